Context: an optimization exercise on an open-source flow, tuned for a short achievable clock period and few clock cycles. The choices shown serve that exercise and are no tape-out recipe.
At most, simulation tests tie the RTL to the original design; equivalence was not proved.
Runs are listed by start time; runs that overlapped did not see each other's results, and the first one shown may already differ from the original design.
Not every run is shown, and edits may drop behaviour that the tests do not exercise.
The RTL of runs 3 to 7, 9 to 12 and 15 was laid out without a check of its function.
The clock cells of runs 10 to 18 come from the design's own scripts or RTL, not from TritonCTS.
The clock port is modelled as an ideal driver, which makes a skipped or thinned clock tree look cheaper than it is; a real chip needs a root buffer or a tree.

### design/flow/design.v
`timescale 1ns / 1ps
module AND(
input a,
input b,
output c
    );
assign c = a & b;
endmodule
`timescale 1ns / 1ps
module MUX(
    input wire signal,
    input wire [7:0] mux_in1,
    input wire [7:0] mux_in2,
    output reg [7:0] mux_out
);
always @(*) begin
   case(signal)
       1'b0: mux_out = mux_in1;
       1'b1: mux_out = mux_in2;
   endcase
end
endmodule
`timescale 1ns / 1ps
module ALU(
    input wire [7:0] data_in1,
    input wire [7:0] data_in2,
    input wire [3:0] opcode,
    input wire ALU_src,
    input wire clk,
    input wire rst,
    output reg [7:0] result,
    output reg compare
);
reg [7:0] alu_value;
always @(*) begin
    alu_value = 8'b00000000;
    case (opcode)
        4'b0000: alu_value = data_in1 + data_in2;    
        4'b0001: alu_value = data_in1 - data_in2;    
        4'b0010: alu_value = data_in1 & data_in2;    
        4'b0011: alu_value = data_in1 | data_in2;    
        4'b0100: alu_value = data_in1 ^ data_in2;    
        4'b0101: alu_value = data_in1 >> data_in2;   
        4'b0110: alu_value = data_in1 << data_in2;   
        4'b1001: alu_value = data_in1 + data_in2;    
        4'b1010: alu_value = data_in1 + data_in2;    
        default: alu_value = 8'b00000000;
    endcase
end
always @(*) begin
    compare = 1'b0;
    if (ALU_src) begin
        case (opcode)
            4'b0111: compare = (data_in1 == data_in2);  
            4'b1000: compare = (data_in1 != data_in2);  
            default: compare = 1'b0;
        endcase
    end
end
always @(posedge clk or posedge rst) begin
    if (rst)
        result <= 8'b00000000;
    else if (ALU_src)
        result <= alu_value;
end
endmodule
`timescale 1ns / 1ps
module program_counter(
    input clk,
    input rst,
    input [7:0] pc_increment,  
    input jump,
    input PC_enable,
    input [7:0] jump_label,
    output reg [5:0] instruction_addr
);
    always @(posedge clk or posedge rst) begin
        if (rst) begin
            instruction_addr <= 6'b000001;
        end
        else if (PC_enable) begin
            if (jump)
                instruction_addr <= jump_label[5:0];   
            else if (pc_increment[5:0] == 6'b000000)
                instruction_addr <= instruction_addr + 6'b000001;   
            else
                instruction_addr <= instruction_addr + pc_increment[5:0];  
        end
    end
endmodule
module instruction_decoder(
    input wire [16:0] instruction,   
    output reg [4:0] opcode,         
    output reg [3:0] read_reg1,      
    output reg [3:0] read_reg2,      
    output reg [3:0] write_reg,      
    output reg [7:0] immediate       
);
always @(*) begin
    opcode    = instruction[16:12];  
    read_reg1 = instruction[11:8];   
    read_reg2 = instruction[7:4];    
    if (opcode < 5'b00111) begin  
        write_reg  = instruction[3:0];    
        immediate  = 8'b00000000;         
    end
    else if (instruction[16] == 1'b1) begin  
        write_reg  = instruction[3:0];    
        immediate  = {4'b0000, instruction[11:8]};
    end
    else begin
        write_reg  = instruction[11:8];              
        immediate  = {4'b0000, instruction[3:0]};    
    end
end
endmodule
module control_unit_multicycle(
    input wire clk,               
    input wire reset,             
    input wire [4:0] opcode,      
    output reg reg_write,         
    output reg branch,
    output reg ALU_src,
    output reg load,
    output reg immediate_signal,
    output reg mem_write,
    output reg jump,
    output reg PC_enable,         
    output reg IR_enable,         
    output reg mem_enable,        
    output reg reg_enable,        
    output reg halted             
);
localparam FETCH = 3'b000;
localparam DECODE = 3'b001;
localparam EXECUTE = 3'b010;
localparam MEMORY = 3'b011;
localparam WRITEBACK = 3'b100;
reg [2:0] state, next_state;
always @(posedge clk or posedge reset) begin
    if (reset)
        state <= FETCH;
    else
        state <= next_state;
end
always @(posedge clk or posedge reset) begin
    if (reset)
        halted <= 1'b0;
    else if (state == EXECUTE && opcode > 5'b01011)
        halted <= 1'b1;
end
always @(*) begin
    case (state)
        FETCH: next_state = DECODE;
        DECODE: next_state = EXECUTE;
        EXECUTE: begin
            if (opcode == 5'b01001 || opcode == 5'b01010)   
                next_state = MEMORY;
            else if (opcode < 7)                           
                next_state = WRITEBACK;
            else                                         
                next_state = FETCH;
        end
        MEMORY: begin
            if (opcode == 5'b01001)                       
                next_state = WRITEBACK;
            else                                         
                next_state = FETCH;
        end
        WRITEBACK: next_state = FETCH;
        default: next_state = FETCH;
    endcase
end
always @(*) begin
    reg_write = 1'b0;
    branch = 1'b0;
    ALU_src = 1'b0;
    load = 1'b0;
    immediate_signal = 1'b0;
    mem_write = 1'b0;
    jump = 1'b0;
    PC_enable = 1'b0;
    IR_enable = 1'b0;
    mem_enable = 1'b0;
    reg_enable = 1'b0;
    case (state)
        FETCH: begin
            IR_enable = 1'b1;     
        end
        DECODE: begin
            reg_enable = 1'b1;    
        end
        EXECUTE: begin
            if (opcode < 7) begin
                ALU_src = 1'b1;   
            end
            else if (opcode[4] == 1'b1) begin
                ALU_src = 1'b0;   
                immediate_signal = 1'b1;
            end
            else begin
                case (opcode)
                    5'b00111, 5'b01000: begin   
                        ALU_src = 1'b1;
                        branch = 1'b1;
                        PC_enable = 1'b1;     
                    end
                    5'b01001, 5'b01010: begin   
                        ALU_src = 1'b1;
                        load = 1'b1;          
                    end
                    5'b01011: begin           
                        jump = 1'b1;
                        PC_enable = 1'b1;     
                    end
                    default: ;
                endcase
            end
        end
        MEMORY: begin
            mem_enable = 1'b1;    
            if (opcode == 5'b01010) begin   
                mem_write = 1'b1;
                PC_enable = 1'b1;   
            end
        end
        WRITEBACK: begin
            reg_enable = 1'b1;     
            reg_write = 1'b1;      
            load = (opcode == 5'b01001);  
            PC_enable = 1'b1;      
        end
        default: ;
    endcase
end
endmodule
`timescale 1ns / 1ps
module Register_file(
input clk,
input rst,
input [3:0] read_reg1,
input [3:0] read_reg2,
input [3:0] write_reg,
input [7:0] write_data,
input reg_write,
input reg_enable,
output reg [7:0] read_data1,
output reg [7:0] read_data2,
    output [7:0] r4_out,
    output [7:0] r8_out
);
reg [7:0] register_memory [15:0];
function [7:0] reset_value;
    input [3:0] idx;
    begin
        case (idx)
            4'd1, 4'd2, 4'd7: reset_value = 8'd1;
            4'd6, 4'd8, 4'd9, 4'd10: reset_value = 8'd0;
            4'd11: reset_value = 8'd4;
            default: reset_value = 8'd5;
        endcase
    end
endfunction
integer i;
always @(posedge clk or posedge rst) begin
    if (rst) begin
        for (i = 0; i < 16; i = i + 1)
            register_memory[i] <= reset_value(i[3:0]);
    end
    else if (reg_enable && reg_write) begin
        register_memory[write_reg] <= write_data;
    end
end
always @(posedge clk or posedge rst) begin
    if (rst) begin
        read_data1 <= 8'b00000000;
        read_data2 <= 8'b00000000;
    end
    else if (reg_enable && !reg_write) begin
        read_data1 <= register_memory[read_reg1];
        read_data2 <= register_memory[read_reg2];
    end
end
assign r4_out = register_memory[4];
assign r8_out = register_memory[8];
endmodule
`timescale 1ns / 1ps
module RISC_16_top(
    input clk,
    input rst,
    output [5:0] instruction_addr,
    input [16:0] instruction,
    output [7:0] mem_addr,
    output [7:0] mem_wdata,
    output mem_we,
    input [7:0] mem_rdata,
    output halted,
    output [7:0] r4_out,   
    output [7:0] r8_out    
);
    wire [4:0] opcode;    
    wire [3:0] read_reg1;  
    wire [3:0] read_reg2;  
    wire [3:0] write_reg;  
    wire [7:0] write_data;
    wire [7:0] read_data1;
    wire [7:0] read_data2;
    wire [7:0] immediate;
    wire compare;
    wire mem_write;
    wire load_signal;
    wire reg_write;         
    wire ALU_src;
    wire branch;
    wire jump;
    wire immediate_signal;
    wire branch_increment_signal;
    wire [7:0] pc_increment;
    wire [7:0] alu_result;
    wire [7:0] read_data1_mux;
    wire PC_enable;
    wire reg_enable;
    wire IR_enable;
    wire mem_enable;
    program_counter uut (
        .clk(clk),
        .rst(rst),
        .instruction_addr(instruction_addr),
        .pc_increment(pc_increment),
        .jump(jump),
        .jump_label(immediate),
        .PC_enable(PC_enable)
    );
    instruction_decoder id(
    .opcode(opcode),
    .read_reg1(read_reg1),
    .read_reg2(read_reg2),
    .write_reg(write_reg),
    .instruction(instruction),
    .immediate(immediate)
    );
    control_unit_multicycle cu(
    .reset(rst),
    .clk(clk),
    .opcode(opcode),
    .branch(branch),
    .ALU_src(ALU_src),
    .reg_write(reg_write),
    .load(load_signal),
    .mem_write(mem_write),
    .jump(jump),
    .immediate_signal(immediate_signal),
    .PC_enable(PC_enable),
    .reg_enable(reg_enable),
    .mem_enable(mem_enable),
    .IR_enable(IR_enable),
    .halted(halted)
    );
    Register_file rf(
    .clk(clk),
    .rst(rst),
    .read_reg1(read_reg1),
    .read_reg2(read_reg2),
    .write_reg(write_reg),
    .write_data(write_data),
    .read_data1(read_data1),
    .read_data2(read_data2),
    .reg_write(reg_write),
    .reg_enable(reg_enable),
    .r4_out(r4_out),
    .r8_out(r8_out)
    );
    ALU alu(
    .data_in1(read_data1_mux),
    .data_in2(read_data2),
    .opcode(opcode[3:0]),
    .clk(clk),
    .rst(rst),
    .result(alu_result),
    .ALU_src(ALU_src),
    .compare(compare)
    );
    assign mem_addr  = alu_result;
    assign mem_wdata = read_data1;
    assign mem_we    = mem_write & mem_enable;
    MUX memory_ALU_mux(
    .signal(load_signal),
    .mux_in2(mem_rdata),
    .mux_in1(alu_result),
    .mux_out(write_data)
    );
    AND branch_ALU(
    .a(branch),
    .b(compare),
    .c(branch_increment_signal)
    );
     MUX alu_input_selector(
    .signal(load_signal),
    .mux_in2(immediate),
    .mux_in1(read_data1),
    .mux_out(read_data1_mux)
    );
    MUX branch_mux(
    .signal(branch_increment_signal),
    .mux_in2(immediate),
    .mux_in1(8'b1),
    .mux_out(pc_increment)
    );
endmodule
### design/flow/run.sh
#!/bin/bash
# synth_recipe.tcl (not shown) runs the flow's synth.tcl, then flattens the netlist and writes it again
# the make line also repeats each setting of config.mk as NAME=value (left out here)
make -C /OpenROAD-flow-scripts/flow DESIGN_CONFIG=/design/flow/config.mk WORK_HOME=/design/flow/orfs CLKGATE_MAP_FILE= SYNTH_SCRIPT=/design/flow/synth_recipe.tcl finish
### design/flow/constraint.sdc
create_clock -name core_clock -period 10.0 [get_ports {clk}]
set_input_delay 2.0000 -clock core_clock [delete_from_list [all_inputs] [get_ports {clk}]]
set_output_delay 2.0000 -clock core_clock [all_outputs]
set_load 0.01 [all_outputs]
### design/flow/config.mk
export PLATFORM = sky130hd
export DESIGN_NAME = RISC_16_top
export DESIGN_NICKNAME = RISC_16_top
export VERILOG_FILES = /design/flow/design.v
export SDC_FILE = /design/flow/constraint.sdc
export NUM_CORES = 4
export LEC_CHECK = 0
export CAP_MARGIN = 20
export CORE_MARGIN = 2
export CORE_UTILIZATION = 40
export PLACE_DENSITY = 0.6
export SLEW_MARGIN = 20
==> results of run 1 <==
flip-flops by register name, summed over array words and instances (netlist names):
| signal | count |
|---|---|
| alu.result | 8 |
| cu.halted | 1 |
| cu.state | 3 |
| rf.read_data1 | 8 |
| rf.read_data2 | 8 |
| rf.register_memory | 128 |
| uut.instruction_addr | 6 |
stage by stage:
step	hold slack [ps]	setup WS (ps)	area, um2	util
after floorplan	456.9	3658	11010	-
after global placement	464.1	2725	11910	0.4408
after detailed placement	480.5	2605	11910	0.4408
after CTS	490.2	3041	12510	0.4628
after global routing	511.5	2565	12540	0.4639
final	483.5	2976	12540	0.4639
worst max path at each step:
stage	startpoint	endpoint	slack, ps	depth (start not counted)
floorplan	rst	alu.result[0]	3660	1
global placement	instruction[15]	uut.instruction_addr[5]	2730	19
detailed placement	instruction[15]	uut.instruction_addr[5]	2610	19
CTS	instruction[15]	uut.instruction_addr[5]	3040	19
global route	instruction[15]	uut.instruction_addr[5]	2570	19
finish	instruction[15]	uut.instruction_addr[5]	2980	19
cells by family (layout without fill, tap and decap cells):
family,count (synthesis),in the layout
multiplexers,109,109
AO/OA/AOI/OAI,400,400
AND/OR/NAND/NOR,428,428
buffers and inverters,131,165
adder cells (fa/ha/maj),34,34
XOR/XNOR,11,11
flip-flops,162,162
layer usage:
| layer | track usage | share of wire | wire (um) |
|---|---|---|---|
| met5 | 0 | 0 | 0 |
| met1 | 0.3859 | 0.44 | 17120 |
| met3 | 0.03186 | 0.070 | 2737 |
| met4 | 0.1301 | 0.050 | 1960 |
| met2 | 0.4257 | 0.44 | 17480 |
layout make-up:
cell class | count | area (um2)
flip-flops and latches | 162 | 4080
fillers | 2665 | 14490
repair buffers | 92 | 860.8
inverters | 41 | 158.9
clock buffers | 18 | 429.2
multi-input cells | 982 | 6417
clock inverters | 14 | 165.2
well taps | 341 | 426.7
placed cells by master (no fill, tap or decap), types with 7 or more instances in the layout:
| master | netlist | layout |
|---|---|---|
| nand2_1 | 165 | 165 |
| dfrtp_1 | 141 | 141 |
| o21ai_0 | 115 | 115 |
| nor2_1 | 100 | 100 |
| a21oi_1 | 99 | 99 |
| mux2_2 | 63 | 63 |
| clkdlybuf4s50_1 | 0 | 63 |
| inv_1 | 40 | 39 |
| mux2i_1 | 37 | 36 |
| ha_1 | 31 | 31 |
| nand3_1 | 29 | 29 |
| nor2b_1 | 28 | 27 |
| buf_4 | 0 | 25 |
| a22oi_1 | 21 | 21 |
| dfstp_2 | 21 | 21 |
| a221oi_1 | 18 | 18 |
| clkbuf_16 | 0 | 17 |
| and2_1 | 16 | 16 |
| nand2b_1 | 15 | 15 |
| nor3_1 | 15 | 15 |
| o22ai_1 | 15 | 15 |
| a32oi_1 | 14 | 14 |
| o211ai_1 | 14 | 14 |
| a31oi_1 | 13 | 13 |
| a211oi_1 | 12 | 12 |
| and3_1 | 10 | 10 |
| nand4_1 | 9 | 9 |
| mux4_2 | 9 | 9 |
| inv_6 | 0 | 8 |
| or3_1 | 7 | 7 |
==> run notes, run 1 <==
outcome=no timing/DRC/antenna violations; flip-flop and latch count after synthesis=162; overall fraction of global-route tracks in use=0.2754; number of buffer and inverter stages on the critical path=3; data arrival time at the worst-slack endpoint=7360 ps; overall routed net length=39,300 um; dominant cells by area after synthesis=dfrtp_1 (32%), mux2_2 (6.4%), nand2_1 (5.6%), o21ai_0 (5.2%), dfstp_2 (5.0%); fraction of the yosys area taken by sequential cells=0.3706; number of antenna violations at the first check in global routing=0; Cells on Worst Hold Path=1; Yosys top cell by area=dfrtp_1; largest net degree at the start of global routing=108; Core Rows=60; internal reg-to-reg setup slack=5110 ps; full die area=28,870 um2; source-to-sink clock delay at the later pin of the worst-skew pair=440 ps; combinational family with the most area after synthesis=compound AO/OA/AOI/OAI gates; commonest cells in the netlist=nand2_1 (165), dfrtp_1 (141), o21ai_0 (115); total of max-cap violations=0; hold path startpoint=cu.halted; Crit Path Category=in -> reg; post-synthesis average cell area=8.636 um2; clock-pin slew on the worst setup and hold paths=70 ps; startpoint type of the worst setup path=input port; detailed-router iteration count before antenna repair=5; WP data required=10,330 ps; final sum of negative setup slack=0 ps; Clk Tree Root Cell=clkbuf_16; Post-CTS Resized=0; hpwl dp=27,780 um; first-pass GRT wire length=60,150 um; Max stage delay cell, worst path=clkdlybuf4s50_1; iteration-0 DRC count of the detailed router=1,199; cell family with the largest share of critical-path delay=simple AND/OR/NAND/NOR gates; vias per std cell=6.270; critical register-to-register path endpoint=uut.instruction_addr[5]; Finish-stage setup viols=0; Layout Skew=13.89 ps; number of nets at the end of the flow=1,357; global placer's final weighted congestion=0.9643; stage delay of the slowest cell on the critical path=900 ps; count of hold-fix buffers inserted at cts=0; synthesized-area fraction occupied by ao, oa, aoi and oai cells=0.2328; Syn. warnings=7; count of flip-flops with a built-in enable after synthesis=0; fraction of the mapped netlist area in simple logic gates=0.1835; multiplexer area fraction after synthesis=0.1165; starting density of the core=0.4074; number of standard cells in the final layout excluding fillers=1,650; die outline height=169.9 um; fraction of final layout cells sized beyond drive strength 1=0.1337; total DRC errors in the routed layout=0; I/O pins=67; Post-Synth Adder-Cell Area=0.04068; # diodes=0; Inserted Clock Buffers=17; cell with the most instances after synthesis=nand2_1; Post-Synthesis Cells=1,275; proportion of register bits with asynchronous set or reset after synthesis=1.000; Yosys top cell area share=0.3205; Core Area=27,030 um2; fin crit share=0.7024; die extent in x=169.9 um; largest driver fanout on the critical path=20; summed instance area of the synthesized netlist=11,010 um2; number of levels in the clock H-tree=4; post-CTS setup buffers=0; critical path cell sequence=clkdlybuf4s50_1 -> nor3b_2 -> nand2_1 -> nor2_4 -> mux2i_1 -> inv_1 -> ha_1 -> nand4_1 -> or3_1 -> a211o_1 -> nand2b_1 -> inv_1 -> ha_1 -> a21o_1 -> a21oi_1 -> nor2b_1 -> o211ai_1 -> xnor2_1 -> and2_1; Final Hold Fails=0; number of buffers added on ports=66; minimum period implied by the final worst setup slack=7024 ps; synthesized netlist net count=1,336; number of max-slew violations in the final report=0; maximum count of clock buffers along a single path=2; most common flop cell mapped by yosys=dfrtp_1; unique cell type count in the Yosys netlist=78; area overhead of the layout relative to synthesis=13.88%; endpoint with the worst hold slack=cu.halted; HP Class=reg -> reg; vias=10,350; number of placed instances, taps included=1,617; clk sink count=162; Final ANT Viol Nets=0; critical path endpoint category=register; via count of the first global-routing pass=9,662; Critical R2R Launch=cu.state[2]; total global routing overflow=0; synthesized-area fraction occupied by xor and xnor cells=0.008750; Tightest Pin Transition=1037 ps; timing-limited maximum frequency=0.1424 GHz; TritonCTS clock tree=built; Register-to-Register Path Depth=20; post-detailed-route wirelength per cell=23.82 um; RSZ-0062 raised after global routing=no; slew margin rel.=0.2886
Testbench counts, summed over its fixed seeds: cycles 177,589.
Power of run 1 is not shown: the default activity estimate is doubtful for this run.
==> run 2: changes to the inputs <==
--- a/design/flow/design.v
+++ b/design/flow/design.v
@@ -298,112 +298,143 @@
     output [7:0] r4_out,   
     output [7:0] r8_out    
 );
-    wire [4:0] opcode;    
-    wire [3:0] read_reg1;  
-    wire [3:0] read_reg2;  
-    wire [3:0] write_reg;  
-    wire [7:0] write_data;
-    wire [7:0] read_data1;
-    wire [7:0] read_data2;
-    wire [7:0] immediate;
-    wire compare;
-    wire mem_write;
-    wire load_signal;
-    wire reg_write;         
-    wire ALU_src;
-    wire branch;
-    wire jump;
-    wire immediate_signal;
-    wire branch_increment_signal;
-    wire [7:0] pc_increment;
-    wire [7:0] alu_result;
-    wire [7:0] read_data1_mux;
-    wire PC_enable;
-    wire reg_enable;
-    wire IR_enable;
-    wire mem_enable;
-    program_counter uut (
-        .clk(clk),
-        .rst(rst),
-        .instruction_addr(instruction_addr),
-        .pc_increment(pc_increment),
-        .jump(jump),
-        .jump_label(immediate),
-        .PC_enable(PC_enable)
-    );
-    instruction_decoder id(
-    .opcode(opcode),
-    .read_reg1(read_reg1),
-    .read_reg2(read_reg2),
-    .write_reg(write_reg),
-    .instruction(instruction),
-    .immediate(immediate)
-    );
-    control_unit_multicycle cu(
-    .reset(rst),
-    .clk(clk),
-    .opcode(opcode),
-    .branch(branch),
-    .ALU_src(ALU_src),
-    .reg_write(reg_write),
-    .load(load_signal),
-    .mem_write(mem_write),
-    .jump(jump),
-    .immediate_signal(immediate_signal),
-    .PC_enable(PC_enable),
-    .reg_enable(reg_enable),
-    .mem_enable(mem_enable),
-    .IR_enable(IR_enable),
-    .halted(halted)
-    );
-    Register_file rf(
-    .clk(clk),
-    .rst(rst),
-    .read_reg1(read_reg1),
-    .read_reg2(read_reg2),
-    .write_reg(write_reg),
-    .write_data(write_data),
-    .read_data1(read_data1),
-    .read_data2(read_data2),
-    .reg_write(reg_write),
-    .reg_enable(reg_enable),
-    .r4_out(r4_out),
-    .r8_out(r8_out)
-    );
-    ALU alu(
-    .data_in1(read_data1_mux),
-    .data_in2(read_data2),
-    .opcode(opcode[3:0]),
-    .clk(clk),
-    .rst(rst),
-    .result(alu_result),
-    .ALU_src(ALU_src),
-    .compare(compare)
-    );
-    assign mem_addr  = alu_result;
-    assign mem_wdata = read_data1;
-    assign mem_we    = mem_write & mem_enable;
-    MUX memory_ALU_mux(
-    .signal(load_signal),
-    .mux_in2(mem_rdata),
-    .mux_in1(alu_result),
-    .mux_out(write_data)
-    );
-    AND branch_ALU(
-    .a(branch),
-    .b(compare),
-    .c(branch_increment_signal)
-    );
-     MUX alu_input_selector(
-    .signal(load_signal),
-    .mux_in2(immediate),
-    .mux_in1(read_data1),
-    .mux_out(read_data1_mux)
-    );
-    MUX branch_mux(
-    .signal(branch_increment_signal),
-    .mux_in2(immediate),
-    .mux_in1(8'b1),
-    .mux_out(pc_increment)
-    );
+    reg [5:0] f_pc;      
+    reg [5:0] d_pc;      
+    reg       d_v;       
+    reg       boot;      
+    reg [16:0] ir;
+    reg [5:0]  e_pc;
+    reg        e_v;
+    reg [7:0] R [0:15];
+    reg       l1_v, l2_v;
+    reg [3:0] l1_d, l2_d;
+    reg [7:0] ma, mwd;
+    reg       mwe;
+    reg       halted_r;
+    assign instruction_addr = f_pc;
+    assign mem_addr  = ma;
+    assign mem_wdata = mwd;
+    assign mem_we    = mwe;
+    assign halted    = halted_r;
+    assign r4_out    = R[4];
+    assign r8_out    = R[8];
+    wire [4:0] op = ir[16:12];
+    wire [3:0] fa = ir[11:8];
+    wire [3:0] fb = ir[7:4];
+    wire [3:0] fd = ir[3:0];
+    wire is_alu  = (op < 5'd7);
+    wire is_br   = (op == 5'd7) || (op == 5'd8);
+    wire is_ld   = (op == 5'd9);
+    wire is_st   = (op == 5'd10);
+    wire is_halt = (op >= 5'd12);
+    wire use_a = is_alu | is_br | is_st;
+    wire use_b = is_alu | is_br | is_ld | is_st;
+    wire haz_a = use_a & ((l1_v & (l1_d == fa)) | (l2_v & (l2_d == fa)));
+    wire haz_b = use_b & ((l1_v & (l1_d == fb)) | (l2_v & (l2_d == fb)));
+    wire stall = haz_a | haz_b | (is_halt & l1_v);
+    wire go      = e_v & ~stall & ~halted_r;
+    wire ex_free = ~e_v | go;
+    wire [7:0] a = R[fa];
+    wire [7:0] b = R[fb];
+    reg [7:0] res;
+    always @(*) begin
+        case (op[2:0])
+            3'd0: res = a + b;
+            3'd1: res = a - b;
+            3'd2: res = a & b;
+            3'd3: res = a | b;
+            3'd4: res = a ^ b;
+            3'd5: res = (b[7:3] != 5'd0) ? 8'd0 : (a >> b[2:0]);
+            3'd6: res = (b[7:3] != 5'd0) ? 8'd0 : (a << b[2:0]);
+            default: res = 8'd0;
+        endcase
+    end
+    wire eq    = (a == b);
+    wire taken = go & is_br & (op[0] ? eq : ~eq);    
+    wire [5:0] br_target = e_pc + ((fd == 4'd0) ? 6'd1 : {2'b00, fd});
+    wire halt_now = go & is_halt;
+    wire alu_we   = go & is_alu;
+    wire id_jump = d_v & (instruction[16:12] == 5'd11) & ~taken;
+    wire refetch = d_v & ~ex_free & ~id_jump;
+    always @(posedge clk or posedge rst) begin
+        if (rst) begin
+            f_pc <= 6'd1;
+            d_pc <= 6'd1;
+            d_v  <= 1'b1;
+            boot <= 1'b1;
+        end else if (!halted_r) begin
+            boot <= 1'b0;
+            d_pc <= f_pc;
+            if (halt_now) begin
+                f_pc <= e_pc;
+                d_v  <= 1'b0;
+            end else if (taken) begin
+                f_pc <= br_target;
+                d_v  <= 1'b0;
+            end else if (id_jump) begin
+                f_pc <= {2'b00, instruction[3:0]};
+                d_v  <= 1'b0;
+            end else if (refetch) begin
+                f_pc <= d_pc;
+                d_v  <= 1'b0;
+            end else begin
+                f_pc <= f_pc + 6'd1;
+                d_v  <= ~boot;
+            end
+        end
+    end
+    always @(posedge clk or posedge rst) begin
+        if (rst) begin
+            ir   <= 17'd0;
+            e_pc <= 6'd0;
+            e_v  <= 1'b0;
+        end else if (ex_free) begin
+            ir   <= instruction;
+            e_pc <= d_pc;
+            e_v  <= d_v & ~taken & ~id_jump & ~halt_now
+                    & (instruction[16:12] != 5'd11);
+        end
+    end
+    always @(posedge clk or posedge rst) begin
+        if (rst) begin
+            halted_r <= 1'b0;
+            l1_v <= 1'b0; l1_d <= 4'd0;
+            l2_v <= 1'b0; l2_d <= 4'd0;
+            ma <= 8'd0; mwd <= 8'd0; mwe <= 1'b0;
+        end else begin
+            if (halt_now) halted_r <= 1'b1;
+            l1_v <= go & is_ld;
+            l1_d <= fa;
+            l2_v <= l1_v & ~(alu_we & (fd == l1_d));
+            l2_d <= l1_d;
+            ma  <= b + {4'b0000, fd};
+            mwd <= a;
+            mwe <= go & is_st;
+        end
+    end
+    function [7:0] reset_value;
+        input [3:0] idx;
+        begin
+            case (idx)
+                4'd1, 4'd2, 4'd7: reset_value = 8'd1;
+                4'd6, 4'd8, 4'd9, 4'd10: reset_value = 8'd0;
+                4'd11: reset_value = 8'd4;
+                default: reset_value = 8'd5;
+            endcase
+        end
+    endfunction
+    integer i;
+    always @(posedge clk or posedge rst) begin
+        if (rst) begin
+            for (i = 0; i < 16; i = i + 1)
+                R[i] <= reset_value(i[3:0]);
+        end else begin
+            for (i = 0; i < 16; i = i + 1) begin
+                if (alu_we && fd == i[3:0])
+                    R[i] <= res;
+                else if (l2_v && l2_d == i[3:0])
+                    R[i] <= mem_rdata;
+            end
+        end
+    end
 endmodule
==> run 2 against run 1 <==
Still clean on timing, DRC and antenna. First-iteration DRC count rose by 7.8%. Critical path depth fell by 1. Synthesized cell count rose by 15%. Core utilization fell by 1.1 points. Largest cell class unchanged. Highest routed layer unchanged.
==> run notes, run 2 <==
outcome=no timing/DRC/antenna violations; Syn. warnings=2 (-5); final sum of negative setup slack=0 ps (unchanged); register ranked first by flip-flop count=R; HP Class=reg -> reg; minimum period implied by the final worst setup slack=5412 ps (-1611 ps); detailed-router iteration count before antenna repair=5 (unchanged); most frequent standard cell in the layout excluding fill and tap cells=dfrtp_1; WP data required=10,290 ps (-40 ps); Max stage delay cell, worst path=a21oi_4; cell with the most instances after synthesis=dfrtp_1; Yosys top cell area share=0.3126 (-0.007840); number of nets at the end of the flow=1,534 (+13%); maximum count of clock buffers along a single path=2 (unchanged); most common flop cell mapped by yosys=dfrtp_1; proportion of register bits with asynchronous set or reset after synthesis=1.000 (unchanged); Inserted Clock Buffers=17 (unchanged); Final ANT Viol Nets=0 (unchanged); fraction of final layout cells sized beyond drive strength 1=0.1388 (+0.005124); hpwl dp=35,760 um (+29%); Multi-input gate area=8100 um2 (+26%); fin crit share=0.5412 (-0.1611); endpoint with the worst hold slack=e_pc[1]; summed instance area of the synthesized netlist=13,610 um2 (+24%); area overhead of the layout relative to synthesis=11.56%; Largest register FFs=128 (unchanged); Yosys top cell by area=dfrtp_1; synthesized netlist net count=1,535 (+15%); via count of the first global-routing pass=11,570 (+20%); critical register-to-register path endpoint=R[15][6]; overall routed net length=50,230 um (+28%); Critical R2R Launch=ir[10]; total of max-cap violations=0 (unchanged); Placed Instance Area=14,600 um2 (+23%); number of levels in the clock H-tree=4 (unchanged); cell family with the largest share of critical-path delay=compound AO/OA/AOI/OAI gates; die extent in x=188.4 um (+11%); die outline height=188.4 um (+11%); source-to-sink clock delay at the later pin of the worst-skew pair=460 ps (+20 ps); Core Rows=67 (+12%); clk sink count=194 (+20%); commonest cells in the netlist=dfrtp_1 (170), a21oi_1 (150), mux2i_1 (111); I/O pins=67 (unchanged); dominant cells by area after synthesis=dfrtp_1 (31%), mux2i_1 (8.2%), mux2_2 (6.4%), a21oi_1 (5.5%), dfstp_2 (4.6%); RSZ-0062 raised after global routing=no; post-CTS setup buffers=0 (unchanged); largest net degree at the start of global routing=122 (+13%); critical path endpoint category=register; full die area=35,510 um2 (+23%); data arrival time at the worst-slack endpoint=5700 ps (-1660 ps); Post-CTS Resized=0 (unchanged); unique cell type count in the Yosys netlist=86 (+10%); Post-Synthesis Cells=1,472 (+15%); Final Hold Fails=0 (unchanged); Tightest Pin Transition=1145 ps (+107.4 ps); Crit Path Category=reg -> reg; slew margin rel.=0.2344 (-0.05420); critical path cell sequence=buf_4 -> nor2_1 -> a22o_1 -> a221oi_1 -> o21ai_0 -> o32ai_1 -> inv_1 -> ha_1 -> fa_1 -> inv_1 -> o21bai_1 -> a21o_1 -> a21o_1 -> a21oi_1 -> o31a_1 -> o221ai_1 -> a21oi_4 -> mux2i_1; largest driver fanout on the critical path=38 (+90%); vias per std cell=6.286 (+0.26%); Core Area=33,530 um2 (+24%); TritonCTS clock tree=built; count of flip-flops with a built-in enable after synthesis=0 (unchanged); post-synthesis average cell area=9.245 um2 (+7.1%); internal reg-to-reg setup slack=4590 ps (-520 ps); flip-flop and latch count after synthesis=194 (+20%); total global routing overflow=0 (unchanged); number of antenna violations at the first check in global routing=0 (unchanged); startpoint type of the worst setup path=register; Register-to-Register Path Depth=18 (-10%); # diodes=0 (unchanged); post-detailed-route wirelength per cell=26.00 um (+9.2%); sequential standard cell area=4890 um2 (+20%); final instance area=15,180 um2 (+21%); Finish-stage setup viols=0 (unchanged); timing-limited maximum frequency=0.1848 GHz (+30%); first-pass GRT wire length=75,630 um (+26%); number of buffer and inverter stages on the critical path=3 (unchanged); Clk Tree Root Cell=clkbuf_16; leading cell types in the layout, fill and taps excluded=dfrtp_1 (166), a21oi_1 (150), mux2i_1 (111); hold path startpoint=d_pc[1]; iteration-0 DRC count of the detailed router=1,292 (+7.8%); Filler Cells Inserted=3,230 (+21%); global placer's final weighted congestion=1.002 (+3.9%); number of buffers added on ports=66 (unchanged); Cells on Worst Hold Path=2 (+1); clock-pin slew on the worst setup and hold paths=80 ps (about the same); starting density of the core=0.4058 (-0.001587); stage delay of the slowest cell on the critical path=630 ps (-270 ps); Layout Skew=15.63 ps (+1.746 ps); overall fraction of global-route tracks in use=0.2822 (+0.006882); number of max-slew violations in the final report=0 (unchanged); count of hold-fix buffers inserted at cts=0 (unchanged); fraction of the yosys area taken by sequential cells=0.3590 (-0.01161); total DRC errors in the routed layout=0 (unchanged); vias=12,140 (+17%)
## run 2: cell types whose count changed in the layout (fill, tap and decap cells not counted), moves of 15 or more
| cell | before | now |
|---|---|---|
| nand2_1 | 165 | 62 |
| mux2i_1 | 36 | 111 |
| o21ai_0 | 115 | 52 |
| a211oi_1 | 12 | 64 |
| a21oi_1 | 99 | 150 |
| nor2b_1 | 27 | 72 |
| dfrtp_1 | 141 | 166 |
| nand3b_1 | 3 | 18 |
## run 2: area by class of cell
class	count	share of cell area
inverter	49	0.01269
clock buffer	21	0.02901
clock inverter	11	0.005522
sequential	194	0.3221
timing repair buffer	97	0.06017
multi-input combinational	1112	0.5336
tap	448	0.03692
## run 2: worst max-delay path by stage
| stage | cells past startpoint | to | start |
|---|---|---|---|
| after floorplan | 1 | R[0][1] | rst |
| after global placement | 18 | R[13][6] | ir[10] |
| after detailed placement | 18 | R[15][6] | ir[10] |
| after CTS | 18 | R[2][6] | ir[10] |
| after global routing | 18 | R[2][6] | ir[10] |
| final | 18 | R[15][6] | ir[10] |
## run 2: cells by family after synthesis
group                    after synthesis  share of synthesized area
AO/OA/AOI/OAI                        434                     0.2144
AND/OR/NAND/NOR                      413                     0.1614
multiplexers                         194                     0.1553
flip-flops                           194                     0.3590
buffers and inverters                166                    0.05213
adder cells (fa/ha/maj)               36                    0.03531
XOR/XNOR                              35                    0.02253
## run 2: stage by stage
step / hold WS [ps] / setup WS [ps] / utilization / instances
3_5_place_dp: 488.3 / 4546 / 0.4355 / 1899
5_1_grt: 517.7 / 4232 / 0.4527 / 1932
2_1_floorplan: 348.7 / 2756 / - / 1472
3_3_place_gp: 469.0 / 4648 / 0.4352 / 1899
6_report: 501.6 / 4588 / 0.4527 / 1932
4_1_cts: 503.1 / 4516 / 0.4512 / 1931
## run 2: worst reg2reg max path, delay by kind of cell (launching register included)
kind | cells | cell delay [ps]
flip-flops | 1 | 590
multiplexers | 1 | 190
AND/OR/NAND/NOR | 1 | 190
adder cells (fa/ha/maj) | 2 | 700
AO/OA/AOI/OAI | 11 | 2820
buffers and inverters | 3 | 740
## run 2: per-layer routing
metal / share of wire / vias up / global-route usage / wire length [um]
met2: 0.46 / 548 / 0.4498 / 23140
met1: 0.43 / 6042 / 0.3781 / 21620
met3: 0.061 / 139 / 0.04396 / 3089
li1: - / 5415 / - / -
met4: 0.047 / 0 / 0.1292 / 2380
met5: 0 / - / 0 / 0
Testbench counts for the RTL of run 2, summed over its fixed seeds: cycles 55,868.
Power of run 2 is not shown: the default activity estimate is doubtful for this run.
==> run 3: changes to the inputs <==
--- a/design/flow/design.v
+++ b/design/flow/design.v
@@ -298,19 +298,52 @@
     output [7:0] r4_out,   
     output [7:0] r8_out    
 );
-    reg [5:0] f_pc;      
-    reg [5:0] d_pc;      
-    reg       d_v;       
-    reg       boot;      
-    reg [16:0] ir;
-    reg [5:0]  e_pc;
+    function [15:0] onehot;
+        input [3:0] x;
+        begin
+            onehot = 16'd1 << x;
+        end
+    endfunction
+    function [7:0] reset_value;
+        input [3:0] idx;
+        begin
+            case (idx)
+                4'd1, 4'd2, 4'd7: reset_value = 8'd1;
+                4'd6, 4'd8, 4'd9, 4'd10: reset_value = 8'd0;
+                4'd11: reset_value = 8'd4;
+                default: reset_value = 8'd5;
+            endcase
+        end
+    endfunction
+    reg [5:0]  f_pc;
+    reg [5:0]  d_pc;
+    reg        d_v;         
+    reg        d_pt;        
+    reg        boot;        
     reg        e_v;
-    reg [7:0] R [0:15];
-    reg       l1_v, l2_v;
-    reg [3:0] l1_d, l2_d;
-    reg [7:0] ma, mwd;
-    reg       mwe;
-    reg       halted_r;
+    reg [1:0]  e_cnt;       
+    reg [5:0]  e_pc;
+    reg        e_pt;
+    reg [7:0]  op_a, op_b;  
+    reg [15:0] e_sa, e_sb;  
+    reg [15:0] e_wd;        
+    reg [3:0]  e_fa;        
+    reg [3:0]  e_fd;        
+    reg        e_add, e_sub, e_and, e_or, e_xor, e_srl, e_sll;
+    reg        e_alu, e_br, e_beq, e_ld, e_st, e_halt;
+    reg [5:0]  e_bt;        
+    reg [5:0]  e_rt;        
+    reg [7:0]  R [0:15];
+    reg [15:0] l1_m, l2_m;  
+    reg [7:0]  ma, mwd;
+    reg        mwe;
+    reg        halted_r;
+    reg [15:0] bt_v, bt_t;
+    reg [1:0]  bt_tag [0:15];
+    reg [5:0]  bt_tgt [0:15];
+    reg        js_v;
+    reg [5:0]  js_key;
+    reg [3:0]  js_tgt;
     assign instruction_addr = f_pc;
     assign mem_addr  = ma;
     assign mem_wdata = mwd;
@@ -318,111 +351,188 @@
     assign halted    = halted_r;
     assign r4_out    = R[4];
     assign r8_out    = R[8];
-    wire [4:0] op = ir[16:12];
-    wire [3:0] fa = ir[11:8];
-    wire [3:0] fb = ir[7:4];
-    wire [3:0] fd = ir[3:0];
-    wire is_alu  = (op < 5'd7);
-    wire is_br   = (op == 5'd7) || (op == 5'd8);
-    wire is_ld   = (op == 5'd9);
-    wire is_st   = (op == 5'd10);
-    wire is_halt = (op >= 5'd12);
-    wire use_a = is_alu | is_br | is_st;
-    wire use_b = is_alu | is_br | is_ld | is_st;
-    wire haz_a = use_a & ((l1_v & (l1_d == fa)) | (l2_v & (l2_d == fa)));
-    wire haz_b = use_b & ((l1_v & (l1_d == fb)) | (l2_v & (l2_d == fb)));
-    wire stall = haz_a | haz_b | (is_halt & l1_v);
+    wire stall   = (e_cnt != 2'd0);
     wire go      = e_v & ~stall & ~halted_r;
     wire ex_free = ~e_v | go;
-    wire [7:0] a = R[fa];
-    wire [7:0] b = R[fb];
-    reg [7:0] res;
+    wire       sub = e_sub;
+    wire [7:0] sum = op_a + (op_b ^ {8{sub}}) + {7'd0, sub};
+    wire       shz = |op_b[7:3];
+    wire [7:0] srl = shz ? 8'd0 : (op_a >> op_b[2:0]);
+    wire [7:0] sll = shz ? 8'd0 : (op_a << op_b[2:0]);
+    wire [7:0] res = ({8{e_add | e_sub}} & sum)
+                   | ({8{e_and}} & (op_a & op_b))
+                   | ({8{e_or}}  & (op_a | op_b))
+                   | ({8{e_xor}} & (op_a ^ op_b))
+                   | ({8{e_srl}} & srl)
+                   | ({8{e_sll}} & sll);
+    wire eq       = (op_a == op_b);
+    wire br_cond  = e_beq ? eq : ~eq;
+    wire br_go    = go & e_br;
+    wire mispred  = br_go & (br_cond != e_pt);
+    wire halt_now = go & e_halt;
+    wire [15:0] alu_we = go ? e_wd : 16'd0;
+    wire hit_a = |(l2_m & e_sa);
+    wire hit_b = |(l2_m & e_sb);
+    wire [7:0] a_m = hit_a ? mem_rdata : op_a;
+    wire [7:0] b_m = hit_b ? mem_rdata : op_b;
+    wire [4:0] i_op = instruction[16:12];
+    wire [3:0] i_a  = instruction[11:8];
+    wire [3:0] i_b  = instruction[7:4];
+    wire [3:0] i_d  = instruction[3:0];
+    wire i_alu  = (i_op < 5'd7);
+    wire i_br   = (i_op == 5'd7) | (i_op == 5'd8);
+    wire i_ld   = (i_op == 5'd9);
+    wire i_st   = (i_op == 5'd10);
+    wire i_jmp  = (i_op == 5'd11);
+    wire i_halt = (i_op >= 5'd12);
+    wire [15:0] i_sa = onehot(i_a);
+    wire [15:0] i_sb = onehot(i_b);
+    wire i_ua  = i_alu | i_br | i_st;          
+    wire i_ub  = i_alu | i_br | i_ld | i_st;   
+    wire i_mem = i_ld | i_st;                  
+    wire p_alu = e_v & e_alu;                  
+    wire [15:0] l2_w = l2_m & ~(p_alu ? e_wd : 16'd0);
+    reg  [7:0] rf_a, rf_b;
+    integer k;
     always @(*) begin
-        case (op[2:0])
-            3'd0: res = a + b;
-            3'd1: res = a - b;
-            3'd2: res = a & b;
-            3'd3: res = a | b;
-            3'd4: res = a ^ b;
-            3'd5: res = (b[7:3] != 5'd0) ? 8'd0 : (a >> b[2:0]);
-            3'd6: res = (b[7:3] != 5'd0) ? 8'd0 : (a << b[2:0]);
-            default: res = 8'd0;
-        endcase
-    end
-    wire eq    = (a == b);
-    wire taken = go & is_br & (op[0] ? eq : ~eq);    
-    wire [5:0] br_target = e_pc + ((fd == 4'd0) ? 6'd1 : {2'b00, fd});
-    wire halt_now = go & is_halt;
-    wire alu_we   = go & is_alu;
-    wire id_jump = d_v & (instruction[16:12] == 5'd11) & ~taken;
+        rf_a = R[i_a];
+        rf_b = R[i_b];
+    end
+    wire [7:0] rd_a = (p_alu & (e_fd == i_a)) ? res : (|(l2_w & i_sa)) ? mem_rdata : rf_a;
+    wire [7:0] rd_b = (p_alu & (e_fd == i_b)) ? res : (|(l2_w & i_sb)) ? mem_rdata : rf_b;
+    wire ex_ld = e_v & e_ld;                            
+    wire [15:0] l1_live = l1_m & ~(p_alu ? e_wd : 16'd0);  
+    wire h1a = ex_ld & i_ua & (i_a == e_fa);
+    wire h1b = ex_ld & i_ub & (i_b == e_fa);
+    wire h2a = i_ua & |(i_sa & l1_live);
+    wire h2b = i_ub & |(i_sb & l1_live);
+    wire [1:0] i_cnt = ((h1a | h1b) & ~i_mem) ? 2'd2 :
+                       ((h1a | h1b) | ((h2a | h2b) & ~i_mem) | (i_halt & ex_ld)) ? 2'd1 : 2'd0;
+    wire [5:0] i_bt  = d_pc + ((i_d == 4'd0) ? 6'd1 : {2'b00, i_d});
+    wire id_jump = d_v & i_jmp & ~mispred;
+    wire id_fix  = d_v & d_pt & ~i_br & ~i_jmp & ~mispred;
     wire refetch = d_v & ~ex_free & ~id_jump;
+    wire [3:0] f_ix = f_pc[3:0];
+    wire       f_bh = bt_v[f_ix] & (bt_tag[f_ix] == f_pc[5:4]);
+    wire       f_bt = f_bh & bt_t[f_ix];
+    wire       f_js = js_v & (js_key == f_pc);
+    wire [5:0] f_next = f_bt ? bt_tgt[f_ix] :
+                        f_js ? {2'b00, js_tgt} : f_pc + 6'd1;
     always @(posedge clk or posedge rst) begin
         if (rst) begin
             f_pc <= 6'd1;
             d_pc <= 6'd1;
             d_v  <= 1'b1;
+            d_pt <= 1'b0;
             boot <= 1'b1;
         end else if (!halted_r) begin
             boot <= 1'b0;
             d_pc <= f_pc;
-            if (halt_now) begin
-                f_pc <= e_pc;
+            d_pt <= f_bt;
+            if (mispred) begin
+                f_pc <= e_rt;
                 d_v  <= 1'b0;
-            end else if (taken) begin
-                f_pc <= br_target;
+            end else if (halt_now) begin
+                f_pc <= e_pc;
                 d_v  <= 1'b0;
             end else if (id_jump) begin
-                f_pc <= {2'b00, instruction[3:0]};
+                f_pc <= {2'b00, i_d};
                 d_v  <= 1'b0;
             end else if (refetch) begin
                 f_pc <= d_pc;
                 d_v  <= 1'b0;
+            end else if (id_fix) begin
+                f_pc <= d_pc + 6'd1;
+                d_v  <= 1'b0;
             end else begin
-                f_pc <= f_pc + 6'd1;
+                f_pc <= f_next;
                 d_v  <= ~boot;
             end
         end
     end
     always @(posedge clk or posedge rst) begin
         if (rst) begin
-            ir   <= 17'd0;
-            e_pc <= 6'd0;
-            e_v  <= 1'b0;
+            e_v   <= 1'b0;
+            e_cnt <= 2'd0;
         end else if (ex_free) begin
-            ir   <= instruction;
+            e_v   <= d_v & ~i_jmp & ~mispred & ~id_fix & ~halt_now;
+            e_cnt <= i_cnt;
+        end else if (stall) begin
+            e_cnt <= e_cnt - 2'd1;
+        end
+    end
+    always @(posedge clk) begin
+        if (ex_free) begin
             e_pc <= d_pc;
-            e_v  <= d_v & ~taken & ~id_jump & ~halt_now
-                    & (instruction[16:12] != 5'd11);
+            e_pt <= d_pt;
+            op_a <= rd_a;
+            op_b <= rd_b;
+            e_sa <= i_sa;
+            e_sb <= i_sb;
+            e_wd <= i_alu ? onehot(i_d) : 16'd0;
+            e_fa <= i_a;
+            e_fd <= i_d;
+            e_add <= (i_op == 5'd0);
+            e_sub <= (i_op == 5'd1);
+            e_and <= (i_op == 5'd2);
+            e_or  <= (i_op == 5'd3);
+            e_xor <= (i_op == 5'd4);
+            e_srl <= (i_op == 5'd5);
+            e_sll <= (i_op == 5'd6);
+            e_alu <= i_alu;
+            e_br  <= i_br;
+            e_beq <= (i_op == 5'd7);
+            e_ld  <= i_ld;
+            e_st  <= i_st;
+            e_halt <= i_halt;
+            e_bt  <= i_bt;
+            e_rt  <= d_pt ? d_pc + 6'd1 : i_bt;
+        end else begin
+            op_a <= a_m;
+            op_b <= b_m;
         end
     end
     always @(posedge clk or posedge rst) begin
         if (rst) begin
             halted_r <= 1'b0;
-            l1_v <= 1'b0; l1_d <= 4'd0;
-            l2_v <= 1'b0; l2_d <= 4'd0;
-            ma <= 8'd0; mwd <= 8'd0; mwe <= 1'b0;
+            l1_m <= 16'd0;
+            l2_m <= 16'd0;
+            mwe  <= 1'b0;
         end else begin
             if (halt_now) halted_r <= 1'b1;
-            l1_v <= go & is_ld;
-            l1_d <= fa;
-            l2_v <= l1_v & ~(alu_we & (fd == l1_d));
-            l2_d <= l1_d;
-            ma  <= b + {4'b0000, fd};
-            mwd <= a;
-            mwe <= go & is_st;
+            l1_m <= (go & e_ld) ? onehot(e_fa) : 16'd0;
+            l2_m <= l1_m & ~alu_we;
+            mwe  <= go & e_st;
         end
     end
-    function [7:0] reset_value;
-        input [3:0] idx;
-        begin
-            case (idx)
-                4'd1, 4'd2, 4'd7: reset_value = 8'd1;
-                4'd6, 4'd8, 4'd9, 4'd10: reset_value = 8'd0;
-                4'd11: reset_value = 8'd4;
-                default: reset_value = 8'd5;
-            endcase
+    always @(posedge clk) begin
+        ma  <= b_m + {4'b0000, e_fd};
+        mwd <= a_m;
+    end
+    always @(posedge clk or posedge rst) begin
+        if (rst) begin
+            bt_v <= 16'd0;
+            bt_t <= 16'd0;
+            js_v <= 1'b0;
+        end else begin
+            if (br_go) begin
+                bt_v[e_pc[3:0]] <= 1'b1;
+                bt_t[e_pc[3:0]] <= br_cond;
+            end
+            if (d_v && i_jmp && !halted_r)
+                js_v <= 1'b1;
         end
-    endfunction
+    end
+    always @(posedge clk) begin
+        if (br_go) begin
+            bt_tag[e_pc[3:0]] <= e_pc[5:4];
+            bt_tgt[e_pc[3:0]] <= e_bt;
+        end
+        if (d_v && i_jmp && !halted_r) begin
+            js_key <= d_pc - 6'd1;
+            js_tgt <= i_d;
+        end
+    end
     integer i;
     always @(posedge clk or posedge rst) begin
         if (rst) begin
@@ -430,9 +540,9 @@
                 R[i] <= reset_value(i[3:0]);
         end else begin
             for (i = 0; i < 16; i = i + 1) begin
-                if (alu_we && fd == i[3:0])
+                if (alu_we[i])
                     R[i] <= res;
-                else if (l2_v && l2_d == i[3:0])
+                else if (l2_m[i])
                     R[i] <= mem_rdata;
             end
         end
==> design/flow/flow/run.sh (new file) <==
#!/bin/bash
# Layout: the standard flow (standard.sh), with the standard synthesis
# unchanged. Placement and repair differ only in: ports are buffered with
# buf_4 cells instead of the default delay buffer, the resizer may change a
# cell's footprint, and timing repair aims for extra setup margin.
set -euo pipefail
bash standard.sh synth > synth.log 2>&1
bash standard.sh MATCH_CELL_FOOTPRINT=0 \
    "BUFFER_PORTS_ARGS=-buffer_cell sky130_fd_sc_hd__buf_4" \
    SETUP_SLACK_MARGIN=7.5 finish > layout.log 2>&1
==> design/flow/standard.sh (new file) <==
#!/bin/bash
# synth_recipe.tcl (not shown) runs the flow's synth.tcl, then flattens the netlist and writes it again
# the make line also repeats each setting of config.mk as NAME=value (left out here)
make -C /OpenROAD-flow-scripts/flow DESIGN_CONFIG=/design/flow/config.mk WORK_HOME=/design/flow/orfs CLKGATE_MAP_FILE= SYNTH_SCRIPT=/design/flow/synth_recipe.tcl "${@:-finish}"
--- a/design/flow/config.mk
+++ b/design/flow/config.mk
@@ -5,6 +5,7 @@
 export SDC_FILE = /design/flow/constraint.sdc
 export NUM_CORES = 4
 export LEC_CHECK = 0
+export ABC_CLOCK_PERIOD_IN_PS = 2000
 export CAP_MARGIN = 20
 export CORE_MARGIN = 2
 export CORE_UTILIZATION = 40
removed: design/flow/run.sh
==> run 3 against run 2 <==
Worst hold slack lost 36 ps. Flip-flop and latch count grew 277. Die area grew 76%. Setup slack gained 1900 ps. Critical path depth shrank 16. Non-clock buffer count grew 285. Global-route usage grew 3.6 points. Final cell count grew 69%. Synthesized cell count grew 47%. Still clean on timing, DRC and antenna. Sequential share of layout area grew 6.8 points.
==> run notes, run 3 <==
outcome=no timing/DRC/antenna violations; area overhead of the layout relative to synthesis=36.54%; summed instance area of the synthesized netlist=24,150 um2 (+77%); vias per std cell=6.322 (+0.57%); first-pass GRT wire length=144,000 um (+90%); fraction of the yosys area taken by sequential cells=0.5295 (+0.1705); Filler Cells Inserted=4,985 (+54%); post-detailed-route wirelength per cell=31.47 um (+21%); overall fraction of global-route tracks in use=0.3183 (+0.03603); detailed-router iteration count before antenna repair=9 (+4); number of buffers added on ports=66 (unchanged); die outline height=249.7 um (+33%); WP data required=8000 ps (-2290 ps); I/O pins=67 (unchanged); RSZ-0062 raised after global routing=yes; cell family with the largest share of critical-path delay=flip-flops; data arrival time at the worst-slack endpoint=1480 ps (-4220 ps); most common flop cell mapped by yosys=edfxtp_1; unique cell type count in the Yosys netlist=82 (-4.7%); starting density of the core=0.4024 (-0.003444); post-synthesis average cell area=11.18 um2 (+21%); number of nets at the end of the flow=2,500 (+63%); vias=20,590 (+70%); Layout Skew=46.48 ps (+30.85 ps); Largest register FFs=128 (unchanged); Yosys top cell area share=0.2810 (-0.03161); number of levels in the clock H-tree=2 (-2); fin crit share=0.3476 (-0.1937); register ranked first by flip-flop count=R; total of max-cap violations=0 (unchanged); total global routing overflow=0 (unchanged); via count of the first global-routing pass=19,880 (+72%); full die area=62,360 um2 (+76%); Final Hold Fails=0 (unchanged); flip-flop and latch count after synthesis=471 (+140%); timing-limited maximum frequency=0.2877 GHz (+56%); cell with the most instances after synthesis=edfxtp_1; number of antenna violations at the first check in global routing=2 (+2); minimum period implied by the final worst setup slack=3476 ps (-1937 ps); die extent in x=249.7 um (+33%); count of flip-flops with a built-in enable after synthesis=226 (+226); Inserted Clock Buffers=53 (+36); maximum count of clock buffers along a single path=3 (+1); stage delay of the slowest cell on the critical path=640 ps (about the same); synthesized netlist net count=2,231 (+45%); internal reg-to-reg setup slack=6980 ps (+2390 ps); source-to-sink clock delay at the later pin of the worst-skew pair=640 ps (+180 ps); # diodes=0 (unchanged); Clk Tree Root Cell=clkbuf_16; global placer's final weighted congestion=1.012 (+1.0%); clock-pin slew on the worst setup and hold paths=60 ps (-20 ps); hpwl dp=63,640 um (+78%); Syn. warnings=2 (unchanged); commonest cells in the netlist=edfxtp_1 (226), nor2_1 (203), dfrtp_1 (189); Yosys top cell by area=edfxtp_1; HP Class=reg -> reg; fraction of final layout cells sized beyond drive strength 1=0.3976 (+0.2588); slew margin rel.=0.4079 (+0.1735); Final ANT Viol Nets=0 (unchanged); critical path endpoint category=primary output; number of standard cells in the final layout excluding fillers=3,257 (+69%); sequential standard cell area=12,870 um2 (+160%); Multi-input gate area=12,570 um2 (+55%); largest driver fanout on the critical path=2 (-95%); overall routed net length=102,500 um (+100%); critical path cell sequence=buf_12 -> buf_6; Tightest Pin Transition=883.3 ps (-261.6 ps); dominant cells by area after synthesis=edfxtp_1 (28%), dfrtp_1 (20%), mux2i_1 (6.1%), mux4_2 (3.8%), nor2_1 (3.2%); leading cell types in the layout, fill and taps excluded=edfxtp_1 (226), buf_4 (210), dfrtp_1 (170); Finish-stage setup viols=0 (unchanged); Max stage delay cell, worst path=dfstp_4; largest net degree at the start of global routing=74 (-39%); Core Area=60,020 um2 (+79%); TritonCTS clock tree=built; total DRC errors in the routed layout=0 (unchanged); clk sink count=471 (+140%); Crit Path Category=reg -> out; number of max-slew violations in the final report=0 (unchanged); Post-Synthesis Cells=2,161 (+47%); Core Rows=90 (+34%); iteration-0 DRC count of the detailed router=2,497 (+93%); startpoint type of the worst setup path=register; count of hold-fix buffers inserted at cts=0 (unchanged); proportion of register bits with asynchronous set or reset after synthesis=0.4522 (-0.5478); final sum of negative setup slack=0 ps (unchanged); most frequent standard cell in the layout excluding fill and tap cells=edfxtp_1; number of placed instances, taps included=2,884 (+52%); number of buffer and inverter stages on the critical path=2 (-1)
-- run 3: cell types whose count changed in the layout (fill, tap and decap cells not counted), moves of 53 or more --
cell and delta:
buf_4 +180, nor2b_1 -68, nand2_1 +53, mux2_2 -59
a211oi_1 -62, nor2_4 +57, clkdlybuf4s50_1 -66, a22oi_1 +63
nand3_1 +60, clkbuf_16 +65, buf_6 +83, edfxtp_1 +226
-- run 3: layer usage --
metal / track usage / vias to the layer above / wire length [um]
li1: - / 8609 / -
met1: 0.4639 / 10500 / 43530
met2: 0.4634 / 1213 / 44590
met3: 0.06341 / 269 / 9921
met4: 0.1293 / 2 / 4431
met5: 0 / - / 13
-- run 3: what timing repair did --
action,CTS,global route
buffers inserted,186,54
endpoints found under the setup margin,662,431
pin swaps,124,90
cloned,27,6
resized for setup,440,189
-- run 3: layout make-up --
class,count,area share
Clock buffer,82,0.04917
Inverter,59,0.008423
Sequential cell,471,0.3902
Tap cell,782,0.02967
Multi-Input combinational cell,1462,0.3813
Clock inverter,18,0.007095
Timing Repair Buffer,382,0.1340
Timing Repair inverter,1,0.0001518
-- run 3: logic make-up (layout without fill, tap and decap cells) --
family / count (synthesis) / count (layout) / share of synthesized area
AO/OA/AOI/OAI: 478 / 478 / 0.1301
XOR/XNOR: 64 / 64 / 0.02414
adder cells (fa/ha/maj): 43 / 43 / 0.02321
buffers and inverters: 228 / 542 / 0.03730
flip-flops: 471 / 471 / 0.5295
multiplexers: 248 / 248 / 0.1272
AND/OR/NAND/NOR: 629 / 629 / 0.1285
-- run 3: worst register-to-register path, delay by kind of cell (launching register included) --
kind	cells	cell delay, ps
muxes	3	1220
xor gates and xnor gates	1	220
AOI/OAI and AO/OA	2	440
DFF	1	430
and+or+nand+nor	1	280
buffers and inverters	3	370
-- run 3: path summary, 6_finish.rpt --
path	startpoint	depth (start not counted)	end
worst max register to register	f_pc[2]	10	f_pc[1]
worst min-delay path	bt_v[7]	1	bt_v[7]
min in group asynchronous	rst	2	R[13][1]
worst max-delay path	f_pc[0]	2	instruction_addr[0]
max in group asynchronous	rst	3	R[4][4]
worst min register to register	bt_v[7]	1	bt_v[7]
-- run 3: stage by stage --
stage | utilization | cell area, um2 | hold WS (ps) | setup WS, ps
after CTS | 0.5282 | 31700 | 470.3 | 6502
after global routing | 0.5494 | 32980 | 486.9 | 6503
after floorplan | - | 25450 | 423.1 | 5249
after global placement | 0.4328 | 25970 | 449.4 | 5208
after detailed placement | 0.4334 | 26020 | 452.7 | 5140
final | 0.5494 | 32980 | 465.9 | 6524
Power of run 3 is not shown: the default activity estimate is doubtful for this run.
==> run 4: changes to the inputs <==
--- a/design/flow/design.v
+++ b/design/flow/design.v
@@ -315,7 +315,8 @@
             endcase
         end
     endfunction
-    reg [5:0]  f_pc;
+    reg [5:0]  f_pcs;       
+    wire [5:0] f_pc = f_pcs ^ 6'd1;
     reg [5:0]  d_pc;
     reg        d_v;         
     reg        d_pt;        
@@ -333,7 +334,14 @@
     reg        e_alu, e_br, e_beq, e_ld, e_st, e_halt;
     reg [5:0]  e_bt;        
     reg [5:0]  e_rt;        
-    reg [7:0]  R [0:15];
+    reg [7:0]  Rs [0:15];   
+    wire [7:0] R [0:15];
+    genvar g;
+    generate
+        for (g = 0; g < 16; g = g + 1) begin : rdec
+            assign R[g] = Rs[g] ^ reset_value(g);
+        end
+    endgenerate
     reg [15:0] l1_m, l2_m;  
     reg [7:0]  ma, mwd;
     reg        mwe;
@@ -420,7 +428,7 @@
                         f_js ? {2'b00, js_tgt} : f_pc + 6'd1;
     always @(posedge clk or posedge rst) begin
         if (rst) begin
-            f_pc <= 6'd1;
+            f_pcs <= 6'd0;
             d_pc <= 6'd1;
             d_v  <= 1'b1;
             d_pt <= 1'b0;
@@ -430,22 +438,22 @@
             d_pc <= f_pc;
             d_pt <= f_bt;
             if (mispred) begin
-                f_pc <= e_rt;
+                f_pcs <= (e_rt) ^ 6'd1;
                 d_v  <= 1'b0;
             end else if (halt_now) begin
-                f_pc <= e_pc;
+                f_pcs <= (e_pc) ^ 6'd1;
                 d_v  <= 1'b0;
             end else if (id_jump) begin
-                f_pc <= {2'b00, i_d};
+                f_pcs <= ({2'b00, i_d}) ^ 6'd1;
                 d_v  <= 1'b0;
             end else if (refetch) begin
-                f_pc <= d_pc;
+                f_pcs <= (d_pc) ^ 6'd1;
                 d_v  <= 1'b0;
             end else if (id_fix) begin
-                f_pc <= d_pc + 6'd1;
+                f_pcs <= (d_pc + 6'd1) ^ 6'd1;
                 d_v  <= 1'b0;
             end else begin
-                f_pc <= f_next;
+                f_pcs <= (f_next) ^ 6'd1;
                 d_v  <= ~boot;
             end
         end
@@ -537,13 +545,13 @@
     always @(posedge clk or posedge rst) begin
         if (rst) begin
             for (i = 0; i < 16; i = i + 1)
-                R[i] <= reset_value(i[3:0]);
+                Rs[i] <= 8'd0;
         end else begin
             for (i = 0; i < 16; i = i + 1) begin
                 if (alu_we[i])
-                    R[i] <= res;
+                    Rs[i] <= res ^ reset_value(i[3:0]);
                 else if (l2_m[i])
-                    R[i] <= mem_rdata;
+                    Rs[i] <= mem_rdata ^ reset_value(i[3:0]);
             end
         end
     end
==> run 4 against run 3 <==
Still clean. Global-route usage up 1.2 points. Wire length up 5.3%. Clock skew up 8.6 ps. Flip-flop and latch count unchanged. Via count up 3.6%. Critical path depth up 8. Worst hold slack worse by 9.8 ps. Maximum frequency down 0.63%. Clock-buffer cell count down 7. Design area up 2.9%. Register-to-register slack worse by 60 ps. Highest routed layer is now met4.
==> run notes, run 4 <==
hold path startpoint=e_st; final sum of negative setup slack=0 ps (unchanged); die outline height=252.8 um (+1.2%); unique cell type count in the Yosys netlist=96 (+17%); number of max-slew violations in the final report=0 (unchanged); Final Hold Fails=0 (unchanged); endpoint with the worst hold slack=mwe; via count of the first global-routing pass=20,480 (+3.0%); register ranked first by flip-flop count=Rs; slew margin rel.=0.4076 (about the same); total global routing overflow=0 (unchanged); Inserted Clock Buffers=53 (unchanged); fin crit share=0.3498 (+0.002212); Layout Skew=55.09 ps (+8.604 ps); maximum count of clock buffers along a single path=3 (unchanged); Syn. warnings=2 (unchanged); vias=21,330 (+3.6%); clk sink count=471 (unchanged); fraction of the yosys area taken by sequential cells=0.5152 (-0.01425); overall routed net length=107,900 um (+5.3%); number of placed instances, taps included=2,948 (+2.2%); HP Class=reg -> reg; I/O pins=67 (unchanged); cell with the most instances after synthesis=edfxtp_1; Largest register FFs=128 (unchanged); Register-to-Register Path Depth=12 (+2); most common flop cell mapped by yosys=edfxtp_1; largest net degree at the start of global routing=68 (-8.1%); dominant cells by area after synthesis=edfxtp_1 (27%), dfrtp_1 (21%), mux4_2 (4.2%), mux2i_1 (3.8%), mux2_2 (3.6%); number of antenna violations at the first check in global routing=3 (+1); Core Area=61,480 um2 (+2.4%); count of flip-flops with a built-in enable after synthesis=226 (unchanged); timing-limited maximum frequency=0.2859 GHz (-0.63%); number of levels in the clock H-tree=2 (unchanged); most frequent standard cell in the layout excluding fill and tap cells=edfxtp_1; area overhead of the layout relative to synthesis=37.02%; flip-flop and latch count after synthesis=471 (unchanged); TritonCTS clock tree=built; clock-pin slew on the worst setup and hold paths=60 ps (about the same); proportion of register bits with asynchronous set or reset after synthesis=0.4522 (unchanged); Yosys top cell by area=edfxtp_1; number of nets at the end of the flow=2,552 (+2.1%); full die area=63,930 um2 (+2.5%); outcome=no timing/DRC/antenna violations; Tightest Pin Transition=881.2 ps (-2.035 ps); vias per std cell=6.426 (+1.6%); Clk Tree Root Cell=clkbuf_16; internal reg-to-reg setup slack=6920 ps (-60 ps); die extent in x=252.8 um (+1.2%); critical path endpoint category=register; Crit Path Category=in -> reg; critical register-to-register path endpoint=Rs[7][7]; RSZ-0062 raised after global routing=yes; leading cell types in the layout, fill and taps excluded=edfxtp_1 (226), buf_4 (196), dfrtp_1 (192); Core Rows=91 (+1.1%); Post-Synthesis Cells=2,231 (+3.2%); commonest cells in the netlist=edfxtp_1 (226), dfrtp_1 (210), nand2_1 (176); fraction of final layout cells sized beyond drive strength 1=0.4052 (+0.007648); post-detailed-route wirelength per cell=32.49 um (+3.3%); number of standard cells in the final layout excluding fillers=3,320 (+1.9%); WP data required=10,520 ps (+2520 ps); total of max-cap violations=0 (unchanged); global placer's final weighted congestion=1.017 (+0.44%); worst slack at placement=5001 ps (-139.5 ps); worst hold slack after final layout=456.1 ps (-9.805 ps); Finish-stage setup viols=0 (unchanged); detailed-router iteration count before antenna repair=9 (unchanged); hpwl dp=64,900 um (+2.0%); source-to-sink clock delay at the later pin of the worst-skew pair=640 ps (about the same); data arrival time at the worst-slack endpoint=4020 ps (+2540 ps); Yosys top cell area share=0.2740 (-0.006999); total DRC errors in the routed layout=0 (unchanged); synthesized netlist net count=2,301 (+3.1%); largest driver fanout on the critical path=8 (+6); startpoint type of the worst setup path=input port; minimum period implied by the final worst setup slack=3498 ps (+22.12 ps); first-pass GRT wire length=150,500 um (+4.5%); starting density of the core=0.4028 (+0.0004522); count of hold-fix buffers inserted at cts=0 (unchanged); overall fraction of global-route tracks in use=0.3303 (+0.01205); Critical R2R Launch=e_sub; Cells on Worst Hold Path=1 (unchanged); iteration-0 DRC count of the detailed router=2,576 (+3.2%); summed instance area of the synthesized netlist=24,770 um2 (+2.6%); Final ANT Viol Nets=0 (unchanged); post-synthesis average cell area=11.10 um2 (-0.66%); post-route worst setup slack=6502 ps (-22.12 ps); number of buffers added on ports=66 (unchanged)
## run 4: cell types whose count changed after synthesis, moves of 34 or more
| cell | previous run | this run |
|---|---|---|
| nor2_1 | 203 | 139 |
| mux2i_1 | 146 | 95 |
| o21ai_0 | 51 | 102 |
| a21oi_1 | 148 | 104 |
| o21ai_1 | 41 | 1 |
| nand2_1 | 142 | 176 |
## run 4: cells by family (layout without fill, tap and decap cells)
| logic type | count (synthesis) | count (layout) | synth area share |
|---|---|---|---|
| xor+xnor | 59 | 59 | 0.02086 |
| buf+inv | 265 | 560 | 0.04718 |
| flops | 471 | 471 | 0.5152 |
| mux | 222 | 222 | 0.1172 |
| other cells | 0 | 3 | 0 |
| compound gates | 505 | 505 | 0.1395 |
| simple gates | 666 | 667 | 0.1374 |
| fa+ha+maj | 43 | 43 | 0.02263 |
## run 4: repair_timing
action,CTS,global route
buffers inserted,171,62
pin swaps,106,120
hold endpoints to repair,0,0
endpoints found under the setup margin,727,382
gates resized for setup,463,223
cloned,27,9
## run 4: through the flow
stage | area (um2) | util
after floorplan | 26060 | -
after global placement | 26560 | 0.4320
after detailed placement | 26560 | 0.4320
after CTS | 32340 | 0.5259
after global routing | 33930 | 0.5519
final | 33940 | 0.5520
## run 4: routing by layer
layer,vias up,share of wire,track usage
met5,-,0,0
met2,1192,0.47,0.5320
met4,0,0.066,0.1748
li1,8903,-,-
met3,358,0.083,0.06312
met1,10880,0.38,0.4229
## run 4: how the worst max path moves through the flow
stage / start / slack (ps) / cells past startpoint / endpoint
floorplan: rst / 5230 / 1 / Rs[0][0]
global placement: instruction[5] / 5050 / 8 / op_b[6]
detailed placement: instruction[5] / 5000 / 8 / op_b[1]
CTS: f_pcs[0] / 6530 / 3 / instruction_addr[0]
global route: instruction[8] / 6510 / 12 / op_a[1]
finish: instruction[11] / 6500 / 10 / e_cnt[0]
## run 4: layout make-up
class | instances | area (um2)
fillers | 5103 | 27550
multi-input cells | 1496 | 13370
flip-flops and latches | 471 | 12840
repair buffers | 380 | 4541
clock buffers | 75 | 1514
well taps | 790 | 988.4
inverters | 79 | 375.4
clock inverters | 25 | 296.5
diodes | 3 | 7.507
repair inverters | 1 | 5.005
## run 4: critical path: stages
cell,delay [ps]
buf_16,100
buf_12,140
buf_4,120
and4b_4,210
o211ai_1,200
and4_1,210
nand4_1,140
o41ai_4,520
a21boi_1,130
or2_4,230
Power of run 4 is not shown: the default activity estimate is doubtful for this run.
==> run 5: changes to the inputs <==
--- a/design/flow/design.v
+++ b/design/flow/design.v
@@ -315,12 +315,19 @@
             endcase
         end
     endfunction
-    reg [5:0]  f_pcs;       
-    wire [5:0] f_pc = f_pcs ^ 6'd1;
+    reg [5:0]  f_pc;        
     reg [5:0]  d_pc;
     reg        d_v;         
     reg        d_pt;        
-    reg        boot;        
+    reg        d1_v;
+    reg [5:0]  d1_pc;
+    reg        d1_pt;
+    reg [3:0]  d1_a, d1_b, d1_d;
+    reg        d1_add, d1_sub, d1_and, d1_or, d1_xor, d1_srl, d1_sll;
+    reg        d1_alu, d1_br, d1_beq, d1_ld, d1_st, d1_halt;
+    reg        d1_ua, d1_ub, d1_mem;
+    reg [15:0] d1_sa, d1_sb, d1_wd;
+    reg [5:0]  d1_bt, d1_rt;
     reg        e_v;
     reg [1:0]  e_cnt;       
     reg [5:0]  e_pc;
@@ -334,14 +341,7 @@
     reg        e_alu, e_br, e_beq, e_ld, e_st, e_halt;
     reg [5:0]  e_bt;        
     reg [5:0]  e_rt;        
-    reg [7:0]  Rs [0:15];   
-    wire [7:0] R [0:15];
-    genvar g;
-    generate
-        for (g = 0; g < 16; g = g + 1) begin : rdec
-            assign R[g] = Rs[g] ^ reset_value(g);
-        end
-    endgenerate
+    reg [7:0]  R [0:15];    
     reg [15:0] l1_m, l2_m;  
     reg [7:0]  ma, mwd;
     reg        mwe;
@@ -378,11 +378,28 @@
     wire br_go    = go & e_br;
     wire mispred  = br_go & (br_cond != e_pt);
     wire halt_now = go & e_halt;
+    wire flush    = mispred | halt_now;
     wire [15:0] alu_we = go ? e_wd : 16'd0;
     wire hit_a = |(l2_m & e_sa);
     wire hit_b = |(l2_m & e_sb);
     wire [7:0] a_m = hit_a ? mem_rdata : op_a;
     wire [7:0] b_m = hit_b ? mem_rdata : op_b;
+    wire p_alu = e_v & e_alu;                  
+    wire [15:0] p_wd = p_alu ? e_wd : 16'd0;
+    wire [15:0] l2_w = l2_m & ~p_wd;
+    wire [7:0] rd_a = (p_alu & (e_fd == d1_a)) ? res :
+                      (|(l2_w & d1_sa)) ? mem_rdata : R[d1_a];
+    wire [7:0] rd_b = (p_alu & (e_fd == d1_b)) ? res :
+                      (|(l2_w & d1_sb)) ? mem_rdata : R[d1_b];
+    wire ex_ld = e_v & e_ld;                   
+    wire [15:0] l1_live = l1_m & ~p_wd;        
+    wire h1a = ex_ld & d1_ua & (d1_a == e_fa);
+    wire h1b = ex_ld & d1_ub & (d1_b == e_fa);
+    wire h2a = d1_ua & |(d1_sa & l1_live);
+    wire h2b = d1_ub & |(d1_sb & l1_live);
+    wire [1:0] d1_cnt = ((h1a | h1b) & ~d1_mem) ? 2'd2 :
+                        ((h1a | h1b) | ((h2a | h2b) & ~d1_mem) | (d1_halt & ex_ld)) ? 2'd1 : 2'd0;
+    wire d1_free = ~d1_v | ex_free;
     wire [4:0] i_op = instruction[16:12];
     wire [3:0] i_a  = instruction[11:8];
     wire [3:0] i_b  = instruction[7:4];
@@ -393,69 +410,79 @@
     wire i_st   = (i_op == 5'd10);
     wire i_jmp  = (i_op == 5'd11);
     wire i_halt = (i_op >= 5'd12);
-    wire [15:0] i_sa = onehot(i_a);
-    wire [15:0] i_sb = onehot(i_b);
-    wire i_ua  = i_alu | i_br | i_st;          
-    wire i_ub  = i_alu | i_br | i_ld | i_st;   
-    wire i_mem = i_ld | i_st;                  
-    wire p_alu = e_v & e_alu;                  
-    wire [15:0] l2_w = l2_m & ~(p_alu ? e_wd : 16'd0);
-    reg  [7:0] rf_a, rf_b;
-    integer k;
-    always @(*) begin
-        rf_a = R[i_a];
-        rf_b = R[i_b];
-    end
-    wire [7:0] rd_a = (p_alu & (e_fd == i_a)) ? res : (|(l2_w & i_sa)) ? mem_rdata : rf_a;
-    wire [7:0] rd_b = (p_alu & (e_fd == i_b)) ? res : (|(l2_w & i_sb)) ? mem_rdata : rf_b;
-    wire ex_ld = e_v & e_ld;                            
-    wire [15:0] l1_live = l1_m & ~(p_alu ? e_wd : 16'd0);  
-    wire h1a = ex_ld & i_ua & (i_a == e_fa);
-    wire h1b = ex_ld & i_ub & (i_b == e_fa);
-    wire h2a = i_ua & |(i_sa & l1_live);
-    wire h2b = i_ub & |(i_sb & l1_live);
-    wire [1:0] i_cnt = ((h1a | h1b) & ~i_mem) ? 2'd2 :
-                       ((h1a | h1b) | ((h2a | h2b) & ~i_mem) | (i_halt & ex_ld)) ? 2'd1 : 2'd0;
-    wire [5:0] i_bt  = d_pc + ((i_d == 4'd0) ? 6'd1 : {2'b00, i_d});
-    wire id_jump = d_v & i_jmp & ~mispred;
-    wire id_fix  = d_v & d_pt & ~i_br & ~i_jmp & ~mispred;
-    wire refetch = d_v & ~ex_free & ~id_jump;
+    wire [5:0] i_bt = d_pc + ((i_d == 4'd0) ? 6'd1 : {2'b00, i_d});
+    wire id_jump = d_v & i_jmp & ~flush;
+    wire id_fix  = d_v & d_pt & ~i_br & ~i_jmp & ~flush;
+    wire refetch = d_v & ~d1_free & ~i_jmp;
     wire [3:0] f_ix = f_pc[3:0];
     wire       f_bh = bt_v[f_ix] & (bt_tag[f_ix] == f_pc[5:4]);
     wire       f_bt = f_bh & bt_t[f_ix];
     wire       f_js = js_v & (js_key == f_pc);
     wire [5:0] f_next = f_bt ? bt_tgt[f_ix] :
                         f_js ? {2'b00, js_tgt} : f_pc + 6'd1;
+    always @(posedge clk) begin
+        if (rst)
+            f_pc <= 6'd1;
+        else if (!halted_r) begin
+            if (mispred)
+                f_pc <= e_rt;
+            else if (halt_now)
+                f_pc <= e_pc;
+            else if (id_jump)
+                f_pc <= {2'b00, i_d};
+            else if (refetch)
+                f_pc <= d_pc;
+            else if (id_fix)
+                f_pc <= d_pc + 6'd1;
+            else
+                f_pc <= f_next;
+        end
+    end
     always @(posedge clk or posedge rst) begin
         if (rst) begin
-            f_pcs <= 6'd0;
             d_pc <= 6'd1;
-            d_v  <= 1'b1;
+            d_v  <= 1'b0;
             d_pt <= 1'b0;
-            boot <= 1'b1;
         end else if (!halted_r) begin
-            boot <= 1'b0;
             d_pc <= f_pc;
             d_pt <= f_bt;
-            if (mispred) begin
-                f_pcs <= (e_rt) ^ 6'd1;
-                d_v  <= 1'b0;
-            end else if (halt_now) begin
-                f_pcs <= (e_pc) ^ 6'd1;
-                d_v  <= 1'b0;
-            end else if (id_jump) begin
-                f_pcs <= ({2'b00, i_d}) ^ 6'd1;
-                d_v  <= 1'b0;
-            end else if (refetch) begin
-                f_pcs <= (d_pc) ^ 6'd1;
-                d_v  <= 1'b0;
-            end else if (id_fix) begin
-                f_pcs <= (d_pc + 6'd1) ^ 6'd1;
-                d_v  <= 1'b0;
-            end else begin
-                f_pcs <= (f_next) ^ 6'd1;
-                d_v  <= ~boot;
-            end
+            d_v  <= ~(flush | id_jump | refetch | id_fix);
+        end
+    end
+    always @(posedge clk or posedge rst) begin
+        if (rst)
+            d1_v <= 1'b0;
+        else if (d1_free)
+            d1_v <= d_v & ~i_jmp & ~id_fix & ~flush;
+    end
+    always @(posedge clk) begin
+        if (d1_free) begin
+            d1_pc <= d_pc;
+            d1_pt <= d_pt;
+            d1_a  <= i_a;
+            d1_b  <= i_b;
+            d1_d  <= i_d;
+            d1_sa <= onehot(i_a);
+            d1_sb <= onehot(i_b);
+            d1_wd <= i_alu ? onehot(i_d) : 16'd0;
+            d1_add <= (i_op == 5'd0);
+            d1_sub <= (i_op == 5'd1);
+            d1_and <= (i_op == 5'd2);
+            d1_or  <= (i_op == 5'd3);
+            d1_xor <= (i_op == 5'd4);
+            d1_srl <= (i_op == 5'd5);
+            d1_sll <= (i_op == 5'd6);
+            d1_alu <= i_alu;
+            d1_br  <= i_br;
+            d1_beq <= (i_op == 5'd7);
+            d1_ld  <= i_ld;
+            d1_st  <= i_st;
+            d1_halt <= i_halt;
+            d1_ua  <= i_alu | i_br | i_st;
+            d1_ub  <= i_alu | i_br | i_ld | i_st;
+            d1_mem <= i_ld | i_st;
+            d1_bt  <= i_bt;
+            d1_rt  <= d_pt ? d_pc + 6'd1 : i_bt;
         end
     end
     always @(posedge clk or posedge rst) begin
@@ -463,38 +490,38 @@
             e_v   <= 1'b0;
             e_cnt <= 2'd0;
         end else if (ex_free) begin
-            e_v   <= d_v & ~i_jmp & ~mispred & ~id_fix & ~halt_now;
-            e_cnt <= i_cnt;
+            e_v   <= d1_v & ~flush;
+            e_cnt <= d1_cnt;
         end else if (stall) begin
             e_cnt <= e_cnt - 2'd1;
         end
     end
     always @(posedge clk) begin
         if (ex_free) begin
-            e_pc <= d_pc;
-            e_pt <= d_pt;
+            e_pc <= d1_pc;
+            e_pt <= d1_pt;
             op_a <= rd_a;
             op_b <= rd_b;
-            e_sa <= i_sa;
-            e_sb <= i_sb;
-            e_wd <= i_alu ? onehot(i_d) : 16'd0;
-            e_fa <= i_a;
-            e_fd <= i_d;
-            e_add <= (i_op == 5'd0);
-            e_sub <= (i_op == 5'd1);
-            e_and <= (i_op == 5'd2);
-            e_or  <= (i_op == 5'd3);
-            e_xor <= (i_op == 5'd4);
-            e_srl <= (i_op == 5'd5);
-            e_sll <= (i_op == 5'd6);
-            e_alu <= i_alu;
-            e_br  <= i_br;
-            e_beq <= (i_op == 5'd7);
-            e_ld  <= i_ld;
-            e_st  <= i_st;
-            e_halt <= i_halt;
-            e_bt  <= i_bt;
-            e_rt  <= d_pt ? d_pc + 6'd1 : i_bt;
+            e_sa <= d1_sa;
+            e_sb <= d1_sb;
+            e_wd <= d1_wd;
+            e_fa <= d1_a;
+            e_fd <= d1_d;
+            e_add <= d1_add;
+            e_sub <= d1_sub;
+            e_and <= d1_and;
+            e_or  <= d1_or;
+            e_xor <= d1_xor;
+            e_srl <= d1_srl;
+            e_sll <= d1_sll;
+            e_alu <= d1_alu;
+            e_br  <= d1_br;
+            e_beq <= d1_beq;
+            e_ld  <= d1_ld;
+            e_st  <= d1_st;
+            e_halt <= d1_halt;
+            e_bt  <= d1_bt;
+            e_rt  <= d1_rt;
         end else begin
             op_a <= a_m;
             op_b <= b_m;
@@ -505,15 +532,14 @@
             halted_r <= 1'b0;
             l1_m <= 16'd0;
             l2_m <= 16'd0;
-            mwe  <= 1'b0;
         end else begin
             if (halt_now) halted_r <= 1'b1;
             l1_m <= (go & e_ld) ? onehot(e_fa) : 16'd0;
             l2_m <= l1_m & ~alu_we;
-            mwe  <= go & e_st;
         end
     end
     always @(posedge clk) begin
+        mwe <= go & e_st;
         ma  <= b_m + {4'b0000, e_fd};
         mwd <= a_m;
     end
@@ -542,17 +568,14 @@
         end
     end
     integer i;
-    always @(posedge clk or posedge rst) begin
-        if (rst) begin
-            for (i = 0; i < 16; i = i + 1)
-                Rs[i] <= 8'd0;
-        end else begin
-            for (i = 0; i < 16; i = i + 1) begin
-                if (alu_we[i])
-                    Rs[i] <= res ^ reset_value(i[3:0]);
-                else if (l2_m[i])
-                    Rs[i] <= mem_rdata ^ reset_value(i[3:0]);
-            end
+    always @(posedge clk) begin
+        for (i = 0; i < 16; i = i + 1) begin
+            if (rst)
+                R[i] <= reset_value(i[3:0]);
+            else if (alu_we[i])
+                R[i] <= res;
+            else if (l2_m[i])
+                R[i] <= mem_rdata;
         end
     end
 endmodule
==> run 5 against run 4 <==
Setup slack improved by 100 ps. Global-route usage fell by 6.6 points. Critical path type unchanged. Still clean. Largest cell class is now registers. Non-clock buffer count fell by 69. Critical path depth fell by 1. Flip-flop and latch count rose by 99. Clock skew fell by 15 ps. Maximum frequency rose by 3.0%. Worst hold slack got worse by 43 ps. First-iteration DRC count fell by 2.8%. Sequential share of layout area rose by 4.2 points. Core utilization fell by 2.6 points.
==> run notes, run 5 <==
Final Hold Fails=0 (unchanged); outcome=no timing/DRC/antenna violations; Cells on Worst Hold Path=0 (-1); most common flop cell mapped by yosys=edfxtp_1; post-synthesis average cell area=11.10 um2 (about the same); Core Rows=96 (+5.5%); area overhead of the layout relative to synthesis=29.67%; Largest register FFs=128 (unchanged); Register-to-Register Path Depth=9 (-3); WP data required=10,550 ps (+30 ps); I/O pins=67 (unchanged); Core Area=68,830 um2 (+12%); register ranked first by flip-flop count=R; fraction of final layout cells sized beyond drive strength 1=0.3511 (-0.05415); Final ANT Viol Nets=0 (unchanged); Filler Cells Inserted=5,891 (+15%); post-detailed-route wirelength per cell=27.58 um (-15%); clk sink count=570 (+21%); Inserted Clock Buffers=61 (+15%); final sum of negative setup slack=0 ps (unchanged); internal reg-to-reg setup slack=6890 ps (-30 ps); worst hold slack after final layout=413.3 ps (-42.77 ps); summed instance area of the synthesized netlist=27,940 um2 (+13%); proportion of register bits with asynchronous set or reset after synthesis=0.1368 (-0.3154); unique cell type count in the Yosys netlist=93 (-3.1%); most frequent standard cell in the layout excluding fill and tap cells=edfxtp_1; clock-pin slew on the worst setup and hold paths=60 ps (about the same); number of max-slew violations in the final report=0 (unchanged); detailed-router iteration count before antenna repair=6 (-3); Clk Tree Root Cell=clkbuf_16; vias=22,590 (+5.9%); startpoint type of the worst setup path=input port; Finish-stage setup viols=0 (unchanged); RSZ-0062 raised after global routing=yes; overall routed net length=101,300 um (-6.1%); Syn. warnings=2 (unchanged); dominant cells by area after synthesis=edfxtp_1 (35%), dfxtp_1 (12%), dfrtp_1 (6.9%), a211oi_1 (4.2%), mux4_2 (3.4%); total DRC errors in the routed layout=0 (unchanged); data arrival time at the worst-slack endpoint=3950 ps (-70 ps); Yosys top cell area share=0.3450 (+0.07101); die outline height=268.3 um (+6.1%); die extent in x=268.3 um (+6.1%); count of flip-flops with a built-in enable after synthesis=321 (+42%); number of standard cells in the final layout excluding fillers=3,675 (+11%); via count of the first global-routing pass=21,430 (+4.6%); full die area=71,970 um2 (+13%); leading cell types in the layout, fill and taps excluded=edfxtp_1 (321), buf_4 (171), nor2_1 (160); total global routing overflow=0 (unchanged); TritonCTS clock tree=built; iteration-0 DRC count of the detailed router=2,503 (-2.8%); vias per std cell=6.147 (-4.3%); number of nets at the end of the flow=2,762 (+8.2%); total of max-cap violations=0 (unchanged); number of placed instances, taps included=3,354 (+14%); overall fraction of global-route tracks in use=0.2644 (-0.06589); first-pass GRT wire length=142,000 um (-5.6%); source-to-sink clock delay at the later pin of the worst-skew pair=660 ps (+20 ps); HP Class=reg -> reg; global placer's final weighted congestion=0.9432 (-7.2%); slew margin rel.=0.5305 (+0.1229); count of hold-fix buffers inserted at cts=0 (unchanged); Post-Synthesis Cells=2,518 (+13%); number of antenna violations at the first check in global routing=2 (-1); hold path startpoint=d1_add; cell with the most instances after synthesis=edfxtp_1; fin crit share=0.3395 (-0.01030); flip-flop and latch count after synthesis=570 (+21%); critical path endpoint category=register; largest driver fanout on the critical path=2 (-6); timing-limited maximum frequency=0.2946 GHz (+3.0%); endpoint with the worst hold slack=e_add; hpwl dp=63,390 um (-2.3%); number of levels in the clock H-tree=2 (unchanged); commonest cells in the netlist=edfxtp_1 (321), nor2_1 (185), dfxtp_1 (171); minimum period implied by the final worst setup slack=3395 ps (-103.0 ps); maximum count of clock buffers along a single path=3 (unchanged); Critical R2R Launch=halted_r; Yosys top cell by area=edfxtp_1; largest net degree at the start of global routing=72 (+5.9%); starting density of the core=0.4059 (+0.003094); Crit Path Category=in -> reg; fraction of the yosys area taken by sequential cells=0.5375 (+0.02223); final instance area=36,230 um2 (+6.8%); launching instance or port of the critical path=instruction[12]; Tightest Pin Transition=698.4 ps (-182.8 ps); Layout Skew=40.48 ps (-14.61 ps); number of buffers added on ports=66 (unchanged); synthesized netlist net count=2,588 (+12%); Placed Instance Area=30,060 um2 (+13%)
==> run 5: through the flow <==
| stage | utilization | setup WS [ps] |
|---|---|---|
| after floorplan | - | 6148 |
| after global placement | 0.4368 | 5811 |
| after detailed placement | 0.4368 | 5799 |
| after CTS | 0.4978 | 6629 |
| after global routing | 0.5263 | 6589 |
| final | 0.5264 | 6605 |
==> run 5: final cells by class <==
cell class                 instances  area [um2]  area share
antenna                            1       2.502  0.00006908
multi-input combinational       1690       13860      0.3827
clock buffer                      82        1665     0.04597
clock inverter                    32       520.5     0.01437
timing repair buffer             311        3521     0.09719
tap                              931        1165     0.03215
inverter                          58       269.0    0.007426
sequential                       570       15220      0.4201
==> run 5: worst max-delay path by stage <==
stage,end,slack [ps],depth (start not counted)
CTS,f_pc[0],6630,9
detailed placement,register,5800,9
floorplan,register,6150,8
global route,f_pc[0],6590,9
global placement,register,5810,9
finish,register,6610,9
==> run 5: per-layer routing <==
metal | GRT usage | wire length, um
met1 | 0.3682 | 42030
met2 | 0.4270 | 46810
met3 | 0.03464 | 8547
met4 | 0.08772 | 3952
met5 | 0 | 9
==> run 5: logic make-up after synthesis <==
group           count (synthesis)  share of synthesized area
xor+xnor                       60                    0.01881
mux                           199                    0.09557
buf+inv                       259                    0.03704
flops                         570                     0.5375
compound gates                596                     0.1490
simple gates                  791                     0.1421
fa+ha+maj                      43                    0.02006
==> run 5: critical path, stage by stage <==
cell and delay (ps):
buf_12 100, or4b_4 550, a21oi_4 160, nor2b_2 70, nor4b_4 120, buf_4 150
or4b_1 460, a31o_1 200, a41oi_2 140
==> run 5: what timing repair did <==
| item | in CTS | in global routing |
|---|---|---|
| hold endpoints to repair | 0 | 0 |
| setup endpoints to repair | 609 | 453 |
| pin swaps | 37 | 47 |
| setup buffers | 90 | 94 |
| resized for setup | 327 | 200 |
| cloned | 4 | 18 |
Power of run 5 is not shown: the default activity estimate is doubtful for this run.
==> run 6: changes to the inputs <==
--- a/design/flow/design.v
+++ b/design/flow/design.v
@@ -319,13 +319,17 @@
     reg [5:0]  d_pc;
     reg        d_v;         
     reg        d_pt;        
+    reg        sk_v;
+    reg [16:0] sk_w;
+    reg [5:0]  sk_pc;
+    reg        sk_pt;
     reg        d1_v;
     reg [5:0]  d1_pc;
     reg        d1_pt;
     reg [3:0]  d1_a, d1_b, d1_d;
     reg        d1_add, d1_sub, d1_and, d1_or, d1_xor, d1_srl, d1_sll;
     reg        d1_alu, d1_br, d1_beq, d1_ld, d1_st, d1_halt;
-    reg        d1_ua, d1_ub, d1_mem;
+    reg        d1_ua, d1_ub, d1_mem, d1_jmp;
     reg [15:0] d1_sa, d1_sb, d1_wd;
     reg [5:0]  d1_bt, d1_rt;
     reg        e_v;
@@ -345,7 +349,8 @@
     reg [15:0] l1_m, l2_m;  
     reg [7:0]  ma, mwd;
     reg        mwe;
-    reg        halted_r;
+    reg        halted_r;    
+    reg        frz;         
     reg [15:0] bt_v, bt_t;
     reg [1:0]  bt_tag [0:15];
     reg [5:0]  bt_tgt [0:15];
@@ -360,7 +365,7 @@
     assign r4_out    = R[4];
     assign r8_out    = R[8];
     wire stall   = (e_cnt != 2'd0);
-    wire go      = e_v & ~stall & ~halted_r;
+    wire go      = e_v & ~stall;
     wire ex_free = ~e_v | go;
     wire       sub = e_sub;
     wire [7:0] sum = op_a + (op_b ^ {8{sub}}) + {7'd0, sub};
@@ -399,21 +404,28 @@
     wire h2b = d1_ub & |(d1_sb & l1_live);
     wire [1:0] d1_cnt = ((h1a | h1b) & ~d1_mem) ? 2'd2 :
                         ((h1a | h1b) | ((h2a | h2b) & ~d1_mem) | (d1_halt & ex_ld)) ? 2'd1 : 2'd0;
-    wire d1_free = ~d1_v | ex_free;
-    wire [4:0] i_op = instruction[16:12];
-    wire [3:0] i_a  = instruction[11:8];
-    wire [3:0] i_b  = instruction[7:4];
-    wire [3:0] i_d  = instruction[3:0];
+    wire d1_jump = d1_v & d1_jmp & ~flush;
+    wire d1_fix  = d1_v & d1_pt & ~d1_br & ~d1_jmp & ~flush;
+    wire redir1  = d1_jump | d1_fix;
+    wire d1_free = ~d1_v | ex_free | d1_jump;
+    wire [16:0] s_w  = sk_v ? sk_w  : instruction;
+    wire [5:0]  s_pc = sk_v ? sk_pc : d_pc;
+    wire        s_pt = sk_v ? sk_pt : d_pt;
+    wire        s_v  = sk_v | d_v;
+    wire [4:0] i_op = s_w[16:12];
+    wire [3:0] i_a  = s_w[11:8];
+    wire [3:0] i_b  = s_w[7:4];
+    wire [3:0] i_d  = s_w[3:0];
     wire i_alu  = (i_op < 5'd7);
     wire i_br   = (i_op == 5'd7) | (i_op == 5'd8);
     wire i_ld   = (i_op == 5'd9);
     wire i_st   = (i_op == 5'd10);
     wire i_jmp  = (i_op == 5'd11);
     wire i_halt = (i_op >= 5'd12);
-    wire [5:0] i_bt = d_pc + ((i_d == 4'd0) ? 6'd1 : {2'b00, i_d});
-    wire id_jump = d_v & i_jmp & ~flush;
-    wire id_fix  = d_v & d_pt & ~i_br & ~i_jmp & ~flush;
-    wire refetch = d_v & ~d1_free & ~i_jmp;
+    wire [5:0] i_bt = s_pc + ((i_d == 4'd0) ? 6'd1 : {2'b00, i_d});
+    wire kill    = flush | redir1;
+    wire refetch = d_v & sk_v & ~d1_free;
+    wire sk_load = d_v & ((sk_v & d1_free) | (~sk_v & ~d1_free));
     wire [3:0] f_ix = f_pc[3:0];
     wire       f_bh = bt_v[f_ix] & (bt_tag[f_ix] == f_pc[5:4]);
     wire       f_bt = f_bh & bt_t[f_ix];
@@ -423,17 +435,17 @@
     always @(posedge clk) begin
         if (rst)
             f_pc <= 6'd1;
-        else if (!halted_r) begin
+        else if (!frz) begin
             if (mispred)
                 f_pc <= e_rt;
             else if (halt_now)
                 f_pc <= e_pc;
-            else if (id_jump)
-                f_pc <= {2'b00, i_d};
+            else if (d1_jump)
+                f_pc <= {2'b00, d1_d};
+            else if (d1_fix)
+                f_pc <= d1_pc + 6'd1;
             else if (refetch)
                 f_pc <= d_pc;
-            else if (id_fix)
-                f_pc <= d_pc + 6'd1;
             else
                 f_pc <= f_next;
         end
@@ -443,22 +455,37 @@
             d_pc <= 6'd1;
             d_v  <= 1'b0;
             d_pt <= 1'b0;
-        end else if (!halted_r) begin
+        end else begin
             d_pc <= f_pc;
             d_pt <= f_bt;
-            d_v  <= ~(flush | id_jump | refetch | id_fix);
+            d_v  <= ~(frz | kill | refetch);
         end
     end
     always @(posedge clk or posedge rst) begin
         if (rst)
             d1_v <= 1'b0;
         else if (d1_free)
-            d1_v <= d_v & ~i_jmp & ~id_fix & ~flush;
+            d1_v <= s_v & ~kill;
+    end
+    always @(posedge clk or posedge rst) begin
+        if (rst)
+            sk_v <= 1'b0;
+        else if (kill)
+            sk_v <= 1'b0;
+        else
+            sk_v <= sk_load | (sk_v & ~d1_free);
+    end
+    always @(posedge clk) begin
+        if (sk_load) begin
+            sk_w  <= instruction;
+            sk_pc <= d_pc;
+            sk_pt <= d_pt;
+        end
     end
     always @(posedge clk) begin
         if (d1_free) begin
-            d1_pc <= d_pc;
-            d1_pt <= d_pt;
+            d1_pc <= s_pc;
+            d1_pt <= s_pt;
             d1_a  <= i_a;
             d1_b  <= i_b;
             d1_d  <= i_d;
@@ -481,8 +508,9 @@
             d1_ua  <= i_alu | i_br | i_st;
             d1_ub  <= i_alu | i_br | i_ld | i_st;
             d1_mem <= i_ld | i_st;
+            d1_jmp <= i_jmp;
             d1_bt  <= i_bt;
-            d1_rt  <= d_pt ? d_pc + 6'd1 : i_bt;
+            d1_rt  <= s_pt ? s_pc + 6'd1 : i_bt;
         end
     end
     always @(posedge clk or posedge rst) begin
@@ -490,7 +518,7 @@
             e_v   <= 1'b0;
             e_cnt <= 2'd0;
         end else if (ex_free) begin
-            e_v   <= d1_v & ~flush;
+            e_v   <= d1_v & ~d1_jmp & ~flush;
             e_cnt <= d1_cnt;
         end else if (stall) begin
             e_cnt <= e_cnt - 2'd1;
@@ -530,10 +558,12 @@
     always @(posedge clk or posedge rst) begin
         if (rst) begin
             halted_r <= 1'b0;
+            frz  <= 1'b0;
             l1_m <= 16'd0;
             l2_m <= 16'd0;
         end else begin
             if (halt_now) halted_r <= 1'b1;
+            if (halt_now) frz <= 1'b1;
             l1_m <= (go & e_ld) ? onehot(e_fa) : 16'd0;
             l2_m <= l1_m & ~alu_we;
         end
@@ -553,7 +583,7 @@
                 bt_v[e_pc[3:0]] <= 1'b1;
                 bt_t[e_pc[3:0]] <= br_cond;
             end
-            if (d_v && i_jmp && !halted_r)
+            if (d1_jump)
                 js_v <= 1'b1;
         end
     end
@@ -562,9 +592,9 @@
             bt_tag[e_pc[3:0]] <= e_pc[5:4];
             bt_tgt[e_pc[3:0]] <= e_bt;
         end
-        if (d_v && i_jmp && !halted_r) begin
-            js_key <= d_pc - 6'd1;
-            js_tgt <= i_d;
+        if (d1_jump) begin
+            js_key <= d1_pc - 6'd1;
+            js_tgt <= d1_d;
         end
     end
     integer i;
==> run 6 against run 5 <==
Clock-buffer cell count up 10. Register-to-register slack better by 90 ps. Worst hold slack better by 0.65 ps. Synthesized cell count down 0.48%. Critical path type unchanged. Highest routed layer is now met4.
==> run notes, run 6 <==
outcome=no timing/DRC/antenna violations; number of nets at the end of the flow=2,729 (-1.2%); Post-Synth Adder-Cell Area=0.02029 (+0.0002286); fraction of the yosys area taken by sequential cells=0.5472 (+0.009778); number of buffers added on ports=66 (unchanged); die extent in x=272.6 um (+1.6%); startpoint type of the worst setup path=input port; first-pass GRT wire length=140,600 um (-1.0%); Final Hold Fails=0 (unchanged); internal reg-to-reg setup slack=6980 ps (+90 ps); stage delay of the slowest cell on the critical path=340 ps (-210 ps); post-route worst setup slack=6666 ps (+60.75 ps); Cells on Worst Hold Path=0 (unchanged); Final ANT Viol Nets=0 (unchanged); synthesized-area fraction occupied by ao, oa, aoi and oai cells=0.1355 (-0.01350); number of antenna violations at the first check in global routing=0 (-2); starting density of the core=0.4037 (-0.002258); vias per std cell=6.076 (-1.2%); post-synthesis average cell area=11.51 um2 (+3.8%); fraction of final layout cells sized beyond drive strength 1=0.3676 (+0.01655); die outline height=272.6 um (+1.6%); synthesized netlist net count=2,578 (-0.39%); Tightest Pin Transition=1130 ps (+432.0 ps); total of max-cap violations=0 (unchanged); vias=22,250 (-1.5%); Core Area=71,490 um2 (+3.9%); TritonCTS clock tree=built; fin crit share=0.3334 (-0.006075); number of buffer and inverter stages on the critical path=3 (+1); final sum of negative setup slack=0 ps (unchanged); number of max-slew violations in the final report=0 (unchanged); Crit Path Category=in -> reg; fraction of the mapped netlist area in simple logic gates=0.1312 (-0.01089); met1 Use GR=0.3498 (-0.01845); I/O pins=67 (unchanged); Yosys top cell area share=0.3601 (+0.01504); hold path startpoint=d1_beq; count of hold-fix buffers inserted at cts=0 (unchanged); RSZ-0062 raised after global routing=yes; GR Util met2=0.3980 (-0.02897); total DRC errors in the routed layout=0 (unchanged); source-to-sink clock delay at the later pin of the worst-skew pair=630 ps (-30 ps); worst slack at placement=5919 ps (+120.0 ps); total global routing overflow=0 (unchanged); Post-Synthesis Cells=2,506 (-0.48%); cell family with the largest share of critical-path delay=adder cells; critical path endpoint category=register; Core Rows=98 (+2.1%); critical register-to-register path endpoint=d1_rt[5]; largest net degree at the start of global routing=86 (+19%); commonest cells in the netlist=edfxtp_1 (346), dfxtp_1 (171), a211oi_1 (167); dominant cells by area after synthesis=edfxtp_1 (36%), dfxtp_1 (12%), dfrtp_1 (6.8%), mux4_2 (4.5%), a211oi_1 (4.3%); Yosys top cell by area=edfxtp_1; minimum period implied by the final worst setup slack=3334 ps (-60.75 ps); hpwl dp=61,730 um (-2.6%); detailed-router iteration count before antenna repair=7 (+1); full die area=74,310 um2 (+3.2%); largest driver fanout on the critical path=2 (unchanged); timing-limited maximum frequency=0.2999 GHz (+1.8%); global placer's final weighted congestion=0.9484 (+0.55%); synthesized-area fraction occupied by xor and xnor cells=0.02029 (+0.001483); count of flip-flops with a built-in enable after synthesis=346 (+7.8%); most common flop cell mapped by yosys=edfxtp_1; global routing met3 resource utilization=0.03963 (+0.004990); register ranked first by flip-flop count=R; via count of the first global-routing pass=21,660 (+1.1%); Max stage delay cell, worst path=fa_2; slew margin rel.=0.2464 (-0.2841); leading cell types in the layout, fill and taps excluded=edfxtp_1 (346), buf_4 (153), nor2_1 (134); Inserted Clock Buffers=68 (+11%); Crit path top cell by count=inv_2; summed instance area of the synthesized netlist=28,860 um2 (+3.3%); cell with the most instances after synthesis=edfxtp_1; data arrival time at the worst-slack endpoint=3720 ps (-230 ps); Critical R2R Launch=sk_v; number of levels in the clock H-tree=3 (+1); flip-flop and latch count after synthesis=596 (+4.6%); combinational family with the most area after synthesis=compound AO/OA/AOI/OAI gates; multiplexer area fraction after synthesis=0.1087 (+0.01317); HP Class=reg -> reg; Finish-stage setup viols=0 (unchanged); clock-pin slew on the worst setup and hold paths=60 ps (about the same); maximum count of clock buffers along a single path=3 (unchanged); clk sink count=596 (+4.6%); post-detailed-route wirelength per cell=26.61 um (-3.5%); Clk Tree Root Cell=clkbuf_16; area overhead of the layout relative to synthesis=28.21%; unique cell type count in the Yosys netlist=87 (-6.5%); WP data required=10,390 ps (-160 ps); most crowded layer after global routing=met2; Largest register FFs=128 (unchanged); overall routed net length=97,450 um (-3.8%); Register-to-Register Path Depth=11 (+2); Layout Skew=36.99 ps (-3.495 ps); proportion of register bits with asynchronous set or reset after synthesis=0.1326 (-0.004292); # diodes=0 (-1); most frequent standard cell in the layout excluding fill and tap cells=edfxtp_1; Syn. warnings=2 (unchanged); overall fraction of global-route tracks in use=0.2508 (-0.01359); fraction of the core area covered by cells at the end of the flow=0.5176 (-0.008805); critical path cell sequence=buf_6 -> mux2_4 -> o31ai_2 -> ha_2 -> inv_2 -> fa_2 -> inv_2 -> a21o_1 -> a21oi_2 -> xnor2_1 -> nor2_1 -> a21oi_1; endpoint with the worst hold slack=e_beq; iteration-0 DRC count of the detailed router=2,268 (-9.4%)
[run 6: layer usage]
metal	share of wire	wire length (um)
met5	0	0
met4	0.043	4181
met3	0.077	7462
met2	0.46	44710
met1	0.42	41100
[run 6: worst max path at each step]
stage	start	end	slack [ps]	cells after the start
2_1_floorplan	instruction[2]	d1_rt[4]	6180	11
3_3_place_gp	instruction[1]	d1_rt[4]	5920	13
3_5_place_dp	instruction[1]	d1_rt[4]	5920	13
4_1_cts	instruction[3]	d1_rt[4]	6730	12
5_1_grt	instruction[3]	d1_rt[4]	6620	12
6_report	instruction[3]	d1_rt[4]	6670	12
[run 6: what timing repair did]
action,in CTS,in global routing
gates cloned,11,12
setup endpoints to repair,362,320
resized for setup,307,167
pin swaps,45,72
setup buffers,96,59
[run 6: kinds of logic (layout without fill, tap and decap cells)]
logic type	Yosys count	count (layout)
adder cells (fa/ha/maj)	45	45
flip-flops	596	596
XOR/XNOR	66	66
AND/OR/NAND/NOR	744	747
buffers and inverters	272	475
multiplexers	222	222
AO/OA/AOI/OAI	561	561
[run 6: area by class of cell]
cell class                      count  area, um2
Timing Repair Buffer              273       2970
Tap cell                          950       1189
Fill cell                        6029      34490
Clock buffer                       92       1842
Timing Repair inverter              1      11.26
Sequential cell                   596      16020
Clock inverter                     33      420.4
Inverter                           76      346.6
Multi-Input combinational cell   1641      14200
[run 6: through the flow]
step,std cells,cell area (um2),hold WS [ps]
2_1_floorplan,2506,30430,360.4
3_3_place_gp,3359,31220,404.6
3_5_place_dp,3359,31220,404.5
4_1_cts,3591,35560,416.0
5_1_grt,3662,37000,424.7
6_report,3662,37000,413.9
Power of run 6 is not shown: the default activity estimate is doubtful for this run.
==> run 7: changes to the inputs <==
--- a/design/flow/design.v
+++ b/design/flow/design.v
@@ -330,23 +330,23 @@
     reg        d1_add, d1_sub, d1_and, d1_or, d1_xor, d1_srl, d1_sll;
     reg        d1_alu, d1_br, d1_beq, d1_ld, d1_st, d1_halt;
     reg        d1_ua, d1_ub, d1_mem, d1_jmp;
-    reg [15:0] d1_sa, d1_sb, d1_wd;
-    reg [5:0]  d1_bt, d1_rt;
     reg        e_v;
     reg [1:0]  e_cnt;       
     reg [5:0]  e_pc;
     reg        e_pt;
     reg [7:0]  op_a, op_b;  
-    reg [15:0] e_sa, e_sb;  
     reg [15:0] e_wd;        
     reg [3:0]  e_fa;        
+    reg [3:0]  e_fb;        
     reg [3:0]  e_fd;        
     reg        e_add, e_sub, e_and, e_or, e_xor, e_srl, e_sll;
     reg        e_alu, e_br, e_beq, e_ld, e_st, e_halt;
     reg [5:0]  e_bt;        
     reg [5:0]  e_rt;        
     reg [7:0]  R [0:15];    
-    reg [15:0] l1_m, l2_m;  
+    reg        l1_v, l2_v;
+    reg [3:0]  l1_d, l2_d;  
+    wire [15:0] l2_m = l2_v ? onehot(l2_d) : 16'd0;
     reg [7:0]  ma, mwd;
     reg        mwe;
     reg        halted_r;    
@@ -385,25 +385,26 @@
     wire halt_now = go & e_halt;
     wire flush    = mispred | halt_now;
     wire [15:0] alu_we = go ? e_wd : 16'd0;
-    wire hit_a = |(l2_m & e_sa);
-    wire hit_b = |(l2_m & e_sb);
+    wire hit_a = l2_v & (l2_d == e_fa);
+    wire hit_b = l2_v & (l2_d == e_fb);
     wire [7:0] a_m = hit_a ? mem_rdata : op_a;
     wire [7:0] b_m = hit_b ? mem_rdata : op_b;
     wire p_alu = e_v & e_alu;                  
-    wire [15:0] p_wd = p_alu ? e_wd : 16'd0;
-    wire [15:0] l2_w = l2_m & ~p_wd;
+    wire l2_live = l2_v & ~(p_alu & (e_fd == l2_d));
     wire [7:0] rd_a = (p_alu & (e_fd == d1_a)) ? res :
-                      (|(l2_w & d1_sa)) ? mem_rdata : R[d1_a];
+                      (l2_live & (l2_d == d1_a)) ? mem_rdata : R[d1_a];
     wire [7:0] rd_b = (p_alu & (e_fd == d1_b)) ? res :
-                      (|(l2_w & d1_sb)) ? mem_rdata : R[d1_b];
+                      (l2_live & (l2_d == d1_b)) ? mem_rdata : R[d1_b];
     wire ex_ld = e_v & e_ld;                   
-    wire [15:0] l1_live = l1_m & ~p_wd;        
+    wire l1_live = l1_v & ~(p_alu & (e_fd == l1_d));    
     wire h1a = ex_ld & d1_ua & (d1_a == e_fa);
     wire h1b = ex_ld & d1_ub & (d1_b == e_fa);
-    wire h2a = d1_ua & |(d1_sa & l1_live);
-    wire h2b = d1_ub & |(d1_sb & l1_live);
+    wire h2a = l1_live & d1_ua & (d1_a == l1_d);
+    wire h2b = l1_live & d1_ub & (d1_b == l1_d);
     wire [1:0] d1_cnt = ((h1a | h1b) & ~d1_mem) ? 2'd2 :
                         ((h1a | h1b) | ((h2a | h2b) & ~d1_mem) | (d1_halt & ex_ld)) ? 2'd1 : 2'd0;
+    wire [5:0] d1_bt = d1_pc + ((d1_d == 4'd0) ? 6'd1 : {2'b00, d1_d});
+    wire [5:0] d1_rt = d1_pt ? d1_pc + 6'd1 : d1_bt;
     wire d1_jump = d1_v & d1_jmp & ~flush;
     wire d1_fix  = d1_v & d1_pt & ~d1_br & ~d1_jmp & ~flush;
     wire redir1  = d1_jump | d1_fix;
@@ -422,7 +423,6 @@
     wire i_st   = (i_op == 5'd10);
     wire i_jmp  = (i_op == 5'd11);
     wire i_halt = (i_op >= 5'd12);
-    wire [5:0] i_bt = s_pc + ((i_d == 4'd0) ? 6'd1 : {2'b00, i_d});
     wire kill    = flush | redir1;
     wire refetch = d_v & sk_v & ~d1_free;
     wire sk_load = d_v & ((sk_v & d1_free) | (~sk_v & ~d1_free));
@@ -489,9 +489,6 @@
             d1_a  <= i_a;
             d1_b  <= i_b;
             d1_d  <= i_d;
-            d1_sa <= onehot(i_a);
-            d1_sb <= onehot(i_b);
-            d1_wd <= i_alu ? onehot(i_d) : 16'd0;
             d1_add <= (i_op == 5'd0);
             d1_sub <= (i_op == 5'd1);
             d1_and <= (i_op == 5'd2);
@@ -509,8 +506,6 @@
             d1_ub  <= i_alu | i_br | i_ld | i_st;
             d1_mem <= i_ld | i_st;
             d1_jmp <= i_jmp;
-            d1_bt  <= i_bt;
-            d1_rt  <= s_pt ? s_pc + 6'd1 : i_bt;
         end
     end
     always @(posedge clk or posedge rst) begin
@@ -530,10 +525,9 @@
             e_pt <= d1_pt;
             op_a <= rd_a;
             op_b <= rd_b;
-            e_sa <= d1_sa;
-            e_sb <= d1_sb;
-            e_wd <= d1_wd;
+            e_wd <= d1_alu ? onehot(d1_d) : 16'd0;
             e_fa <= d1_a;
+            e_fb <= d1_b;
             e_fd <= d1_d;
             e_add <= d1_add;
             e_sub <= d1_sub;
@@ -559,16 +553,20 @@
         if (rst) begin
             halted_r <= 1'b0;
             frz  <= 1'b0;
-            l1_m <= 16'd0;
-            l2_m <= 16'd0;
+            l1_v <= 1'b0;
+            l2_v <= 1'b0;
         end else begin
             if (halt_now) halted_r <= 1'b1;
             if (halt_now) frz <= 1'b1;
-            l1_m <= (go & e_ld) ? onehot(e_fa) : 16'd0;
-            l2_m <= l1_m & ~alu_we;
+            l1_v <= go & e_ld;
+            l2_v <= l1_v & ~(go & e_alu & (e_fd == l1_d));
         end
     end
     always @(posedge clk) begin
+        l1_d <= e_fa;
+        l2_d <= l1_d;
+    end
+    always @(posedge clk) begin
         mwe <= go & e_st;
         ma  <= b_m + {4'b0000, e_fd};
         mwd <= a_m;
==> run 7 against run 6 <==
Still clean. Setup slack better by 110 ps. Core utilization up 0.80 points. Die area shrank 15%. Clock-buffer cell count is 24 lower. Worst hold slack lost 10 ps. Synthesized cell count is 9.5% lower. Non-clock buffer count shrank 29. Clock skew decreased by 4.1 ps. Critical path depth shrank 10. Sequential share of layout area is 3.3 points lower. Area after synthesis decreased by 15%. Via count down 12%. Critical path type is now reg -> out.
==> run notes, run 7 <==
commonest cells in the netlist=edfxtp_1 (258), nor2_1 (228), nand2_1 (216); Core Area=60,580 um2 (-15%); Yosys top cell by area=edfxtp_1; endpoint with the worst hold slack=l2_d[0]; WP data required=8000 ps (-2390 ps); iteration-0 DRC count of the detailed router=1,797 (-21%); most common flop cell mapped by yosys=edfxtp_1; fraction of the mapped netlist area in simple logic gates=0.1190 (-0.01213); minimum period implied by the final worst setup slack=3227 ps (-106.7 ps); starting density of the core=0.4060 (+0.002345); Crit Path Category=reg -> out; stage delay of the slowest cell on the critical path=350 ps (about the same); startpoint type of the worst setup path=register; hold path startpoint=l1_d[0]; number of standard cells in the final layout excluding fillers=3,234 (-12%); area overhead of the layout relative to synthesis=29.43%; die outline height=252.0 um (-7.6%); fraction of the yosys area taken by sequential cells=0.5106 (-0.03669); first-pass GRT wire length=123,600 um (-12%); clk sink count=486 (-18%); slew margin rel.=0.2979 (+0.05149); overall fraction of global-route tracks in use=0.2580 (+0.007135); TritonCTS clock tree=built; Critical R2R Launch=e_sub; combinational family with the most area after synthesis=multiplexers; multiplexer area fraction after synthesis=0.1458 (+0.03704); critical path endpoint category=primary output; dominant cells by area after synthesis=edfxtp_1 (31%), dfxtp_1 (15%), mux2i_1 (6.8%), dfrtp_1 (4.9%), mux4_2 (4.7%); global placer's final weighted congestion=0.9690 (+2.2%); total global routing overflow=0 (unchanged); Inserted Clock Buffers=53 (-22%); Register-to-Register Path Depth=12 (+1); data arrival time at the worst-slack endpoint=1230 ps (-2490 ps); Post-Synth Adder-Cell Area=0.02330 (+0.003005); number of buffers added on ports=66 (unchanged); via count of the first global-routing pass=19,230 (-11%); worst hold slack after final layout=403.5 ps (-10.43 ps); flip-flop and latch count after synthesis=486 (-18%); fin crit share=0.3227 (-0.01067); number of placed instances, taps included=2,983 (-11%); Syn. warnings=2 (unchanged); detailed-router iteration count before antenna repair=5 (-2); synthesized netlist net count=2,338 (-9.3%); largest net degree at the start of global routing=71 (-17%); final instance area=31,840 um2 (-14%); internal reg-to-reg setup slack=7090 ps (+110 ps); number of antenna violations at the first check in global routing=1 (+1); count of flip-flops with a built-in enable after synthesis=258 (-25%); source-to-sink clock delay at the later pin of the worst-skew pair=650 ps (+20 ps); Yosys top cell area share=0.3150 (-0.04509); synthesized-area fraction occupied by xor and xnor cells=0.03276 (+0.01247); summed instance area of the synthesized netlist=24,600 um2 (-15%); outcome=no timing/DRC/antenna violations; number of nets at the end of the flow=2,480 (-9.1%); Largest register FFs=128 (unchanged); total DRC errors in the routed layout=0 (unchanged); hpwl dp=53,600 um (-13%); cell with the most instances after synthesis=edfxtp_1; Clk Tree Root Cell=clkbuf_16; post-detailed-route wirelength per cell=26.15 um (-1.8%); Post-Synthesis Cells=2,267 (-9.5%); RSZ-0062 raised after global routing=yes; HP Class=reg -> reg; final sum of negative setup slack=0 ps (unchanged); Final ANT Viol Nets=0 (unchanged); vias per std cell=6.071 (about the same); overall routed net length=84,550 um (-13%); # diodes=0 (unchanged); largest driver fanout on the critical path=2 (unchanged); Layout Skew=32.88 ps (-4.109 ps); count of hold-fix buffers inserted at cts=0 (unchanged); vias=19,630 (-12%); Cells on Worst Hold Path=0 (unchanged); Tightest Pin Transition=1049 ps (-81.11 ps); number of max-slew violations in the final report=0 (unchanged); timing-limited maximum frequency=0.3099 GHz (+3.3%); register ranked first by flip-flop count=R; most frequent standard cell in the layout excluding fill and tap cells=edfxtp_1; clock-pin slew on the worst setup and hold paths=60 ps (about the same); total of max-cap violations=0 (unchanged); Placed Instance Area=26,170 um2 (-16%); critical register-to-register path endpoint=R[2][6]; synthesized-area fraction occupied by ao, oa, aoi and oai cells=0.1340 (-0.001514); unique cell type count in the Yosys netlist=74 (-15%); post-synthesis average cell area=10.85 um2 (-5.8%); Core Rows=90 (-8.2%); die extent in x=252.0 um (-7.6%); critical path cell sequence=buf_12 -> buf_6; I/O pins=67 (unchanged); maximum count of clock buffers along a single path=3 (unchanged); proportion of register bits with asynchronous set or reset after synthesis=0.1008 (-0.03173); number of levels in the clock H-tree=2 (-1); Max stage delay cell, worst path=dfxtp_4; Finish-stage setup viols=0 (unchanged); leading cell types in the layout, fill and taps excluded=edfxtp_1 (258), nand2_1 (195), mux2i_1 (162); Final Hold Fails=0 (unchanged); full die area=63,490 um2 (-15%); fraction of final layout cells sized beyond drive strength 1=0.3442 (-0.02342)
run 7: stage by stage:
step / util / setup slack, ps
finish: 0.5255 / 6773
floorplan: - / 6535
global route: 0.5255 / 6739
detailed placement: 0.4320 / 5929
CTS: 0.5026 / 6746
global placement: 0.4317 / 5871
run 7: routing by layer:
layer | share of wire | track usage | vias to the layer above | wire length [um]
met5 | 0.00012 | 0 | - | 10
li1 | - | - | 8740 | -
met2 | 0.49 | 0.4403 | 855 | 41600
met4 | 0.044 | 0.1079 | 2 | 3729
met3 | 0.065 | 0.03446 | 214 | 5525
met1 | 0.40 | 0.3298 | 9823 | 33690
run 7: cells by family (layout without fill, tap and decap cells):
kind of cell	Yosys count	count (layout)
simple gates	659	663
fa+ha+maj	44	44
flops	486	486
mux	286	286
compound gates	480	480
xor+xnor	92	92
buf+inv	220	401
run 7: layout make-up:
cell class              instances  area [um2]
inverters                      59       271.5
well taps                     782       978.4
clock buffers                  68        1466
repair buffers                244        2655
fillers                      5169       28750
multi-input cells            1565       13350
clock inverters                30       384.1
flip-flops and latches        486       12740
run 7: how the worst max path moves through the flow:
stage,start,end
2_1_floorplan,mem_rdata[0],ma[6]
3_5_place_dp,rst,f_pc[4]
4_1_cts,f_pc[1],instruction_addr[1]
5_1_grt,f_pc[1],instruction_addr[1]
3_3_place_gp,rst,f_pc[4]
6_report,f_pc[1],instruction_addr[1]
run 7: repair_timing:
action,4_1_cts,5_1_grt
buffers inserted,97,37
endpoints found under the setup margin,507,264
hold endpoints to repair,0,0
pin swaps,97,96
gates cloned,13,5
resized for setup,371,209
run 7: critical path: cells and delay by family (launching register included):
family | cells | cell delay, ps
buffers and inverters | 2 | 230
flip-flops | 1 | 350
Power of run 7 is not shown: the default activity estimate is doubtful for this run.
==> run 8: changes to the inputs <==
--- a/design/flow/design.v
+++ b/design/flow/design.v
@@ -315,6 +315,15 @@
             endcase
         end
     endfunction
+    function sum_is;
+        input [7:0] a, b, c;
+        input cin;
+        reg [7:0] k;
+        begin
+            k = {(a[6:0] & b[6:0]) | ((a[6:0] ^ b[6:0]) & ~c[6:0]), cin};
+            sum_is = ((a ^ b ^ c) == k);
+        end
+    endfunction
     reg [5:0]  f_pc;        
     reg [5:0]  d_pc;
     reg        d_v;         
@@ -405,6 +414,22 @@
                         ((h1a | h1b) | ((h2a | h2b) & ~d1_mem) | (d1_halt & ex_ld)) ? 2'd1 : 2'd0;
     wire [5:0] d1_bt = d1_pc + ((d1_d == 4'd0) ? 6'd1 : {2'b00, d1_d});
     wire [5:0] d1_rt = d1_pt ? d1_pc + 6'd1 : d1_bt;
+    wire [7:0] ra = R[d1_a];
+    wire [7:0] rb = R[d1_b];
+    wire by_a = p_alu & (e_fd == d1_a);
+    wire by_b = p_alu & (e_fd == d1_b);
+    wire ld_a = (l2_live & (l2_d == d1_a)) | (ex_ld & (d1_a == e_fa)) | (l1_live & (d1_a == l1_d));
+    wire ld_b = (l2_live & (l2_d == d1_b)) | (ex_ld & (d1_b == e_fa)) | (l1_live & (d1_b == l1_d));
+    wire [7:0] by_c = by_a ? rb : ra;            
+    wire res_is_c = ((e_add | e_sub) & sum_is(op_a, op_b ^ {8{e_sub}}, by_c, e_sub))
+                  | (e_and & ((op_a & op_b) == by_c))
+                  | (e_or  & ((op_a | op_b) == by_c))
+                  | (e_xor & ((op_a ^ op_b) == by_c));
+    wire eq1 = (d1_a == d1_b) | ((by_a | by_b) ? res_is_c : (ra == rb));
+    wire early = d1_v & d1_br & ex_free & ~flush & ~ld_a & ~ld_b
+               & ~((by_a | by_b) & (e_srl | e_sll));
+    wire cond1 = d1_beq ? eq1 : ~eq1;
+    wire mis1  = early & (cond1 != d1_pt);
     wire d1_jump = d1_v & d1_jmp & ~flush;
     wire d1_fix  = d1_v & d1_pt & ~d1_br & ~d1_jmp & ~flush;
     wire redir1  = d1_jump | d1_fix;
@@ -423,7 +448,7 @@
     wire i_st   = (i_op == 5'd10);
     wire i_jmp  = (i_op == 5'd11);
     wire i_halt = (i_op >= 5'd12);
-    wire kill    = flush | redir1;
+    wire kill    = flush | redir1 | mis1;
     wire refetch = d_v & sk_v & ~d1_free;
     wire sk_load = d_v & ((sk_v & d1_free) | (~sk_v & ~d1_free));
     wire [3:0] f_ix = f_pc[3:0];
@@ -440,6 +465,8 @@
                 f_pc <= e_rt;
             else if (halt_now)
                 f_pc <= e_pc;
+            else if (mis1)
+                f_pc <= d1_rt;
             else if (d1_jump)
                 f_pc <= {2'b00, d1_d};
             else if (d1_fix)
@@ -522,7 +549,7 @@
     always @(posedge clk) begin
         if (ex_free) begin
             e_pc <= d1_pc;
-            e_pt <= d1_pt;
+            e_pt <= early ? cond1 : d1_pt;
             op_a <= rd_a;
             op_b <= rd_b;
             e_wd <= d1_alu ? onehot(d1_d) : 16'd0;
--- a/design/flow/config.mk
+++ b/design/flow/config.mk
@@ -8,6 +8,6 @@
 export ABC_CLOCK_PERIOD_IN_PS = 2000
 export CAP_MARGIN = 20
 export CORE_MARGIN = 2
-export CORE_UTILIZATION = 40
-export PLACE_DENSITY = 0.6
+export CORE_UTILIZATION = 60
+export PLACE_DENSITY = 0.75
 export SLEW_MARGIN = 20
==> run 8 against run 7 <==
Setup slack got worse by 1700 ps. Design area rose by 6.6%. Global-route usage up 21 points. Wire length up 32%. Synthesized cell count grew 6.4%. Critical path depth grew 17. Largest cell class unchanged.
==> run notes, run 8 <==
outcome=no timing/DRC/antenna violations; clock-pin slew on the worst setup and hold paths=60 ps (about the same); launching instance or port of the critical path=d1_b[3]; Finish-stage setup viols=0 (unchanged); post-detailed-route wirelength per cell=34.37 um (+31%); number of antenna violations at the first check in global routing=6 (+5); number of standard cells in the final layout excluding fillers=3,240 (+0.19%); fin crit share=0.4961 (+0.1734); sequential standard cell area=12,720 um2 (about the same); fraction of final layout cells sized beyond drive strength 1=0.3603 (+0.01614); register ranked first by flip-flop count=R; Layout Skew=36.99 ps (+4.114 ps); via count of the first global-routing pass=21,810 (+13%); largest net degree at the start of global routing=77 (+8.5%); Multi-input gate area=14,710 um2 (+10%); fraction of the core area covered by cells at the end of the flow=0.7897 (+0.2642); number of max-slew violations in the final report=0 (unchanged); worst hold slack after final layout=399.3 ps (-4.163 ps); Inserted Clock Buffers=49 (-7.5%); leading cell types in the layout, fill and taps excluded=edfxtp_1 (258), mux2i_1 (191), nand2_1 (166); area overhead of the layout relative to synthesis=30.36%; synthesized-area fraction occupied by xor and xnor cells=0.04873 (+0.01597); synthesized-area fraction occupied by ao, oa, aoi and oai cells=0.1270 (-0.006978); synthesized netlist net count=2,486 (+6.3%); number of nets at the end of the flow=2,686 (+8.3%); commonest cells in the netlist=edfxtp_1 (258), nor2_1 (248), mux2i_1 (198); multiplexer area fraction after synthesis=0.1491 (+0.003325); most common flop cell mapped by yosys=edfxtp_1; full die area=45,080 um2 (-29%); number of levels in the clock H-tree=2 (unchanged); detailed-router iteration count before antenna repair=8 (+3); total global routing overflow=0 (unchanged); Post-Synth Adder-Cell Area=0.02403 (+0.0007297); Final ANT Viol Nets=0 (unchanged); Critical R2R Launch=d1_b[3]; dominant cells by area after synthesis=edfxtp_1 (30%), dfxtp_1 (14%), mux2i_1 (7.6%), dfrtp_1 (4.6%), mux4_2 (4.2%); hpwl dp=60,730 um (+13%); fraction of the mapped netlist area in simple logic gates=0.1284 (+0.009322); proportion of register bits with asynchronous set or reset after synthesis=0.1008 (unchanged); Clk Tree Root Cell=clkbuf_16; flip-flop and latch count after synthesis=486 (unchanged); Core Rows=76 (-16%); number of placed instances, taps included=2,922 (-2.0%); combinational family with the most area after synthesis=multiplexers; timing-limited maximum frequency=0.2016 GHz (-35%); I/O pins=67 (unchanged); overall routed net length=111,300 um (+32%); largest driver fanout on the critical path=8 (+6); Filler Cells Inserted=2,426 (-53%); summed instance area of the synthesized netlist=26,040 um2 (+5.9%); critical path endpoint category=register; Post-Synthesis Cells=2,412 (+6.4%); startpoint type of the worst setup path=register; RSZ-0062 raised after global routing=yes; source-to-sink clock delay at the later pin of the worst-skew pair=660 ps (about the same); hold path startpoint=d1_and; Yosys top cell area share=0.2975 (-0.01742); data arrival time at the worst-slack endpoint=5450 ps (+4220 ps); count of flip-flops with a built-in enable after synthesis=258 (unchanged); post-synthesis average cell area=10.79 um2 (-0.51%); HP Class=reg -> reg; Tightest Pin Transition=1160 ps (+110.4 ps); fraction of the yosys area taken by sequential cells=0.4823 (-0.02824); total of max-cap violations=0 (unchanged); global placer's final weighted congestion=1.014 (+4.6%); Cells on Worst Hold Path=0 (unchanged); vias per std cell=7.228 (+19%); slew margin rel.=0.2250 (-0.07289); number of buffers added on ports=66 (unchanged); final sum of negative setup slack=0 ps (unchanged); most frequent standard cell in the layout excluding fill and tap cells=edfxtp_1; Yosys top cell by area=edfxtp_1; die extent in x=212.3 um (-16%); maximum count of clock buffers along a single path=3 (unchanged); total DRC errors in the routed layout=0 (unchanged); unique cell type count in the Yosys netlist=93 (+26%); TritonCTS clock tree=built; clk sink count=486 (unchanged); Final Hold Fails=0 (unchanged); vias=23,420 (+19%); count of hold-fix buffers inserted at cts=0 (unchanged); Syn. warnings=2 (unchanged); cell with the most instances after synthesis=edfxtp_1; Core Area=42,980 um2 (-29%); Register-to-Register Path Depth=19 (+7); minimum period implied by the final worst setup slack=4961 ps (+1734 ps); WP data required=10,490 ps (+2490 ps); Crit Path Category=reg -> reg; die outline height=212.3 um (-16%); overall fraction of global-route tracks in use=0.4637 (+0.2057); iteration-0 DRC count of the detailed router=3,892 (+120%); first-pass GRT wire length=149,100 um (+21%); Largest register FFs=128 (unchanged); starting density of the core=0.6058 (+0.1998)
[run 8: cell types whose count changed in the layout (fill, tap and decap cells not counted), sizes merged, moves of 13 or more]
cell / delta
clkbuf: +23
nand2: -36
mux2i: +37
xor2: +36
a31oi: -13
nor2: +23
buf: +56
inv: +13
xnor2: +16
[run 8: worst paths after layout]
kind	endpoint	slack, ps
setup reg to reg	f_pc[2]	5040
setup / recovery	f_pc[2]	5040
hold reg to reg	e_and	400
hold / removal	e_and	400
max in group asynchronous	frz	7660
min in group asynchronous	bt_v[0]	1810
[run 8: critical path, cell delays in order (launching register included)]
cell and delay (ps):
edfxtp_1 420, buf_6 150, buf_12 140, buf_4 140
buf_12 120, mux2i_1 350, o2bb2ai_1 160, a22oi_1 450
a31oi_4 270, mux2i_4 340, nor2_1 110, nor4_2 300
o311ai_1 140, or4_1 450, o2111a_1 290, nor2_4 220
xnor2_4 200, mux2_4 330, o21ai_2 130, a221oi_2 80
[run 8: logic make-up (layout without fill, tap and decap cells)]
logic type / Yosys count / in the layout
DFF: 486 / 486
buffers and inverters: 245 / 483
xor gates and xnor gates: 144 / 144
AOI/OAI and AO/OA: 472 / 472
and+or+nand+nor: 705 / 708
adders and majority gates: 47 / 47
other: 0 / 2
muxes: 313 / 313
[run 8: routing by layer]
| metal | track usage | vias up | routed length (um) |
|---|---|---|---|
| met1 | 0.5744 | 11300 | 37940 |
| met4 | 0.3164 | 10 | 10790 |
| met5 | 0 | - | 106 |
| met3 | 0.1350 | 679 | 14560 |
| met2 | 0.7047 | 2076 | 47940 |
| li1 | - | 9357 | - |
[run 8: what timing repair did]
action                                  CTS  global route
buffers inserted                        100            83
gates resized for setup                 417           271
cloned                                   30             8
pin swaps                               126           113
endpoints found under the setup margin  399           472
[run 8: metrics by stage]
stage	area, um2	worst slack, ps
floorplan	26990	5342
global placement	27260	4059
detailed placement	27260	4017
CTS	32020	5216
global route	33940	4994
finish	33940	5039
[run 8: area by class of cell]
cell class | count | area share
antenna | 2 | 0.0001474
clock buffer | 75 | 0.04320
clock inverter | 17 | 0.006414
inverter | 74 | 0.009474
multi-input combinational | 1684 | 0.4333
sequential | 486 | 0.3749
tap | 585 | 0.02156
timing repair buffer | 316 | 0.1108
timing repair inverter | 1 | 0.0002212
Testbench counts for the RTL of run 8, summed over its fixed seeds: cycles 48,744.
Power of run 8 is not shown: the default activity estimate is doubtful for this run.
==> run 9: changes to the inputs <==
--- a/design/flow/design.v
+++ b/design/flow/design.v
@@ -324,6 +324,30 @@
             sum_is = ((a ^ b ^ c) == k);
         end
     endfunction
+    function [7:0] fast_add;
+        input [7:0] a, b;
+        input cin;
+        reg [7:0] p, g, gg, pp, g1, p1;
+        integer n, d;
+        begin
+            p = a ^ b;
+            g = a & b;
+            g[0] = g[0] | (p[0] & cin);
+            gg = g;
+            pp = p;
+            for (d = 1; d < 8; d = d * 2) begin
+                g1 = gg;
+                p1 = pp;
+                for (n = d; n < 8; n = n + 1) begin
+                    g1[n] = gg[n] | (pp[n] & gg[n - d]);
+                    p1[n] = pp[n] & pp[n - d];
+                end
+                gg = g1;
+                pp = p1;
+            end
+            fast_add = p ^ {gg[6:0], cin};
+        end
+    endfunction
     reg [5:0]  f_pc;        
     reg [5:0]  d_pc;
     reg        d_v;         
@@ -338,7 +362,7 @@
     reg [3:0]  d1_a, d1_b, d1_d;
     reg        d1_add, d1_sub, d1_and, d1_or, d1_xor, d1_srl, d1_sll;
     reg        d1_alu, d1_br, d1_beq, d1_ld, d1_st, d1_halt;
-    reg        d1_ua, d1_ub, d1_mem, d1_jmp;
+    reg        d1_ua, d1_ub, d1_mem;
     reg        e_v;
     reg [1:0]  e_cnt;       
     reg [5:0]  e_pc;
@@ -377,7 +401,7 @@
     wire go      = e_v & ~stall;
     wire ex_free = ~e_v | go;
     wire       sub = e_sub;
-    wire [7:0] sum = op_a + (op_b ^ {8{sub}}) + {7'd0, sub};
+    wire [7:0] sum = fast_add(op_a, op_b ^ {8{sub}}, sub);
     wire       shz = |op_b[7:3];
     wire [7:0] srl = shz ? 8'd0 : (op_a >> op_b[2:0]);
     wire [7:0] sll = shz ? 8'd0 : (op_a << op_b[2:0]);
@@ -430,14 +454,17 @@
                & ~((by_a | by_b) & (e_srl | e_sll));
     wire cond1 = d1_beq ? eq1 : ~eq1;
     wire mis1  = early & (cond1 != d1_pt);
-    wire d1_jump = d1_v & d1_jmp & ~flush;
-    wire d1_fix  = d1_v & d1_pt & ~d1_br & ~d1_jmp & ~flush;
-    wire redir1  = d1_jump | d1_fix;
-    wire d1_free = ~d1_v | ex_free | d1_jump;
+    wire d1_fix  = d1_v & d1_pt & ~d1_br & ~flush;
+    wire redir1  = d1_fix;
+    wire d1_free = ~d1_v | ex_free;
+    wire j_jmp  = (instruction[16:12] == 5'd11);
+    wire [3:0] j_d = instruction[3:0];
+    wire d0_jump = d_v & j_jmp;
+    wire d_keep  = d_v & ~j_jmp;
     wire [16:0] s_w  = sk_v ? sk_w  : instruction;
     wire [5:0]  s_pc = sk_v ? sk_pc : d_pc;
     wire        s_pt = sk_v ? sk_pt : d_pt;
-    wire        s_v  = sk_v | d_v;
+    wire        s_v  = sk_v | d_keep;
     wire [4:0] i_op = s_w[16:12];
     wire [3:0] i_a  = s_w[11:8];
     wire [3:0] i_b  = s_w[7:4];
@@ -446,11 +473,10 @@
     wire i_br   = (i_op == 5'd7) | (i_op == 5'd8);
     wire i_ld   = (i_op == 5'd9);
     wire i_st   = (i_op == 5'd10);
-    wire i_jmp  = (i_op == 5'd11);
     wire i_halt = (i_op >= 5'd12);
     wire kill    = flush | redir1 | mis1;
     wire refetch = d_v & sk_v & ~d1_free;
-    wire sk_load = d_v & ((sk_v & d1_free) | (~sk_v & ~d1_free));
+    wire sk_load = d_keep & ((sk_v & d1_free) | (~sk_v & ~d1_free));
     wire [3:0] f_ix = f_pc[3:0];
     wire       f_bh = bt_v[f_ix] & (bt_tag[f_ix] == f_pc[5:4]);
     wire       f_bt = f_bh & bt_t[f_ix];
@@ -467,10 +493,10 @@
                 f_pc <= e_pc;
             else if (mis1)
                 f_pc <= d1_rt;
-            else if (d1_jump)
-                f_pc <= {2'b00, d1_d};
             else if (d1_fix)
                 f_pc <= d1_pc + 6'd1;
+            else if (d0_jump)
+                f_pc <= {2'b00, j_d};
             else if (refetch)
                 f_pc <= d_pc;
             else
@@ -485,7 +511,7 @@
         end else begin
             d_pc <= f_pc;
             d_pt <= f_bt;
-            d_v  <= ~(frz | kill | refetch);
+            d_v  <= ~(frz | kill | refetch | d0_jump);
         end
     end
     always @(posedge clk or posedge rst) begin
@@ -503,7 +529,7 @@
             sk_v <= sk_load | (sk_v & ~d1_free);
     end
     always @(posedge clk) begin
-        if (sk_load) begin
+        if (!(sk_v && !d1_free)) begin
             sk_w  <= instruction;
             sk_pc <= d_pc;
             sk_pt <= d_pt;
@@ -532,7 +558,6 @@
             d1_ua  <= i_alu | i_br | i_st;
             d1_ub  <= i_alu | i_br | i_ld | i_st;
             d1_mem <= i_ld | i_st;
-            d1_jmp <= i_jmp;
         end
     end
     always @(posedge clk or posedge rst) begin
@@ -540,7 +565,7 @@
             e_v   <= 1'b0;
             e_cnt <= 2'd0;
         end else if (ex_free) begin
-            e_v   <= d1_v & ~d1_jmp & ~flush;
+            e_v   <= d1_v & ~flush;
             e_cnt <= d1_cnt;
         end else if (stall) begin
             e_cnt <= e_cnt - 2'd1;
@@ -595,7 +620,7 @@
     end
     always @(posedge clk) begin
         mwe <= go & e_st;
-        ma  <= b_m + {4'b0000, e_fd};
+        ma  <= fast_add(b_m, {4'b0000, e_fd}, 1'b0);
         mwd <= a_m;
     end
     always @(posedge clk or posedge rst) begin
@@ -608,7 +633,7 @@
                 bt_v[e_pc[3:0]] <= 1'b1;
                 bt_t[e_pc[3:0]] <= br_cond;
             end
-            if (d1_jump)
+            if (d0_jump)
                 js_v <= 1'b1;
         end
     end
@@ -617,9 +642,9 @@
             bt_tag[e_pc[3:0]] <= e_pc[5:4];
             bt_tgt[e_pc[3:0]] <= e_bt;
         end
-        if (d1_jump) begin
-            js_key <= d1_pc - 6'd1;
-            js_tgt <= d1_d;
+        if (d0_jump) begin
+            js_key <= d_pc - 6'd1;
+            js_tgt <= j_d;
         end
     end
     integer i;
==> run 9 against run 8 <==
Clock skew about the same. Non-clock buffer count decreased by 37. Worst hold slack improved by 15 ps. Setup slack improved by 660 ps. Critical endpoint is now d_v. Highest routed layer unchanged. Via count decreased by 3.3%. Maximum frequency increased by 15%.
==> run notes, run 9 <==
first-pass GRT wire length=142,700 um (-4.3%); register ranked first by flip-flop count=R; most frequent standard cell in the layout excluding fill and tap cells=edfxtp_1; iteration-0 DRC count of the detailed router=3,265 (-16%); via count of the first global-routing pass=21,400 (-1.9%); slew margin rel.=0.2264 (+0.001377); post-detailed-route wirelength per cell=32.03 um (-6.8%); Filler Cells Inserted=2,478 (+2.1%); clk sink count=485 (-0.21%); dominant cells by area after synthesis=edfxtp_1 (30%), dfxtp_1 (14%), mux2i_1 (7.9%), dfrtp_1 (4.6%), mux4_2 (4.2%); Core Rows=76 (unchanged); Register-to-Register Path Depth=17 (-2); area overhead of the layout relative to synthesis=29.32%; Largest register FFs=128 (unchanged); clock-pin slew on the worst setup and hold paths=60 ps (about the same); number of antenna violations at the first check in global routing=4 (-2); count of flip-flops with a built-in enable after synthesis=257 (-0.39%); minimum period implied by the final worst setup slack=4298 ps (-662.7 ps); number of buffers added on ports=66 (unchanged); overall fraction of global-route tracks in use=0.4355 (-0.02821); overall routed net length=102,500 um (-7.9%); cell with the most instances after synthesis=edfxtp_1; Tightest Pin Transition=1158 ps (-2.061 ps); Finish-stage setup viols=0 (unchanged); Cells on Worst Hold Path=0 (unchanged); summed instance area of the synthesized netlist=25,970 um2 (-0.24%); HP Class=reg -> reg; largest driver fanout on the critical path=12 (+4); hpwl dp=59,320 um (-2.3%); vias=22,650 (-3.3%); sequential standard cell area=12,660 um2 (-0.47%); total global routing overflow=0 (unchanged); global placer's final weighted congestion=0.9999 (-1.4%); final sum of negative setup slack=0 ps (unchanged); leading cell types in the layout, fill and taps excluded=edfxtp_1 (257), mux2i_1 (195), nand2_1 (176); detailed-router iteration count before antenna repair=7 (-1); die extent in x=212.1 um (-0.12%); source-to-sink clock delay at the later pin of the worst-skew pair=640 ps (-20 ps); maximum count of clock buffers along a single path=3 (unchanged); Crit path top cell by count=buf_12; total of max-cap violations=0 (unchanged); I/O pins=67 (unchanged); full die area=44,970 um2 (-0.24%); vias per std cell=7.075 (-2.1%); number of levels in the clock H-tree=2 (unchanged); starting density of the core=0.6057 (about the same); Layout Skew=37.34 ps (+0.3456 ps); Crit Path Category=reg -> reg; fraction of the core area covered by cells at the end of the flow=0.7833 (-0.006448); Syn. warnings=2 (unchanged); outcome=no timing/DRC/antenna violations; Final ANT Viol Nets=0 (unchanged); most common flop cell mapped by yosys=edfxtp_1; Core Area=42,890 um2 (-0.22%); startpoint type of the worst setup path=register; Inserted Clock Buffers=49 (unchanged); Yosys top cell area share=0.2971 (-0.0004394); Yosys top cell by area=edfxtp_1; Clk Tree Root Cell=clkbuf_16; synthesized netlist net count=2,486 (unchanged); proportion of register bits with asynchronous set or reset after synthesis=0.1010 (+0.0002079); number of nets at the end of the flow=2,650 (-1.3%); Max stage delay cell, worst path=or4_4; unique cell type count in the Yosys netlist=90 (-3.2%); TritonCTS clock tree=built; # diodes=0 (-2); number of max-slew violations in the final report=0 (unchanged); RSZ-0062 raised after global routing=yes; WP data required=10,520 ps (+30 ps); fraction of the yosys area taken by sequential cells=0.4823 (about the same); Multi-input gate area=14,670 um2 (-0.23%); total DRC errors in the routed layout=0 (unchanged); fraction of final layout cells sized beyond drive strength 1=0.3486 (-0.01172); data arrival time at the worst-slack endpoint=4820 ps (-630 ps); critical path cell sequence=buf_6 -> buf_12 -> or2b_4 -> a21oi_1 -> or4_4 -> o32a_1 -> mux2i_4 -> o21ai_2 -> mux2_2 -> a2111oi_4 -> o2111ai_2 -> and4_4 -> o21ai_4 -> buf_12 -> buf_4 -> nand2_4 -> nor4b_4; post-synthesis average cell area=10.77 um2 (-0.24%); Final Hold Fails=0 (unchanged); die outline height=212.1 um (-0.12%); stage delay of the slowest cell on the critical path=560 ps (+110 ps); commonest cells in the netlist=edfxtp_1 (257), nor2_1 (229), mux2i_1 (204); largest net degree at the start of global routing=71 (-7.8%); flip-flop and latch count after synthesis=485 (-0.21%); critical path endpoint category=register; Post-Synthesis Cells=2,412 (unchanged); fin crit share=0.4298 (-0.06627); worst hold slack after final layout=413.9 ps (+14.52 ps); timing-limited maximum frequency=0.2327 GHz (+15%)
-- run 9: stage by stage --
step                      std cells  instance area (um2)  worst slack (ps)
final                          3201                33590              5702
after detailed placement       2924                27440              5116
after floorplan                2412                27090              6218
after global placement         2924                27440              5168
after global routing           3201                33590              5545
after CTS                      3147                32090              5847
-- run 9: logic make-up after synthesis --
family | after synthesis | synth area share
AND/OR/NAND/NOR | 702 | 0.1313
buffers and inverters | 246 | 0.03931
adder cells (fa/ha/maj) | 47 | 0.02408
flip-flops | 485 | 0.4823
AO/OA/AOI/OAI | 482 | 0.1282
multiplexers | 310 | 0.1475
XOR/XNOR | 140 | 0.04721
-- run 9: layer usage --
layer  track usage  wire length, um  vias to the layer above
met3       0.08966            11100                      533
met2        0.6903            46080                     1738
met5             0               60                        -
met1        0.5525            36850                    11080
li1              -                -                     9286
met4        0.2635             8424                        6
-- run 9: cell type report --
class	instances	area share
Timing Repair inverter	1	0.0002235
Sequential cell	485	0.3770
Tap cell	585	0.02179
Clock inverter	21	0.008567
Inverter	75	0.009684
Clock buffer	70	0.04094
Timing Repair Buffer	279	0.1050
Multi-Input combinational cell	1685	0.4368
-- run 9: timing repair --
action	CTS	global route
resized for setup	425	199
endpoints found under the setup margin	352	305
setup buffers	106	39
cloned	26	15
hold buffers	0	0
pin swaps	136	103
-- run 9: critical path, delay by kind of cell (launching register included) --
kind | cells | cell delay (ps)
buffers and inverters | 4 | 600
AO/OA/AOI/OAI | 6 | 1230
AND/OR/NAND/NOR | 5 | 1340
flip-flops | 1 | 410
multiplexers | 2 | 600
-- run 9: final timing paths --
path                       startpoint  endpoint  slack, ps
setup / recovery              d1_b[1]       d_v       5700
hold / removal                 d1_srl     e_srl        410
setup reg to reg              d1_b[1]       d_v       5700
hold reg to reg                d1_srl     e_srl        410
max in group asynchronous         rst   d_pc[0]       8020
min in group asynchronous         rst       e_v       1610
Power of run 9 is not shown: the default activity estimate is doubtful for this run.
==> run 10: changes to the inputs <==
--- a/design/flow/design.v
+++ b/design/flow/design.v
@@ -315,15 +315,6 @@
             endcase
         end
     endfunction
-    function sum_is;
-        input [7:0] a, b, c;
-        input cin;
-        reg [7:0] k;
-        begin
-            k = {(a[6:0] & b[6:0]) | ((a[6:0] ^ b[6:0]) & ~c[6:0]), cin};
-            sum_is = ((a ^ b ^ c) == k);
-        end
-    endfunction
     function [7:0] fast_add;
         input [7:0] a, b;
         input cin;
@@ -360,9 +351,23 @@
     reg [5:0]  d1_pc;
     reg        d1_pt;
     reg [3:0]  d1_a, d1_b, d1_d;
-    reg        d1_add, d1_sub, d1_and, d1_or, d1_xor, d1_srl, d1_sll;
-    reg        d1_alu, d1_br, d1_beq, d1_ld, d1_st, d1_halt;
-    reg        d1_ua, d1_ub, d1_mem;
+    reg [4:0]  d1_op;
+    wire d1_add = (d1_op == 5'd0);
+    wire d1_sub = (d1_op == 5'd1);
+    wire d1_and = (d1_op == 5'd2);
+    wire d1_or  = (d1_op == 5'd3);
+    wire d1_xor = (d1_op == 5'd4);
+    wire d1_srl = (d1_op == 5'd5);
+    wire d1_sll = (d1_op == 5'd6);
+    wire d1_alu = (d1_op < 5'd7);
+    wire d1_br  = (d1_op == 5'd7) | (d1_op == 5'd8);
+    wire d1_beq = (d1_op == 5'd7);
+    wire d1_ld  = (d1_op == 5'd9);
+    wire d1_st  = (d1_op == 5'd10);
+    wire d1_halt = (d1_op >= 5'd12);
+    wire d1_ua  = d1_alu | d1_br | d1_st;
+    wire d1_ub  = d1_alu | d1_br | d1_ld | d1_st;
+    wire d1_mem = d1_ld | d1_st;
     reg        e_v;
     reg [1:0]  e_cnt;       
     reg [5:0]  e_pc;
@@ -422,6 +427,9 @@
     wire hit_b = l2_v & (l2_d == e_fb);
     wire [7:0] a_m = hit_a ? mem_rdata : op_a;
     wire [7:0] b_m = hit_b ? mem_rdata : op_b;
+    wire [4:0] rd_lo = {1'b0, mem_rdata[3:0]} + {1'b0, e_fd};
+    wire [3:0] rd_hi1 = mem_rdata[7:4] + 4'd1;
+    wire [7:0] rd_addr = {rd_lo[4] ? rd_hi1 : mem_rdata[7:4], rd_lo[3:0]};
     wire p_alu = e_v & e_alu;                  
     wire l2_live = l2_v & ~(p_alu & (e_fd == l2_d));
     wire [7:0] rd_a = (p_alu & (e_fd == d1_a)) ? res :
@@ -438,22 +446,6 @@
                         ((h1a | h1b) | ((h2a | h2b) & ~d1_mem) | (d1_halt & ex_ld)) ? 2'd1 : 2'd0;
     wire [5:0] d1_bt = d1_pc + ((d1_d == 4'd0) ? 6'd1 : {2'b00, d1_d});
     wire [5:0] d1_rt = d1_pt ? d1_pc + 6'd1 : d1_bt;
-    wire [7:0] ra = R[d1_a];
-    wire [7:0] rb = R[d1_b];
-    wire by_a = p_alu & (e_fd == d1_a);
-    wire by_b = p_alu & (e_fd == d1_b);
-    wire ld_a = (l2_live & (l2_d == d1_a)) | (ex_ld & (d1_a == e_fa)) | (l1_live & (d1_a == l1_d));
-    wire ld_b = (l2_live & (l2_d == d1_b)) | (ex_ld & (d1_b == e_fa)) | (l1_live & (d1_b == l1_d));
-    wire [7:0] by_c = by_a ? rb : ra;            
-    wire res_is_c = ((e_add | e_sub) & sum_is(op_a, op_b ^ {8{e_sub}}, by_c, e_sub))
-                  | (e_and & ((op_a & op_b) == by_c))
-                  | (e_or  & ((op_a | op_b) == by_c))
-                  | (e_xor & ((op_a ^ op_b) == by_c));
-    wire eq1 = (d1_a == d1_b) | ((by_a | by_b) ? res_is_c : (ra == rb));
-    wire early = d1_v & d1_br & ex_free & ~flush & ~ld_a & ~ld_b
-               & ~((by_a | by_b) & (e_srl | e_sll));
-    wire cond1 = d1_beq ? eq1 : ~eq1;
-    wire mis1  = early & (cond1 != d1_pt);
     wire d1_fix  = d1_v & d1_pt & ~d1_br & ~flush;
     wire redir1  = d1_fix;
     wire d1_free = ~d1_v | ex_free;
@@ -469,12 +461,7 @@
     wire [3:0] i_a  = s_w[11:8];
     wire [3:0] i_b  = s_w[7:4];
     wire [3:0] i_d  = s_w[3:0];
-    wire i_alu  = (i_op < 5'd7);
-    wire i_br   = (i_op == 5'd7) | (i_op == 5'd8);
-    wire i_ld   = (i_op == 5'd9);
-    wire i_st   = (i_op == 5'd10);
-    wire i_halt = (i_op >= 5'd12);
-    wire kill    = flush | redir1 | mis1;
+    wire kill    = flush | redir1;
     wire refetch = d_v & sk_v & ~d1_free;
     wire sk_load = d_keep & ((sk_v & d1_free) | (~sk_v & ~d1_free));
     wire [3:0] f_ix = f_pc[3:0];
@@ -483,25 +470,17 @@
     wire       f_js = js_v & (js_key == f_pc);
     wire [5:0] f_next = f_bt ? bt_tgt[f_ix] :
                         f_js ? {2'b00, js_tgt} : f_pc + 6'd1;
+    wire j_hold = mispred | halt_now | d1_fix;
+    wire j_take = d0_jump & ~j_hold;
+    wire [5:0] f_base = mispred  ? e_rt :
+                        halt_now ? e_pc :
+                        d1_fix   ? d1_pc + 6'd1 :
+                        refetch  ? d_pc : f_next;
     always @(posedge clk) begin
         if (rst)
             f_pc <= 6'd1;
-        else if (!frz) begin
-            if (mispred)
-                f_pc <= e_rt;
-            else if (halt_now)
-                f_pc <= e_pc;
-            else if (mis1)
-                f_pc <= d1_rt;
-            else if (d1_fix)
-                f_pc <= d1_pc + 6'd1;
-            else if (d0_jump)
-                f_pc <= {2'b00, j_d};
-            else if (refetch)
-                f_pc <= d_pc;
-            else
-                f_pc <= f_next;
-        end
+        else if (!frz)
+            f_pc <= j_take ? {2'b00, j_d} : f_base;
     end
     always @(posedge clk or posedge rst) begin
         if (rst) begin
@@ -542,22 +521,7 @@
             d1_a  <= i_a;
             d1_b  <= i_b;
             d1_d  <= i_d;
-            d1_add <= (i_op == 5'd0);
-            d1_sub <= (i_op == 5'd1);
-            d1_and <= (i_op == 5'd2);
-            d1_or  <= (i_op == 5'd3);
-            d1_xor <= (i_op == 5'd4);
-            d1_srl <= (i_op == 5'd5);
-            d1_sll <= (i_op == 5'd6);
-            d1_alu <= i_alu;
-            d1_br  <= i_br;
-            d1_beq <= (i_op == 5'd7);
-            d1_ld  <= i_ld;
-            d1_st  <= i_st;
-            d1_halt <= i_halt;
-            d1_ua  <= i_alu | i_br | i_st;
-            d1_ub  <= i_alu | i_br | i_ld | i_st;
-            d1_mem <= i_ld | i_st;
+            d1_op <= i_op;
         end
     end
     always @(posedge clk or posedge rst) begin
@@ -574,7 +538,7 @@
     always @(posedge clk) begin
         if (ex_free) begin
             e_pc <= d1_pc;
-            e_pt <= early ? cond1 : d1_pt;
+            e_pt <= d1_pt;
             op_a <= rd_a;
             op_b <= rd_b;
             e_wd <= d1_alu ? onehot(d1_d) : 16'd0;
@@ -620,7 +584,7 @@
     end
     always @(posedge clk) begin
         mwe <= go & e_st;
-        ma  <= fast_add(b_m, {4'b0000, e_fd}, 1'b0);
+        ma  <= hit_b ? rd_addr : fast_add(op_b, {4'b0000, e_fd}, 1'b0);
         mwd <= a_m;
     end
     always @(posedge clk or posedge rst) begin
==> design/flow/flow/run.sh (replaced) <==
#!/bin/bash
# Layout: the standard flow (standard.sh), with the standard synthesis
# unchanged, except:
#  - ports are buffered with buf_4 cells instead of the default delay
#    buffer, and the resizer may change a cell's footprint;
#  - timing repair aims for extra setup margin;
#  - the clock tree is built by flow/cts.tcl instead of TritonCTS: the clock
#    port drives one root buffer per column of flip-flop groups, each root
#    drives the leaf buffers of its column, each leaf drives one group
#    (balanced, about 22 flip-flops); then the same repair as ORFS's CTS.
set -euo pipefail
KNOBS=(MATCH_CELL_FOOTPRINT=0 "BUFFER_PORTS_ARGS=-buffer_cell sky130_fd_sc_hd__buf_4" SETUP_SLACK_MARGIN=7.5)
bash standard.sh synth > synth.log 2>&1
bash standard.sh "${KNOBS[@]}" place > place.log 2>&1
RES=orfs/results/sky130hd/RISC_16_top/base
RES=$RES OUT_DIR=$RES MARGIN=7.5 PER_LEAF=22 \
    openroad -no_init -exit flow/cts.tcl > cts.log 2>&1
bash standard.sh "${KNOBS[@]}" finish > layout.log 2>&1
==> design/flow/flow/cts.tcl (new file) <==
# Clock tree built by hand: the clock port drives one root buffer, which
# drives one leaf buffer per group of flip-flops; groups come from a
# balanced grid split of the flip-flops by position. Then the same repair
# and legalization as ORFS's CTS step.
# env: RES (results folder), LIB, RC (setRC.tcl), MARGIN, OUT_ODB, OUT_SDC
if {![info exists ::env(LIB)]} { set ::env(LIB) /OpenROAD-flow-scripts/flow/platforms/sky130hd/lib/sky130_fd_sc_hd__tt_025C_1v80.lib }
if {![info exists ::env(RC)]} { set ::env(RC) /OpenROAD-flow-scripts/flow/platforms/sky130hd/setRC.tcl }
read_liberty $::env(LIB)
read_db $::env(RES)/3_place.odb
read_sdc $::env(RES)/3_place.sdc
source $::env(RC)
set_dont_use [get_lib_cells {sky130_fd_sc_hd__probe* sky130_fd_sc_hd__lpflow*}]

set db [ord::get_db]
set block [ord::get_db_block]
set clk_net [$block findNet clk]
set bufm [$db findMaster sky130_fd_sc_hd__clkbuf_16]
set per [expr {[info exists ::env(PER_LEAF)] ? $::env(PER_LEAF) : 36}]

set sinks {}
foreach it [$clk_net getITerms] {
  set inst [$it getInst]
  set bb [$inst getBBox]
  set x [expr {([$bb xMin] + [$bb xMax]) / 2}]
  set y [expr {([$bb yMin] + [$bb yMax]) / 2}]
  lappend sinks [list $it $x $y]
}
set n [llength $sinks]
set k [expr {int(ceil(double($n) / $per))}]
set cols [expr {min(4, max(1, int(round(sqrt($k)))))}]
puts "manual CTS: $n sinks, $k leaves, $cols columns"

# balanced grid split: columns by x, then rows by y within each column
set byx [lsort -integer -index 1 $sinks]
set groups {}
set gcol {}
set left $k
set rest $n
set start 0
for {set c 0} {$c < $cols} {incr c} {
  set kc [expr {int(round(double($left) / ($cols - $c)))}]
  set nc [expr {int(round(double($rest) * $kc / $left))}]
  set col [lsort -integer -index 2 [lrange $byx $start [expr {$start + $nc - 1}]]]
  set s2 0
  for {set r 0} {$r < $kc} {incr r} {
    set nr [expr {int(round(double($nc - $s2) / ($kc - $r)))}]
    lappend groups [lrange $col $s2 [expr {$s2 + $nr - 1}]]
    lappend gcol $c
    incr s2 $nr
  }
  incr start $nc
  incr rest -$nc
  incr left -$kc
}

# one root buffer per column, all driven by the clock port
set roots {}
for {set c 0} {$c < $cols} {incr c} {
  set r [odb::dbInst_create $block $bufm clkbuf_root_$c]
  set rn [odb::dbNet_create $block clknet_root_$c]
  $rn setSigType CLOCK
  [$r findITerm A] connect $clk_net
  [$r findITerm X] connect $rn
  lappend roots [list $r $rn 0 0 0]
}

set i 0
foreach g $groups c $gcol {
  set gx 0
  set gy 0
  foreach s $g {
    incr gx [lindex $s 1]
    incr gy [lindex $s 2]
  }
  set gx [expr {$gx / [llength $g]}]
  set gy [expr {$gy / [llength $g]}]
  set leaf [odb::dbInst_create $block $bufm clkbuf_leaf_$i]
  set net [odb::dbNet_create $block clknet_leaf_$i]
  $net setSigType CLOCK
  $leaf setLocation $gx $gy
  $leaf setPlacementStatus PLACED
  set rt [lindex $roots $c]
  [$leaf findITerm A] connect [lindex $rt 1]
  [$leaf findITerm X] connect $net
  lset roots $c [list [lindex $rt 0] [lindex $rt 1] [expr {[lindex $rt 2] + $gx}] [expr {[lindex $rt 3] + $gy}] [expr {[lindex $rt 4] + 1}]]
  foreach s $g {
    set it [lindex $s 0]
    $it disconnect
    $it connect $net
  }
  incr i
}
foreach rt $roots {
  set r [lindex $rt 0]
  set m [lindex $rt 4]
  $r setLocation [expr {[lindex $rt 2] / $m}] [expr {[lindex $rt 3] / $m}]
  $r setPlacementStatus PLACED
}

detailed_placement
set_propagated_clock [all_clocks]
estimate_parasitics -placement
report_clock_latency -clock core_clock
if {[info exists ::env(MARGIN)]} {
  repair_timing -setup_margin $::env(MARGIN) -hold_margin 0 -repair_tns 100
  detailed_placement
  check_placement -verbose
  estimate_parasitics -placement
  report_clock_latency -clock core_clock
}
report_worst_slack -max
if {[info exists ::env(OUT_DIR)]} {
  write_db $::env(OUT_DIR)/4_1_cts.odb
  write_db $::env(OUT_DIR)/4_cts.odb
  write_sdc -no_timestamp $::env(OUT_DIR)/4_cts.sdc
}
if {[info exists ::env(SHOWPATH)]} {
  report_checks -path_delay max -to [lindex [all_registers -clock_pins] 0] -format full_clock_expanded -fields {cap slew fanout}
  report_checks -path_delay max -to [all_outputs] -format full_clock_expanded -fields {cap slew fanout}
}
--- a/design/flow/config.mk
+++ b/design/flow/config.mk
@@ -5,7 +5,7 @@
 export SDC_FILE = /design/flow/constraint.sdc
 export NUM_CORES = 4
 export LEC_CHECK = 0
-export ABC_CLOCK_PERIOD_IN_PS = 2000
+export ABC_CLOCK_PERIOD_IN_PS = 1000
 export CAP_MARGIN = 20
 export CORE_MARGIN = 2
 export CORE_UTILIZATION = 60
==> run 10 against run 9 <==
Still clean. Final cell count fell by 8.3%. Core utilization fell by 3.4 points. First-iteration DRC count fell by 16%. Worst hold slack improved by 13 ps. Critical path depth fell by 8. Wire length fell by 18%. Setup slack improved by 990 ps. Via count fell by 9.6%. Register-to-register slack improved by 1200 ps. Critical path type is now in -> reg. Highest routed layer is now met4.
==> run notes, run 10 <==
first-pass GRT wire length=122,500 um (-14%); count of flip-flops with a built-in enable after synthesis=254 (-1.2%); I/O pins=67 (unchanged); hold path startpoint=l1_d[2]; Register-to-Register Path Depth=12 (-5); minimum period implied by the final worst setup slack=3303 ps (-994.8 ps); global placer's final weighted congestion=1.012 (+1.3%); Tightest Pin Transition=1196 ps (+38.84 ps); Yosys top cell by area=edfxtp_1; startpoint type of the worst setup path=input port; die extent in x=206.1 um (-2.8%); Syn. warnings=2 (unchanged); vias per std cell=6.971 (-1.5%); Crit Path Category=in -> reg; dominant cells by area after synthesis=edfxtp_1 (31%), dfxtp_1 (14%), mux2i_1 (6.2%), dfrtp_1 (4.9%), mux4_2 (4.3%); Final ANT Viol Nets=0 (unchanged); unique cell type count in the Yosys netlist=84 (-6.7%); iteration-0 DRC count of the detailed router=2,757 (-16%); Layout Skew=31.64 ps (-5.695 ps); overall routed net length=84,020 um (-18%); outcome=no timing/DRC/antenna violations; RSZ-0062 raised after global routing=yes; number of buffers added on ports=66 (unchanged); leading cell types in the layout, fill and taps excluded=edfxtp_1 (254), nand2_1 (165), mux2i_1 (139); post-detailed-route wirelength per cell=28.62 um (-11%); detailed-router iteration count before antenna repair=8 (+1); most frequent standard cell in the layout excluding fill and tap cells=edfxtp_1; summed instance area of the synthesized netlist=24,520 um2 (-5.6%); total global routing overflow=0 (unchanged); synthesized netlist net count=2,365 (-4.9%); Cells on Worst Hold Path=0 (unchanged); register ranked first by flip-flop count=R; HP Class=reg -> reg; WP data required=10,250 ps (-270 ps); number of antenna violations at the first check in global routing=1 (-3); largest driver fanout on the critical path=3 (-9); Core Rows=74 (-2.6%); fraction of final layout cells sized beyond drive strength 1=0.3400 (-0.008632); Core Area=40,550 um2 (-5.4%); fraction of the yosys area taken by sequential cells=0.5008 (+0.01847); total DRC errors in the routed layout=0 (unchanged); commonest cells in the netlist=edfxtp_1 (254), nor2_1 (241), nand2_1 (187); overall fraction of global-route tracks in use=0.3884 (-0.04713); fin crit share=0.3303 (-0.09948); Multi-input gate area=13,480 um2 (-8.1%); critical register-to-register path endpoint=R[0][6]; total of max-cap violations=0 (unchanged); post-synthesis average cell area=10.72 um2 (-0.50%); Yosys top cell area share=0.3111 (+0.01399); number of max-slew violations in the final report=0 (unchanged); Largest register FFs=128 (unchanged); clock-pin slew on the worst setup and hold paths=90 ps (+30 ps); hpwl dp=49,770 um (-16%); vias=20,470 (-9.6%); starting density of the core=0.6046 (-0.001112); die outline height=206.1 um (-2.8%); most common flop cell mapped by yosys=edfxtp_1; largest net degree at the start of global routing=73 (+2.8%); via count of the first global-routing pass=19,680 (-8.0%); timing-limited maximum frequency=0.3027 GHz (+30%); critical path endpoint category=register; internal reg-to-reg setup slack=6950 ps (+1250 ps); cell with the most instances after synthesis=edfxtp_1; Post-Synthesis Cells=2,288 (-5.1%); Finish-stage setup viols=0 (unchanged); number of nets at the end of the flow=2,482 (-6.3%); final sum of negative setup slack=0 ps (unchanged); area overhead of the layout relative to synthesis=23.95%; full die area=42,500 um2 (-5.5%); Filler Cells Inserted=2,660 (+7.3%); Critical R2R Launch=op_b[0]; slew margin rel.=0.2015 (-0.02488); data arrival time at the worst-slack endpoint=3560 ps (-1260 ps); Final Hold Fails=0 (unchanged); endpoint with the worst hold slack=l2_d[2]; proportion of register bits with asynchronous set or reset after synthesis=0.1034 (+0.002345); source-to-sink clock delay at the later pin of the worst-skew pair=360 ps (-280 ps); sequential standard cell area=12,410 um2 (-2.0%); flip-flop and latch count after synthesis=474 (-2.3%)
run 10: cell types whose count changed after synthesis, moves of 14 or more:
cell      previous run  this run
mux2i_1            204       151
a21oi_1             71        92
a221oi_1             7        22
nand3b_1            26         4
clkbuf_1           111       132
buf_2               36        17
a22oi_1             10        28
nor2b_1             18        32
inv_1               74        56
xnor2_1             84        41
a211oi_1           125       106
run 10: area by class of cell:
type,count,area share
multi-input combinational,1586,0.4436
sequential,474,0.4083
timing repair buffer,255,0.09531
tap,532,0.02190
buffer,26,0.02141
inverter,61,0.009223
timing repair inverter,1,0.0002470
antenna,1,0.00008235
run 10: cell families (layout without fill, tap and decap cells):
| group | count (synthesis) | after routing | share of synthesized area |
|---|---|---|---|
| fa+ha+maj | 50 | 50 | 0.02674 |
| mux | 243 | 243 | 0.1255 |
| buf+inv | 228 | 343 | 0.03639 |
| compound gates | 530 | 530 | 0.1503 |
| simple gates | 666 | 666 | 0.1250 |
| xor+xnor | 97 | 97 | 0.03526 |
| flops | 474 | 474 | 0.5008 |
| other cells | 0 | 1 | 0 |
run 10: worst max path at each step:
| stage | startpoint | endpoint | slack (ps) |
|---|---|---|---|
| 5_1_grt | instruction[14] | f_pc[3] | 6680 |
| 3_5_place_dp | op_b[0] | op_b[6] | 6200 |
| 2_1_floorplan | instruction[14] | register | 6690 |
| 3_3_place_gp | op_b[0] | op_b[6] | 6260 |
| 6_report | instruction[14] | register | 6700 |
run 10: per-stage QoR:
| stage | util | std cells | worst slack (ps) | hold slack, ps | cell area [um2] |
|---|---|---|---|---|---|
| 3_5_place_dp | 0.6376 | 2739 | 6197 | 404.5 | 25860 |
| 2_1_floorplan | - | 2288 | 6691 | 360.4 | 25500 |
| 6_report | 0.7494 | 2936 | 6697 | 427.2 | 30390 |
| 3_3_place_gp | 0.6376 | 2739 | 6263 | 406.7 | 25860 |
| 5_1_grt | 0.7493 | 2935 | 6680 | 442.9 | 30390 |
run 10: routing by layer:
metal	wire length (um)	up-vias	GRT usage
li1	-	8724	-
met1	30310	9985	0.4915
met2	38060	1328	0.6091
met3	8260	431	0.07143
met4	7385	0	0.2651
met5	0	-	0
run 10: worst max-delay path: stages:
cell	delay, ps
buf_8	100
nor4bb_4	290
nand2_2	120
nor3_4	240
buf_6	160
and3_4	200
a221oi_2	60
o21ai_1	220
o2bb2ai_2	150
Power of run 10 is not shown: the default activity estimate is doubtful for this run.
==> run 11: changes to the inputs <==
--- a/design/flow/config.mk
+++ b/design/flow/config.mk
@@ -5,7 +5,7 @@
 export SDC_FILE = /design/flow/constraint.sdc
 export NUM_CORES = 4
 export LEC_CHECK = 0
-export ABC_CLOCK_PERIOD_IN_PS = 1000
+export ABC_CLOCK_PERIOD_IN_PS = 2000
 export CAP_MARGIN = 20
 export CORE_MARGIN = 2
 export CORE_UTILIZATION = 60
==> run 11 against run 10 <==
First-iteration DRC count stayed put. Sequential share of layout area stayed put. Wire length stayed put. Design area stayed put. Register-to-register slack hardly changed. Critical path depth stayed put. Area after synthesis stayed put. Final cell count stayed put. Setup slack stayed put. Core utilization stayed put. Critical path type unchanged.
==> run notes, run 11 <==
outcome=no timing/DRC/antenna violations; Largest register FFs=128 (unchanged); most frequent standard cell in the layout excluding fill and tap cells=edfxtp_1; number of buffers added on ports=66 (unchanged); first-pass GRT wire length=122,500 um (unchanged); iteration-0 DRC count of the detailed router=2,757 (unchanged); slew margin rel.=0.2015 (unchanged); starting density of the core=0.6046 (unchanged); synthesized netlist net count=2,365 (unchanged); total global routing overflow=0 (unchanged); flip-flop and latch count after synthesis=474 (unchanged); Yosys top cell area share=0.3111 (unchanged); leading cell types in the layout, fill and taps excluded=edfxtp_1 (254), nand2_1 (165), mux2i_1 (139); largest driver fanout on the critical path=3 (unchanged); timing-limited maximum frequency=0.3027 GHz (unchanged); hpwl dp=49,770 um (unchanged); Register-to-Register Path Depth=12 (unchanged); number of nets at the end of the flow=2,482 (unchanged); most common flop cell mapped by yosys=edfxtp_1; WP data required=10,250 ps (about the same); unique cell type count in the Yosys netlist=84 (unchanged); Finish-stage setup viols=0 (unchanged); vias=20,470 (unchanged); Layout Skew=31.64 ps (unchanged); HP Class=reg -> reg; Tightest Pin Transition=1196 ps (unchanged); register ranked first by flip-flop count=R; critical path endpoint category=register; global placer's final weighted congestion=1.012 (unchanged); Yosys top cell by area=edfxtp_1; area overhead of the layout relative to synthesis=23.95% (unchanged); detailed-router iteration count before antenna repair=8 (unchanged); minimum period implied by the final worst setup slack=3303 ps (unchanged); Syn. warnings=2 (unchanged); internal reg-to-reg setup slack=6950 ps (about the same); proportion of register bits with asynchronous set or reset after synthesis=0.1034 (unchanged); die outline height=206.1 um (unchanged); fraction of final layout cells sized beyond drive strength 1=0.3400 (unchanged); Core Rows=74 (unchanged); Final Hold Fails=0 (unchanged); summed instance area of the synthesized netlist=24,520 um2 (unchanged); post-synthesis average cell area=10.72 um2 (unchanged); commonest cells in the netlist=edfxtp_1 (254), nor2_1 (241), nand2_1 (187); source-to-sink clock delay at the later pin of the worst-skew pair=360 ps (about the same); overall fraction of global-route tracks in use=0.3884 (unchanged); Core Area=40,550 um2 (unchanged); die extent in x=206.1 um (unchanged); dominant cells by area after synthesis=edfxtp_1 (31%), dfxtp_1 (14%), mux2i_1 (6.2%), dfrtp_1 (4.9%), mux4_2 (4.3%); post-detailed-route wirelength per cell=28.62 um (unchanged); total DRC errors in the routed layout=0 (unchanged); count of flip-flops with a built-in enable after synthesis=254 (unchanged); total of max-cap violations=0 (unchanged); Cells on Worst Hold Path=0 (unchanged); Placed Instance Area=25,860 um2 (unchanged); fraction of the yosys area taken by sequential cells=0.5008 (unchanged); I/O pins=67 (unchanged); largest net degree at the start of global routing=73 (unchanged); fin crit share=0.3303 (unchanged); Crit Path Category=in -> reg; number of antenna violations at the first check in global routing=1 (unchanged); worst hold slack after final layout=427.2 ps (unchanged); final sum of negative setup slack=0 ps (unchanged); full die area=42,500 um2 (unchanged); cell with the most instances after synthesis=edfxtp_1; final instance area=30,390 um2 (unchanged); Final ANT Viol Nets=0 (unchanged); number of max-slew violations in the final report=0 (unchanged); data arrival time at the worst-slack endpoint=3560 ps (about the same); vias per std cell=6.971 (unchanged); RSZ-0062 raised after global routing=yes; via count of the first global-routing pass=19,680 (unchanged); startpoint type of the worst setup path=input port; clock-pin slew on the worst setup and hold paths=90 ps (about the same); Post-Synthesis Cells=2,288 (unchanged); overall routed net length=84,020 um (unchanged)
-- run 11: cell counts after synthesis --
No cell type changed its count.
-- run 11: worst paths after layout --
check,startpoint,endpoint
max,instruction[14],register
min,l1_d[2],l2_d[2]
max reg2reg,op_b[0],R[0][6]
min reg2reg,l1_d[2],l2_d[2]
max in group asynchronous,rst,d_pc[0]
min in group asynchronous,rst,bt_t[7]
-- run 11: metrics by stage --
stage	std cells	util	worst slack [ps]
2_1_floorplan	2288	-	6691
3_5_place_dp	2739	0.6376	6197
3_3_place_gp	2739	0.6376	6263
5_1_grt	2935	0.7493	6680
6_report	2936	0.7494	6697
-- run 11: kinds of logic after synthesis --
logic type | Yosys count | share of synthesized area
XOR/XNOR | 97 | 0.03526
multiplexers | 243 | 0.1255
flip-flops | 474 | 0.5008
buffers and inverters | 228 | 0.03639
AND/OR/NAND/NOR | 666 | 0.1250
AO/OA/AOI/OAI | 530 | 0.1503
adder cells (fa/ha/maj) | 50 | 0.02674
-- run 11: worst max-delay path, cell delays in order --
cell	delay [ps]
buf_8	100
nor4bb_4	290
nand2_2	120
nor3_4	240
buf_6	160
and3_4	200
a221oi_2	60
o21ai_1	220
o2bb2ai_2	150
-- run 11: area by class of cell --
| cell class | count | area (um2) |
|---|---|---|
| diodes | 1 | 2.502 |
| plain buffers | 26 | 650.6 |
| fillers | 2660 | 10160 |
| inverters | 61 | 280.3 |
| multi-input cells | 1586 | 13480 |
| flip-flops and latches | 474 | 12410 |
| well taps | 532 | 665.6 |
| repair buffers | 255 | 2897 |
| repair inverters | 1 | 7.507 |
-- run 11: metal layers --
metal  GRT usage  vias up  routed length (um)
met5           0        -                   0
met4      0.2651        0                7385
met3     0.07143      431                8260
met2      0.6091     1328               38060
met1      0.4915     9985               30310
li1            -     8724                   -
Power of run 11 is not shown: the default activity estimate is doubtful for this run.
==> run 12: changes to the inputs <==
--- a/design/flow/design.v
+++ b/design/flow/design.v
@@ -351,23 +351,9 @@
     reg [5:0]  d1_pc;
     reg        d1_pt;
     reg [3:0]  d1_a, d1_b, d1_d;
-    reg [4:0]  d1_op;
-    wire d1_add = (d1_op == 5'd0);
-    wire d1_sub = (d1_op == 5'd1);
-    wire d1_and = (d1_op == 5'd2);
-    wire d1_or  = (d1_op == 5'd3);
-    wire d1_xor = (d1_op == 5'd4);
-    wire d1_srl = (d1_op == 5'd5);
-    wire d1_sll = (d1_op == 5'd6);
-    wire d1_alu = (d1_op < 5'd7);
-    wire d1_br  = (d1_op == 5'd7) | (d1_op == 5'd8);
-    wire d1_beq = (d1_op == 5'd7);
-    wire d1_ld  = (d1_op == 5'd9);
-    wire d1_st  = (d1_op == 5'd10);
-    wire d1_halt = (d1_op >= 5'd12);
-    wire d1_ua  = d1_alu | d1_br | d1_st;
-    wire d1_ub  = d1_alu | d1_br | d1_ld | d1_st;
-    wire d1_mem = d1_ld | d1_st;
+    reg        d1_add, d1_sub, d1_and, d1_or, d1_xor, d1_srl, d1_sll;
+    reg        d1_alu, d1_br, d1_beq, d1_ld, d1_st, d1_halt;
+    reg        d1_ua, d1_ub, d1_mem, d1_jmp;
     reg        e_v;
     reg [1:0]  e_cnt;       
     reg [5:0]  e_pc;
@@ -427,9 +413,6 @@
     wire hit_b = l2_v & (l2_d == e_fb);
     wire [7:0] a_m = hit_a ? mem_rdata : op_a;
     wire [7:0] b_m = hit_b ? mem_rdata : op_b;
-    wire [4:0] rd_lo = {1'b0, mem_rdata[3:0]} + {1'b0, e_fd};
-    wire [3:0] rd_hi1 = mem_rdata[7:4] + 4'd1;
-    wire [7:0] rd_addr = {rd_lo[4] ? rd_hi1 : mem_rdata[7:4], rd_lo[3:0]};
     wire p_alu = e_v & e_alu;                  
     wire l2_live = l2_v & ~(p_alu & (e_fd == l2_d));
     wire [7:0] rd_a = (p_alu & (e_fd == d1_a)) ? res :
@@ -446,41 +429,50 @@
                         ((h1a | h1b) | ((h2a | h2b) & ~d1_mem) | (d1_halt & ex_ld)) ? 2'd1 : 2'd0;
     wire [5:0] d1_bt = d1_pc + ((d1_d == 4'd0) ? 6'd1 : {2'b00, d1_d});
     wire [5:0] d1_rt = d1_pt ? d1_pc + 6'd1 : d1_bt;
-    wire d1_fix  = d1_v & d1_pt & ~d1_br & ~flush;
-    wire redir1  = d1_fix;
-    wire d1_free = ~d1_v | ex_free;
-    wire j_jmp  = (instruction[16:12] == 5'd11);
-    wire [3:0] j_d = instruction[3:0];
-    wire d0_jump = d_v & j_jmp;
-    wire d_keep  = d_v & ~j_jmp;
+    wire d1_jump = d1_v & d1_jmp & ~flush;
+    wire d1_fix  = d1_v & d1_pt & ~d1_br & ~d1_jmp & ~flush;
+    wire redir1  = d1_jump | d1_fix;
+    wire d1_free = ~d1_v | ex_free | d1_jump;
     wire [16:0] s_w  = sk_v ? sk_w  : instruction;
     wire [5:0]  s_pc = sk_v ? sk_pc : d_pc;
     wire        s_pt = sk_v ? sk_pt : d_pt;
-    wire        s_v  = sk_v | d_keep;
+    wire        s_v  = sk_v | d_v;
     wire [4:0] i_op = s_w[16:12];
     wire [3:0] i_a  = s_w[11:8];
     wire [3:0] i_b  = s_w[7:4];
     wire [3:0] i_d  = s_w[3:0];
+    wire i_alu  = (i_op < 5'd7);
+    wire i_br   = (i_op == 5'd7) | (i_op == 5'd8);
+    wire i_ld   = (i_op == 5'd9);
+    wire i_st   = (i_op == 5'd10);
+    wire i_jmp  = (i_op == 5'd11);
+    wire i_halt = (i_op >= 5'd12);
     wire kill    = flush | redir1;
     wire refetch = d_v & sk_v & ~d1_free;
-    wire sk_load = d_keep & ((sk_v & d1_free) | (~sk_v & ~d1_free));
+    wire sk_load = d_v & ((sk_v & d1_free) | (~sk_v & ~d1_free));
     wire [3:0] f_ix = f_pc[3:0];
     wire       f_bh = bt_v[f_ix] & (bt_tag[f_ix] == f_pc[5:4]);
     wire       f_bt = f_bh & bt_t[f_ix];
     wire       f_js = js_v & (js_key == f_pc);
     wire [5:0] f_next = f_bt ? bt_tgt[f_ix] :
                         f_js ? {2'b00, js_tgt} : f_pc + 6'd1;
-    wire j_hold = mispred | halt_now | d1_fix;
-    wire j_take = d0_jump & ~j_hold;
-    wire [5:0] f_base = mispred  ? e_rt :
-                        halt_now ? e_pc :
-                        d1_fix   ? d1_pc + 6'd1 :
-                        refetch  ? d_pc : f_next;
     always @(posedge clk) begin
         if (rst)
             f_pc <= 6'd1;
-        else if (!frz)
-            f_pc <= j_take ? {2'b00, j_d} : f_base;
+        else if (!frz) begin
+            if (mispred)
+                f_pc <= e_rt;
+            else if (halt_now)
+                f_pc <= e_pc;
+            else if (d1_jump)
+                f_pc <= {2'b00, d1_d};
+            else if (d1_fix)
+                f_pc <= d1_pc + 6'd1;
+            else if (refetch)
+                f_pc <= d_pc;
+            else
+                f_pc <= f_next;
+        end
     end
     always @(posedge clk or posedge rst) begin
         if (rst) begin
@@ -490,7 +482,7 @@
         end else begin
             d_pc <= f_pc;
             d_pt <= f_bt;
-            d_v  <= ~(frz | kill | refetch | d0_jump);
+            d_v  <= ~(frz | kill | refetch);
         end
     end
     always @(posedge clk or posedge rst) begin
@@ -521,7 +513,23 @@
             d1_a  <= i_a;
             d1_b  <= i_b;
             d1_d  <= i_d;
-            d1_op <= i_op;
+            d1_add <= (i_op == 5'd0);
+            d1_sub <= (i_op == 5'd1);
+            d1_and <= (i_op == 5'd2);
+            d1_or  <= (i_op == 5'd3);
+            d1_xor <= (i_op == 5'd4);
+            d1_srl <= (i_op == 5'd5);
+            d1_sll <= (i_op == 5'd6);
+            d1_alu <= i_alu;
+            d1_br  <= i_br;
+            d1_beq <= (i_op == 5'd7);
+            d1_ld  <= i_ld;
+            d1_st  <= i_st;
+            d1_halt <= i_halt;
+            d1_ua  <= i_alu | i_br | i_st;
+            d1_ub  <= i_alu | i_br | i_ld | i_st;
+            d1_mem <= i_ld | i_st;
+            d1_jmp <= i_jmp;
         end
     end
     always @(posedge clk or posedge rst) begin
@@ -529,7 +537,7 @@
             e_v   <= 1'b0;
             e_cnt <= 2'd0;
         end else if (ex_free) begin
-            e_v   <= d1_v & ~flush;
+            e_v   <= d1_v & ~d1_jmp & ~flush;
             e_cnt <= d1_cnt;
         end else if (stall) begin
             e_cnt <= e_cnt - 2'd1;
@@ -584,7 +592,7 @@
     end
     always @(posedge clk) begin
         mwe <= go & e_st;
-        ma  <= hit_b ? rd_addr : fast_add(op_b, {4'b0000, e_fd}, 1'b0);
+        ma  <= fast_add(b_m, {4'b0000, e_fd}, 1'b0);
         mwd <= a_m;
     end
     always @(posedge clk or posedge rst) begin
@@ -597,7 +605,7 @@
                 bt_v[e_pc[3:0]] <= 1'b1;
                 bt_t[e_pc[3:0]] <= br_cond;
             end
-            if (d0_jump)
+            if (d1_jump)
                 js_v <= 1'b1;
         end
     end
@@ -606,9 +614,9 @@
             bt_tag[e_pc[3:0]] <= e_pc[5:4];
             bt_tgt[e_pc[3:0]] <= e_bt;
         end
-        if (d0_jump) begin
-            js_key <= d_pc - 6'd1;
-            js_tgt <= j_d;
+        if (d1_jump) begin
+            js_key <= d1_pc - 6'd1;
+            js_tgt <= d1_d;
         end
     end
     integer i;
==> run 12 against run 11 <==
Maximum frequency rose by 4.7%. Worst hold slack got worse by 23 ps. Global-route usage fell by 2.6 points. Area after synthesis rose by 1.2%. Final cell count fell by 0.10%. Core utilization fell by 0.81 points. Clock skew fell by 6.6 ps. Critical path type unchanged. Die area rose by 1.1%. Sequential share of layout area rose by 1.1 points. Critical path depth rose by 2. Design area fell by 0.41%. First-iteration DRC count rose by 6.1%.
==> run notes, run 12 <==
Syn. warnings=2 (unchanged); Max stage delay cell, worst path=fa_2; total of max-cap violations=0 (unchanged); via count of the first global-routing pass=18,810 (-4.4%); I/O pins=67 (unchanged); startpoint type of the worst setup path=input port; summed instance area of the synthesized netlist=24,810 um2 (+1.2%); number of buffer and inverter stages on the critical path=5 (+3); fin crit share=0.3156 (-0.01479); # diodes=0 (-1); Layout Skew=25.05 ps (-6.593 ps); post-detailed-route wirelength per cell=29.94 um (+4.6%); clock-pin slew on the worst setup and hold paths=100 ps (about the same); leading cell types in the layout, fill and taps excluded=edfxtp_1 (258), nand2_1 (172), buf_4 (143); largest net degree at the start of global routing=84 (+15%); Largest register FFs=128 (unchanged); full die area=42,980 um2 (+1.1%); Final ANT Viol Nets=0 (unchanged); count of flip-flops with a built-in enable after synthesis=258 (+1.6%); Multi-input gate area=12,950 um2 (-3.9%); Tightest Pin Transition=1125 ps (-71.93 ps); proportion of register bits with asynchronous set or reset after synthesis=0.1008 (-0.002552); Filler Cells Inserted=2,723 (+2.4%); number of antenna violations at the first check in global routing=1 (unchanged); largest driver fanout on the critical path=2 (-1); Core Rows=74 (unchanged); critical path cell sequence=buf_16 -> mux2i_4 -> buf_6 -> buf_6 -> buf_6 -> fa_2 -> inv_2 -> a21o_1 -> a21oi_2 -> nor3_2 -> xnor2_1; final sum of negative setup slack=0 ps (unchanged); data arrival time at the worst-slack endpoint=3400 ps (-160 ps); synthesized netlist net count=2,355 (-0.42%); most common flop cell mapped by yosys=edfxtp_1; total global routing overflow=0 (unchanged); worst hold slack after final layout=404.0 ps (-23.14 ps); detailed-router iteration count before antenna repair=9 (+1); overall fraction of global-route tracks in use=0.3624 (-0.02595); commonest cells in the netlist=edfxtp_1 (258), nor2_1 (199), nand2_1 (185); Yosys top cell area share=0.3123 (+0.001233); total DRC errors in the routed layout=0 (unchanged); outcome=no timing/DRC/antenna violations; Final Hold Fails=0 (unchanged); starting density of the core=0.6075 (+0.002935); most frequent standard cell in the layout excluding fill and tap cells=edfxtp_1; Post-Synthesis Cells=2,284 (-0.17%); fraction of final layout cells sized beyond drive strength 1=0.3240 (-0.01596); overall routed net length=87,820 um (+4.5%); Crit path top cell by count=buf_6; die extent in x=207.3 um (+0.57%); RSZ-0062 raised after global routing=yes; Core Area=40,830 um2 (+0.69%); Finish-stage setup viols=0 (unchanged); minimum period implied by the final worst setup slack=3156 ps (-147.9 ps); hpwl dp=52,910 um (+6.3%); post-synthesis average cell area=10.86 um2 (+1.4%); Yosys top cell by area=edfxtp_1; WP data required=10,250 ps (about the same); vias=20,640 (+0.84%); vias per std cell=7.037 (+0.94%); cell family with the largest share of critical-path delay=buffers and inverters; cell with the most instances after synthesis=edfxtp_1; area overhead of the layout relative to synthesis=22.01%; die outline height=207.3 um (+0.57%); register ranked first by flip-flop count=R; stage delay of the slowest cell on the critical path=200 ps (-90 ps); timing-limited maximum frequency=0.3169 GHz (+4.7%); first-pass GRT wire length=119,800 um (-2.2%); dominant cells by area after synthesis=edfxtp_1 (31%), dfxtp_1 (14%), dfrtp_1 (4.8%), mux2i_1 (4.5%), a211oi_1 (4.4%); source-to-sink clock delay at the later pin of the worst-skew pair=360 ps (about the same); critical path endpoint category=register; flip-flop and latch count after synthesis=486 (+2.5%); number of buffers added on ports=66 (unchanged); fraction of the yosys area taken by sequential cells=0.5063 (+0.005489); Crit Path Category=in -> reg; iteration-0 DRC count of the detailed router=2,924 (+6.1%); number of nets at the end of the flow=2,474 (-0.32%); number of max-slew violations in the final report=0 (unchanged); HP Class=reg -> reg; unique cell type count in the Yosys netlist=81 (-3.6%); sequential standard cell area=12,700 um2 (+2.3%); slew margin rel.=0.2495 (+0.04801); global placer's final weighted congestion=0.9870 (-2.5%)
-- run 12: path summary, 6_finish.rpt --
path / from / to / slack [ps] / cells after the start
max: mem_rdata[1] / ma[6] / 6840 / 11
min: d1_sll / e_sll / 400 / 0
max reg2reg: op_b[5] / R[2][4] / 7050 / 10
min reg2reg: d1_sll / e_sll / 400 / 0
max in group asynchronous: rst / d_pc[0] / 7980 / 2
min in group asynchronous: rst / e_cnt[1] / 1690 / 2
-- run 12: per-layer routing --
metal / wire length, um / share of wire / up-vias / GRT usage
li1: - / - / 8740 / -
met1: 32380 / 0.37 / 9997 / 0.5030
met2: 39070 / 0.44 / 1550 / 0.5644
met3: 9843 / 0.11 / 351 / 0.05431
met4: 6504 / 0.074 / 2 / 0.1714
met5: 12 / 0.00014 / - / 0
-- run 12: final cells by class --
type | instances | share of cell area
buffer | 27 | 0.02232
sequential | 486 | 0.4195
multi-input combinational | 1555 | 0.4280
timing repair buffer | 258 | 0.09583
tap | 532 | 0.02199
timing repair inverter | 2 | 0.0006201
inverter | 73 | 0.01174
-- run 12: logic make-up (layout without fill, tap and decap cells) --
group | Yosys count | in the layout | synth area share
multiplexers | 239 | 239 | 0.1257
XOR/XNOR | 90 | 90 | 0.03178
buffers and inverters | 246 | 360 | 0.03965
flip-flops | 486 | 486 | 0.5063
AO/OA/AOI/OAI | 531 | 534 | 0.1503
AND/OR/NAND/NOR | 648 | 648 | 0.1232
adder cells (fa/ha/maj) | 44 | 44 | 0.02310
-- run 12: through the flow --
stage	utilization	cell area, um2	worst slack [ps]	std cells
floorplan	-	25510	6436	2284
global placement	0.6343	25900	6243	2736
detailed placement	0.6348	25920	6219	2738
global route	0.7412	30270	6785	2933
finish	0.7412	30270	6844	2933
-- run 12: worst reg2reg max path, cell delays in order (launching register included) --
cell and delay (ps):
dfxtp_1 370, or4_1 600, nor2_4 440, and3_4 430, o21ai_0 220, o2111ai_4 180
buf_12 180, buf_12 110, clkbuf_16 160, nor2_4 40, a211oi_2 140
Power of run 12 is not shown: the default activity estimate is doubtful for this run.
==> run 13: changes to the inputs <==
--- a/design/flow/design.v
+++ b/design/flow/design.v
@@ -353,7 +353,7 @@
     reg [3:0]  d1_a, d1_b, d1_d;
     reg        d1_add, d1_sub, d1_and, d1_or, d1_xor, d1_srl, d1_sll;
     reg        d1_alu, d1_br, d1_beq, d1_ld, d1_st, d1_halt;
-    reg        d1_ua, d1_ub, d1_mem, d1_jmp;
+    reg        d1_ua, d1_ub, d1_mem;
     reg        e_v;
     reg [1:0]  e_cnt;       
     reg [5:0]  e_pc;
@@ -429,14 +429,17 @@
                         ((h1a | h1b) | ((h2a | h2b) & ~d1_mem) | (d1_halt & ex_ld)) ? 2'd1 : 2'd0;
     wire [5:0] d1_bt = d1_pc + ((d1_d == 4'd0) ? 6'd1 : {2'b00, d1_d});
     wire [5:0] d1_rt = d1_pt ? d1_pc + 6'd1 : d1_bt;
-    wire d1_jump = d1_v & d1_jmp & ~flush;
-    wire d1_fix  = d1_v & d1_pt & ~d1_br & ~d1_jmp & ~flush;
-    wire redir1  = d1_jump | d1_fix;
-    wire d1_free = ~d1_v | ex_free | d1_jump;
+    wire d1_fix  = d1_v & d1_pt & ~d1_br & ~flush;
+    wire redir1  = d1_fix;
+    wire d1_free = ~d1_v | ex_free;
+    wire j_jmp  = (instruction[16:12] == 5'd11);
+    wire [3:0] j_d = instruction[3:0];
+    wire d0_jump = d_v & j_jmp;
+    wire d_keep  = d_v & ~j_jmp;
     wire [16:0] s_w  = sk_v ? sk_w  : instruction;
     wire [5:0]  s_pc = sk_v ? sk_pc : d_pc;
     wire        s_pt = sk_v ? sk_pt : d_pt;
-    wire        s_v  = sk_v | d_v;
+    wire        s_v  = sk_v | d_keep;
     wire [4:0] i_op = s_w[16:12];
     wire [3:0] i_a  = s_w[11:8];
     wire [3:0] i_b  = s_w[7:4];
@@ -445,11 +448,10 @@
     wire i_br   = (i_op == 5'd7) | (i_op == 5'd8);
     wire i_ld   = (i_op == 5'd9);
     wire i_st   = (i_op == 5'd10);
-    wire i_jmp  = (i_op == 5'd11);
     wire i_halt = (i_op >= 5'd12);
     wire kill    = flush | redir1;
     wire refetch = d_v & sk_v & ~d1_free;
-    wire sk_load = d_v & ((sk_v & d1_free) | (~sk_v & ~d1_free));
+    wire sk_load = d_keep & ((sk_v & d1_free) | (~sk_v & ~d1_free));
     wire [3:0] f_ix = f_pc[3:0];
     wire       f_bh = bt_v[f_ix] & (bt_tag[f_ix] == f_pc[5:4]);
     wire       f_bt = f_bh & bt_t[f_ix];
@@ -464,10 +466,10 @@
                 f_pc <= e_rt;
             else if (halt_now)
                 f_pc <= e_pc;
-            else if (d1_jump)
-                f_pc <= {2'b00, d1_d};
             else if (d1_fix)
                 f_pc <= d1_pc + 6'd1;
+            else if (d0_jump)
+                f_pc <= {2'b00, j_d};
             else if (refetch)
                 f_pc <= d_pc;
             else
@@ -482,7 +484,7 @@
         end else begin
             d_pc <= f_pc;
             d_pt <= f_bt;
-            d_v  <= ~(frz | kill | refetch);
+            d_v  <= ~(frz | kill | refetch | d0_jump);
         end
     end
     always @(posedge clk or posedge rst) begin
@@ -529,7 +531,6 @@
             d1_ua  <= i_alu | i_br | i_st;
             d1_ub  <= i_alu | i_br | i_ld | i_st;
             d1_mem <= i_ld | i_st;
-            d1_jmp <= i_jmp;
         end
     end
     always @(posedge clk or posedge rst) begin
@@ -537,7 +538,7 @@
             e_v   <= 1'b0;
             e_cnt <= 2'd0;
         end else if (ex_free) begin
-            e_v   <= d1_v & ~d1_jmp & ~flush;
+            e_v   <= d1_v & ~flush;
             e_cnt <= d1_cnt;
         end else if (stall) begin
             e_cnt <= e_cnt - 2'd1;
@@ -605,7 +606,7 @@
                 bt_v[e_pc[3:0]] <= 1'b1;
                 bt_t[e_pc[3:0]] <= br_cond;
             end
-            if (d1_jump)
+            if (d0_jump)
                 js_v <= 1'b1;
         end
     end
@@ -614,9 +615,9 @@
             bt_tag[e_pc[3:0]] <= e_pc[5:4];
             bt_tgt[e_pc[3:0]] <= e_bt;
         end
-        if (d1_jump) begin
-            js_key <= d1_pc - 6'd1;
-            js_tgt <= d1_d;
+        if (d0_jump) begin
+            js_key <= d_pc - 6'd1;
+            js_tgt <= j_d;
         end
     end
     integer i;
==> run 13 against run 12 <==
First-iteration DRC count decreased by 2.7%. Area after synthesis rose by 1.2%. Maximum frequency rose by 1.5%. Largest cell class unchanged. Global-route usage rose by 1.7 points. Critical path type unchanged. Sequential share of layout area fell by 0.18 points.
==> run notes, run 13 <==
cell with the most instances after synthesis=edfxtp_1; global placer's final weighted congestion=1.006 (+2.0%); Finish-stage setup viols=0 (unchanged); clock-pin slew on the worst setup and hold paths=80 ps (-20 ps); number of max-slew violations in the final report=0 (unchanged); source-to-sink clock delay at the later pin of the worst-skew pair=360 ps (about the same); fin crit share=0.3109 (-0.004622); number of buffers added on ports=66 (unchanged); via count of the first global-routing pass=19,490 (+3.6%); proportion of register bits with asynchronous set or reset after synthesis=0.1010 (+0.0002079); detailed-router iteration count before antenna repair=6 (-3); global routing met3 resource utilization=0.05087 (-0.003444); leading cell types in the layout, fill and taps excluded=edfxtp_1 (257), nand2_1 (175), mux2i_1 (131); Yosys top cell by area=edfxtp_1; timing-limited maximum frequency=0.3216 GHz (+1.5%); unique cell type count in the Yosys netlist=91 (+12%); total of max-cap violations=0 (unchanged); Core Rows=74 (unchanged); largest net degree at the start of global routing=59 (-30%); minimum period implied by the final worst setup slack=3109 ps (-46.22 ps); vias=20,420 (-1.1%); Crit Path Category=in -> reg; I/O pins=67 (unchanged); count of flip-flops with a built-in enable after synthesis=257 (-0.39%); # diodes=0 (unchanged); hold path startpoint=d1_st; outcome=no timing/DRC/antenna violations; number of nets at the end of the flow=2,445 (-1.2%); iteration-0 DRC count of the detailed router=2,845 (-2.7%); Core Area=41,020 um2 (+0.45%); Register-to-Register Path Depth=11 (+1); overall routed net length=86,110 um (-1.9%); hpwl dp=54,930 um (+3.8%); total global routing overflow=0 (unchanged); overall fraction of global-route tracks in use=0.3794 (+0.01697); most crowded layer after global routing=met2; Final ANT Viol Nets=0 (unchanged); commonest cells in the netlist=edfxtp_1 (257), nand2_1 (188), dfxtp_1 (179); die outline height=208.5 um (+0.57%); full die area=43,480 um2 (+1.1%); number of antenna violations at the first check in global routing=0 (-1); post-synthesis average cell area=10.99 um2 (+1.2%); Yosys top cell area share=0.3075 (-0.004809); flip-flop and latch count after synthesis=485 (-0.21%); slew margin rel.=0.2985 (+0.04899); final sum of negative setup slack=0 ps (unchanged); Largest register FFs=128 (unchanged); post-detailed-route wirelength per cell=29.65 um (-0.97%); Final Hold Fails=0 (unchanged); most common flop cell mapped by yosys=edfxtp_1; vias per std cell=7.030 (about the same); GR Util met2=0.6030 (+0.03868); total DRC errors in the routed layout=0 (unchanged); RSZ-0062 raised after global routing=yes; Layout Skew=23.90 ps (-1.146 ps); launching instance or port of the critical path=mem_rdata[0]; summed instance area of the synthesized netlist=25,100 um2 (+1.2%); most frequent standard cell in the layout excluding fill and tap cells=edfxtp_1; fraction of final layout cells sized beyond drive strength 1=0.3250 (+0.001011); HP Class=reg -> reg; WP data required=10,230 ps (-20 ps); starting density of the core=0.6118 (+0.004334); Post-Synthesis Cells=2,284 (unchanged); Syn. warnings=2 (unchanged); critical path endpoint category=register; data arrival time at the worst-slack endpoint=3340 ps (-60 ps); dominant cells by area after synthesis=edfxtp_1 (31%), dfxtp_1 (14%), mux2i_1 (5.5%), dfrtp_1 (4.8%), mux4_2 (4.0%); area overhead of the layout relative to synthesis=20.86%; largest driver fanout on the critical path=2 (unchanged); startpoint type of the worst setup path=input port; synthesized netlist net count=2,355 (unchanged); first-pass GRT wire length=125,300 um (+4.6%); met1 Use GR=0.5073 (+0.004384); Tightest Pin Transition=1051 ps (-73.40 ps); Critical R2R Launch=op_b[6]; register ranked first by flip-flop count=R; die extent in x=208.5 um (+0.57%); Cells on Worst Hold Path=0 (unchanged); fraction of the yosys area taken by sequential cells=0.4992 (-0.007053)
-- run 13: final timing paths --
kind,slack (ps),end
setup / recovery,6890,ma[7]
hold reg to reg,420,e_st
hold / removal,420,e_st
min in group asynchronous,1670,frz
setup reg to reg,7190,f_pc[2]
max in group asynchronous,7980,d_pc[0]
-- run 13: area by class of cell --
| type | instances | area [um2] |
|---|---|---|
| multi-input cells | 1564 | 13430 |
| well taps | 532 | 665.6 |
| inverters | 60 | 291.5 |
| plain buffers | 27 | 675.6 |
| flip-flops and latches | 485 | 12670 |
| repair inverters | 2 | 18.77 |
| repair buffers | 234 | 2577 |
| fillers | 2691 | 10690 |
-- run 13: metrics by stage --
stage	utilization	setup WS, ps	hold WS, ps	std cells	instance area (um2)
2_1_floorplan	-	6600	358.7	2284	26160
3_3_place_gp	0.6461	6202	401.1	2738	26500
3_5_place_dp	0.6464	6025	404.5	2739	26510
5_1_grt	0.7394	6815	435.7	2904	30330
6_report	0.7394	6891	423.7	2904	30330
-- run 13: cell families (layout without fill, tap and decap cells) --
| logic type | Yosys count | count (layout) | share of synthesized area |
|---|---|---|---|
| simple gates | 638 | 638 | 0.1220 |
| compound gates | 534 | 534 | 0.1543 |
| flops | 485 | 485 | 0.4992 |
| mux | 253 | 253 | 0.1295 |
| buf+inv | 235 | 323 | 0.03904 |
| xor+xnor | 95 | 95 | 0.03316 |
| fa+ha+maj | 44 | 44 | 0.02283 |
-- run 13: critical path: stages --
cell and delay (ps):
buf_16 110, nand2_4 60, o21ai_4 80, ha_4 190, buf_6 110, a21o_1 160, a21oi_2 160, nor2b_2 60
o21bai_2 190, nor3_2 80, xnor2_1 150
-- run 13: metal layers --
layer	wire length [um]	vias up	share of wire
met5	0	-	0
met4	6485	0	0.075
met3	8439	349	0.098
met2	39180	1415	0.46
met1	32000	9935	0.37
li1	-	8717	-
Testbench counts for the RTL of run 13, summed over its fixed seeds: cycles 48,957.
Power of run 13 is not shown: the default activity estimate is doubtful for this run.
==> run 14: changes to the inputs <==
--- a/design/flow/design.v
+++ b/design/flow/design.v
@@ -353,7 +353,7 @@
     reg [3:0]  d1_a, d1_b, d1_d;
     reg        d1_add, d1_sub, d1_and, d1_or, d1_xor, d1_srl, d1_sll;
     reg        d1_alu, d1_br, d1_beq, d1_ld, d1_st, d1_halt;
-    reg        d1_ua, d1_ub, d1_mem;
+    reg        d1_ua, d1_ub, d1_mem, d1_jmp;
     reg        e_v;
     reg [1:0]  e_cnt;       
     reg [5:0]  e_pc;
@@ -425,21 +425,18 @@
     wire h1b = ex_ld & d1_ub & (d1_b == e_fa);
     wire h2a = l1_live & d1_ua & (d1_a == l1_d);
     wire h2b = l1_live & d1_ub & (d1_b == l1_d);
-    wire [1:0] d1_cnt = ((h1a | h1b) & ~d1_mem) ? 2'd2 :
-                        ((h1a | h1b) | ((h2a | h2b) & ~d1_mem) | (d1_halt & ex_ld)) ? 2'd1 : 2'd0;
+    wire [1:0] d1_cnt = ((h1a & ~d1_st) | h1b) ? 2'd2 :
+                        (h1a | (h2a & ~d1_st) | h2b | (d1_halt & ex_ld)) ? 2'd1 : 2'd0;
     wire [5:0] d1_bt = d1_pc + ((d1_d == 4'd0) ? 6'd1 : {2'b00, d1_d});
     wire [5:0] d1_rt = d1_pt ? d1_pc + 6'd1 : d1_bt;
-    wire d1_fix  = d1_v & d1_pt & ~d1_br & ~flush;
-    wire redir1  = d1_fix;
-    wire d1_free = ~d1_v | ex_free;
-    wire j_jmp  = (instruction[16:12] == 5'd11);
-    wire [3:0] j_d = instruction[3:0];
-    wire d0_jump = d_v & j_jmp;
-    wire d_keep  = d_v & ~j_jmp;
+    wire d1_jump = d1_v & d1_jmp & ~flush;
+    wire d1_fix  = d1_v & d1_pt & ~d1_br & ~d1_jmp & ~flush;
+    wire redir1  = d1_jump | d1_fix;
+    wire d1_free = ~d1_v | ex_free | d1_jump;
     wire [16:0] s_w  = sk_v ? sk_w  : instruction;
     wire [5:0]  s_pc = sk_v ? sk_pc : d_pc;
     wire        s_pt = sk_v ? sk_pt : d_pt;
-    wire        s_v  = sk_v | d_keep;
+    wire        s_v  = sk_v | d_v;
     wire [4:0] i_op = s_w[16:12];
     wire [3:0] i_a  = s_w[11:8];
     wire [3:0] i_b  = s_w[7:4];
@@ -448,10 +445,11 @@
     wire i_br   = (i_op == 5'd7) | (i_op == 5'd8);
     wire i_ld   = (i_op == 5'd9);
     wire i_st   = (i_op == 5'd10);
+    wire i_jmp  = (i_op == 5'd11);
     wire i_halt = (i_op >= 5'd12);
     wire kill    = flush | redir1;
     wire refetch = d_v & sk_v & ~d1_free;
-    wire sk_load = d_keep & ((sk_v & d1_free) | (~sk_v & ~d1_free));
+    wire sk_load = d_v & ((sk_v & d1_free) | (~sk_v & ~d1_free));
     wire [3:0] f_ix = f_pc[3:0];
     wire       f_bh = bt_v[f_ix] & (bt_tag[f_ix] == f_pc[5:4]);
     wire       f_bt = f_bh & bt_t[f_ix];
@@ -466,10 +464,10 @@
                 f_pc <= e_rt;
             else if (halt_now)
                 f_pc <= e_pc;
+            else if (d1_jump)
+                f_pc <= {2'b00, d1_d};
             else if (d1_fix)
                 f_pc <= d1_pc + 6'd1;
-            else if (d0_jump)
-                f_pc <= {2'b00, j_d};
             else if (refetch)
                 f_pc <= d_pc;
             else
@@ -484,7 +482,7 @@
         end else begin
             d_pc <= f_pc;
             d_pt <= f_bt;
-            d_v  <= ~(frz | kill | refetch | d0_jump);
+            d_v  <= ~(frz | kill | refetch);
         end
     end
     always @(posedge clk or posedge rst) begin
@@ -531,6 +529,7 @@
             d1_ua  <= i_alu | i_br | i_st;
             d1_ub  <= i_alu | i_br | i_ld | i_st;
             d1_mem <= i_ld | i_st;
+            d1_jmp <= i_jmp;
         end
     end
     always @(posedge clk or posedge rst) begin
@@ -538,7 +537,7 @@
             e_v   <= 1'b0;
             e_cnt <= 2'd0;
         end else if (ex_free) begin
-            e_v   <= d1_v & ~flush;
+            e_v   <= d1_v & ~d1_jmp & ~flush;
             e_cnt <= d1_cnt;
         end else if (stall) begin
             e_cnt <= e_cnt - 2'd1;
@@ -593,7 +592,7 @@
     end
     always @(posedge clk) begin
         mwe <= go & e_st;
-        ma  <= fast_add(b_m, {4'b0000, e_fd}, 1'b0);
+        ma  <= fast_add(op_b, {4'b0000, e_fd}, 1'b0);
         mwd <= a_m;
     end
     always @(posedge clk or posedge rst) begin
@@ -606,7 +605,7 @@
                 bt_v[e_pc[3:0]] <= 1'b1;
                 bt_t[e_pc[3:0]] <= br_cond;
             end
-            if (d0_jump)
+            if (d1_jump)
                 js_v <= 1'b1;
         end
     end
@@ -615,9 +614,9 @@
             bt_tag[e_pc[3:0]] <= e_pc[5:4];
             bt_tgt[e_pc[3:0]] <= e_bt;
         end
-        if (d0_jump) begin
-            js_key <= d_pc - 6'd1;
-            js_tgt <= j_d;
+        if (d1_jump) begin
+            js_key <= d1_pc - 6'd1;
+            js_tgt <= d1_d;
         end
     end
     integer i;
==> run 14 against run 13 <==
First-iteration DRC count rose by 11%. Register-to-register slack got worse by 50 ps. Setup slack improved by 160 ps. Final cell count rose by 0.41%. Critical path depth fell by 9.
==> run notes, run 14 <==
outcome=no timing/DRC/antenna violations; critical path endpoint category=primary output; Filler Cells Inserted=2,551 (-5.2%); fraction of the yosys area taken by sequential cells=0.5088 (+0.009609); data arrival time at the worst-slack endpoint=950 ps (-2390 ps); minimum period implied by the final worst setup slack=2953 ps (-156.0 ps); Core Rows=74 (unchanged); WP data required=8000 ps (-2230 ps); register ranked first by flip-flop count=R; endpoint with the worst hold slack=e_add; largest net degree at the start of global routing=78 (+32%); most frequent standard cell in the layout excluding fill and tap cells=edfxtp_1; Register-to-Register Path Depth=13 (+2); Placed Instance Area=25,840 um2 (-2.5%); timing-limited maximum frequency=0.3386 GHz (+5.3%); count of flip-flops with a built-in enable after synthesis=265 (+3.1%); Critical R2R Launch=op_b[0]; leading cell types in the layout, fill and taps excluded=edfxtp_1 (265), nand2_1 (157), buf_4 (140); number of standard cells in the final layout excluding fillers=2,916 (+0.41%); via count of the first global-routing pass=19,340 (-0.78%); fraction of the mapped netlist area in simple logic gates=0.1235 (+0.001558); Core Area=40,830 um2 (-0.45%); die outline height=207.2 um (-0.62%); dominant cells by area after synthesis=edfxtp_1 (32%), dfxtp_1 (14%), mux2i_1 (5.1%), dfrtp_1 (4.8%), mux4_2 (4.6%); largest driver fanout on the critical path=2 (unchanged); hold path startpoint=d1_add; RSZ-0062 raised after global routing=yes; hpwl dp=52,460 um (-4.5%); Final Hold Fails=0 (unchanged); Layout Skew=25.09 ps (+1.185 ps); combinational family with the most area after synthesis=compound AO/OA/AOI/OAI gates; Finish-stage setup viols=0 (unchanged); synthesized-area fraction occupied by xor and xnor cells=0.03323 (+0.00007010); total DRC errors in the routed layout=0 (unchanged); Yosys top cell area share=0.3211 (+0.01362); synthesized netlist net count=2,317 (-1.6%); critical path cell sequence=buf_12 -> buf_6; HP Class=reg -> reg; number of placed instances, taps included=2,699 (-1.5%); Post-Synth Adder-Cell Area=0.02313 (+0.0002917); Largest register FFs=128 (unchanged); total of max-cap violations=0 (unchanged); proportion of register bits with asynchronous set or reset after synthesis=0.1010 (unchanged); synthesized-area fraction occupied by ao, oa, aoi and oai cells=0.1420 (-0.01232); Crit Path Category=reg -> out; Yosys top cell by area=edfxtp_1; number of antenna violations at the first check in global routing=0 (unchanged); I/O pins=67 (unchanged); unique cell type count in the Yosys netlist=82 (-9.9%); starting density of the core=0.6069 (-0.004978); source-to-sink clock delay at the later pin of the worst-skew pair=360 ps (about the same); post-synthesis average cell area=11.03 um2 (+0.41%); Syn. warnings=2 (unchanged); fraction of final layout cells sized beyond drive strength 1=0.3582 (+0.03318); number of nets at the end of the flow=2,457 (+0.49%); Tightest Pin Transition=1050 ps (-1.213 ps); vias=20,530 (+0.54%); Cells on Worst Hold Path=0 (unchanged); internal reg-to-reg setup slack=7140 ps (-50 ps); vias per std cell=7.039 (+0.13%); Max stage delay cell, worst path=dfxtp_4; area overhead of the layout relative to synthesis=25.11%; Final ANT Viol Nets=0 (unchanged); worst hold slack after final layout=429.6 ps (+5.839 ps); final instance area=31,000 um2 (+2.2%); slew margin rel.=0.2993 (+0.0008090); detailed-router iteration count before antenna repair=8 (+2); cell with the most instances after synthesis=edfxtp_1; most common flop cell mapped by yosys=edfxtp_1; iteration-0 DRC count of the detailed router=3,161 (+11%); full die area=42,940 um2 (-1.2%); fin crit share=0.2953 (-0.01560); overall routed net length=87,670 um (+1.8%); stage delay of the slowest cell on the critical path=370 ps (+180 ps); overall fraction of global-route tracks in use=0.3769 (-0.002491); number of max-slew violations in the final report=0 (unchanged); die extent in x=207.2 um (-0.62%); multiplexer area fraction after synthesis=0.1310 (+0.001503); clock-pin slew on the worst setup and hold paths=110 ps (+30 ps); # diodes=0 (unchanged); critical register-to-register path endpoint=R[4][6]; Post-Synthesis Cells=2,246 (-1.7%); startpoint type of the worst setup path=register; final sum of negative setup slack=0 ps (unchanged); first-pass GRT wire length=123,800 um (-1.2%); post-detailed-route wirelength per cell=30.06 um (+1.4%); total global routing overflow=0 (unchanged); commonest cells in the netlist=edfxtp_1 (265), nor2_1 (190), dfxtp_1 (171); flip-flop and latch count after synthesis=485 (unchanged); number of buffers added on ports=66 (unchanged); summed instance area of the synthesized netlist=24,780 um2 (-1.3%); global placer's final weighted congestion=0.9985 (-0.78%)
==> run 14: changes by cell type in the layout (fill, tap and decap cells not counted), sizes merged, moves of 13 or more <==
cell,delta
buf,+40
nand3,+26
nand2,-22
a311oi,-17
a31oi,-17
nor3,-16
and2,+13
==> run 14: final cells by class <==
class                      instances  area, um2  share of cell area
timing repair inverter             2      15.01           0.0004843
sequential                       485      12730              0.4108
multi-input combinational       1528      13550              0.4370
timing repair buffer             276       3075             0.09920
tap                              532      665.6             0.02147
inverter                          66      287.8            0.009283
buffer                            27      675.6             0.02179
==> run 14: logic make-up (layout without fill, tap and decap cells) <==
family                   Yosys count  after routing
XOR/XNOR                          94             94
flip-flops                       485            485
multiplexers                     247            247
AND/OR/NAND/NOR                  638            642
adder cells (fa/ha/maj)           44             44
buffers and inverters            237            371
AO/OA/AOI/OAI                    501            501
==> run 14: per-layer routing <==
metal	GRT usage	part of all wire
met5	0	0
met4	0.1830	0.067
met1	0.5210	0.38
met3	0.04569	0.099
met2	0.5960	0.46
==> run 14: worst max path at each step <==
stage               depth (start not counted)             endpoint     from  slack [ps]
detailed placement                         10              sk_w[7]  op_b[1]        5610
finish                                      2  instruction_addr[1]  f_pc[1]        7050
global route                                2  instruction_addr[1]  f_pc[1]        7040
global placement                           10              sk_w[6]  op_b[1]        5750
floorplan                                  12             sk_pc[0]  op_b[0]        6880
==> run 14: worst max-delay path, delay by kind of cell, from the launching register on <==
| family | cells | cell delay (ps) |
|---|---|---|
| flip-flops | 1 | 370 |
| buffers and inverters | 2 | 240 |
==> run 14: through the flow <==
stage / util / setup slack (ps)
5_1_grt: 0.7592 / 7037
2_1_floorplan: - / 6875
6_report: 0.7592 / 7047
3_5_place_dp: 0.6329 / 5607
3_3_place_gp: 0.6329 / 5750
Testbench counts for the RTL of run 14, summed over its fixed seeds: cycles 50,308.
Power of run 14 is not shown: the default activity estimate is doubtful for this run.
==> run 15: changes to the inputs <==
--- a/design/flow/design.v
+++ b/design/flow/design.v
@@ -340,9 +340,11 @@
         end
     endfunction
     reg [5:0]  f_pc;        
+    reg [5:0]  f_out_n;     
     reg [5:0]  d_pc;
     reg        d_v;         
     reg        d_pt;        
+    reg        boot;        
     reg        sk_v;
     reg [16:0] sk_w;
     reg [5:0]  sk_pc;
@@ -381,7 +383,7 @@
     reg        js_v;
     reg [5:0]  js_key;
     reg [3:0]  js_tgt;
-    assign instruction_addr = f_pc;
+    assign instruction_addr = ~f_out_n;
     assign mem_addr  = ma;
     assign mem_wdata = mwd;
     assign mem_we    = mwe;
@@ -456,10 +458,17 @@
     wire       f_js = js_v & (js_key == f_pc);
     wire [5:0] f_next = f_bt ? bt_tgt[f_ix] :
                         f_js ? {2'b00, js_tgt} : f_pc + 6'd1;
+    wire [5:0] f_fetch = mispred  ? e_rt :
+                         halt_now ? e_pc :
+                         d1_jump  ? {2'b00, d1_d} :
+                         d1_fix   ? d1_pc + 6'd1 :
+                         refetch  ? d_pc : f_next;
     always @(posedge clk) begin
-        if (rst)
+        if (rst) begin
             f_pc <= 6'd1;
-        else if (!frz) begin
+            f_out_n <= ~6'd1;
+        end else if (!frz) begin
+            f_out_n <= ~f_fetch;
             if (mispred)
                 f_pc <= e_rt;
             else if (halt_now)
@@ -474,15 +483,16 @@
                 f_pc <= f_next;
         end
     end
-    always @(posedge clk or posedge rst) begin
+    always @(posedge clk) begin
+        boot <= rst;
         if (rst) begin
             d_pc <= 6'd1;
-            d_v  <= 1'b0;
+            d_v  <= (f_pc == 6'd1);
             d_pt <= 1'b0;
         end else begin
             d_pc <= f_pc;
             d_pt <= f_bt;
-            d_v  <= ~(frz | kill | refetch);
+            d_v  <= ~(frz | kill | refetch) & ~(boot & d_v);
         end
     end
     always @(posedge clk or posedge rst) begin
--- a/design/flow/flow/run.sh
+++ b/design/flow/flow/run.sh
@@ -7,12 +7,12 @@
 #  - the clock tree is built by flow/cts.tcl instead of TritonCTS: the clock
 #    port drives one root buffer per column of flip-flop groups, each root
 #    drives the leaf buffers of its column, each leaf drives one group
-#    (balanced, about 22 flip-flops); then the same repair as ORFS's CTS.
+#    (balanced, about 16 flip-flops); then the same repair as ORFS's CTS.
 set -euo pipefail
 KNOBS=(MATCH_CELL_FOOTPRINT=0 "BUFFER_PORTS_ARGS=-buffer_cell sky130_fd_sc_hd__buf_4" SETUP_SLACK_MARGIN=7.5)
 bash standard.sh synth > synth.log 2>&1
 bash standard.sh "${KNOBS[@]}" place > place.log 2>&1
 RES=orfs/results/sky130hd/RISC_16_top/base
-RES=$RES OUT_DIR=$RES MARGIN=7.5 PER_LEAF=22 \
+RES=$RES OUT_DIR=$RES MARGIN=7.5 PER_LEAF=16 \
     openroad -no_init -exit flow/cts.tcl > cts.log 2>&1
 bash standard.sh "${KNOBS[@]}" finish > layout.log 2>&1
==> run 15 against run 14 <==
Still clean. Wire length rose by 7.2%. Area after synthesis is 1.1% higher. Synthesized cell count grew 3.1%. Final cell count increased by 5.0%. Highest routed layer unchanged.
==> run notes, run 15 <==
Critical R2R Launch=op_b[3]; Tightest Pin Transition=1130 ps (+79.90 ps); number of max-slew violations in the final report=0 (unchanged); largest driver fanout on the critical path=3 (+1); flip-flop and latch count after synthesis=492 (+1.4%); vias per std cell=7.081 (+0.59%); synthesized-area fraction occupied by xor and xnor cells=0.03215 (-0.001072); fraction of the yosys area taken by sequential cells=0.5071 (-0.001772); full die area=43,420 um2 (+1.1%); internal reg-to-reg setup slack=6940 ps (-200 ps); WP data required=10,230 ps (+2230 ps); area overhead of the layout relative to synthesis=30.26%; Final ANT Viol Nets=0 (unchanged); # diodes=0 (unchanged); proportion of register bits with asynchronous set or reset after synthesis=0.08333 (-0.01770); dominant cells by area after synthesis=edfxtp_1 (32%), dfxtp_1 (15%), mux2i_1 (5.4%), mux4_2 (4.1%), dfrtp_1 (4.1%); leading cell types in the layout, fill and taps excluded=edfxtp_1 (265), buf_4 (179), nand2_1 (175); Core Rows=74 (unchanged); Yosys top cell by area=edfxtp_1; slew margin rel.=0.2450 (-0.05434); fraction of the mapped netlist area in simple logic gates=0.1231 (-0.0003889); hpwl dp=54,040 um (+3.0%); number of nets at the end of the flow=2,605 (+6.0%); most frequent standard cell in the layout excluding fill and tap cells=edfxtp_1; fin crit share=0.3061 (+0.01075); die outline height=208.4 um (+0.55%); Finish-stage setup viols=0 (unchanged); HP Class=reg -> reg; multiplexer area fraction after synthesis=0.1356 (+0.004620); global routing met3 resource utilization=0.06083 (+0.01514); Largest register FFs=128 (unchanged); number of placed instances, taps included=2,782 (+3.1%); endpoint with the worst hold slack=e_srl; Crit Path Category=reg -> reg; Cells on Worst Hold Path=0 (unchanged); unique cell type count in the Yosys netlist=85 (+3.7%); post-detailed-route wirelength per cell=30.69 um (+2.1%); detailed-router iteration count before antenna repair=6 (-2); Final Hold Fails=0 (unchanged); vias=21,690 (+5.7%); met1 Use GR=0.5138 (-0.007206); critical register-to-register path endpoint=f_out_n[4]; Post-Synthesis Cells=2,316 (+3.1%); startpoint type of the worst setup path=register; data arrival time at the worst-slack endpoint=3300 ps (+2350 ps); Yosys top cell area share=0.3175 (-0.003608); post-synthesis average cell area=10.82 um2 (-1.9%); most crowded layer after global routing=met2; synthesized netlist net count=2,388 (+3.1%); total DRC errors in the routed layout=0 (unchanged); number of antenna violations at the first check in global routing=1 (+1); die extent in x=208.4 um (+0.55%); combinational family with the most area after synthesis=compound AO/OA/AOI/OAI gates; Post-Synth Adder-Cell Area=0.02337 (+0.0002395); Placed Instance Area=26,440 um2 (+2.3%); starting density of the core=0.6110 (+0.004124); critical path endpoint category=register; I/O pins=67 (unchanged); first-pass GRT wire length=132,400 um (+6.9%); Core Area=41,020 um2 (+0.45%); number of standard cells in the final layout excluding fillers=3,063 (+5.0%); Layout Skew=17.13 ps (-7.954 ps); via count of the first global-routing pass=21,180 (+9.5%); total global routing overflow=0 (unchanged); GR Util met2=0.6451 (+0.04916); most common flop cell mapped by yosys=edfxtp_1; global placer's final weighted congestion=1.015 (+1.6%); Register-to-Register Path Depth=14 (+1); register ranked first by flip-flop count=R; total of max-cap violations=0 (unchanged); number of buffers added on ports=66 (unchanged); final sum of negative setup slack=0 ps (unchanged); hold path startpoint=d1_srl; RSZ-0062 raised after global routing=yes; source-to-sink clock delay at the later pin of the worst-skew pair=360 ps (about the same); largest net degree at the start of global routing=63 (-19%); overall fraction of global-route tracks in use=0.4029 (+0.02598); iteration-0 DRC count of the detailed router=3,097 (-2.0%); final instance area=32,640 um2 (+5.3%); clock-pin slew on the worst setup and hold paths=90 ps (-20 ps); cell with the most instances after synthesis=edfxtp_1; timing-limited maximum frequency=0.3267 GHz (-3.5%); minimum period implied by the final worst setup slack=3061 ps (+107.5 ps); fraction of final layout cells sized beyond drive strength 1=0.4081 (+0.04992); outcome=no timing/DRC/antenna violations; overall routed net length=94,020 um (+7.2%); commonest cells in the netlist=edfxtp_1 (265), nor2_1 (231), nand2_1 (200); Syn. warnings=2 (unchanged); count of flip-flops with a built-in enable after synthesis=265 (unchanged); synthesized-area fraction occupied by ao, oa, aoi and oai cells=0.1419 (about the same); summed instance area of the synthesized netlist=25,060 um2 (+1.1%)
[run 15: cell count changes after synthesis, sizes merged, moves of 8 or more]
cell,delta
nor2,+40
nand2,+34
a21oi,+24
a211oi,-22
o21ai,+16
dfxtp,+15
mux2,+15
nand3,-15
a31oi,+12
and3,-11
buf,-10
and2,-8
xnor2,-8
[run 15: through the flow]
step           hold slack [ps]  setup WS (ps)  utilization
2_1_floorplan            395.0           6845            -
3_3_place_gp             404.0           5811       0.6443
3_5_place_dp             407.0           5677       0.6447
5_1_grt                  438.2           6865       0.7959
6_report                 427.7           6939       0.7959
[run 15: kinds of logic (layout without fill, tap and decap cells)]
group                      Yosys count  in the layout
and+or+nand+nor                    670            674
AOI/OAI and AO/OA                  521            521
DFF                                492            492
muxes                              265            265
buffers and inverters              231            442
xor gates and xnor gates            92             92
adders and majority gates           45             45
[run 15: area by class of cell]
class / count / area [um2]
multi-input combinational: 1597 / 14240
timing repair buffer: 339 / 3725
timing repair inverter: 2 / 12.51
sequential: 492 / 12840
fill: 2360 / 8373
inverter: 66 / 284.0
buffer: 35 / 875.8
tap: 532 / 665.6
[run 15: worst max path at each step]
stage	from	end	slack, ps	depth (start not counted)
5_1_grt	op_b[4]	f_out_n[4]	6860	14
3_5_place_dp	op_b[0]	sk_pc[5]	5680	11
2_1_floorplan	op_b[1]	sk_pc[0]	6840	13
3_3_place_gp	op_b[0]	sk_pc[4]	5810	11
6_report	op_b[3]	f_out_n[4]	6940	14
[run 15: critical path, cell delays in order, from the launching register on]
cell and delay, ps:
edfxtp_1 500, inv_1 80, ha_1 330, nor4_4 250, buf_6 180, o2111a_2 250, or2_4 160, nor2_4 50
nand3_4 130, clkinvlp_4 160, a211oi_4 310, o21ai_2 110, a21oi_2 140, o221ai_2 120, a21boi_1 140
[run 15: layer usage]
metal,up-vias,share of wire
met5,-,0
met2,1627,0.46
met1,10540,0.35
li1,8991,-
met4,0,0.084
met3,528,0.11
Power of run 15 is not shown: the default activity estimate is doubtful for this run.
==> run 16: changes to the inputs <==
--- a/design/flow/design.v
+++ b/design/flow/design.v
@@ -340,7 +340,6 @@
         end
     endfunction
     reg [5:0]  f_pc;        
-    reg [5:0]  f_out_n;     
     reg [5:0]  d_pc;
     reg        d_v;         
     reg        d_pt;        
@@ -383,7 +382,7 @@
     reg        js_v;
     reg [5:0]  js_key;
     reg [3:0]  js_tgt;
-    assign instruction_addr = ~f_out_n;
+    assign instruction_addr = f_pc;
     assign mem_addr  = ma;
     assign mem_wdata = mwd;
     assign mem_we    = mwe;
@@ -458,17 +457,10 @@
     wire       f_js = js_v & (js_key == f_pc);
     wire [5:0] f_next = f_bt ? bt_tgt[f_ix] :
                         f_js ? {2'b00, js_tgt} : f_pc + 6'd1;
-    wire [5:0] f_fetch = mispred  ? e_rt :
-                         halt_now ? e_pc :
-                         d1_jump  ? {2'b00, d1_d} :
-                         d1_fix   ? d1_pc + 6'd1 :
-                         refetch  ? d_pc : f_next;
     always @(posedge clk) begin
-        if (rst) begin
+        if (rst)
             f_pc <= 6'd1;
-            f_out_n <= ~6'd1;
-        end else if (!frz) begin
-            f_out_n <= ~f_fetch;
+        else if (!frz) begin
             if (mispred)
                 f_pc <= e_rt;
             else if (halt_now)
--- a/design/flow/flow/run.sh
+++ b/design/flow/flow/run.sh
@@ -7,12 +7,12 @@
 #  - the clock tree is built by flow/cts.tcl instead of TritonCTS: the clock
 #    port drives one root buffer per column of flip-flop groups, each root
 #    drives the leaf buffers of its column, each leaf drives one group
-#    (balanced, about 16 flip-flops); then the same repair as ORFS's CTS.
+#    (balanced, about 22 flip-flops); then the same repair as ORFS's CTS.
 set -euo pipefail
 KNOBS=(MATCH_CELL_FOOTPRINT=0 "BUFFER_PORTS_ARGS=-buffer_cell sky130_fd_sc_hd__buf_4" SETUP_SLACK_MARGIN=7.5)
 bash standard.sh synth > synth.log 2>&1
 bash standard.sh "${KNOBS[@]}" place > place.log 2>&1
 RES=orfs/results/sky130hd/RISC_16_top/base
-RES=$RES OUT_DIR=$RES MARGIN=7.5 PER_LEAF=16 \
+RES=$RES OUT_DIR=$RES MARGIN=7.5 PER_LEAF=22 \
     openroad -no_init -exit flow/cts.tcl > cts.log 2>&1
 bash standard.sh "${KNOBS[@]}" finish > layout.log 2>&1
==> run 16 against run 15 <==
Core utilization fell by 4.4 points. Clock skew rose by 13 ps. Worst hold slack got worse by 10 ps. Critical path type is now reg -> out. Largest cell class unchanged. Highest routed layer unchanged.
==> run notes, run 16 <==
outcome=no timing/DRC/antenna violations; fin crit share=0.2959 (-0.01014); HP Class=reg -> reg; WP data required=8000 ps (-2230 ps); fraction of final layout cells sized beyond drive strength 1=0.3549 (-0.05322); unique cell type count in the Yosys netlist=81 (-4.7%); cell with the most instances after synthesis=edfxtp_1; Core Rows=74 (unchanged); via count of the first global-routing pass=19,240 (-9.2%); proportion of register bits with asynchronous set or reset after synthesis=0.08436 (+0.001029); total of max-cap violations=0 (unchanged); hpwl dp=50,670 um (-6.2%); overall routed net length=84,200 um (-10%); Syn. warnings=2 (unchanged); critical path cell sequence=buf_12 -> buf_6; Cells on Worst Hold Path=0 (unchanged); timing-limited maximum frequency=0.3379 GHz (+3.4%); overall fraction of global-route tracks in use=0.3670 (-0.03590); synthesized netlist net count=2,322 (-2.8%); flip-flop and latch count after synthesis=486 (-1.2%); number of antenna violations at the first check in global routing=0 (-1); Largest register FFs=128 (unchanged); register ranked first by flip-flop count=R; launching instance or port of the critical path=f_pc[0]; post-synthesis average cell area=11.08 um2 (+2.4%); summed instance area of the synthesized netlist=24,940 um2 (-0.48%); most frequent standard cell in the layout excluding fill and tap cells=edfxtp_1; leading cell types in the layout, fill and taps excluded=edfxtp_1 (265), nor2_1 (140), buf_4 (130); slew margin rel.=0.2684 (+0.02340); area overhead of the layout relative to synthesis=23.32%; hold path startpoint=d1_sll; fraction of the yosys area taken by sequential cells=0.5047 (-0.002374); clock-pin slew on the worst setup and hold paths=100 ps (about the same); count of flip-flops with a built-in enable after synthesis=265 (unchanged); number of buffer and inverter stages on the critical path=2 (-1); cell count along the critical path=2 (-12); number of buffers added on ports=66 (unchanged); Layout Skew=29.99 ps (+12.85 ps); I/O pins=67 (unchanged); Crit Path Category=reg -> out; # diodes=0 (unchanged); Finish-stage setup viols=0 (unchanged); Filler Cells Inserted=2,650 (+12%); fraction of the mapped netlist area in simple logic gates=0.1212 (-0.001966); data arrival time at the worst-slack endpoint=960 ps (-2340 ps); vias per std cell=6.913 (-2.4%); dominant cells by area after synthesis=edfxtp_1 (32%), dfxtp_1 (14%), mux4_2 (4.3%), mux2i_1 (4.3%), a211oi_1 (4.2%); full die area=43,210 um2 (-0.47%); sequential standard cell area=12,720 um2 (-0.93%); number of max-slew violations in the final report=0 (unchanged); global placer's final weighted congestion=0.9880 (-2.6%); cell family with the largest share of critical-path delay=flip-flops; Tightest Pin Transition=1096 ps (-33.54 ps); Final Hold Fails=0 (unchanged); total global routing overflow=0 (unchanged); die outline height=207.9 um (-0.24%); die extent in x=207.9 um (-0.24%); Yosys top cell by area=edfxtp_1; detailed-router iteration count before antenna repair=9 (+3); first-pass GRT wire length=121,500 um (-8.2%); post-detailed-route wirelength per cell=28.93 um (-5.7%); most common flop cell mapped by yosys=edfxtp_1; final sum of negative setup slack=0 ps (unchanged); RSZ-0062 raised after global routing=yes; number of nets at the end of the flow=2,452 (-5.9%); Multi-input gate area=13,420 um2 (-5.8%); stage delay of the slowest cell on the critical path=370 ps (-130 ps); synthesized-area fraction occupied by xor and xnor cells=0.03301 (+0.0008572); Register-to-Register Path Depth=12 (-2); source-to-sink clock delay at the later pin of the worst-skew pair=360 ps (about the same); Post-Synthesis Cells=2,250 (-2.8%); Final ANT Viol Nets=0 (unchanged); total DRC errors in the routed layout=0 (unchanged); Critical R2R Launch=op_b[0]; multiplexer area fraction after synthesis=0.1327 (-0.002909); Yosys top cell area share=0.3191 (+0.001529); startpoint type of the worst setup path=register; synthesized-area fraction occupied by ao, oa, aoi and oai cells=0.1452 (+0.003292); Max stage delay cell, worst path=dfxtp_4; combinational family with the most area after synthesis=compound AO/OA/AOI/OAI gates; minimum period implied by the final worst setup slack=2959 ps (-101.4 ps); starting density of the core=0.6094 (-0.001553); vias=20,120 (-7.2%); iteration-0 DRC count of the detailed router=2,245 (-28%); critical path endpoint category=primary output; Post-Synth Adder-Cell Area=0.02348 (+0.0001125); Core Area=40,920 um2 (-0.23%); largest driver fanout on the critical path=2 (-1); largest net degree at the start of global routing=75 (+19%); commonest cells in the netlist=edfxtp_1 (265), nor2_1 (213), dfxtp_1 (180)
run 16: cell types whose count changed after synthesis, sizes merged, moves of 18 or more:
cell	before	now
o21ai	111	83
buf	41	86
nand2	200	139
clkbuf	124	83
mux2i	134	106
a211oi	121	141
nor2	231	213
run 16: cells by family after synthesis:
logic type / after synthesis
buf+inv: 235
fa+ha+maj: 45
xor+xnor: 94
compound gates: 512
flops: 486
mux: 248
simple gates: 630
run 16: stage by stage:
| step | area (um2) | util | hold slack, ps | setup WS (ps) | cells |
|---|---|---|---|---|---|
| after floorplan | 26050 | - | 396.5 | 7110 | 2250 |
| after detailed placement | 26340 | 0.6437 | 404.5 | 6174 | 2707 |
| after global placement | 26340 | 0.6437 | 403.5 | 6214 | 2707 |
| after global routing | 30760 | 0.7515 | 432.9 | 7003 | 2910 |
| final | 30760 | 0.7515 | 417.3 | 7041 | 2910 |
run 16: worst paths after layout:
check,endpoint,slack (ps)
hold reg to reg,e_sll,420
setup reg to reg,R[9][6],7080
setup / recovery,instruction_addr[0],7040
hold / removal,e_sll,420
max in group asynchronous,frz,8060
min in group asynchronous,sk_v,1590
run 16: worst reg2reg max path, stage by stage, from the launching register on:
cell       delay [ps]
edfxtp_1          450
buf_6             150
mux2_4            300
fa_2              340
a21o_1            170
a21o_1            240
a2111oi_4         440
a311oi_4           80
o21ai_4           190
buf_12            150
buf_6             100
nor2_1             30
a211oi_1          200
run 16: cell type report:
| type | count | area share |
|---|---|---|
| Multi-Input combinational cell | 1530 | 0.4364 |
| Sequential cell | 486 | 0.4135 |
| Timing Repair Buffer | 266 | 0.09552 |
| Buffer | 27 | 0.02197 |
| Tap cell | 532 | 0.02164 |
| Inverter | 66 | 0.01013 |
| Timing Repair inverter | 3 | 0.0008543 |
run 16: layer usage:
layer / wire length, um / global-route usage / vias up / part of all wire
met5: 0 / 0 / - / 0
met4: 5837 / 0.1893 / 0 / 0.069
met3: 7610 / 0.05673 / 325 / 0.090
met2: 39630 / 0.5980 / 1246 / 0.47
met1: 31120 / 0.4779 / 9890 / 0.37
li1: - / - / 8656 / -
Testbench counts for the RTL of run 16, summed over its fixed seeds: cycles 49,828.
Power of run 16 is not shown: the default activity estimate is doubtful for this run.
==> run 17: changes to the inputs <==
--- a/design/flow/flow/run.sh
+++ b/design/flow/flow/run.sh
@@ -9,10 +9,10 @@
 #    drives the leaf buffers of its column, each leaf drives one group
 #    (balanced, about 22 flip-flops); then the same repair as ORFS's CTS.
 set -euo pipefail
-KNOBS=(MATCH_CELL_FOOTPRINT=0 "BUFFER_PORTS_ARGS=-buffer_cell sky130_fd_sc_hd__buf_4" SETUP_SLACK_MARGIN=7.5)
+KNOBS=(MATCH_CELL_FOOTPRINT=0 "BUFFER_PORTS_ARGS=-buffer_cell sky130_fd_sc_hd__buf_4" SETUP_SLACK_MARGIN=7.1)
 bash standard.sh synth > synth.log 2>&1
 bash standard.sh "${KNOBS[@]}" place > place.log 2>&1
 RES=orfs/results/sky130hd/RISC_16_top/base
-RES=$RES OUT_DIR=$RES MARGIN=7.5 PER_LEAF=22 \
+RES=$RES OUT_DIR=$RES MARGIN=7.1 PER_LEAF=22 \
     openroad -no_init -exit flow/cts.tcl > cts.log 2>&1
 bash standard.sh "${KNOBS[@]}" finish > layout.log 2>&1
==> run 17 against run 16 <==
Still clean. Via count fell by 5.4%. Sequential share of layout area rose by 4.8 points. Global-route usage fell by 3.0 points. Maximum frequency rose by 0.12%. Core utilization fell by 8.1 points. Wire length fell by 10%. Flip-flop and latch count did not move.
==> run notes, run 17 <==
starting density of the core=0.6094 (unchanged); Core Area=40,920 um2 (unchanged); post-route worst setup slack=7044 ps (+3.610 ps); Tightest Pin Transition=1149 ps (+52.30 ps); post-detailed-route wirelength per cell=27.05 um (-6.5%); hpwl dp=50,640 um (about the same); fin crit share=0.2956 (-0.0003610); area overhead of the layout relative to synthesis=9.954%; Syn. warnings=2 (unchanged); dominant cells by area after synthesis=edfxtp_1 (32%), dfxtp_1 (14%), mux4_2 (4.3%), mux2i_1 (4.3%), a211oi_1 (4.2%); routed wire length on met3=6249 um (-18%); WP data required=10,090 ps (+2090 ps); critical path endpoint category=register; Layout Skew=19.26 ps (-10.72 ps); I/O pins=67 (unchanged); overall routed net length=75,690 um (-10%); slew margin rel.=0.2335 (-0.03491); startpoint type of the worst setup path=register; number of standard cells in the final layout excluding fillers=2,798 (-3.8%); vias per std cell=6.798 (-1.7%); outcome=no timing/DRC/antenna violations; Filler Cells Inserted=3,082 (+16%); Core Rows=74 (unchanged); total of max-cap violations=0 (unchanged); iteration-0 DRC count of the detailed router=2,130 (-5.1%); fraction of final layout cells sized beyond drive strength 1=0.1924 (-0.1625); wl on met1=29,920 um (-3.9%); # diodes=0 (unchanged); Post-Synthesis Cells=2,250 (unchanged); commonest cells in the netlist=edfxtp_1 (265), nor2_1 (213), dfxtp_1 (180); first-pass GRT wire length=113,000 um (-7.0%); detailed-router iteration count before antenna repair=7 (-2); critical path cell sequence=buf_12 -> mux2_4 -> fa_2 -> a21o_1 -> a21o_1 -> a21o_1 -> a311oi_2 -> o21ai_1 -> buf_4 -> nor3_2 -> a211oi_1; routed length on met2=35,620 um (-10%); Final ANT Viol Nets=0 (unchanged); Max stage delay cell, worst path=edfxtp_1; number of max-slew violations in the final report=0 (unchanged); total DRC errors in the routed layout=0 (unchanged); internal reg-to-reg setup slack=7040 ps (-40 ps); flip-flop and latch count after synthesis=486 (unchanged); highest routed metal layer=met4; count of flip-flops with a built-in enable after synthesis=265 (unchanged); Crit Path Category=reg -> reg; cell with the most instances after synthesis=edfxtp_1; number of buffers added on ports=66 (unchanged); Crit path top cell by count=a21o_1; summed instance area of the synthesized netlist=24,940 um2 (unchanged); Final Hold Fails=0 (unchanged); RSZ-0062 raised after global routing=yes; minimum period implied by the final worst setup slack=2956 ps (-3.610 ps); die outline height=207.9 um (unchanged); via count of the first global-routing pass=18,230 (-5.3%); global placer's final weighted congestion=0.9976 (+0.97%); most frequent standard cell in the layout excluding fill and tap cells=edfxtp_1; data arrival time at the worst-slack endpoint=3050 ps (+2090 ps); synthesized netlist net count=2,322 (unchanged); crit path to=op_b[6]; final sum of negative setup slack=0 ps (unchanged); die extent in x=207.9 um (unchanged); critical register-to-register path endpoint=op_b[6]; timing-limited maximum frequency=0.3383 GHz (+0.12%); fraction of the yosys area taken by sequential cells=0.5047 (unchanged); HP Class=reg -> reg; Yosys top cell area share=0.3191 (unchanged); Yosys top cell by area=edfxtp_1; register ranked first by flip-flop count=R; launching instance or port of the critical path=op_b[0]; proportion of register bits with asynchronous set or reset after synthesis=0.08436 (unchanged); full die area=43,210 um2 (unchanged); post-synthesis average cell area=11.08 um2 (unchanged); vias=19,020 (-5.4%); clock-pin slew on the worst setup and hold paths=90 ps (about the same); largest driver fanout on the critical path=3 (+1); most common flop cell mapped by yosys=edfxtp_1; number of nets at the end of the flow=2,340 (-4.6%); worst hold slack after final layout=421.2 ps (+3.900 ps); worst slack at placement=6302 ps (+128.2 ps); Largest register FFs=128 (unchanged); number of placed instances, taps included=2,712 (+0.18%); Register-to-Register Path Depth=11 (-1); leading cell types in the layout, fill and taps excluded=edfxtp_1 (265), nor2_1 (202), dfxtp_1 (146); number of antenna violations at the first check in global routing=0 (unchanged); Critical R2R Launch=op_b[0]; source-to-sink clock delay at the later pin of the worst-skew pair=360 ps (about the same); overall fraction of global-route tracks in use=0.3368 (-0.03013); largest net degree at the start of global routing=98 (+31%); total global routing overflow=0 (unchanged); unique cell type count in the Yosys netlist=81 (unchanged); stage delay of the slowest cell on the critical path=450 ps (+80 ps); Finish-stage setup viols=0 (unchanged)
run 17: area by class of cell:
type | count | area (um2) | area share
sequential | 486 | 12650 | 0.4615
multi-input combinational | 1529 | 11730 | 0.4277
timing repair buffer | 156 | 1416 | 0.05165
buffer | 27 | 675.6 | 0.02464
tap | 532 | 665.6 | 0.02427
inverter | 66 | 267.8 | 0.009764
timing repair inverter | 2 | 15.01 | 0.0005475
run 17: through the flow:
stage / util / area, um2
final: 0.6701 / 27420
after global routing: 0.6701 / 27420
after detailed placement: 0.6280 / 25700
after global placement: 0.6280 / 25700
after floorplan: - / 25060
run 17: worst min path at each step:
| stage | start | to | slack [ps] | cells after the start |
|---|---|---|---|---|
| after floorplan | l1_d[1] | l2_d[1] | 400 | 0 |
| after global placement | d1_add | e_add | 400 | 0 |
| after detailed placement | d1_sub | e_sub | 400 | 0 |
| after global routing | d1_and | e_and | 430 | 0 |
| final | d1_sub | e_sub | 420 | 0 |
run 17: kinds of logic after synthesis:
logic type	after synthesis	synth area share
AND/OR/NAND/NOR	630	0.1212
adder cells (fa/ha/maj)	45	0.02348
XOR/XNOR	94	0.03301
multiplexers	248	0.1327
flip-flops	486	0.5047
AO/OA/AOI/OAI	512	0.1452
buffers and inverters	235	0.03978
run 17: worst max-delay path: cells and delay by family, from the launching register on:
kind / cells / cell delay, ps
fa+ha+maj: 1 / 360
mux: 1 / 310
flops: 1 / 450
simple gates: 1 / 140
buf+inv: 2 / 360
compound gates: 6 / 1070
run 17: layer usage:
layer,track usage,up-vias
met1,0.4571,9366
met2,0.5510,1009
met4,0.1445,0
li1,-,8413
met3,0.03979,233
met5,0,-
Power of run 17 is not shown: the default activity estimate is doubtful for this run.
==> run 18: changes to the inputs <==
--- a/design/flow/flow/run.sh
+++ b/design/flow/flow/run.sh
@@ -9,10 +9,10 @@
 #    drives the leaf buffers of its column, each leaf drives one group
 #    (balanced, about 22 flip-flops); then the same repair as ORFS's CTS.
 set -euo pipefail
-KNOBS=(MATCH_CELL_FOOTPRINT=0 "BUFFER_PORTS_ARGS=-buffer_cell sky130_fd_sc_hd__buf_4" SETUP_SLACK_MARGIN=7.1)
+KNOBS=(MATCH_CELL_FOOTPRINT=0 "BUFFER_PORTS_ARGS=-buffer_cell sky130_fd_sc_hd__buf_4" SETUP_SLACK_MARGIN=8)
 bash standard.sh synth > synth.log 2>&1
 bash standard.sh "${KNOBS[@]}" place > place.log 2>&1
 RES=orfs/results/sky130hd/RISC_16_top/base
-RES=$RES OUT_DIR=$RES MARGIN=7.1 PER_LEAF=22 \
+RES=$RES OUT_DIR=$RES MARGIN=8 PER_LEAF=22 \
     openroad -no_init -exit flow/cts.tcl > cts.log 2>&1
 bash standard.sh "${KNOBS[@]}" finish > layout.log 2>&1
==> run 18 against run 17 <==
Setup slack improved by 20 ps. Flip-flop and latch count did not move. Register-to-register slack improved by 70 ps. Critical endpoint is now halted. Synthesized cell count did not move. Wire length rose by 29%. Final cell count rose by 8.5%.
==> run notes, run 18 <==
clock-pin slew on the worst setup and hold paths=90 ps (about the same); number of buffers added on ports=66 (unchanged); Cells on Worst Hold Path=0 (unchanged); RSZ-0062 raised after global routing=yes; number of buffer and inverter stages on the critical path=1 (-1); Core Area=40,920 um2 (unchanged); Syn. warnings=2 (unchanged); flip-flop and latch count after synthesis=486 (unchanged); Tightest Pin Transition=1262 ps (+113.3 ps); Max stage delay cell, worst path=dfrtp_2; cell with the most instances after synthesis=edfxtp_1; Yosys top cell by area=edfxtp_1; endpoint with the worst hold slack=e_srl; Yosys top cell area share=0.3191 (unchanged); Core Rows=74 (unchanged); unique cell type count in the Yosys netlist=81 (unchanged); slew margin rel.=0.1579 (-0.07560); Finish-stage setup viols=0 (unchanged); data arrival time at the worst-slack endpoint=940 ps (-2110 ps); post-synthesis average cell area=11.08 um2 (unchanged); dominant cells by area after synthesis=edfxtp_1 (32%), dfxtp_1 (14%), mux4_2 (4.3%), mux2i_1 (4.3%), a211oi_1 (4.2%); vias per std cell=7.261 (+6.8%); number of max-slew violations in the final report=0 (unchanged); first-pass GRT wire length=132,500 um (+17%); minimum period implied by the final worst setup slack=2935 ps (-20.50 ps); overall routed net length=97,990 um (+29%); hpwl dp=51,550 um (+1.8%); proportion of register bits with asynchronous set or reset after synthesis=0.08436 (unchanged); synthesized netlist net count=2,322 (unchanged); global placer's final weighted congestion=0.9960 (-0.16%); via count of the first global-routing pass=20,760 (+14%); commonest cells in the netlist=edfxtp_1 (265), nor2_1 (213), dfxtp_1 (180); source-to-sink clock delay at the later pin of the worst-skew pair=360 ps (about the same); total DRC errors in the routed layout=0 (unchanged); largest net degree at the start of global routing=70 (-29%); post-detailed-route wirelength per cell=32.27 um (+19%); full die area=43,210 um2 (unchanged); number of nets at the end of the flow=2,579 (+10%); most common flop cell mapped by yosys=edfxtp_1; overall fraction of global-route tracks in use=0.4049 (+0.06810); iteration-0 DRC count of the detailed router=2,939 (+38%); sequential standard cell area=12,720 um2 (+0.52%); critical path cell sequence=buf_6; internal reg-to-reg setup slack=7110 ps (+70 ps); final sum of negative setup slack=0 ps (unchanged); summed instance area of the synthesized netlist=24,940 um2 (unchanged); Critical R2R Launch=op_a[3]; starting density of the core=0.6094 (unchanged); fraction of the yosys area taken by sequential cells=0.5047 (unchanged); WP data required=8000 ps (-2090 ps); area overhead of the layout relative to synthesis=34.32%; Final ANT Viol Nets=0 (unchanged); Crit Path Category=reg -> out; die outline height=207.9 um (unchanged); timing-limited maximum frequency=0.3407 GHz (+0.70%); count of flip-flops with a built-in enable after synthesis=265 (unchanged); most frequent standard cell in the layout excluding fill and tap cells=edfxtp_1; outcome=no timing/DRC/antenna violations; cell family with the largest share of critical-path delay=flip-flops; hold path startpoint=d1_srl; total of max-cap violations=0 (unchanged); Filler Cells Inserted=2,145 (-30%); largest driver fanout on the critical path=2 (-1); startpoint type of the worst setup path=register; Multi-input gate area=14,420 um2 (+23%); I/O pins=67 (unchanged); total global routing overflow=0 (unchanged); fraction of final layout cells sized beyond drive strength 1=0.4323 (+0.2399); Largest register FFs=128 (unchanged); fin crit share=0.2935 (-0.002050); critical register-to-register path endpoint=f_pc[4]; die extent in x=207.9 um (unchanged); register ranked first by flip-flop count=R; stage delay of the slowest cell on the critical path=450 ps (about the same); vias=22,050 (+16%); Register-to-Register Path Depth=12 (+1); HP Class=reg -> reg; number of antenna violations at the first check in global routing=1 (+1); Final Hold Fails=0 (unchanged); leading cell types in the layout, fill and taps excluded=edfxtp_1 (265), buf_4 (161), buf_6 (145); Layout Skew=22.40 ps (+3.139 ps); critical path endpoint category=primary output; detailed-router iteration count before antenna repair=8 (+1); # diodes=0 (unchanged); Post-Synthesis Cells=2,250 (unchanged)
run 18: area by class of cell:
type,instances,area share
well taps,532,0.01987
repair inverters,4,0.001008
multi-input cells,1530,0.4305
flip-flops and latches,486,0.3797
inverters,66,0.009151
repair buffers,392,0.1396
plain buffers,27,0.02017
run 18: cells by family after synthesis:
logic type / after synthesis / synth area share
AND/OR/NAND/NOR: 630 / 0.1212
AO/OA/AOI/OAI: 512 / 0.1452
flip-flops: 486 / 0.5047
multiplexers: 248 / 0.1327
buffers and inverters: 235 / 0.03978
XOR/XNOR: 94 / 0.03301
adder cells (fa/ha/maj): 45 / 0.02348
run 18: layer usage:
metal  up-vias  share of wire  track usage  routed length (um)
met2      1816           0.45       0.6510               44580
met1     10730           0.34       0.5117               33440
met5         -              0            0                   0
met4         0          0.092       0.2553                9036
met3       588           0.11      0.06899               10940
li1       8920              -            -                   -
run 18: how the worst max path moves through the flow:
stage | to | start | slack, ps | cells after the start
2_1_floorplan | d1_ub | instruction[12] | 7110 | 4
3_3_place_gp | op_b[6] | op_b[0] | 6300 | 9
3_5_place_dp | op_b[6] | op_b[0] | 6220 | 9
5_1_grt | f_pc[1] | op_a[3] | 7010 | 12
6_report | halted | frz | 7060 | 1
run 18: per-stage QoR:
stage	area [um2]	std cells	hold WS (ps)	utilization	worst slack, ps
after floorplan	26180	2250	396.5	-	7111
after global placement	26410	2702	402.3	0.6454	6296
after detailed placement	26420	2702	405.6	0.6457	6224
after global routing	33500	3037	428.3	0.8186	7010
final	33500	3037	425.0	0.8186	7065
Power of run 18 is not shown: the default activity estimate is doubtful for this run.

[what the ideal ports hide]
The flow's constraints put no driver on any port. The routed layouts listed below were extracted and timed again, unchanged, in two steps. Step 1 sets driving cells, clkbuf_16 on the clock port and buf_2 on the other inputs (assumed; they add their load-dependent delay and slew). Step 2 times the ports against the registers' clock, not the clock port: input delays grow and output delays shrink by t, the midpoint of the rising clock arrivals with the driver on. Three values: no drivers, after step 1, after step 2; two values: the first two.
run | t, ns | setup WS [ns] | worst hold slack (ns) | pins driven straight from the clock port
run 1 | 0.483 | 2.976 / 2.996 / 2.513 | 0.484 / 0.484 / 0.484 | 1
run 2 | 0.506 | 4.588 / 4.588 / 4.588 | 0.502 / 0.502 / 0.502 | 1
run 3 | 0.680 | 6.524 / 6.461 / 5.805 | 0.466 / 0.466 / 0.466 | 1
run 4 | 0.679 | 6.502 / 6.324 / 5.645 | 0.456 / 0.456 / 0.456 | 1
run 5 | 0.710 | 6.605 / 6.581 / 5.871 | 0.413 / 0.413 / 0.413 | 1
run 6 | 0.680 | 6.666 / 6.697 / 6.017 | 0.414 / 0.414 / 0.414 | 1
run 7 | 0.687 | 6.773 / 6.715 / 6.213 | 0.404 / 0.404 / 0.404 | 1
run 8 | 0.706 | 5.039 / 5.039 / 5.039 | 0.399 / 0.399 / 0.399 | 1
run 9 | 0.683 | 5.702 / 5.702 / 5.702 | 0.414 / 0.414 / 0.414 | 1
run 10 | 0.456 | 6.697 / 6.752 / 6.296 | 0.427 / 0.427 / 0.427 | 4
run 11 | 0.456 | 6.697 / 6.752 / 6.296 | 0.427 / 0.427 / 0.427 | 4
run 12 | 0.452 | 6.844 / 6.824 / 6.372 | 0.404 / 0.404 / 0.404 | 4
run 13 | 0.448 | 6.891 / 6.834 / 6.386 | 0.424 / 0.424 / 0.424 | 4
run 14 | 0.456 | 7.047 / 6.939 / 6.798 | 0.430 / 0.430 / 0.430 | 4
run 15 | 0.461 | 6.939 / 6.939 / 6.558 | 0.428 / 0.428 / 0.428 | 4
run 16 | 0.450 | 7.041 / 6.936 / 6.759 | 0.417 / 0.417 / 0.417 | 4
run 17 | 0.451 | 7.044 / 6.967 / 6.822 | 0.421 / 0.421 / 0.421 | 4
run 18 | 0.464 | 7.065 / 6.952 / 6.543 | 0.425 / 0.425 / 0.425 | 4
After both steps setup and hold are still met in every run listed. The setup slack of run 4, which loses most, moves by -0.178 ns with the drivers and by -0.857 ns with both steps.
